Context: an optimization exercise on an open-source flow, tuned for small area, a short achievable clock period and few clock cycles per item. The choices shown serve that exercise and are no tape-out recipe. At most, simulation tests tie the RTL to the original design; equivalence was not proved. The runs stand in the order in which they began. Some may have run side by side, so a run need not build on the results above it, and the first need not be the original design. Some runs may be left out. An edit can pass the tests and still lose a function that they never use. Function not checked in runs 2 to 4, 12, 14, 15, 17, 18, 20, 21 and 24: the RTL went through the layout flow alone. No activity file was given, so power comes from the tool's default toggle rates.

<file path="flow/config.mk">
export PLATFORM = sky130hd
export DESIGN_NAME = ntt_16point
export DESIGN_NICKNAME = ntt_16point
export VERILOG_FILES = /design/flow/design.v
export SDC_FILE = /design/flow/constraint.sdc
export NUM_CORES = 4
export LEC_CHECK = 0
export CAP_MARGIN = 20
export CORE_MARGIN = 2
export CORE_UTILIZATION = 40
export SLEW_MARGIN = 20
</file>
<file path="flow/constraint.sdc">
create_clock -name core_clock -period 16.0 [get_ports {clk}]
set_input_delay 3.2000 -clock core_clock [delete_from_list [all_inputs] [get_ports {clk}]]
set_output_delay 3.2000 -clock core_clock [all_outputs]
set_load 0.01 [all_outputs]
</file>
<file path="flow/design.v">
module ntt_16point(
    input wire clk,
    input wire rst,
    input wire start,
    input wire [111:0] data_in,
    output reg done,
    output reg [6:0] result_0,
    output reg [6:0] result_1,
    output reg [6:0] result_2,
    output reg [6:0] result_3,
    output reg [6:0] result_4,
    output reg [6:0] result_5,
    output reg [6:0] result_6,
    output reg [6:0] result_7,
    output reg [6:0] result_8,
    output reg [6:0] result_9,
    output reg [6:0] result_10,
    output reg [6:0] result_11,
    output reg [6:0] result_12,
    output reg [6:0] result_13,
    output reg [6:0] result_14,
    output reg [6:0] result_15
);
    localparam Q = 97;
    wire [6:0] omega [0:15];
    wire [6:0] input_data [0:15];
    reg [6:0] data [0:15];
    reg [3:0] stage;
    reg [4:0] i;
    reg computing;
    reg [3:0] m, k, j;
    reg [6:0] t, u, tw;
    reg [4:0] twiddle_idx;
    assign omega[0] = 1;
    assign omega[1] = 27;
    assign omega[2] = 50;
    assign omega[3] = 41;
    assign omega[4] = 96;
    assign omega[5] = 70;
    assign omega[6] = 47;
    assign omega[7] = 56;
    assign omega[8] = 1;
    assign omega[9] = 27;
    assign omega[10] = 50;
    assign omega[11] = 41;
    assign omega[12] = 96;
    assign omega[13] = 70;
    assign omega[14] = 47;
    assign omega[15] = 56;
    genvar gk;
    generate
        for (gk = 0; gk < 16; gk = gk + 1) begin : g_in
            assign input_data[gk] = data_in[7*gk +: 7];
        end
    endgenerate
    function [6:0] mod_mult;
        input [6:0] a;
        input [6:0] b;
        reg [13:0] temp;
        begin
            temp = a * b;
            mod_mult = temp % Q;
        end
    endfunction
    function [6:0] mod_add;
        input [6:0] a;
        input [6:0] b;
        reg [7:0] temp;
        begin
            temp = a + b;
            if (temp >= Q)
                mod_add = temp - Q;
            else
                mod_add = temp[6:0];
        end
    endfunction
    function [6:0] mod_sub;
        input [6:0] a;
        input [6:0] b;
        reg signed [7:0] temp;
        begin
            temp = a - b;
            if (temp < 0)
                mod_sub = temp + Q;
            else
                mod_sub = temp[6:0];
        end
    endfunction
    function [3:0] bit_reverse;
        input [3:0] idx;
        begin
            bit_reverse = {idx[0], idx[1], idx[2], idx[3]};
        end
    endfunction
    always @(posedge clk) begin
        if (rst) begin
            done <= 0;
            computing <= 0;
            stage <= 0;
            i <= 0;
        end else begin
            if (start && !computing) begin
                data[0] <= input_data[bit_reverse(0)];
                data[1] <= input_data[bit_reverse(1)];
                data[2] <= input_data[bit_reverse(2)];
                data[3] <= input_data[bit_reverse(3)];
                data[4] <= input_data[bit_reverse(4)];
                data[5] <= input_data[bit_reverse(5)];
                data[6] <= input_data[bit_reverse(6)];
                data[7] <= input_data[bit_reverse(7)];
                data[8] <= input_data[bit_reverse(8)];
                data[9] <= input_data[bit_reverse(9)];
                data[10] <= input_data[bit_reverse(10)];
                data[11] <= input_data[bit_reverse(11)];
                data[12] <= input_data[bit_reverse(12)];
                data[13] <= input_data[bit_reverse(13)];
                data[14] <= input_data[bit_reverse(14)];
                data[15] <= input_data[bit_reverse(15)];
                computing <= 1;
                done <= 0;
                stage <= 0;
                i <= 0;
            end else if (computing) begin
                if (stage < 4) begin
                    if (i < 16) begin
                        m = 1 << stage;   
                        k = i >> (stage + 1);   
                        j = i & ((1 << (stage + 1)) - 1);   
                        if (j < m) begin
                            twiddle_idx = (j << (4 - stage - 1)) & 15;
                            tw = omega[twiddle_idx];
                            t = mod_mult(tw, data[i + m]);
                            u = data[i];
                            data[i] <= mod_add(u, t);
                            data[i + m] <= mod_sub(u, t);
                        end
                        i <= i + 1;
                    end else begin
                        i <= 0;
                        stage <= stage + 1;
                    end
                end else begin
                    result_0 <= data[0];
                    result_1 <= data[1];
                    result_2 <= data[2];
                    result_3 <= data[3];
                    result_4 <= data[4];
                    result_5 <= data[5];
                    result_6 <= data[6];
                    result_7 <= data[7];
                    result_8 <= data[8];
                    result_9 <= data[9];
                    result_10 <= data[10];
                    result_11 <= data[11];
                    result_12 <= data[12];
                    result_13 <= data[13];
                    result_14 <= data[14];
                    result_15 <= data[15];
                    done <= 1;
                    computing <= 0;
                end
            end
        end
    end
endmodule
</file>
<file path="flow/run.sh">
#!/bin/bash
# synth_recipe.tcl (not shown) runs the flow's synth.tcl, then flattens the netlist and writes it again
# the make line also repeats each setting of config.mk as NAME=value (left out here)
make -C /OpenROAD-flow-scripts/flow DESIGN_CONFIG=/design/flow/config.mk WORK_HOME=/design/flow/orfs CLKGATE_MAP_FILE= SYNTH_SCRIPT=/design/flow/synth_recipe.tcl finish
</file>
==> run notes, run 1 <==
- Status: complete, no violations
- Required time worst endpoint: 16.26 ns
- TritonCTS buffer count: 25
- Number of storage elements in the synthesis netlist: 239
- Drt pass-1 iters: 6
- Fraction of layout cells with a size suffix above 1: 0.1787
- GR Util All Layers: 0.2816
- Ratio of final minimum period to clock period: 0.9672
- Critical path startpoint category: flip-flop
- Number of placed instances with taps included: 2439
- Antenna cell count: 0
- Total of hold buffers inserted after clock tree synthesis: 0
- Layout overhead on the synthesized area: 29.70%
- # Max-Cap Violations: 0
- Die Width: 209.7 um
- Via Count: 15130
- Worst-path clk slew: 0.06 ns
- Worst hold slack after final layout: 0.4495 ns
- Period minus WS final: 15.47 ns
- Number of antenna violations at the first check in global routing: 0
- Mapped Cells: 1653
- Total of endpoints with negative setup slack in the final report: 0
- End-of-flow core utilization: 0.5243
- Detailed-route DRC error count: 0
- Share of synthesized area occupied by flip-flops and latches: 0.4154
- Overall routed net length: 63340 um
- Power Dens Cells: 128.6 mW/mm^2
- Total clock sinks: 239
- Class of the tightest hold or removal check: flip-flop to flip-flop
- Final net count: 2168
- Fillcell total: 3774
- Wire length of the first global-routing pass: 92050 um
- Main synth FF type: edfxtp_1
- Last weighted congestion value of the routability-driven placer: 0.9384
- Share of async-settable or async-resettable flops after synthesis: 0
- Average cell area after synthesis: 10.23 sq um
- Crit. End Element: flip-flop
- Worst setup startpoint: stage[2]
- Aggregate negative setup slack: 0 ns
- # H-tree levels: 1
- Final ANT Viol Nets: 0
- Max Root-Sink Buffers: 3
- RSZ-0062 raised after global routing: yes
- Start point of the worst hold path: done
- Maximum number of pins on one net before global-route repair: 64
- Post-DP HPWL: 48450 um
- Timing-limited maximum frequency: 0.06462 GHz
- Later-pin clock latency in the skew report: 0.55 ns
- Beginning of the worst register-to-register path: stage[2]
- Count of non-filler cells in the finished layout: 2514
- Routed len/inst: 25.19 um
- Post-synth net total: 1865
- # rows: 75
- Number of flip-flops in the largest register: 112
- Reg with most FFs: data
- Cell variety after synth: 92
- Worst setup path category: flip-flop to flip-flop
- Violation count after the first detailed-route iteration: 1439
- Most common cell in the synthesized netlist: nand2_1
- Arrival time of the worst setup path: 15.74 ns
- Die area: 0.04396 sq mm
- Count of flip-flops with a built-in enable after synthesis: 224
- Synth top area cells: edfxtp_1 (40%), mux4_2 (8.4%), nand2_1 (5.5%), ha_1 (5.2%), o21ai_0 (3.4%)
- Via density per instance: 6.019
- Critical path's slowest cell: fa_1
- Worst Clk Skew: 0.02324 ns
- Maximum vdd drop: 0.0001870 V
- Total Power Consumption: 2.822 mW
- Num ports: 228
- Register-to-register setup slack: 0.53 ns
- Mapped cell area: 0.01692 sq mm
- Transition time at the pin with the least slew margin: 0.9790 ns
- Leakage power: 8.292 nW
- Starting Density: 0.4042
- Port Buffer Count: 227
- Post-synth top area cell: edfxtp_1
- Placeable core region: 0.04185 sq mm
- Yosys warning total: 1
- Worst rel slew slack: 0.3423
- Leading post-synthesis cells by instance count: nand2_1 (248), edfxtp_1 (224), nor2_1 (122)
- Largest fanout on the critical path: 16
- Share of the synthesized area in the top cell type: 0.3976
- Number of global-route vias before repair: 14600
- Final max-slew violation count: 0
- Largest stage delay, worst path: 0.58 ns
- TritonCTS clock tree: built
- Number of hold-slack violations in the final timing report: 0
- Root buffer selected by CTS: clkbuf_16
- Overflow left after global routing: 0
- Die H: 209.7 um
-- worst paths after layout --
check / end / depth (start not counted)
max: data[1][5] / 72
min: done / 2
min reg2reg: done / 2
max reg2reg: data[1][5] / 72
-- cell families (layout without fill, tap and decap cells) --
kind of cell | after synthesis | in the layout | share of synthesized area
compound gates | 419 | 419 | 0.1670
fa+ha+maj | 97 | 97 | 0.08372
flops | 239 | 239 | 0.4154
simple gates | 603 | 603 | 0.1659
xor+xnor | 63 | 63 | 0.03262
buf+inv | 136 | 458 | 0.03188
mux | 96 | 96 | 0.1035
-- area by class of cell --
cell class | count | area [sq um] | area share
Clock buffer | 31 | 668.1 | 0.03045
Clock inverter | 15 | 135.1 | 0.006158
Inverter | 53 | 198.9 | 0.009067
Multi-Input combinational cell | 1278 | 9843 | 0.4486
Sequential cell | 239 | 7036 | 0.3206
Tap cell | 539 | 674.4 | 0.03074
Timing Repair Buffer | 359 | 3387 | 0.1544
-- through the flow --
step | area, sq um | worst slack (ns)
2_1_floorplan | 16940 | 0.002139
3_5_place_dp | 20500 | -0.1397
4_1_cts | 21330 | 0.003510
3_3_place_gp | 20490 | 0.1016
5_1_grt | 21940 | -0.2346
6_report | 21940 | 0.5255
-- metal layers --
metal	up-vias	global-route usage	wire (um)
li1	6820	-	-
met1	7369	0.3640	24780
met2	798	0.4746	30310
met3	145	0.04998	5455
met4	0	0.1042	2797
met5	-	0	0
-- layout by cell type, fill, tap and decap left out, types with 20 or more instances in the layout --
master and n:
mux2i_1 27, o21ai_0 102, nor3_1 23, xnor2_1 30
nor2b_1 24, o21ai_1 20, nor2_1 117, o211ai_1 52
nand2_1 247, clkdlybuf4s50_1 227, mux4_2 63, ha_1 60
edfxtp_1 224, buf_4 120, fa_1 25, nand3_1 66
and2_1 27, clkbuf_16 25, a31oi_1 44, a21oi_1 58
inv_1 51
-- worst max-delay path, delay by kind of cell (launching register included) --
family	cells	cell delay (ns)
compound gates	24	4.91
mux	3	0.72
simple gates	20	3.10
flops	1	0.35
buf+inv	9	1.15
xor+xnor	4	0.76
fa+ha+maj	12	4.15
-- what timing repair did --
| action | in CTS | in global routing |
|---|---|---|
| gates resized for setup | 2 | 99 |
| setup buffers | 2 | 27 |
| setup endpoints to repair | 90 | 112 |
| pin swaps | 1 | 36 |
-- power by group --
group          total, mW  internal, mW  switching (mW)
combinational       1.51         0.541           0.970
sequential         0.726         0.706          0.0203
clock              0.585         0.329           0.255
total               2.82          1.58            1.25
Testbench counts, summed over its fixed seeds: cycles 35,840, transforms 512.
--- run 2: outline of the changes from run 1 ---
flow/design.v: 165 -> 2810 lines; modules unchanged: 0
  ntt_fa: new, 4 lines
  ntt_ha: new, 4 lines
  ntt_16point: edited, 165 -> 2802 lines, shown in part
==> module ntt_fa as of run 2 <==
module ntt_fa(input a, input b, input c, output s, output co);
  assign s = a ^ b ^ c;
  assign co = (a & b) | (c & (a ^ b));
endmodule
==> module ntt_ha as of run 2 <==
module ntt_ha(input a, input b, output s, output co);
  assign s = a ^ b;
  assign co = a & b;
endmodule
==> module ntt_16point, changes in run 2, first 61 of 2956 lines <==
@@ -4,162 +4,2799 @@
     input wire start,
     input wire [111:0] data_in,
     output reg done,
-    output reg [6:0] result_0,
-    output reg [6:0] result_1,
-    output reg [6:0] result_2,
-    output reg [6:0] result_3,
-    output reg [6:0] result_4,
-    output reg [6:0] result_5,
-    output reg [6:0] result_6,
-    output reg [6:0] result_7,
-    output reg [6:0] result_8,
-    output reg [6:0] result_9,
-    output reg [6:0] result_10,
-    output reg [6:0] result_11,
-    output reg [6:0] result_12,
-    output reg [6:0] result_13,
-    output reg [6:0] result_14,
-    output reg [6:0] result_15
+    output wire [6:0] result_0,
+    output wire [6:0] result_1,
+    output wire [6:0] result_2,
+    output wire [6:0] result_3,
+    output wire [6:0] result_4,
+    output wire [6:0] result_5,
+    output wire [6:0] result_6,
+    output wire [6:0] result_7,
+    output wire [6:0] result_8,
+    output wire [6:0] result_9,
+    output wire [6:0] result_10,
+    output wire [6:0] result_11,
+    output wire [6:0] result_12,
+    output wire [6:0] result_13,
+    output wire [6:0] result_14,
+    output wire [6:0] result_15
 );
-    localparam Q = 97;
-    wire [6:0] omega [0:15];
-    wire [6:0] input_data [0:15];
-    reg [6:0] data [0:15];
-    reg [3:0] stage;
-    reg [4:0] i;
-    reg computing;
-    reg [3:0] m, k, j;
-    reg [6:0] t, u, tw;
-    reg [4:0] twiddle_idx;
-    assign omega[0] = 1;
-    assign omega[1] = 27;
-    assign omega[2] = 50;
-    assign omega[3] = 41;
-    assign omega[4] = 96;
-    assign omega[5] = 70;
-    assign omega[6] = 47;
-    assign omega[7] = 56;
-    assign omega[8] = 1;
-    assign omega[9] = 27;
-    assign omega[10] = 50;
-    assign omega[11] = 41;
-    assign omega[12] = 96;
-    assign omega[13] = 70;
--- a/flow/config.mk
+++ b/flow/config.mk
@@ -9,3 +9,4 @@
 export CORE_MARGIN = 2
 export CORE_UTILIZATION = 40
 export SLEW_MARGIN = 20
+export SYNTH_HIERARCHICAL = 1
==> run 2 against run 1 <==
  * Still clean on timing, DRC and antenna
  * Register-to-register slack better by 15 ns
  * Cell count is 59% higher
  * Routed wire length is 24% higher
  * Global-route usage is 8.9 points lower
  * Utilization is 8.6 points lower
  * Synthesized cell count is 76% higher
  * Highest routed layer is now met5
==> run notes, run 2 <==
- Routed len/inst: 19.62 um (-22%)
- Total of endpoints with negative setup slack in the final report: 0 (unchanged)
- Most heavily used metal layer in global routing: met2
- Worst hold path cell count: 2 (unchanged)
- Max Root-Sink Buffers: 2 (-1)
- Status: complete, no violations
- Period minus WS final: 13.57 ns (-1.903 ns)
- Largest fanout on the critical path: 27 (+11)
- Post-CTS resize count: 0 (-2)
- Violation count after the first detailed-route iteration: 1473 (+2.4%)
- # H-tree levels: 4 (+3)
- Fraction of layout cells with a size suffix above 1: 0.05846 (-0.1203)
- Main synth FF type: edfxtp_1
- Average cell area after synthesis: 11.11 sq um (+8.5%)
- # Max-Cap Violations: 0 (unchanged)
- TritonCTS buffer count: 17 (-32%)
- Via density per instance: 5.229 (-13%)
- Critical path startpoint category: flip-flop
- Overflow left after global routing: 0 (unchanged)
- Worst-path clk slew: 0.06 ns (about the same)
- Crit. End Element: primary output
- Mapped Cells: 2915 (+76%)
- Class of the tightest hold or removal check: flip-flop to flip-flop
- GR Util All Layers: 0.1926 (-0.08900)
- Drt pass-1 iters: 6 (unchanged)
- Aggregate negative setup slack: 0 ns (unchanged)
- Die Width: 288.5 um (+38%)
- Most common cell after layout, fill and taps aside: fa_1
- Synth top area cells: fa_1 (45%), edfxtp_1 (13%), ha_1 (10%), inv_1 (4.5%), mux2_2 (3.8%)
- Cell variety after synth: 80 (-13%)
- Die H: 288.5 um (+38%)
- Number of cells on the worst reg-to-reg path: 2 (-97%)
- Number of storage elements in the synthesis netlist: 141 (-41%)
- Later-pin clock latency in the skew report: 0.42 ns (-0.13 ns)
- TritonCTS clock tree: built
- Number of setup buffers added after CTS: 0 (-2)
- Critical register-to-register path endpoint: done
- Hold path endpoint: done
- Final max-slew violation count: 0 (unchanged)
- Global-route track usage on met1: 0.2767 (-0.08727)
- Arrival time of the worst setup path: 10.37 ns (-5.37 ns)
- Post-synth net total: 4010 (+120%)
- Met3 usage: 0.04589 (-0.004085)
- # rows: 104 (+39%)
- Commonest cells after routing, fill and taps aside: fa_1 (721), inv_1 (384), ha_1 (259)
- Overall routed net length: 78540 um (+24%)
- Last weighted congestion value of the routability-driven placer: 0.8874 (-5.4%)
- Share of the synthesized area in the top cell type: 0.4458 (+0.04821)
- Die area: 0.08323 sq mm (+89%)
- Leading post-synthesis cells by instance count: fa_1 (721), inv_1 (384), ha_1 (259)
- Post-DP HPWL: 69970 um (+44%)
- Placeable core region: 0.08029 sq mm (+92%)
- Total clock sinks: 141 (-41%)
- Root buffer selected by CTS: clkbuf_16
- Register-to-register setup slack: 15.43 ns (+14.90 ns)
- Post-synth top area cell: fa_1
- Num ports: 228 (unchanged)
- Worst Clk Skew: 0 ns (-0.02324 ns)
- Ratio of final minimum period to clock period: 0.8482 (-0.1189)
- Worst rel slew slack: 0.3444 (+0.002061)
- Met2 usage: 0.3053 (-0.1693)
- Number of global-route vias before repair: 21500 (+47%)
- Transition time at the pin with the least slew margin: 0.9823 ns (+0.003321 ns)
- Number of antenna violations at the first check in global routing: 7 (+7)
- Start point of the worst hold path: done
- Count of flip-flops with a built-in enable after synthesis: 140 (-38%)
- Starting Density: 0.4033 (-0.0009613)
- Final ANT Viol Nets: 0 (unchanged)
- Total of hold buffers inserted after clock tree synthesis: 0 (unchanged)
- Wire length of the first global-routing pass: 121800 um (+32%)
- Share of synthesized area occupied by flip-flops and latches: 0.1305 (-0.2849)
- Mapped cell area: 0.03238 sq mm (+91%)
- RSZ-0062 raised after global routing: no
- Layout overhead on the synthesized area: 8.750%
- Worst setup path category: flip-flop to primary output
- Port Buffer Count: 227 (unchanged)
- Beginning of the worst register-to-register path: done
- Number of hold-slack violations in the final timing report: 0 (unchanged)
- Share of async-settable or async-resettable flops after synthesis: 0 (unchanged)
- Detailed-route DRC error count: 0 (unchanged)
- Required time worst endpoint: 12.80 ns (-3.46 ns)
- Final net count: 4024 (+86%)
- Yosys warning total: 7 (+6)
- Maximum number of pins on one net before global-route repair: 73 (+14%)
- Via Count: 20930 (+38%)
- Most common cell in the synthesized netlist: fa_1
- Timing-limited maximum frequency: 0.07368 GHz (+14%)
-- run 2: changes by cell type after synthesis, sizes merged, moves of 50 or more --
cell	change
fa	+694
inv	+333
ha	+189
buf	+158
mux2	+108
nand2	-92
edfxtp	-84
mux4	-55
nand3	-50
-- run 2: per-module statistics from Yosys (local to each module, per instance) --
module	cells	copies in the design
ntt_16point	2040	1
ntt_fa	1	721
ntt_ha	1	154
-- run 2: cell families after synthesis --
group / count (synthesis) / share of synthesized area
AOI/OAI and AO/OA: 491 / 0.09835
and+or+nand+nor: 486 / 0.07022
adders and majority gates: 981 / 0.5462
DFF: 141 / 0.1305
buffers and inverters: 620 / 0.08761
xor gates and xnor gates: 36 / 0.01020
muxes: 160 / 0.05693
-- run 2: layout make-up --
cell class,count,area (sq um)
Fill cell,7426,45080
Multi-Input combinational cell,2154,25320
Sequential cell,141,4224
Timing Repair Buffer,231,2303
Inverter,384,1441
Tap cell,1060,1326
Clock buffer,18,429.2
Clock inverter,14,166.4
Antenna cell,1,2.502
-- run 2: how the worst max path moves through the flow --
stage	start	end	slack [ns]	cells after the start
after floorplan	r883	result_0[0]	4.20	25
after global placement	r945	result_5[6]	2.93	25
after detailed placement	r945	result_5[6]	2.80	25
after CTS	r945	result_5[6]	2.33	25
after global routing	r945	result_5[6]	1.90	25
final	r945	result_5[6]	2.43	25
-- run 2: stage by stage --
step	instances	setup slack [ns]	util	area (sq um)	hold WS, ns
after global placement	3970	2.934	0.4311	34610	0.4552
after floorplan	2915	4.201	-	32380	0.5028
after global routing	4002	1.896	0.4385	35210	0.5073
after detailed placement	3970	2.805	0.4311	34610	0.4696
after CTS	4002	2.328	0.4385	35210	0.4848
final	4003	2.428	0.4385	35210	0.4886
-- run 2: critical path: stages (launching register included) --
cell and delay (ns):
edfxtp_1 0.41, ha_1 0.23, fa_1 0.54, inv_1 0.07, fa_1 0.42, fa_1 0.39
fa_1 0.39, fa_1 0.40, fa_1 0.39, fa_1 0.38, fa_1 0.39, fa_1 0.40
fa_1 1.15, o21ai_0 0.27, o211a_1 0.29, o21bai_1 0.18, ha_1 0.25, fa_1 0.39
fa_1 0.40, fa_1 0.39, fa_1 0.39, fa_1 0.37, ha_1 0.32, nor2b_1 0.18
a311oi_1 0.34, clkdlybuf4s50_1 0.62
-- run 2: metal layers --
metal,wire length (um),vias to the layer above,share of wire
met1,35630,10730,0.45
met3,5893,43,0.075
met5,74,-,0.00094
li1,-,9599,-
met4,767,12,0.0098
met2,36180,544,0.46
Power of run 2 is not shown: default switching activity piles up to over one toggle a cycle in this logic, so the estimate is an artifact.
==> run 3, diff against run 2 <==
--- a/flow/config.mk
+++ b/flow/config.mk
@@ -8,5 +8,6 @@
 export CAP_MARGIN = 20
 export CORE_MARGIN = 2
 export CORE_UTILIZATION = 40
+export SETUP_SLACK_MARGIN = 5
 export SLEW_MARGIN = 20
 export SYNTH_HIERARCHICAL = 1
==> run 3 against run 2 <==
  * Still clean on timing, DRC and antenna
  * Cell count rose by 7.6%
  * Hold slack better by 0.026 ns
  * First-iteration DRC count decreased by 5.8%
  * Sequential cell count is the same
  * Maximum frequency is 14% higher
  * Clock skew unchanged
  * Critical path depth shrank 1
  * Worst setup slack improved by 1.6 ns
  * Sequential share of layout area decreased by 1.4 points
  * Critical path type unchanged
  * Critical endpoint is now result_0[5]
  * Largest cell class unchanged
==> run notes, run 3 <==
- Status: complete, no violations
- Fillcell total: 6982 (-6.0%)
- Die area: 0.08323 sq mm (unchanged)
- Total of endpoints with negative setup slack in the final report: 0 (unchanged)
- Violation count after the first detailed-route iteration: 1387 (-5.8%)
- Most common cell in the synthesized netlist: fa_1
- Port Buffer Count: 227 (unchanged)
- Post-synth top area cell: fa_1
- Class of the tightest hold or removal check: flip-flop to flip-flop
- Number of hold-slack violations in the final timing report: 0 (unchanged)
- Die Width: 288.5 um (unchanged)
- Post-DP HPWL: 74460 um (+6.4%)
- Starting Density: 0.4033 (unchanged)
- Share of synthesized area occupied by flip-flops and latches: 0.1305 (unchanged)
- Timing-limited maximum frequency: 0.08375 GHz (+14%)
- Via density per instance: 5.284 (+1.1%)
- Later-pin clock latency in the skew report: 0.43 ns (about the same)
- Worst path depth: 24 (-4.0%)
- Worst hold slack after final layout: 0.5148 ns (+0.02615 ns)
- Mapped Cells: 2915 (unchanged)
- Most common cell after layout, fill and taps aside: fa_2
- Share of async-settable or async-resettable flops after synthesis: 0 (unchanged)
- # Max-Cap Violations: 0 (unchanged)
- Share of the synthesized area in the top cell type: 0.4458 (unchanged)
- TritonCTS clock tree: built
- Crit. End Element: primary output
- Via Count: 22770 (+8.8%)
- Critical path buffers and inverters: 2 (unchanged)
- Cell variety after synth: 80 (unchanged)
- Commonest cells after routing, fill and taps aside: fa_2 (399), inv_1 (357), fa_1 (322)
- Critical path's slowest cell: fa_2
- Beginning of the worst register-to-register path: done
- Post-synth net total: 4010 (unchanged)
- Arrival time of the worst setup path: 8.74 ns (-1.63 ns)
- Num ports: 228 (unchanged)
- # H-tree levels: 4 (unchanged)
- Layout overhead on the synthesized area: 23.38%
- # rows: 104 (unchanged)
- Aggregate negative setup slack: 0 ns (unchanged)
- Worst setup startpoint: r954
- Total clock sinks: 141 (unchanged)
- Required time worst endpoint: 12.80 ns (about the same)
- Max Root-Sink Buffers: 2 (unchanged)
- Detailed-route DRC error count: 0 (unchanged)
- Worst Clk Skew: 0 ns (unchanged)
- Largest fanout on the critical path: 7 (-74%)
- Leading post-synthesis cells by instance count: fa_1 (721), inv_1 (384), ha_1 (259)
- Number of storage elements in the synthesis netlist: 141 (unchanged)
- Transition time at the pin with the least slew margin: 0.9984 ns (+0.01610 ns)
- Worst rel slew slack: 0.3344 (-0.009988)
- Worst-path clk slew: 0.07 ns (about the same)
- Final ANT Viol Nets: 0 (unchanged)
- Period minus WS final: 11.94 ns (-1.631 ns)
- Placeable core region: 0.08029 sq mm (unchanged)
- Last weighted congestion value of the routability-driven placer: 0.9147 (+3.1%)
- Final net count: 4320 (+7.4%)
- Critical Path Most Common Cell: fa_2
- Mapped cell area: 0.03238 sq mm (unchanged)
- Root buffer selected by CTS: clkbuf_16
- Critical register-to-register path endpoint: done
- Fraction of layout cells with a size suffix above 1: 0.3582 (+0.2998)
- Ratio of final minimum period to clock period: 0.7463 (-0.1019)
- Drt pass-1 iters: 7 (+1)
- Number of antenna violations at the first check in global routing: 23 (+16)
- Overall routed net length: 90660 um (+15%)
- Number of global-route vias before repair: 24690 (+15%)
- Yosys warning total: 7 (unchanged)
- Synth top area cells: fa_1 (45%), edfxtp_1 (13%), ha_1 (10%), inv_1 (4.5%), mux2_2 (3.8%)
- Overflow left after global routing: 0 (unchanged)
- Timing endpoint of the critical path: result_0[5]
- TritonCTS buffer count: 17 (unchanged)
- Average cell area after synthesis: 11.11 sq um (unchanged)
- Largest stage delay, worst path: 0.64 ns (-0.51 ns)
- Critical path, cell by cell: ha_2 -> fa_2 -> fa_2 -> fa_2 -> fa_2 -> fa_2 -> fa_2 -> fa_2 -> fa_2 -> fa_2 -> fa_2 -> o22ai_2 -> a221o_1 -> or2_4 -> ha_4 -> fa_2 -> fa_2 -> fa_2 -> fa_2 -> fa_2 -> ha_4 -> buf_4 -> mux2_2 -> buf_6
- Final max-slew violation count: 0 (unchanged)
- Main synth FF type: edfxtp_1
- RSZ-0062 raised after global routing: yes
- Critical path startpoint category: flip-flop
- Register-to-register setup slack: 15.42 ns (about the same)
- Wire length of the first global-routing pass: 139200 um (+14%)
- Number of cells on the worst reg-to-reg path: 2 (unchanged)
- Family with the most delay on the worst path: adder cells
- Maximum number of pins on one net before global-route repair: 72 (-1.4%)
- Count of flip-flops with a built-in enable after synthesis: 140 (unchanged)
- Die H: 288.5 um (unchanged)
- Worst setup path category: flip-flop to primary output
- GR Util All Layers: 0.2197 (+0.02706)
- Total of hold buffers inserted after clock tree synthesis: 0 (unchanged)
- Routed len/inst: 21.04 um (+7.2%)
run 3: cell types whose count changed in the layout (fill, tap and decap cells not counted), sizes merged:
cell,change
inv,+1
bufinv,-2
dlygate4sd2,+2
clkdlybuf4s50,-112
diode,+10
clkdlybuf4s15,+2
clkinvlp,+2
buf,+397
clkinv,-1
clkbuf,+7
run 3: layout make-up:
| class | count | area (sq um) | area share |
|---|---|---|---|
| clock buffers | 18 | 429.2 | 0.01074 |
| flip-flops and latches | 141 | 4224 | 0.1057 |
| inverters | 384 | 1449 | 0.03627 |
| diodes | 11 | 27.53 | 0.0006891 |
| clock inverters | 14 | 133.9 | 0.003351 |
| repair buffers | 527 | 4826 | 0.1208 |
| multi-input cells | 2154 | 27530 | 0.6892 |
| well taps | 1060 | 1326 | 0.03320 |
run 3: stage by stage:
step / util / setup WS, ns / cells / area [sq um]
2_1_floorplan: - / 4.670 / 2915 / 33680
3_3_place_gp: 0.4424 / 3.755 / 3967 / 35520
3_5_place_dp: 0.4424 / 3.579 / 3967 / 35520
4_1_cts: 0.4845 / 4.038 / 4236 / 38900
5_1_grt: 0.4974 / 3.835 / 4304 / 39930
6_report: 0.4975 / 4.059 / 4309 / 39950
run 3: what timing repair did:
| item | in CTS | in global routing |
|---|---|---|
| resized for setup | 774 | 179 |
| setup buffers | 237 | 62 |
| gates cloned | 0 | 0 |
| setup endpoints to repair | 112 | 112 |
| pin swaps | 125 | 73 |
run 3: per-layer routing:
layer	GRT usage	up-vias	wire (um)
met2	0.3906	611	47280
met1	0.2746	11810	35840
met5	0	-	157
li1	-	10210	-
met3	0.04502	118	5348
met4	0.05000	26	2040
run 3: cells by family (layout without fill, tap and decap cells):
group / after synthesis / after routing / synth area share
compound gates: 491 / 491 / 0.09835
xor+xnor: 36 / 36 / 0.01020
fa+ha+maj: 981 / 981 / 0.5462
buf+inv: 620 / 943 / 0.08761
flops: 141 / 141 / 0.1305
mux: 160 / 160 / 0.05693
other cells: 0 / 11 / 0
simple gates: 486 / 486 / 0.07022
run 3: worst min-delay path, delay by kind of cell, from the launching register on:
| kind | cells | cell delay (ns) |
|---|---|---|
| flip-flops | 1 | 0.33 |
| AND/OR/NAND/NOR | 2 | 0.14 |
run 3: how the worst min path moves through the flow:
stage	startpoint	endpoint	slack, ns	cells after the start
2_1_floorplan	done	done	0.50	2
3_5_place_dp	done	done	0.51	2
5_1_grt	done	done	0.58	2
6_report	done	done	0.51	2
3_3_place_gp	done	done	0.51	2
4_1_cts	done	done	0.52	2
run 3: Yosys stat by module (local to each module, per instance):
module	flip-flops and latches	times used
ntt_ha	0	154
ntt_16point	141	1
ntt_fa	0	721
Power of run 3 is left out for the same reason.
## Run 4: large edit since run 3, in outline
flow/design.v: 2810 -> 6661 lines; modules unchanged: 2
  ntt_16point: edited, 2802 -> 6653 lines, shown in part
==> module ntt_16point as of run 4, first 32 of 6653 lines <==
module ntt_16point(
    input wire clk,
    input wire rst,
    input wire start,
    input wire [111:0] data_in,
    output reg done,
    output wire [6:0] result_0,
    output wire [6:0] result_1,
    output wire [6:0] result_2,
    output wire [6:0] result_3,
    output wire [6:0] result_4,
    output wire [6:0] result_5,
    output wire [6:0] result_6,
    output wire [6:0] result_7,
    output wire [6:0] result_8,
    output wire [6:0] result_9,
    output wire [6:0] result_10,
    output wire [6:0] result_11,
    output wire [6:0] result_12,
    output wire [6:0] result_13,
    output wire [6:0] result_14,
    output wire [6:0] result_15
);
  wire x1, x2, x3, x4, x5, x6, x7, g8, g9, g10, g11, g12, g13, g14, g15, g16, g17, g18, g19, g20;
  wire g21, g22, g23, g24, g25, g26, g27, g28, g29, g30, g31, g32, x33, x34, x35, x36, x37, x38, x39, x40;
  wire x41, x42, x43, x44, x45, g46, g47, g48, g49, g50, g51, g52, g53, g54, g55, g56, g57, g58, g59, g60;
  wire g61, g62, g63, g64, g65, g66, g67, g68, g69, g70, x71, x72, x73, x74, x75, x76, i77, i78, i79, i80;
  wire i81, i82, i83, x84, x85, x86, x87, x88, x89, x90, g91, g92, g93, g94, g95, g96, g97, g98, g99, g100;
  wire g101, g102, g103, g104, g105, g106, g107, g108, g109, g110, g111, g112, g113, g114, g115, x116, x117, x118, x119, x120;
  wire x121, i122, i123, i124, i125, i126, i127, i128, x129, x130, x131, x132, x133, x134, x135, g136, g137, g138, g139, g140;
  wire g141, g142, g143, g144, g145, g146, g147, g148, g149, g150, g151, g152, g153, g154, g155, g156, g157, g158, g159, g160;
  wire x161, x162, x163, x164, x165, x166, x167, x168, x169, x170, x171, x172, x173, x174, g175, g176, g177, g178, g179, g180;
==> run 4 against run 3 <==
  * Still clean
  * Critical path depth is 3 higher
  * First-iteration DRC count grew 50%
  * Register-to-register slack gained 0.02 ns
  * Hold slack worse by 0.027 ns
  * Sequential share of layout area fell by 1.6 points
  * Global-route usage decreased by 2.0 points
  * Synthesized cell count rose by 69%
  * Area after synthesis increased by 30%
  * Count of clock-buffer cells in the layout fell by 1
  * Routed wire length grew 22%
  * Maximum frequency up 12%
  * Largest cell class unchanged
==> run notes, run 4 <==
- Status: complete, no violations
- Transition time at the pin with the least slew margin: 0.8257 ns (-0.1727 ns)
- Violation count after the first detailed-route iteration: 2083 (+50%)
- Most common cell after layout, fill and taps aside: inv_1
- Post-synth top area cell: ha_1
- Routed len/inst: 17.22 um (-18%)
- Starting Density: 0.4024 (-0.0008104)
- Worst rel slew slack: 0.4495 (+0.1151)
- Total of endpoints with negative setup slack in the final report: 0 (unchanged)
- Ratio of final minimum period to clock period: 0.6685 (-0.07782)
- Port Buffer Count: 227 (unchanged)
- Required time worst endpoint: 12.80 ns (about the same)
- Share of the synthesized area in the top cell type: 0.2212 (-0.2246)
- Class of the tightest hold or removal check: flip-flop to flip-flop
- Number of hold-slack violations in the final timing report: 0 (unchanged)
- Arrival time of the worst setup path: 7.50 ns (-1.24 ns)
- Fraction of layout cells with a size suffix above 1: 0.06415 (-0.2941)
- Number of antenna violations at the first check in global routing: 11 (-52%)
- Worst setup path category: flip-flop to primary output
- Share of synthesized area occupied by flip-flops and latches: 0.09999 (-0.03048)
- Post-DP HPWL: 93930 um (+26%)
- Commonest cells after routing, fill and taps aside: inv_1 (763), ha_1 (743), nor2_1 (398)
- Die area: 0.1082 sq mm (+30%)
- Aggregate negative setup slack: 0 ns (unchanged)
- Max Root-Sink Buffers: 2 (unchanged)
- GR Util All Layers: 0.1998 (-0.01991)
- Largest fanout on the critical path: 31 (+24)
- Crit. End Element: primary output
- Start point of the worst hold path: done
- Beginning of the worst register-to-register path: done
- Detailed-route DRC error count: 0 (unchanged)
- # Max-Cap Violations: 0 (unchanged)
- Yosys warning total: 7 (unchanged)
- Period minus WS final: 10.70 ns (-1.245 ns)
- Average cell area after synthesis: 8.558 sq um (-23%)
- Mapped Cells: 4936 (+69%)
- Via density per instance: 5.214 (-1.3%)
- Overall routed net length: 110700 um (+22%)
- Final ANT Viol Nets: 0 (unchanged)
- Share of async-settable or async-resettable flops after synthesis: 0 (unchanged)
- Total clock sinks: 141 (unchanged)
- End-of-flow core utilization: 0.4476 (-0.04991)
- Die Width: 329.0 um (+14%)
- Layout overhead on the synthesized area: 11.23%
- Final net count: 6282 (+45%)
- Number of cells on the worst reg-to-reg path: 2 (unchanged)
- Final max-slew violation count: 0 (unchanged)
- Leading post-synthesis cells by instance count: inv_1 (765), ha_1 (747), nor2_1 (402)
- Overflow left after global routing: 0 (unchanged)
- Timing-limited maximum frequency: 0.09350 GHz (+12%)
- Cell variety after synth: 82 (+2.5%)
- Later-pin clock latency in the skew report: 0.45 ns (+0.02 ns)
- Die H: 329.0 um (+14%)
- Main synth FF type: edfxtp_1
- Wire length of the first global-routing pass: 173600 um (+25%)
- RSZ-0062 raised after global routing: yes
- Count of flip-flops with a built-in enable after synthesis: 140 (unchanged)
- Worst Clk Skew: 0 ns (unchanged)
- # H-tree levels: 4 (unchanged)
- Num ports: 228 (unchanged)
- Last weighted congestion value of the routability-driven placer: 0.9082 (-0.71%)
- Number of storage elements in the synthesis netlist: 141 (unchanged)
- Number of global-route vias before repair: 32030 (+30%)
- Mapped cell area: 0.04224 sq mm (+30%)
- Worst hold path cell count: 2 (unchanged)
- Register-to-register setup slack: 15.44 ns (+0.02 ns)
- Most common cell in the synthesized netlist: inv_1
- Critical register-to-register path endpoint: done
- TritonCTS buffer count: 17 (unchanged)
- Worst-path clk slew: 0.07 ns (about the same)
- Critical path startpoint category: flip-flop
- Post-synth net total: 6196 (+55%)
- Via Count: 33520 (+47%)
- Placeable core region: 0.1050 sq mm (+31%)
- Total of hold buffers inserted after clock tree synthesis: 0 (unchanged)
- Root buffer selected by CTS: clkbuf_16
- TritonCTS clock tree: built
- Synth top area cells: ha_1 (22%), fa_1 (19%), edfxtp_1 (10%), inv_1 (6.8%), xor2_1 (4.5%)
- Hold path endpoint: done
- Drt pass-1 iters: 6 (-1)
- Maximum number of pins on one net before global-route repair: 81 (+13%)
- # rows: 119 (+14%)
==> run 4: changes by cell type after synthesis, sizes merged, moves of 180 or more <==
cell,change
fa,-323
xor2,+196
nor2,+258
ha,+488
xnor2,+180
a21oi,+231
inv,+382
==> run 4: layer usage <==
metal  track usage  part of all wire
met1        0.2988              0.50
met3       0.02132             0.043
met4       0.02422             0.011
met2        0.3177              0.45
met5             0            0.0012
==> run 4: logic make-up after synthesis <==
logic type      share of synthesized area
xor+xnor                          0.08542
buf+inv                            0.1008
mux                               0.02313
fa+ha+maj                          0.4118
simple gates                       0.1043
compound gates                     0.1745
flops                             0.09999
==> run 4: cell type report <==
type | count | area (sq um)
multi-input cells | 3776 | 34570
diodes | 2 | 5.005
inverters | 772 | 2913
repair buffers | 314 | 2984
clock buffers | 17 | 425.4
flip-flops and latches | 141 | 4224
well taps | 1391 | 1740
clock inverters | 15 | 126.4
fillers | 10210 | 57980
==> run 4: Yosys stat by module (local to each module, per instance) <==
module	cell area (sq um)	cells
ntt_16point	40880	4868
ntt_fa	20.02	1
==> run 4: critical path, stage by stage, from the launching register on <==
cell and delay [ns]:
edfxtp_1 0.42, ha_1 0.24, fa_1 0.41, a21o_1 0.18
a21o_1 0.20, fa_1 0.37, xor2_1 0.29, ha_2 0.40
or3_1 0.36, o211ai_1 0.24, nor2_1 0.07, nor2_1 0.16
fa_2 0.46, buf_6 0.20, inv_2 0.21, maj3_1 0.19
mux2_2 0.14, mux2i_1 0.12, and2_1 0.21, fa_1 0.38
a21o_1 0.16, a21oi_1 0.23, o21ai_0 0.13, o211ai_1 0.11
buf_4 0.20, mux2i_1 0.22, xnor2_1 0.17, clkdlybuf4s50_1 0.58
==> run 4: worst max path at each step <==
| stage | endpoint | depth (start not counted) | slack (ns) | start |
|---|---|---|---|---|
| floorplan | result_2[1] | 29 | 6.25 | r1925 |
| global placement | result_6[0] | 27 | 4.98 | r1925 |
| detailed placement | result_6[0] | 27 | 4.84 | r1925 |
| CTS | result_6[0] | 27 | 4.87 | r1925 |
| global route | result_14[0] | 32 | 4.77 | r2030 |
| finish | result_2[0] | 27 | 5.30 | r1925 |
==> run 4: per-stage QoR <==
stage	instance area, sq um	worst slack, ns	cells	hold slack [ns]
6_report	46990	5.304	6428	0.4880
3_5_place_dp	45120	4.839	6335	0.4681
4_1_cts	45890	4.871	6370	0.4901
2_1_floorplan	42240	6.247	4936	0.5028
3_3_place_gp	45120	4.977	6335	0.4592
5_1_grt	46980	4.774	6426	0.5224
==> run 4: repair_timing <==
action / in CTS / in global routing
setup endpoints to repair: 60 / 105
hold endpoints to repair: 0 / 0
gates resized for setup: 36 / 136
pin swaps: 3 / 29
setup buffers: 3 / 53
gates cloned: 0 / 3
Power of run 4 is left out for the same reason.
--- run 5: outline of the changes from run 4 ---
flow/design.v: 6661 -> 2393 lines; modules unchanged: 2
  ntt_16point: edited, 6653 -> 2385 lines, shown in part
==> module ntt_16point as of run 5, first 32 of 2385 lines <==
module ntt_16point(
    input wire clk,
    input wire rst,
    input wire start,
    input wire [111:0] data_in,
    output reg done,
    output wire [6:0] result_0,
    output wire [6:0] result_1,
    output wire [6:0] result_2,
    output wire [6:0] result_3,
    output wire [6:0] result_4,
    output wire [6:0] result_5,
    output wire [6:0] result_6,
    output wire [6:0] result_7,
    output wire [6:0] result_8,
    output wire [6:0] result_9,
    output wire [6:0] result_10,
    output wire [6:0] result_11,
    output wire [6:0] result_12,
    output wire [6:0] result_13,
    output wire [6:0] result_14,
    output wire [6:0] result_15
);
  wire n1, n2, n3, n4, n5, n6, n7, n8, n9, n10, n11, n12, n13, n14, n15, n16, n17, n18, n19, n20;
  wire n21, n22, n23, n24, n25, n26, n27, n28, i29, i30, i31, i32, i33, i34, i35, n36, n37, n38, n39, n40;
  wire n41, n42, n43, n44, n45, n46, n47, n48, n49, i50, i51, i52, i53, i54, i55, i56, n57, n58, n59, n60;
  wire n61, n62, n63, n64, n65, n66, n67, n68, n69, n70, n71, n72, n73, n74, n75, n76, n77, n78, n79, n80;
  wire n81, n82, n83, n84, n85, n86, i87, i88, i89, i90, i91, i92, i93, i94, n95, n96, n97, n98, n99, n100;
  wire n101, n102, n103, n104, n105, n106, n107, n108, n109, n110, n111, n112, n113, n114, n115, n116, n117, n118, n119, n120;
  wire n121, n122, n123, n124, n125, n126, i127, i128, i129, i130, i131, i132, i133, i134, n135, n136, n137, n138, n139, n140;
  wire n141, n142, n143, n144, n145, n146, n147, n148, n149, n150, n151, n152, n153, n154, n155, n156, n157, n158, n159, n160;
  wire n161, n162, n163, n164, n165, n166, n167, n168, n169, n170, n171, n172, n173, n174, n175, n176, n177, n178, i179, i180;
--- a/flow/config.mk
+++ b/flow/config.mk
@@ -8,6 +8,6 @@
 export CAP_MARGIN = 20
 export CORE_MARGIN = 2
 export CORE_UTILIZATION = 40
-export SETUP_SLACK_MARGIN = 5
+export SETUP_SLACK_MARGIN = 3
 export SLEW_MARGIN = 20
 export SYNTH_HIERARCHICAL = 1
==> run 5 against run 4 <==
  * Still clean on timing, DRC and antenna
  * Area after synthesis fell by 31%
  * Utilization rose by 1.8 points
  * First-iteration DRC count fell by 49%
  * Maximum frequency fell by 16%
  * Hold slack got worse by 0.018 ns
  * Synthesized cell count fell by 48%
  * Count of clock-buffer cells in the layout did not move
  * Critical path type unchanged
  * Highest routed layer unchanged
==> run notes, run 5 <==
- Number of antenna violations at the first check in global routing: 8 (-3)
- Ratio of final minimum period to clock period: 0.7949 (+0.1264)
- Post-DP HPWL: 63270 um (-33%)
- Timing-limited maximum frequency: 0.07863 GHz (-16%)
- Die H: 273.9 um (-17%)
- Maximum number of pins on one net before global-route repair: 78 (-3.7%)
- Worst hold path cell count: 2 (unchanged)
- Last weighted congestion value of the routability-driven placer: 0.8982 (-1.1%)
- TritonCTS clock tree: built
- Average cell area after synthesis: 11.30 sq um (+32%)
- Via Count: 18950 (-43%)
- GR Util All Layers: 0.1897 (-0.01011)
- Yosys warning total: 7 (unchanged)
- # H-tree levels: 4 (unchanged)
- Aggregate negative setup slack: 0 ns (unchanged)
- Largest fanout on the critical path: 14 (-55%)
- Number of hold-slack violations in the final timing report: 0 (unchanged)
- Violation count after the first detailed-route iteration: 1061 (-49%)
- Port Buffer Count: 227 (unchanged)
- Die Width: 273.9 um (-17%)
- Starting Density: 0.4055 (+0.003056)
- Overflow left after global routing: 0 (unchanged)
- Worst Clk Skew: 0 ns (unchanged)
- Combined area of the multi-input logic cells: 0.02251 sq mm (-35%)
- Critical path startpoint category: flip-flop
- Period minus WS final: 12.72 ns (+2.023 ns)
- Later-pin clock latency in the skew report: 0.43 ns (-0.02 ns)
- Most common cell in the synthesized netlist: fa_1
- Worst setup slack after placement: 3.195 ns (-1.644 ns)
- Post-synth top area cell: fa_1
- Die area: 0.07502 sq mm (-31%)
- Post-synth net total: 3654 (-41%)
- Overall routed net length: 71540 um (-35%)
- Detailed-route DRC error count: 0 (unchanged)
- Commonest cells after routing, fill and taps aside: fa_1 (590), inv_1 (482), ha_1 (315)
- RSZ-0062 raised after global routing: yes
- Final WS setup: 3.282 ns (-2.023 ns)
- Status: complete, no violations
- Cell variety after synth: 70 (-15%)
- Final net count: 3833 (-39%)
- Final ANT Viol Nets: 0 (unchanged)
- Fillcell total: 6510 (-36%)
- Most common cell after layout, fill and taps aside: fa_1
- Num ports: 228 (unchanged)
- Drt pass-1 iters: 5 (-1)
- Count of flip-flops with a built-in enable after synthesis: 140 (unchanged)
- Worst setup path category: flip-flop to primary output
- Layout overhead on the synthesized area: 14.76%
- Mapped Cells: 2579 (-48%)
- Worst-path clk slew: 0.07 ns (about the same)
- Mapped cell area: 0.02914 sq mm (-31%)
- Antenna cell count: 0 (-2)
- Share of the synthesized area in the top cell type: 0.4404 (+0.2192)
- Number of cells on the worst reg-to-reg path: 2 (unchanged)
- # Max-Cap Violations: 0 (unchanged)
- Required time worst endpoint: 12.80 ns (about the same)
- Number of global-route vias before repair: 19930 (-38%)
- Via density per instance: 5.092 (-2.3%)
- Synth top area cells: fa_1 (44%), edfxtp_1 (14%), ha_1 (14%), inv_1 (6.2%), buf_4 (2.9%)
- Share of async-settable or async-resettable flops after synthesis: 0 (unchanged)
- Number of storage elements in the synthesis netlist: 141 (unchanged)
- Class of the tightest hold or removal check: flip-flop to flip-flop
- TritonCTS buffer count: 17 (unchanged)
- Placeable core region: 0.07185 sq mm (-32%)
- Crit. End Element: primary output
- Root buffer selected by CTS: clkbuf_16
- Worst rel slew slack: 0.3348 (-0.1147)
- Transition time at the pin with the least slew margin: 0.9978 ns (+0.1720 ns)
- Max Root-Sink Buffers: 2 (unchanged)
- Sequential cell area: 0.004224 sq mm (unchanged)
- Wire length of the first global-routing pass: 108300 um (-38%)
- Total of endpoints with negative setup slack in the final report: 0 (unchanged)
- Final max-slew violation count: 0 (unchanged)
- Share of synthesized area occupied by flip-flops and latches: 0.1450 (+0.04498)
- Routed len/inst: 19.23 um (+12%)
- Main synth FF type: edfxtp_1
- # rows: 98 (-18%)
- Total clock sinks: 141 (unchanged)
- Fraction of layout cells with a size suffix above 1: 0.09166 (+0.02751)
- Leading post-synthesis cells by instance count: fa_1 (641), inv_1 (482), ha_1 (319)
- Arrival time of the worst setup path: 9.52 ns (+2.02 ns)
-- run 5: cell count changes in the layout (fill, tap and decap cells not counted), sizes merged, moves of 174 or more --
cell	change
xor2	-207
nor2	-277
inv	-290
fa	+243
xnor2	-174
a21oi	-213
ha	-428
-- run 5: final timing paths --
path	start	end	slack (ns)
min reg2reg	done	done	0.47
min	done	done	0.47
max	r928	result_10[2]	3.28
max reg2reg	done	done	15.45
-- run 5: Yosys stat by module, one instance, submodules excluded --
| module | flops+latches | cells |
|---|---|---|
| ntt_16point | 141 | 1784 |
| ntt_fa | 0 | 1 |
| ntt_ha | 0 | 1 |
-- run 5: area by class of cell --
| type | instances | share of cell area |
|---|---|---|
| Clock buffer | 17 | 0.01272 |
| Tap cell | 950 | 0.03555 |
| Inverter | 482 | 0.05411 |
| Multi-Input combinational cell | 1797 | 0.6732 |
| Timing Repair Buffer | 319 | 0.09374 |
| Sequential cell | 141 | 0.1263 |
| Clock inverter | 15 | 0.004378 |
-- run 5: timing repair --
item                                    in CTS  in global routing
pin swaps                                    2                 37
hold endpoints to repair                     0                  0
hold buffers                                 0                  0
buffers inserted                             4                 87
cloned                                       0                  8
endpoints found under the setup margin      69                108
gates resized for setup                     24                140
-- run 5: stage by stage --
stage                     cell area, sq um  cells  utilization  hold slack (ns)
after detailed placement             31540   3590       0.4389           0.4635
final                                33440   3721       0.4653           0.4701
after CTS                            32240   3626       0.4487           0.4771
after floorplan                      29140   2579            -           0.5028
after global routing                 33440   3721       0.4653           0.5056
after global placement               31540   3590       0.4389           0.4551
-- run 5: critical path, cell delays in order (launching register included) --
cell and delay [ns]:
edfxtp_1 0.45, ha_1 0.26, fa_2 0.61, inv_1 0.08, fa_1 0.41, fa_1 0.38
fa_1 0.38, fa_1 0.39, fa_1 0.38, fa_1 0.39, fa_1 0.42, fa_2 0.44
ha_4 0.31, and2_1 0.21, a211oi_1 0.26, o21ai_1 0.11, ha_1 0.20, fa_1 0.38
fa_1 0.41, fa_1 0.40, fa_1 0.41, fa_1 0.39, ha_1 0.34, a31oi_4 0.31
mux2i_1 0.23, clkdlybuf4s50_1 0.55
-- run 5: logic make-up (layout without fill, tap and decap cells) --
logic type | Yosys count | count (layout) | synth area share
buf+inv | 649 | 833 | 0.09877
xor+xnor | 33 | 33 | 0.009920
mux | 58 | 58 | 0.02246
compound gates | 397 | 405 | 0.08971
flops | 141 | 141 | 0.1450
simple gates | 338 | 338 | 0.05574
fa+ha+maj | 963 | 963 | 0.5784
-- run 5: routing by layer --
| metal | vias to the layer above | GRT usage | part of all wire |
|---|---|---|---|
| met1 | 9744 | 0.2476 | 0.42 |
| li1 | 8656 | - | - |
| met5 | - | 0 | 0.0012 |
| met4 | 14 | 0.03247 | 0.015 |
| met2 | 465 | 0.3223 | 0.50 |
| met3 | 68 | 0.04887 | 0.066 |
Testbench counts for the RTL of run 5, summed over its fixed seeds: cycles 512, transforms 512.
Power of run 5 is left out for the same reason.
==> run 6, diff against run 5 <==
--- a/flow/config.mk
+++ b/flow/config.mk
@@ -8,6 +8,5 @@
 export CAP_MARGIN = 20
 export CORE_MARGIN = 2
 export CORE_UTILIZATION = 40
-export SETUP_SLACK_MARGIN = 3
 export SLEW_MARGIN = 20
 export SYNTH_HIERARCHICAL = 1
==> run 6 against run 5 <==
  * First-iteration DRC count is 2.0% lower
  * Largest cell class unchanged
  * Final area shrank 4.0%
  * Critical path depth up 2
  * Clock skew unchanged
  * Hold slack about the same
  * Register-to-register slack barely moved
  * Highest routed layer unchanged
  * Sequential cell count stayed put
  * Critical path type unchanged
==> run notes, run 6 <==
- Worst Clk Skew: 0 ns (unchanged)
- Combined area of the multi-input logic cells: 0.02203 sq mm (-2.1%)
- Post-synthesis compound-gate area fraction: 0.08971 (unchanged)
- Post-DP HPWL: 63270 um (unchanged)
- Max Root-Sink Buffers: 2 (unchanged)
- Die H: 273.9 um (unchanged)
- Fillcell total: 6617 (+1.6%)
- RSZ-0062 raised after global routing: no
- Die area: 0.07502 sq mm (unchanged)
- Worst setup slack after placement: 3.195 ns (unchanged)
- Cell area after placement: 0.03154 sq mm (unchanged)
- Most common cell in the synthesized netlist: fa_1
- Number of cells on the worst reg-to-reg path: 2 (unchanged)
- TritonCTS clock tree: built
- Drt pass-1 iters: 5 (unchanged)
- Commonest cells after routing, fill and taps aside: fa_1 (641), inv_1 (482), ha_1 (319)
- Post-CTS resize count: 0 (-100%)
- GR Util All Layers: 0.1892 (-0.0004852)
- Root buffer selected by CTS: clkbuf_16
- Total clock sinks: 141 (unchanged)
- Ratio of final minimum period to clock period: 0.8267 (+0.03179)
- Via Count: 18480 (-2.5%)
- Share of async-settable or async-resettable flops after synthesis: 0 (unchanged)
- Largest fanout on the critical path: 10 (-4)
- Worst setup path category: flip-flop to primary output
- Share of synthesized area occupied by flip-flops and latches: 0.1450 (unchanged)
- Later-pin clock latency in the skew report: 0.43 ns (about the same)
- Synth top area cells: fa_1 (44%), edfxtp_1 (14%), ha_1 (14%), inv_1 (6.2%), buf_4 (2.9%)
- Most common cell after layout, fill and taps aside: fa_1
- Last weighted congestion value of the routability-driven placer: 0.8982 (unchanged)
- Main combinational cell family by area after synthesis: adder cells
- Maximum number of pins on one net before global-route repair: 78 (unchanged)
- Overflow left after global routing: 0 (unchanged)
- TritonCTS buffer count: 17 (unchanged)
- Aggregate negative setup slack: 0 ns (unchanged)
- Worst hold path cell count: 2 (unchanged)
- Worst-path clk slew: 0.07 ns (about the same)
- Routed len/inst: 19.15 um (-0.38%)
- Area fraction in and, or, nand and nor cells after synthesis: 0.05574 (unchanged)
- Multiplexer area fraction after synthesis: 0.02246 (unchanged)
- Starting Density: 0.4055 (unchanged)
- Total of endpoints with negative setup slack in the final report: 0 (unchanged)
- Placeable core region: 0.07185 sq mm (unchanged)
- Arrival time of the worst setup path: 10.03 ns (+0.51 ns)
- Worst rel slew slack: 0.3377 (+0.002865)
- Period minus WS final: 13.23 ns (+0.5086 ns)
- Number of storage elements in the synthesis netlist: 141 (unchanged)
- Class of the tightest hold or removal check: flip-flop to flip-flop
- Required time worst endpoint: 12.80 ns (about the same)
- Fraction of layout cells with a size suffix above 1: 0.02844 (-0.06322)
- Via density per instance: 5.100 (+0.17%)
- Final max-slew violation count: 0 (unchanged)
- Layout overhead on the synthesized area: 10.21%
- Yosys warning total: 7 (unchanged)
- Number of global-route vias before repair: 19840 (-0.46%)
- Leading post-synthesis cells by instance count: fa_1 (641), inv_1 (482), ha_1 (319)
- Final WS setup: 2.773 ns (-0.5086 ns)
- Cell variety after synth: 70 (unchanged)
- Status: complete, no violations
- Mapped cell area: 0.02914 sq mm (unchanged)
- Post-route cell area: 0.03211 sq mm (-4.0%)
- Overall routed net length: 69400 um (-3.0%)
- Adder-cell area share of the yosys netlist: 0.5784 (unchanged)
- Sequential cell area: 0.004224 sq mm (unchanged)
- Die Width: 273.9 um (unchanged)
- Violation count after the first detailed-route iteration: 1040 (-2.0%)
- Number of setup buffers added after CTS: 0 (-4)
- Post-synth top area cell: fa_1
- Wire length of the first global-routing pass: 108000 um (-0.28%)
- # rows: 98 (unchanged)
- Number of antenna violations at the first check in global routing: 8 (unchanged)
- Critical path startpoint category: flip-flop
- Port Buffer Count: 227 (unchanged)
- Transition time at the pin with the least slew margin: 0.9935 ns (-0.004298 ns)
- Main synth FF type: edfxtp_1
- Xor and xnor fraction of the mapped netlist area: 0.009920 (unchanged)
- Final net count: 3734 (-2.6%)
- Mapped Cells: 2579 (unchanged)
- Total of hold buffers inserted after clock tree synthesis: 0 (unchanged)
- Detailed-route DRC error count: 0 (unchanged)
- Count of flip-flops with a built-in enable after synthesis: 140 (unchanged)
- Final ANT Viol Nets: 0 (unchanged)
- Post-synth net total: 3654 (unchanged)
- Number of hold-slack violations in the final timing report: 0 (unchanged)
- Num ports: 228 (unchanged)
- # H-tree levels: 4 (unchanged)
- Timing-limited maximum frequency: 0.07560 GHz (-3.8%)
- Crit. End Element: primary output
- # Max-Cap Violations: 0 (unchanged)
- Share of the synthesized area in the top cell type: 0.4404 (unchanged)
- Average cell area after synthesis: 11.30 sq um (unchanged)
[run 6: changes by cell type in the layout (fill, tap and decap cells not counted), moves of 8 or more]
cell	previous run	this run
buf_4	85	1
dlymetal6s2s_1	65	0
clkdlybuf4s50_1	162	226
fa_1	590	641
fa_2	51	0
o21bai_4	12	0
nor4b_1	5	13
nor4b_2	8	0
[run 6: cell families (layout without fill, tap and decap cells)]
family                   Yosys count  count (layout)
multiplexers                      58              58
adder cells (fa/ha/maj)          963             963
XOR/XNOR                          33              33
AND/OR/NAND/NOR                  338             338
flip-flops                       141             141
other                              0               1
buffers and inverters            649             742
AO/OA/AOI/OAI                    397             397
[run 6: metrics by stage]
| stage | hold slack [ns] | cells | util |
|---|---|---|---|
| 2_1_floorplan | 0.5028 | 2579 | - |
| 3_3_place_gp | 0.4551 | 3590 | 0.4389 |
| 3_5_place_dp | 0.4635 | 3590 | 0.4389 |
| 4_1_cts | 0.4771 | 3622 | 0.4469 |
| 5_1_grt | 0.5056 | 3622 | 0.4469 |
| 6_report | 0.4701 | 3623 | 0.4469 |
[run 6: worst paths after layout]
check	start	endpoint	slack, ns
worst min register to register	done	done	0.47
worst max-delay path	r936	result_11[1]	2.77
worst min-delay path	done	done	0.47
worst max register to register	done	done	15.45
[run 6: area by class of cell]
type,instances,area share
repair buffers,228,0.07103
multi-input cells,1789,0.6862
diodes,1,0.00007793
clock buffers,17,0.01325
clock inverters,15,0.004559
flip-flops and latches,141,0.1315
inverters,482,0.05634
well taps,950,0.03702
[run 6: per-layer routing]
layer,GRT usage,vias to the layer above,part of all wire
met1,0.2474,9485,0.42
li1,-,8439,-
met5,0,-,0.0013
met2,0.3208,479,0.49
met4,0.03247,14,0.016
met3,0.04887,62,0.068
[run 6: per-module statistics from Yosys (local to each module, per instance)]
module | cells | cell area [sq um] | copies in the design
ntt_16point | 1784 | 14380 | 1
ntt_fa | 1 | 20.02 | 641
ntt_ha | 1 | 12.51 | 154
[run 6: worst max-delay path, stage by stage (launching register included)]
cell             delay, ns
edfxtp_1              0.41
ha_1                  0.24
fa_1                  0.39
fa_1                  0.59
inv_1                 0.09
fa_1                  0.43
fa_1                  0.40
fa_1                  0.39
fa_1                  0.39
fa_1                  0.39
fa_1                  0.38
fa_1                  0.39
fa_1                  0.72
nor2b_1               0.27
mux2i_1               0.18
o221a_2               0.34
ha_1                  0.19
fa_1                  0.38
fa_1                  0.39
fa_1                  0.38
fa_1                  0.39
fa_1                  0.37
ha_1                  0.32
nand2_1               0.07
o21bai_2              0.32
nor2_1                0.07
a21oi_1               0.15
clkdlybuf4s50_1       0.57
Power of run 6 is left out for the same reason.
==> run 7: too many edits to list; what changed since run 6 <==
flow/design.v: 2393 -> 2137 lines; modules unchanged: 2
  ntt_16point: edited, 2385 -> 2129 lines, shown in part
==> module ntt_16point as of run 7, first 32 of 2129 lines <==
module ntt_16point(
    input wire clk,
    input wire rst,
    input wire start,
    input wire [111:0] data_in,
    output reg done,
    output wire [6:0] result_0,
    output wire [6:0] result_1,
    output wire [6:0] result_2,
    output wire [6:0] result_3,
    output wire [6:0] result_4,
    output wire [6:0] result_5,
    output wire [6:0] result_6,
    output wire [6:0] result_7,
    output wire [6:0] result_8,
    output wire [6:0] result_9,
    output wire [6:0] result_10,
    output wire [6:0] result_11,
    output wire [6:0] result_12,
    output wire [6:0] result_13,
    output wire [6:0] result_14,
    output wire [6:0] result_15
);
  wire n1, n2, n3, n4, n5, n6, n7, n8, n9, n10, n11, n12, n13, n14, n15, n16, n17, n18, n19, n20;
  wire n21, n22, n23, n24, n25, n26, n27, n28, i29, i30, i31, i32, i33, i34, i35, n36, n37, n38, n39, n40;
  wire n41, n42, n43, n44, n45, n46, n47, n48, n49, i50, i51, i52, i53, i54, i55, i56, n57, n58, n59, n60;
  wire n61, n62, n63, n64, n65, n66, n67, n68, n69, n70, n71, n72, n73, n74, n75, n76, n77, n78, n79, n80;
  wire n81, n82, n83, n84, n85, n86, i87, i88, i89, i90, i91, i92, i93, i94, n95, n96, n97, n98, n99, n100;
  wire n101, n102, n103, n104, n105, n106, n107, n108, n109, n110, n111, n112, n113, n114, n115, n116, n117, n118, n119, n120;
  wire n121, n122, n123, n124, n125, n126, i127, i128, i129, i130, i131, i132, i133, i134, n135, n136, n137, n138, n139, n140;
  wire n141, n142, n143, n144, n145, n146, n147, n148, n149, n150, n151, n152, n153, n154, n155, n156, n157, n158, n159, n160;
  wire n161, n162, n163, n164, n165, n166, n167, n168, n169, n170, n171, n172, n173, n174, n175, n176, n177, n178, i179, i180;
==> run 7 against run 6 <==
  * Area after synthesis up 0.94%
  * Routed wire length down 13%
  * Worst setup slack better by 1.5 ns
  * Final area up 1.0%
  * Register-to-register slack worse by 0.06 ns
  * Utilization down 0.16 points
  * Cell count down 9.8%
  * Largest cell class unchanged
  * Via count down 19%
==> run notes, run 7 <==
- Status: complete, no violations
- Wire length of the first global-routing pass: 99500 um (-7.8%)
- Post-synth top area cell: fa_1
- # rows: 99 (+1.0%)
- Share of the synthesized area in the top cell type: 0.5262 (+0.08575)
- Share of synthesized area occupied by flip-flops and latches: 0.1426 (-0.002372)
- Required time worst endpoint: 12.80 ns (about the same)
- Layout overhead on the synthesized area: 10.27% (about the same)
- Most common cell in the synthesized netlist: fa_1
- Multiplexer area fraction after synthesis: 0.03676 (+0.01430)
- Placeable core region: 0.07283 sq mm (+1.4%)
- Beginning of the worst register-to-register path: done
- Average cell area after synthesis: 13.50 sq um (+20%)
- Fillcell total: 6613 (-0.060%)
- Share of async-settable or async-resettable flops after synthesis: 0 (unchanged)
- Total clock sinks: 140 (-0.71%)
- Worst-path clk slew: 0.07 ns (about the same)
- Commonest cells after routing, fill and taps aside: fa_1 (773), inv_1 (620), ha_1 (377)
- Ratio of final minimum period to clock period: 0.7308 (-0.09590)
- Total of hold buffers inserted after clock tree synthesis: 0 (unchanged)
- Main combinational cell family by area after synthesis: adder cells
- Xor and xnor fraction of the mapped netlist area: 0.01132 (+0.001397)
- TritonCTS buffer count: 17 (unchanged)
- Via density per instance: 4.589 (-10%)
- Crit. End Element: primary output
- Port Buffer Count: 227 (unchanged)
- Antenna cell count: 0 (-1)
- Main synth FF type: edfxtp_1
- Area fraction in and, or, nand and nor cells after synthesis: 0.008253 (-0.04749)
- Cell variety after synth: 15 (-79%)
- Number of antenna violations at the first check in global routing: 1 (-7)
- Start point of the worst hold path: done
- GR Util All Layers: 0.1743 (-0.01493)
- Post-synth net total: 3443 (-5.8%)
- Number of storage elements in the synthesis netlist: 140 (-0.71%)
- Arrival time of the worst setup path: 8.49 ns (-1.54 ns)
- Routed len/inst: 18.47 um (-3.6%)
- Yosys warning total: 7 (unchanged)
- Leading post-synthesis cells by instance count: fa_1 (773), inv_1 (620), ha_1 (377)
- # H-tree levels: 4 (unchanged)
- Critical path startpoint category: flip-flop
- Adder-cell area share of the yosys netlist: 0.6865 (+0.1081)
- Number of global-route vias before repair: 18370 (-7.4%)
- Root buffer selected by CTS: clkbuf_16
- Violation count after the first detailed-route iteration: 525 (-50%)
- Last weighted congestion value of the routability-driven placer: 0.8781 (-2.2%)
- Number of setup buffers added after CTS: 0 (unchanged)
- Post-synthesis compound-gate area fraction: 0.0006807 (-0.08903)
- Number of hold-slack violations in the final timing report: 0 (unchanged)
- Synth top area cells: fa_1 (53%), ha_1 (16%), edfxtp_1 (14%), inv_1 (7.9%), mux2_4 (3.3%)
- Most common cell after layout, fill and taps aside: fa_1
- Transition time at the pin with the least slew margin: 0.8062 ns (-0.1873 ns)
- Starting Density: 0.4038 (-0.001699)
- Largest fanout on the critical path: 7 (-3)
- Die H: 275.2 um (+0.46%)
- Worst setup startpoint: r1176
- Total of endpoints with negative setup slack in the final report: 0 (unchanged)
- Class of the tightest hold or removal check: flip-flop to flip-flop
- Fraction of layout cells with a size suffix above 1: 0.04892 (+0.02047)
- Overflow left after global routing: 0 (unchanged)
- Num ports: 228 (unchanged)
- RSZ-0062 raised after global routing: no
- Post-DP HPWL: 57300 um (-9.4%)
- Detailed-route DRC error count: 0 (unchanged)
- Drt pass-1 iters: 4 (-1)
- Die Width: 275.2 um (+0.46%)
- Worst rel slew slack: 0.4625 (+0.1249)
- Via Count: 15000 (-19%)
- Mapped cell area: 0.02941 sq mm (+0.94%)
- Mapped Cells: 2178 (-16%)
- # Max-Cap Violations: 0 (unchanged)
- Worst setup path category: flip-flop to primary output
- Maximum number of pins on one net before global-route repair: 80 (+2.6%)
- Timing-limited maximum frequency: 0.08552 GHz (+13%)
- Period minus WS final: 11.69 ns (-1.534 ns)
- Count of flip-flops with a built-in enable after synthesis: 139 (-0.71%)
- Overall routed net length: 60390 um (-13%)
- Worst Clk Skew: 0 ns (unchanged)
- Final net count: 3562 (-4.6%)
- Die area: 0.07571 sq mm (+0.93%)
- Final ANT Viol Nets: 0 (unchanged)
- Max Root-Sink Buffers: 2 (unchanged)
- Aggregate negative setup slack: 0 ns (unchanged)
- Final max-slew violation count: 0 (unchanged)
- TritonCTS clock tree: built
- Later-pin clock latency in the skew report: 0.43 ns (about the same)
- Post-CTS resize count: 0 (unchanged)
[run 7: cell families after synthesis]
group | Yosys count
multiplexers | 76
XOR/XNOR | 38
buffers and inverters | 748
adder cells (fa/ha/maj) | 1150
flip-flops | 140
AO/OA/AOI/OAI | 4
AND/OR/NAND/NOR | 22
[run 7: layer usage]
metal,track usage,share of wire
met2,0.3167,0.54
met5,0,0
met3,0.02392,0.037
met4,0.03385,0.017
met1,0.2225,0.41
[run 7: final cells by class]
type | instances | area, sq um | share of cell area
Clock buffer | 17 | 425.4 | 0.01312
Inverter | 620 | 2327 | 0.07176
Tap cell | 959 | 1200 | 0.03700
Clock inverter | 15 | 136.4 | 0.004205
Multi-Input combinational cell | 1290 | 21870 | 0.6743
Sequential cell | 140 | 4194 | 0.1293
Timing Repair Buffer | 228 | 2281 | 0.07033
[run 7: worst max-delay path, stage by stage, from the launching register on]
cell	delay (ns)
edfxtp_1	0.40
ha_1	0.23
fa_1	0.38
fa_1	0.40
fa_1	0.39
fa_1	0.39
fa_1	0.39
fa_1	0.56
inv_1	0.08
fa_1	0.40
fa_1	0.40
fa_1	0.39
fa_1	0.46
ha_1	0.33
fa_1	0.38
fa_1	0.49
inv_1	0.04
ha_1	0.27
inv_1	0.04
ha_1	0.19
fa_1	0.55
nand2b_4	0.21
xnor2_1	0.13
clkdlybuf4s50_1	0.56
[run 7: worst paths after layout]
kind | endpoint | slack, ns | depth (start not counted)
max reg2reg | done | 15.39 | 2
min reg2reg | done | 0.55 | 2
min | done | 0.55 | 2
max | result_4[6] | 4.31 | 23
[run 7: modules after synthesis (local to each module, per instance)]
| module | copies in the design | cells inside |
|---|---|---|
| ntt_16point | 1 | 1101 |
| ntt_ha | 304 | 1 |
| ntt_fa | 773 | 1 |
[run 7: per-stage QoR]
stage	utilization	instance area, sq um	setup slack (ns)	hold slack [ns]	std cells
floorplan	-	29410	5.529	0.5028	2178
global placement	0.4376	31870	4.836	0.5368	3237
detailed placement	0.4376	31870	4.684	0.5434	3237
CTS	0.4453	32430	4.259	0.5551	3269
global route	0.4453	32430	3.950	0.6048	3269
finish	0.4453	32430	4.308	0.5483	3269
Testbench counts for the RTL of run 7, summed over its fixed seeds: cycles 512, transforms 512.
Power of run 7 is left out for the same reason.
==> run 8, diff against run 7 <==
--- a/flow/config.mk
+++ b/flow/config.mk
@@ -7,6 +7,7 @@
 export LEC_CHECK = 0
 export CAP_MARGIN = 20
 export CORE_MARGIN = 2
-export CORE_UTILIZATION = 40
+export CORE_UTILIZATION = 65
+export PLACE_DENSITY = 0.75
 export SLEW_MARGIN = 20
 export SYNTH_HIERARCHICAL = 1
==> run 8 against run 7 <==
  * Still clean on timing, DRC and antenna
  * Sequential cell count stayed put
  * Hold slack got worse by 0.071 ns
  * First-iteration DRC count rose by 35%
  * Critical path depth unchanged
  * Maximum frequency about the same
  * Routed wire length decreased by 8.4%
  * Register-to-register slack better by 0.06 ns
  * Non-clock buffer count grew 1
  * Die area down 38%
  * Via count is 0.93% higher
  * Cell count fell by 11%
  * Synthesized cell count stayed put
  * Largest cell class unchanged
==> run notes, run 8 <==
- Drt pass-1 iters: 5 (+1)
- GR Util All Layers: 0.2637 (+0.08946)
- Aggregate negative setup slack: 0 ns (unchanged)
- Post-route cell area: 0.03209 sq mm (-1.1%)
- # H-tree levels: 4 (unchanged)
- Leading post-synthesis cells by instance count: fa_1 (773), inv_1 (620), ha_1 (377)
- Last weighted congestion value of the routability-driven placer: 0.9126 (+3.9%)
- Status: complete, no violations
- Arrival time of the worst setup path: 8.49 ns (about the same)
- Crit. End Element: primary output
- Worst rel slew slack: 0.5571 (+0.09459)
- Required time worst endpoint: 12.80 ns (about the same)
- Total of hold buffers inserted after clock tree synthesis: 0 (unchanged)
- Fillcell total: 3024 (-54%)
- TritonCTS clock tree: built
- Main combinational cell family by area after synthesis: adder cells
- Multiplexer area fraction after synthesis: 0.03676 (unchanged)
- Wire length of the first global-routing pass: 93840 um (-5.7%)
- Most common cell after layout, fill and taps aside: fa_1
- Number of storage elements in the synthesis netlist: 140 (unchanged)
- Area fraction in and, or, nand and nor cells after synthesis: 0.008253 (unchanged)
- Sequential cell area: 0.004194 sq mm (unchanged)
- Starting Density: 0.6622 (+0.2584)
- Critical path startpoint category: flip-flop
- Critical Path Most Common Cell: fa_1
- Yosys warning total: 7 (unchanged)
- Commonest cells after routing, fill and taps aside: fa_1 (773), inv_1 (620), ha_1 (377)
- Antenna cell count: 0 (unchanged)
- Critical path, cell by cell: ha_1 -> fa_1 -> fa_1 -> fa_1 -> fa_1 -> inv_1 -> fa_1 -> fa_1 -> fa_1 -> fa_1 -> fa_1 -> ha_1 -> fa_1 -> fa_1 -> fa_1 -> inv_1 -> ha_1 -> inv_1 -> ha_1 -> fa_1 -> nand2b_4 -> xnor2_1 -> clkdlybuf4s50_1
- Port Buffer Count: 227 (unchanged)
- Post-DP HPWL: 51710 um (-9.8%)
- Largest stage delay, worst path: 0.56 ns (about the same)
- Class of the tightest hold or removal check: flip-flop to flip-flop
- Worst hold slack after final layout: 0.4772 ns (-0.07110 ns)
- Violation count after the first detailed-route iteration: 711 (+35%)
- Critical register-to-register path endpoint: done
- Num ports: 228 (unchanged)
- Overflow left after global routing: 0 (unchanged)
- Overall routed net length: 55330 um (-8.4%)
- Number of antenna violations at the first check in global routing: 0 (-1)
- Beginning of the worst register-to-register path: done
- Number of cells on the worst reg-to-reg path: 2 (unchanged)
- Via Count: 15140 (+0.93%)
- Via density per instance: 5.215 (+14%)
- Count of flip-flops with a built-in enable after synthesis: 139 (unchanged)
- Die Width: 216.7 um (-21%)
- Cell variety after synth: 15 (unchanged)
- Later-pin clock latency in the skew report: 0.43 ns (about the same)
- Timing-limited maximum frequency: 0.08557 GHz (about the same)
- Worst setup path category: flip-flop to primary output
- Mapped cell area: 0.02941 sq mm (unchanged)
- Period minus WS final: 11.69 ns (-0.006810 ns)
- Largest fanout on the critical path: 7 (unchanged)
- Register-to-register setup slack: 15.45 ns (+0.06 ns)
- Total clock sinks: 140 (unchanged)
- Critical path's slowest cell: fa_1
- Most common cell in the synthesized netlist: fa_1
- Post-CTS resize count: 0 (unchanged)
- Die area: 0.04697 sq mm (-38%)
- Cell area after placement: 0.03142 sq mm (-1.4%)
- Share of async-settable or async-resettable flops after synthesis: 0 (unchanged)
- Placeable core region: 0.04441 sq mm (-39%)
- Final net count: 3563 (+0.028%)
- Worst-path clk slew: 0.06 ns (about the same)
- TritonCTS buffer count: 17 (unchanged)
- Post-synth net total: 3443 (unchanged)
- Post-synthesis compound-gate area fraction: 0.0006807 (unchanged)
- Layout overhead on the synthesized area: 9.096%
- Share of the synthesized area in the top cell type: 0.5262 (unchanged)
- Number of setup buffers added after CTS: 0 (unchanged)
- Detailed-route DRC error count: 0 (unchanged)
- Root buffer selected by CTS: clkbuf_16
- Total of endpoints with negative setup slack in the final report: 0 (unchanged)
- Xor and xnor fraction of the mapped netlist area: 0.01132 (unchanged)
- Post-synth top area cell: fa_1
- # Max-Cap Violations: 0 (unchanged)
- Fraction of layout cells with a size suffix above 1: 0.04933 (+0.0004115)
- Final ANT Viol Nets: 0 (unchanged)
- Final max-slew violation count: 0 (unchanged)
- Mapped Cells: 2178 (unchanged)
- Ratio of final minimum period to clock period: 0.7304 (about the same)
- # rows: 77 (-22%)
- RSZ-0062 raised after global routing: no
- Main synth FF type: edfxtp_1
- Number of hold-slack violations in the final timing report: 0 (unchanged)
- Timing endpoint of the critical path: result_6[6]
- Maximum number of pins on one net before global-route repair: 49 (-39%)
- Routed len/inst: 19.06 um (+3.2%)
- Worst Clk Skew: 0 ns (unchanged)
- Transition time at the pin with the least slew margin: 0.6643 ns (-0.1419 ns)
- Synth top area cells: fa_1 (53%), ha_1 (16%), edfxtp_1 (14%), inv_1 (7.9%), mux2_4 (3.3%)
- Share of synthesized area occupied by flip-flops and latches: 0.1426 (unchanged)
- Max Root-Sink Buffers: 2 (unchanged)
- Average cell area after synthesis: 13.50 sq um (unchanged)
- Number of global-route vias before repair: 18360 (-0.060%)
- Adder-cell area share of the yosys netlist: 0.6865 (unchanged)
- Combined area of the multi-input logic cells: 0.02187 sq mm (unchanged)
- Die H: 216.7 um (-21%)
- Worst setup startpoint: r1185
==> run 8: worst min path at each step <==
stage / startpoint / endpoint / slack (ns) / cells past startpoint
after floorplan: done / done / 0.50 / 2
after global placement: done / done / 0.46 / 2
after detailed placement: done / done / 0.47 / 2
after CTS: done / done / 0.48 / 2
after global routing: done / done / 0.50 / 2
final: done / done / 0.48 / 2
==> run 8: per-layer routing <==
metal,vias up,share of wire,track usage
li1,6650,-,-
met4,0,0.028,0.07397
met3,66,0.036,0.02568
met1,8081,0.39,0.3399
met2,343,0.54,0.4793
met5,-,0,0
==> run 8: cell type report <==
| cell class | count | share of cell area |
|---|---|---|
| Tap cell | 592 | 0.02309 |
| Sequential cell | 140 | 0.1307 |
| Inverter | 620 | 0.07253 |
| Clock buffer | 18 | 0.01338 |
| Multi-Input combinational cell | 1290 | 0.6816 |
| Clock inverter | 14 | 0.007526 |
| Timing Repair Buffer | 229 | 0.07121 |
==> run 8: stage by stage <==
| stage | setup WS (ns) | std cells | util |
|---|---|---|---|
| finish | 4.314 | 2903 | 0.7224 |
| global route | 3.991 | 2903 | 0.7224 |
| CTS | 4.269 | 2903 | 0.7224 |
| detailed placement | 4.752 | 2871 | 0.7073 |
| global placement | 4.878 | 2871 | 0.7073 |
| floorplan | 5.529 | 2178 | - |
==> run 8: cells by family after synthesis <==
| kind of cell | after synthesis |
|---|---|
| multiplexers | 76 |
| AND/OR/NAND/NOR | 22 |
| AO/OA/AOI/OAI | 4 |
| buffers and inverters | 748 |
| XOR/XNOR | 38 |
| adder cells (fa/ha/maj) | 1150 |
| flip-flops | 140 |
==> run 8: critical path, delay by kind of cell, from the launching register on <==
| family | cells | cell delay (ns) |
|---|---|---|
| adder cells (fa/ha/maj) | 17 | 6.58 |
| buffers and inverters | 4 | 0.71 |
| AND/OR/NAND/NOR | 1 | 0.21 |
| XOR/XNOR | 1 | 0.13 |
| flip-flops | 1 | 0.41 |
==> run 8: modules after synthesis (local to each module, per instance) <==
module       flip-flops and latches  area (sq um)
ntt_16point                     140         10130
ntt_fa                            0         20.02
ntt_ha                            0         12.51
Power of run 8 is left out for the same reason.
==> run 9, diff against run 8 <==
--- a/flow/config.mk
+++ b/flow/config.mk
@@ -9,5 +9,6 @@
 export CORE_MARGIN = 2
 export CORE_UTILIZATION = 65
 export PLACE_DENSITY = 0.75
+export SETUP_SLACK_MARGIN = 5
 export SLEW_MARGIN = 20
 export SYNTH_HIERARCHICAL = 1
==> run 9 against run 8 <==
  * Maximum frequency grew 5.0%
  * Register-to-register slack hardly changed
  * First-iteration DRC count grew 6.2%
  * Critical endpoint is now result_14[6]
  * Largest cell class unchanged
==> run notes, run 9 <==
- Detailed-route DRC error count: 0 (unchanged)
- Post-synth top area cell: fa_1
- Worst rel slew slack: 0.5547 (-0.002387)
- Most common cell after layout, fill and taps aside: inv_1
- Timing-limited maximum frequency: 0.08984 GHz (+5.0%)
- Worst Clk Skew: 0 ns (unchanged)
- Later-pin clock latency in the skew report: 0.43 ns (about the same)
- Yosys warning total: 7 (unchanged)
- Total of hold buffers inserted after clock tree synthesis: 0 (unchanged)
- Last weighted congestion value of the routability-driven placer: 0.9126 (unchanged)
- Max Root-Sink Buffers: 2 (unchanged)
- Family with the most delay on the worst path: adder cells
- Combined area of the multi-input logic cells: 0.02265 sq mm (+3.6%)
- Die Width: 216.7 um (unchanged)
- Most common cell in the synthesized netlist: fa_1
- Post-synthesis compound-gate area fraction: 0.0006807 (unchanged)
- GR Util All Layers: 0.2742 (+0.01045)
- Largest stage delay, worst path: 0.49 ns (-0.07 ns)
- Worst setup path category: flip-flop to primary output
- Status: complete, no violations
- Number of antenna violations at the first check in global routing: 0 (unchanged)
- Adder-cell area share of the yosys netlist: 0.6865 (unchanged)
- Cell variety after synth: 15 (unchanged)
- Class of the tightest hold or removal check: flip-flop to flip-flop
- Overall routed net length: 59590 um (+7.7%)
- Final ANT Viol Nets: 0 (unchanged)
- Critical path startpoint category: flip-flop
- Starting Density: 0.6622 (unchanged)
- # rows: 77 (unchanged)
- # Max-Cap Violations: 0 (unchanged)
- Port Buffer Count: 227 (unchanged)
- Share of synthesized area occupied by flip-flops and latches: 0.1426 (unchanged)
- Num ports: 228 (unchanged)
- Period minus WS final: 11.13 ns (-0.5544 ns)
- Drt pass-1 iters: 7 (+2)
- Register-to-register setup slack: 15.45 ns (about the same)
- Timing endpoint of the critical path: result_14[6]
- TritonCTS clock tree: built
- Ratio of final minimum period to clock period: 0.6957 (-0.03465)
- Main combinational cell family by area after synthesis: adder cells
- TritonCTS buffer count: 17 (unchanged)
- Arrival time of the worst setup path: 7.93 ns (-0.56 ns)
- Mapped cell area: 0.02941 sq mm (unchanged)
- Share of the synthesized area in the top cell type: 0.5262 (unchanged)
- RSZ-0062 raised after global routing: yes
- Sequential cell area: 0.004194 sq mm (unchanged)
- Final net count: 3691 (+3.6%)
- Routed len/inst: 19.66 um (+3.2%)
- Multiplexer area fraction after synthesis: 0.03676 (unchanged)
- Count of flip-flops with a built-in enable after synthesis: 139 (unchanged)
- Synth top area cells: fa_1 (53%), ha_1 (16%), edfxtp_1 (14%), inv_1 (7.9%), mux2_4 (3.3%)
- Placeable core region: 0.04441 sq mm (unchanged)
- Total clock sinks: 140 (unchanged)
- Post-DP HPWL: 51710 um (unchanged)
- Fraction of layout cells with a size suffix above 1: 0.2276 (+0.1782)
- Via density per instance: 5.218 (about the same)
- Number of global-route vias before repair: 19140 (+4.2%)
- Worst-path clk slew: 0.06 ns (about the same)
- Via Count: 15820 (+4.5%)
- Transition time at the pin with the least slew margin: 0.6679 ns (+0.003580 ns)
- Area fraction in and, or, nand and nor cells after synthesis: 0.008253 (unchanged)
- Aggregate negative setup slack: 0 ns (unchanged)
- Worst setup startpoint: r1149
- Largest fanout on the critical path: 5 (-2)
- Number of storage elements in the synthesis netlist: 140 (unchanged)
- Required time worst endpoint: 12.80 ns (about the same)
- Mapped Cells: 2178 (unchanged)
- Maximum number of pins on one net before global-route repair: 49 (unchanged)
- Commonest cells after routing, fill and taps aside: inv_1 (616), fa_1 (571), ha_1 (345)
- Critical path buffers and inverters: 7 (+3)
- Share of async-settable or async-resettable flops after synthesis: 0 (unchanged)
- Number of hold-slack violations in the final timing report: 0 (unchanged)
- Root buffer selected by CTS: clkbuf_16
- Die H: 216.7 um (unchanged)
- Crit. End Element: primary output
- Average cell area after synthesis: 13.50 sq um (unchanged)
- Critical path's slowest cell: fa_1
- Post-synth net total: 3443 (unchanged)
- Layout overhead on the synthesized area: 14.86%
- Critical Path Most Common Cell: fa_2
- Beginning of the worst register-to-register path: done
- Main synth FF type: edfxtp_1
- Overflow left after global routing: 0 (unchanged)
- Die area: 0.04697 sq mm (unchanged)
- Violation count after the first detailed-route iteration: 755 (+6.2%)
- Number of cells on the worst reg-to-reg path: 2 (unchanged)
- Final max-slew violation count: 0 (unchanged)
- Critical register-to-register path endpoint: done
- Antenna cell count: 0 (unchanged)
- Xor and xnor fraction of the mapped netlist area: 0.01132 (unchanged)
- Wire length of the first global-routing pass: 97010 um (+3.4%)
- Worst path depth: 26 (+13%)
- # H-tree levels: 4 (unchanged)
- Fillcell total: 2797 (-7.5%)
- Total of endpoints with negative setup slack in the final report: 0 (unchanged)
- Leading post-synthesis cells by instance count: fa_1 (773), inv_1 (620), ha_1 (377)
-- run 9: changes by cell type in the layout (fill, tap and decap cells not counted), sizes merged --
| cell | before | now |
|---|---|---|
| buf | 3 | 170 |
| clkbuf | 18 | 45 |
| clkdlybuf4s15 | 0 | 4 |
| clkdlybuf4s50 | 226 | 118 |
| dlygate4sd2 | 0 | 15 |
| dlymetal6s2s | 0 | 23 |
-- run 9: worst min-delay path, cell delays in order, from the launching register on --
cell	delay, ns
dfxtp_1	0.33
nor2_1	0.05
nor2_1	0.07
-- run 9: cell families after synthesis --
family | count (synthesis)
xor+xnor | 38
buf+inv | 748
flops | 140
simple gates | 22
compound gates | 4
fa+ha+maj | 1150
mux | 76
-- run 9: final cells by class --
class                      count  area share
sequential                   140      0.1242
inverter                     620     0.06889
tap                          592     0.02193
clock buffer                  18     0.01270
clock inverter                14    0.007148
timing repair buffer         357     0.09456
multi-input combinational   1290      0.6706
-- run 9: stage by stage --
stage / instances / cell area [sq um] / util / setup WS [ns] / hold WS (ns)
floorplan: 2178 / 29410 / - / 5.529 / 0.5028
global placement: 2871 / 31420 / 0.7073 / 4.878 / 0.4579
detailed placement: 2871 / 31420 / 0.7073 / 4.752 / 0.4677
CTS: 2982 / 33030 / 0.7436 / 4.760 / 0.4820
global route: 3031 / 33780 / 0.7606 / 4.631 / 0.5037
finish: 3031 / 33780 / 0.7606 / 4.869 / 0.4770
-- run 9: repair_timing --
item                       4_1_cts  5_1_grt
buffers inserted                79       49
gates resized for setup        354      246
setup endpoints to repair       99      110
gates cloned                     0        0
pin swaps                       87      122
-- run 9: layer usage --
metal / share of wire / track usage / vias to the layer above
li1: - / - / 6907
met1: 0.37 / 0.3394 / 8346
met4: 0.041 / 0.1016 / 0
met3: 0.041 / 0.03775 / 124
met2: 0.54 / 0.4933 / 439
met5: 0 / 0 / -
-- run 9: Yosys stat by module (local to each module, per instance) --
| module | times used | cells inside | flops+latches |
|---|---|---|---|
| ntt_fa | 773 | 1 | 0 |
| ntt_16point | 1 | 1101 | 140 |
| ntt_ha | 304 | 1 | 0 |
-- run 9: how the worst min path moves through the flow --
stage	start	endpoint	slack (ns)	cells after the start
floorplan	done	done	0.50	2
global placement	done	done	0.46	2
global route	done	done	0.50	2
CTS	done	done	0.48	2
finish	done	done	0.48	2
detailed placement	done	done	0.47	2
Power of run 9 is left out for the same reason.
==> run 10, diff against run 9 <==
==> flow/flow/run.sh (new file) <==
#!/bin/bash
set -euo pipefail
export BUFFER_PORTS_ARGS="-buffer_cell sky130_fd_sc_hd__buf_2"
bash standard.sh > flow_make.log 2>&1
==> flow/standard.sh (new file) <==
#!/bin/bash
# synth_recipe.tcl (not shown) runs the flow's synth.tcl, then flattens the netlist and writes it again
# the make line also repeats each setting of config.mk as NAME=value (left out here)
make -C /OpenROAD-flow-scripts/flow DESIGN_CONFIG=/design/flow/config.mk WORK_HOME=/design/flow/orfs CLKGATE_MAP_FILE= SYNTH_SCRIPT=/design/flow/synth_recipe.tcl "${@:-finish}"
--- a/flow/config.mk
+++ b/flow/config.mk
@@ -7,8 +7,6 @@
 export LEC_CHECK = 0
 export CAP_MARGIN = 20
 export CORE_MARGIN = 2
-export CORE_UTILIZATION = 65
-export PLACE_DENSITY = 0.75
-export SETUP_SLACK_MARGIN = 5
+export CORE_UTILIZATION = 40
 export SLEW_MARGIN = 20
 export SYNTH_HIERARCHICAL = 1
removed: flow/run.sh
==> run 10 against run 9 <==
  * Global-route usage shrank 10 points
  * First-iteration DRC count shrank 37%
  * Still clean on timing, DRC and antenna
  * Maximum frequency shrank 1.8%
  * Die area grew 61%
  * Clock skew is the same
  * Critical path depth shrank 3
  * Non-clock buffer count shrank 129
==> run notes, run 10 <==
- Status: complete, no violations
- Beginning of the worst register-to-register path: done
- Total clock sinks: 140 (unchanged)
- Start point of the worst hold path: done
- Fraction of layout cells with a size suffix above 1: 0.1472 (-0.08037)
- Overflow left after global routing: 0 (unchanged)
- Most common cell after layout, fill and taps aside: fa_1
- Leading post-synthesis cells by instance count: fa_1 (773), inv_1 (620), ha_1 (377)
- Max Root-Sink Buffers: 2 (unchanged)
- # rows: 99 (+29%)
- Worst Clk Skew: 0 ns (unchanged)
- Worst rel slew slack: 0.3865 (-0.1683)
- Total of endpoints with negative setup slack in the final report: 0 (unchanged)
- Required time worst endpoint: 12.80 ns (about the same)
- Total of hold buffers inserted after clock tree synthesis: 0 (unchanged)
- Post-synth top area cell: fa_1
- Share of synthesized area occupied by flip-flops and latches: 0.1426 (unchanged)
- Via Count: 14840 (-6.2%)
- Worst hold path cell count: 2 (unchanged)
- Critical path startpoint category: flip-flop
- Overall routed net length: 59550 um (about the same)
- Main synth FF type: edfxtp_1
- # Max-Cap Violations: 0 (unchanged)
- Worst-path clk slew: 0.07 ns (about the same)
- Commonest cells after routing, fill and taps aside: fa_1 (773), inv_1 (620), ha_1 (377)
- Routed len/inst: 18.22 um (-7.3%)
- Yosys warning total: 7 (unchanged)
- Most common cell in the synthesized netlist: fa_1
- Number of hold-slack violations in the final timing report: 0 (unchanged)
- Number of global-route vias before repair: 18070 (-5.6%)
- TritonCTS buffer count: 17 (unchanged)
- Later-pin clock latency in the skew report: 0.43 ns (about the same)
- Last weighted congestion value of the routability-driven placer: 0.8938 (-2.1%)
- Critical register-to-register path endpoint: done
- Maximum number of pins on one net before global-route repair: 75 (+53%)
- Ratio of final minimum period to clock period: 0.7085 (+0.01276)
- Detailed-route DRC error count: 0 (unchanged)
- Post-DP HPWL: 56520 um (+9.3%)
- Critical path's slowest cell: fa_1
- Arrival time of the worst setup path: 8.14 ns (+0.21 ns)
- Starting Density: 0.4038 (-0.2584)
- Mapped Cells: 2178 (unchanged)
- Worst setup path category: flip-flop to primary output
- Crit. End Element: primary output
- Die area: 0.07571 sq mm (+61%)
- Number of antenna violations at the first check in global routing: 0 (unchanged)
- Register-to-register setup slack: 15.41 ns (-0.04 ns)
- Violation count after the first detailed-route iteration: 473 (-37%)
- Cell variety after synth: 15 (unchanged)
- Count of flip-flops with a built-in enable after synthesis: 139 (unchanged)
- Timing-limited maximum frequency: 0.08822 GHz (-1.8%)
- Share of the synthesized area in the top cell type: 0.5262 (unchanged)
- Period minus WS final: 11.34 ns (+0.2041 ns)
- Aggregate negative setup slack: 0 ns (unchanged)
- Number of cells on the worst reg-to-reg path: 2 (unchanged)
- Largest fanout on the critical path: 7 (+2)
- Average cell area after synthesis: 13.50 sq um (unchanged)
- Placeable core region: 0.07283 sq mm (+64%)
- Worst hold slack after final layout: 0.4939 ns (+0.01694 ns)
- Critical path, cell by cell: ha_1 -> fa_1 -> fa_1 -> fa_1 -> fa_1 -> fa_1 -> fa_1 -> fa_1 -> inv_1 -> fa_1 -> fa_1 -> fa_1 -> ha_1 -> fa_1 -> fa_1 -> inv_1 -> ha_1 -> inv_1 -> ha_1 -> fa_1 -> nand2b_4 -> xnor2_1 -> buf_2
- Critical path buffers and inverters: 4 (-3)
- Wire length of the first global-routing pass: 97790 um (+0.80%)
- Largest stage delay, worst path: 0.55 ns (+0.06 ns)
- RSZ-0062 raised after global routing: no
- Via density per instance: 4.539 (-13%)
- Layout overhead on the synthesized area: 6.581%
- Drt pass-1 iters: 4 (-3)
- # H-tree levels: 4 (unchanged)
- Final net count: 3562 (-3.5%)
- Root buffer selected by CTS: clkbuf_16
- Synth top area cells: fa_1 (53%), ha_1 (16%), edfxtp_1 (14%), inv_1 (7.9%), mux2_4 (3.3%)
- Class of the tightest hold or removal check: flip-flop to flip-flop
- Num ports: 228 (unchanged)
- Antenna cell count: 0 (unchanged)
- Number of storage elements in the synthesis netlist: 140 (unchanged)
- Port Buffer Count: 227 (unchanged)
- Critical Path Most Common Cell: fa_1
- Transition time at the pin with the least slew margin: 0.9203 ns (+0.2524 ns)
- Hold path endpoint: done
- Post-synth net total: 3443 (unchanged)
- GR Util All Layers: 0.1709 (-0.1033)
- Mapped cell area: 0.02941 sq mm (unchanged)
- Share of async-settable or async-resettable flops after synthesis: 0 (unchanged)
- TritonCTS clock tree: built
- Family with the most delay on the worst path: adder cells
- Die H: 275.2 um (+27%)
- Post-CTS resize count: 0 (-100%)
- Final max-slew violation count: 0 (unchanged)
- Number of setup buffers added after CTS: 0 (-100%)
- Die Width: 275.2 um (+27%)
- Final ANT Viol Nets: 0 (unchanged)
==> run 10: final cells by class <==
type | count | area, sq um
multi-input cells | 1290 | 21870
well taps | 959 | 1200
flip-flops and latches | 140 | 4194
clock inverters | 15 | 181.4
clock buffers | 17 | 425.4
fillers | 6662 | 41490
inverters | 620 | 2327
repair buffers | 228 | 1150
==> run 10: worst max-delay path by stage <==
stage	cells after the start	end	slack, ns	startpoint
finish	23	result_4[6]	4.66	r1176
floorplan	23	result_4[1]	5.53	r1176
global placement	21	result_8[4]	5.24	r1140
detailed placement	22	result_8[1]	5.08	r1176
global route	23	result_4[6]	4.39	r1176
CTS	23	result_4[6]	4.61	r1176
==> run 10: per-module statistics from Yosys (local to each module, per instance) <==
| module | times used | flip-flops and latches |
|---|---|---|
| ntt_ha | 304 | 0 |
| ntt_16point | 1 | 140 |
| ntt_fa | 773 | 0 |
==> run 10: logic make-up (layout without fill, tap and decap cells) <==
family | after synthesis | in the layout | share of synthesized area
buffers and inverters | 748 | 880 | 0.1138
AO/OA/AOI/OAI | 4 | 4 | 0.0006807
adder cells (fa/ha/maj) | 1150 | 1150 | 0.6865
XOR/XNOR | 38 | 38 | 0.01132
flip-flops | 140 | 140 | 0.1426
AND/OR/NAND/NOR | 22 | 22 | 0.008253
multiplexers | 76 | 76 | 0.03676
==> run 10: layer usage <==
metal  vias up  track usage  wire length (um)
met2       204       0.3098             32120
met3        23      0.01894              2128
met1      7966       0.2237             24570
met4         0      0.02817               729
li1       6646            -                 -
met5         -            0                 0
==> run 10: stage by stage <==
stage | area, sq um | util | setup WS [ns] | cells
detailed placement | 30740 | 0.4220 | 5.077 | 3237
global placement | 30740 | 0.4220 | 5.238 | 3237
finish | 31350 | 0.4304 | 4.665 | 3269
CTS | 31350 | 0.4304 | 4.606 | 3269
floorplan | 29410 | - | 5.529 | 2178
global route | 31350 | 0.4304 | 4.386 | 3269
==> run 10: worst reg2reg max path: stages (launching register included) <==
cell     delay (ns)
dfxtp_1        0.32
nor2_1         0.12
nor2_1         0.05
Power of run 10 is left out for the same reason.
==> run 11, diff against run 10 <==
==> flow/flow/run.sh (replaced) <==
#!/bin/bash
set -euo pipefail
export BUFFER_PORTS_ARGS="-buffer_cell sky130_fd_sc_hd__buf_1"
bash standard.sh > flow_make.log 2>&1
==> run 11 against run 10 <==
  * Worst setup slack better by 0.021 ns
  * First-iteration DRC count fell by 1.5%
  * Sequential cell count did not move
  * Largest cell class unchanged
==> run notes, run 11 <==
- Number of setup buffers added after CTS: 0 (unchanged)
- GR Util All Layers: 0.1712 (+0.0003879)
- Number of cells on the worst reg-to-reg path: 2 (unchanged)
- Post-synth net total: 3443 (unchanged)
- Critical path startpoint category: flip-flop
- Status: complete, no violations
- Worst hold slack after final layout: 0.4728 ns (-0.02109 ns)
- Via Count: 14980 (+0.96%)
- Wire length of the first global-routing pass: 97610 um (-0.18%)
- Average cell area after synthesis: 13.50 sq um (unchanged)
- Later-pin clock latency in the skew report: 0.43 ns (about the same)
- Ratio of final minimum period to clock period: 0.7072 (-0.001302)
- Synth top area cells: fa_1 (53%), ha_1 (16%), edfxtp_1 (14%), inv_1 (7.9%), mux2_4 (3.3%)
- Number of antenna violations at the first check in global routing: 0 (unchanged)
- # rows: 99 (unchanged)
- Register-to-register setup slack: 15.43 ns (+0.02 ns)
- Post-synth top area cell: fa_1
- Worst-path clk slew: 0.07 ns (about the same)
- Mapped cell area: 0.02941 sq mm (unchanged)
- Share of the synthesized area in the top cell type: 0.5262 (unchanged)
- Share of async-settable or async-resettable flops after synthesis: 0 (unchanged)
- Count of non-filler cells in the finished layout: 3269 (unchanged)
- Placeable core region: 0.07283 sq mm (unchanged)
- Layout overhead on the synthesized area: 5.450%
- Aggregate negative setup slack: 0 ns (unchanged)
- Transition time at the pin with the least slew margin: 0.9729 ns (+0.05265 ns)
- Total of hold buffers inserted after clock tree synthesis: 0 (unchanged)
- Most common cell after layout, fill and taps aside: fa_1
- Die H: 275.2 um (unchanged)
- Number of global-route vias before repair: 18150 (+0.45%)
- Overall routed net length: 59920 um (+0.62%)
- Worst rel slew slack: 0.3514 (-0.03510)
- Worst Clk Skew: 0 ns (unchanged)
- Largest stage delay, worst path: 0.55 ns (about the same)
- Final net count: 3563 (+0.028%)
- Commonest cells after routing, fill and taps aside: fa_1 (773), inv_1 (620), ha_1 (377)
- Critical path, cell by cell: ha_1 -> fa_1 -> fa_1 -> fa_1 -> fa_1 -> fa_1 -> fa_1 -> fa_1 -> fa_1 -> fa_1 -> ha_1 -> fa_1 -> fa_1 -> fa_1 -> inv_1 -> ha_1 -> inv_1 -> ha_1 -> fa_1 -> nand2b_4 -> xnor2_1 -> buf_1
- Violation count after the first detailed-route iteration: 466 (-1.5%)
- Worst setup path category: flip-flop to primary output
- Routed len/inst: 18.33 um (+0.62%)
- Via density per instance: 4.583 (+0.96%)
- Count of flip-flops with a built-in enable after synthesis: 139 (unchanged)
- Total clock sinks: 140 (unchanged)
- Overflow left after global routing: 0 (unchanged)
- Critical Path Most Common Cell: fa_1
- Class of the tightest hold or removal check: flip-flop to flip-flop
- Detailed-route DRC error count: 0 (unchanged)
- Hold path endpoint: done
- Start point of the worst hold path: done
- Total of endpoints with negative setup slack in the final report: 0 (unchanged)
- Fraction of layout cells with a size suffix above 1: 0.04935 (-0.09784)
- Die Width: 275.2 um (unchanged)
- Post-CTS resize count: 0 (unchanged)
- Port Buffer Count: 227 (unchanged)
- Worst hold path cell count: 2 (unchanged)
- Crit. End Element: primary output
- Cell variety after synth: 15 (unchanged)
- TritonCTS clock tree: built
- Most common cell in the synthesized netlist: fa_1
- Mapped Cells: 2178 (unchanged)
- Number of hold-slack violations in the final timing report: 0 (unchanged)
- Antenna cell count: 0 (unchanged)
- Critical register-to-register path endpoint: done
- Required time worst endpoint: 12.80 ns (about the same)
- RSZ-0062 raised after global routing: no
- # Max-Cap Violations: 0 (unchanged)
- Leading post-synthesis cells by instance count: fa_1 (773), inv_1 (620), ha_1 (377)
- Starting Density: 0.4038 (unchanged)
- Arrival time of the worst setup path: 8.11 ns (-0.03 ns)
- Final ANT Viol Nets: 0 (unchanged)
- Beginning of the worst register-to-register path: done
- Period minus WS final: 11.31 ns (-0.02084 ns)
- # H-tree levels: 4 (unchanged)
- Yosys warning total: 7 (unchanged)
- Maximum number of pins on one net before global-route repair: 75 (unchanged)
- Largest fanout on the critical path: 7 (unchanged)
- Share of synthesized area occupied by flip-flops and latches: 0.1426 (unchanged)
- Max Root-Sink Buffers: 2 (unchanged)
- Number of storage elements in the synthesis netlist: 140 (unchanged)
- Die area: 0.07571 sq mm (unchanged)
- Critical path's slowest cell: fa_1
- Root buffer selected by CTS: clkbuf_16
- Final max-slew violation count: 0 (unchanged)
- Num ports: 228 (unchanged)
- TritonCTS buffer count: 17 (unchanged)
- Timing-limited maximum frequency: 0.08838 GHz (+0.18%)
- Post-DP HPWL: 56960 um (+0.79%)
- Main synth FF type: edfxtp_1
- Drt pass-1 iters: 4 (unchanged)
- Last weighted congestion value of the routability-driven placer: 0.8913 (-0.28%)
- Number of placed instances with taps included: 3238 (+0.031%)
-- run 11: worst max-delay path, delay by kind of cell, from the launching register on --
| kind | cells | cell delay [ns] |
|---|---|---|
| DFF | 1 | 0.42 |
| buffers and inverters | 3 | 0.25 |
| xor gates and xnor gates | 1 | 0.14 |
| adders and majority gates | 17 | 6.65 |
| and+or+nand+nor | 1 | 0.21 |
-- run 11: logic make-up after synthesis --
| kind of cell | share of synthesized area |
|---|---|
| fa+ha+maj | 0.6865 |
| xor+xnor | 0.01132 |
| simple gates | 0.008253 |
| compound gates | 0.0006807 |
| flops | 0.1426 |
| buf+inv | 0.1138 |
| mux | 0.03676 |
-- run 11: area by class of cell --
| class | instances | area (sq um) |
|---|---|---|
| Inverter | 620 | 2327 |
| Clock buffer | 17 | 425.4 |
| Tap cell | 959 | 1200 |
| Fill cell | 6672 | 41820 |
| Sequential cell | 140 | 4194 |
| Multi-Input combinational cell | 1290 | 21870 |
| Clock inverter | 14 | 127.6 |
| Timing Repair Buffer | 229 | 870.8 |
-- run 11: per-module statistics from Yosys, one instance, submodules excluded --
| module | flip-flops and latches | cells |
|---|---|---|
| ntt_16point | 140 | 1101 |
| ntt_fa | 0 | 1 |
| ntt_ha | 0 | 1 |
-- run 11: metrics by stage --
| step | area, sq um | setup slack (ns) | utilization |
|---|---|---|---|
| floorplan | 29410 | 5.529 | - |
| global placement | 30460 | 5.219 | 0.4182 |
| detailed placement | 30460 | 5.059 | 0.4182 |
| CTS | 31010 | 4.607 | 0.4258 |
| global route | 31010 | 4.351 | 0.4258 |
| finish | 31010 | 4.685 | 0.4258 |
-- run 11: how the worst max path moves through the flow --
stage | startpoint | end | cells after the start
5_1_grt | r1149 | result_14[6] | 22
6_report | r1149 | result_6[6] | 22
4_1_cts | r1149 | result_6[6] | 22
3_5_place_dp | r1149 | result_6[6] | 22
3_3_place_gp | r1140 | result_8[6] | 22
2_1_floorplan | r1176 | result_4[1] | 23
-- run 11: metal layers --
metal  vias to the layer above  global-route usage  part of all wire
met5                         -                   0                 0
met4                         0             0.04040             0.023
met3                        49             0.02784             0.043
met2                       255              0.3070              0.53
met1                      8027              0.2164              0.41
li1                       6650                   -                 -
Power of run 11 is left out for the same reason.
--- run 12: outline of the changes from run 11 ---
flow/design.v: 2137 -> 2831 lines; modules unchanged: 2
  ntt_16point: edited, 2129 -> 2823 lines, shown in part
==> module ntt_16point as of run 12, first 32 of 2823 lines <==
module ntt_16point(
    input wire clk,
    input wire rst,
    input wire start,
    input wire [111:0] data_in,
    output reg done,
    output wire [6:0] result_0,
    output wire [6:0] result_1,
    output wire [6:0] result_2,
    output wire [6:0] result_3,
    output wire [6:0] result_4,
    output wire [6:0] result_5,
    output wire [6:0] result_6,
    output wire [6:0] result_7,
    output wire [6:0] result_8,
    output wire [6:0] result_9,
    output wire [6:0] result_10,
    output wire [6:0] result_11,
    output wire [6:0] result_12,
    output wire [6:0] result_13,
    output wire [6:0] result_14,
    output wire [6:0] result_15
);
  wire n1, n2, n3, n4, n5, n6, n7, n8, n9, n10, n11, n12, n13, n14, n15, n16, n17, n18, n19, n20;
  wire n21, n22, n23, n24, n25, n26, n27, n28, i29, i30, i31, i32, i33, i34, i35, n36, n37, n38, n39, n40;
  wire n41, n42, n43, n44, n45, n46, n47, n48, n49, i50, i51, i52, i53, i54, i55, i56, n57, n58, n59, n60;
  wire n61, n62, n63, n64, n65, n66, n67, n68, n69, n70, n71, n72, n73, n74, n75, n76, n77, n78, n79, n80;
  wire n81, n82, n83, n84, n85, n86, i87, i88, i89, i90, i91, i92, i93, i94, n95, n96, n97, n98, n99, n100;
  wire n101, n102, n103, n104, n105, n106, n107, n108, n109, n110, n111, n112, n113, n114, n115, n116, n117, n118, n119, n120;
  wire n121, n122, n123, n124, n125, n126, i127, i128, i129, i130, i131, i132, i133, i134, n135, n136, n137, n138, n139, n140;
  wire n141, n142, n143, n144, n145, n146, n147, n148, n149, n150, n151, n152, n153, n154, n155, n156, n157, n158, n159, n160;
  wire n161, n162, n163, n164, n165, n166, n167, n168, n169, n170, n171, n172, n173, n174, n175, n176, n177, n178, i179, i180;
==> run 12 against run 11 <==
  * Largest cell class unchanged
  * Hold slack improved by 0.00069 ns
  * Synthesized cell count is 19% higher
  * Highest routed layer is now met5
  * Area after synthesis is 6.1% higher
  * First-iteration DRC count grew 67%
  * Routed wire length up 14%
  * Cell count grew 15%
  * Register-to-register slack about the same
  * Sequential share of layout area down 0.82 points
==> run notes, run 12 <==
- Routed len/inst: 18.28 um (-0.29%)
- Met3 usage: 0.04106 (+0.01322)
- Met2 usage: 0.2981 (-0.008895)
- Final net count: 3991 (+12%)
- Fraction of layout cells with a size suffix above 1: 0.03957 (-0.009780)
- Violation count after the first detailed-route iteration: 776 (+67%)
- Share of the synthesized area in the top cell type: 0.4548 (-0.07133)
- Aggregate negative setup slack: 0 ns (unchanged)
- Placeable core region: 0.07734 sq mm (+6.2%)
- Maximum number of pins on one net before global-route repair: 75 (unchanged)
- Total of hold buffers inserted after clock tree synthesis: 0 (unchanged)
- Hold path endpoint: done
- Total of endpoints with negative setup slack in the final report: 0 (unchanged)
- Wire length of the first global-routing pass: 111000 um (+14%)
- Status: complete, no violations
- Worst setup path category: flip-flop to primary output
- Post-synth net total: 3890 (+13%)
- Cell area after placement: 0.03239 sq mm (+6.3%)
- Timing-limited maximum frequency: 0.09039 GHz (+2.3%)
- Post-CTS resize count: 0 (unchanged)
- Ratio of final minimum period to clock period: 0.6915 (-0.01570)
- Share of async-settable or async-resettable flops after synthesis: 0 (unchanged)
- Detailed-route DRC error count: 0 (unchanged)
- Commonest cells after routing, fill and taps aside: fa_1 (709), inv_1 (663), ha_1 (476)
- Number of global-route vias before repair: 20550 (+13%)
- Worst rel slew slack: 0.3003 (-0.05104)
- Number of storage elements in the synthesis netlist: 140 (unchanged)
- Post-DP HPWL: 63660 um (+12%)
- Synth top area cells: fa_1 (45%), ha_1 (19%), edfxtp_1 (13%), inv_1 (8.0%), buf_4 (2.7%)
- # H-tree levels: 4 (unchanged)
- Most common cell after layout, fill and taps aside: fa_1
- Final ANT Viol Nets: 0 (unchanged)
- TritonCTS clock tree: built
- Worst setup startpoint: r1202
- Number of placed instances with taps included: 3712 (+15%)
- Die area: 0.08026 sq mm (+6.0%)
- Number of setup buffers added after CTS: 0 (unchanged)
- Antenna cell count: 0 (unchanged)
- Most heavily used metal layer in global routing: met2
- Mapped cell area: 0.03121 sq mm (+6.1%)
- Number of cells on the worst reg-to-reg path: 2 (unchanged)
- Via Count: 17730 (+18%)
- Last weighted congestion value of the routability-driven placer: 0.9392 (+5.4%)
- Drt pass-1 iters: 5 (+1)
- Later-pin clock latency in the skew report: 0.44 ns (about the same)
- RSZ-0062 raised after global routing: no
- Die H: 283.3 um (+3.0%)
- Transition time at the pin with the least slew margin: 1.050 ns (+0.07656 ns)
- Period minus WS final: 11.06 ns (-0.2512 ns)
- Yosys warning total: 7 (unchanged)
- Post-route cell area: 0.03301 sq mm (+6.4%)
- Layout overhead on the synthesized area: 5.790%
- Cell variety after synth: 46 (+31)
- Worst Clk Skew: 0 ns (unchanged)
- GR Util All Layers: 0.1799 (+0.008679)
- Root buffer selected by CTS: clkbuf_16
- TritonCTS buffer count: 17 (unchanged)
- Beginning of the worst register-to-register path: done
- Critical register-to-register path endpoint: done
- Leading post-synthesis cells by instance count: fa_1 (709), inv_1 (663), ha_1 (476)
- Most common cell in the synthesized netlist: fa_1
- # rows: 102 (+3.0%)
- Critical path startpoint category: flip-flop
- Via density per instance: 4.736 (+3.3%)
- Total clock sinks: 140 (unchanged)
- Mapped Cells: 2590 (+19%)
- Crit. End Element: primary output
- Num ports: 228 (unchanged)
- Worst hold path cell count: 2 (unchanged)
- Count of flip-flops with a built-in enable after synthesis: 139 (unchanged)
- Class of the tightest hold or removal check: flip-flop to flip-flop
- Overflow left after global routing: 0 (unchanged)
- Post-synth top area cell: fa_1
- Count of non-filler cells in the finished layout: 3744 (+15%)
- Average cell area after synthesis: 12.05 sq um (-11%)
- Arrival time of the worst setup path: 7.86 ns (-0.25 ns)
- Number of antenna violations at the first check in global routing: 6 (+6)
- Number of hold-slack violations in the final timing report: 0 (unchanged)
- Required time worst endpoint: 12.80 ns (about the same)
- # Max-Cap Violations: 0 (unchanged)
- Worst hold slack after final layout: 0.4735 ns (+0.0006890 ns)
- Starting Density: 0.4035 (about the same)
- Start point of the worst hold path: done
- Final max-slew violation count: 0 (unchanged)
- Die Width: 283.3 um (+3.0%)
- Register-to-register setup slack: 15.44 ns (about the same)
- Share of synthesized area occupied by flip-flops and latches: 0.1344 (-0.008205)
- Main synth FF type: edfxtp_1
- Port Buffer Count: 227 (unchanged)
- Overall routed net length: 68430 um (+14%)
- Worst-path clk slew: 0.07 ns (about the same)
- Max Root-Sink Buffers: 2 (unchanged)
- Global-route track usage on met1: 0.2455 (+0.02914)
- Largest fanout on the critical path: 8 (+1)
-- run 12: changes by cell type in the layout (fill, tap and decap cells not counted), moves of 13 or more --
cell / change
o21ai_0: +13
ha_1: +99
a21oi_1: +37
mux2_4: -64
mux2_2: +62
nand2b_4: -16
inv_1: +43
xor2_1: +19
xnor2_1: +41
nand2b_1: +33
nand2_1: +30
fa_1: -64
nor2_1: +44
a21o_1: +16
-- run 12: per-stage QoR --
| step | util | setup slack, ns |
|---|---|---|
| final | 0.4269 | 4.937 |
| after CTS | 0.4269 | 4.894 |
| after floorplan | - | 5.742 |
| after global placement | 0.4188 | 5.437 |
| after global routing | 0.4269 | 4.574 |
| after detailed placement | 0.4188 | 5.382 |
-- run 12: per-layer routing --
layer,up-vias,wire length [um]
li1,8051,-
met1,9289,30580
met2,341,33060
met3,42,3951
met4,8,777
met5,-,64
-- run 12: worst max-delay path by stage --
| stage | to | slack (ns) | cells after the start |
|---|---|---|---|
| after floorplan | result_14[6] | 5.74 | 25 |
| after global placement | result_14[6] | 5.44 | 24 |
| after detailed placement | result_14[6] | 5.38 | 24 |
| after CTS | result_14[6] | 4.89 | 24 |
| after global routing | result_14[6] | 4.57 | 25 |
| final | result_5[6] | 4.94 | 22 |
-- run 12: cell type report --
class,instances,area (sq um)
clock inverter,15,195.2
sequential,140,4194
inverter,663,2489
multi-input combinational,1639,23530
fill,7337,44330
clock buffer,17,425.4
timing repair buffer,230,878.3
tap,1040,1301
-- run 12: cell families after synthesis --
logic type / count (synthesis) / share of synthesized area
and+or+nand+nor: 154 / 0.02426
xor gates and xnor gates: 98 / 0.02750
muxes: 80 / 0.02815
DFF: 140 / 0.1344
AOI/OAI and AO/OA: 122 / 0.02843
adders and majority gates: 1185 / 0.6457
buffers and inverters: 811 / 0.1116
-- run 12: worst max-delay path, cell delays in order (launching register included) --
cell and delay, ns:
edfxtp_1 0.40, ha_1 0.23, fa_1 0.44, fa_1 0.55, inv_1 0.07, fa_1 0.40, fa_1 0.40, fa_1 0.41
fa_1 0.41, fa_1 0.41, fa_1 0.42, fa_1 0.40, fa_1 0.46, fa_1 0.39, fa_1 0.49, inv_1 0.04
ha_1 0.26, inv_1 0.04, ha_1 0.20, fa_1 0.50, nand2b_1 0.21, xnor2_1 0.12, buf_1 0.17
-- run 12: per-module statistics from Yosys (local to each module, per instance) --
module,area (sq um),copies in the design,cells inside,flip-flops and latches
ntt_ha,12.51,282,1,0
ntt_fa,20.02,653,1,0
ntt_16point,14610,1,1655,140
Power of run 12 is left out for the same reason.
==> run 13: too many edits to list; what changed since run 12 <==
flow/design.v: 2831 -> 2192 lines; modules unchanged: 2
  ntt_16point: edited, 2823 -> 2184 lines, shown in part
==> module ntt_16point as of run 13, first 32 of 2184 lines <==
module ntt_16point(
    input wire clk,
    input wire rst,
    input wire start,
    input wire [111:0] data_in,
    output reg done,
    output wire [6:0] result_0,
    output wire [6:0] result_1,
    output wire [6:0] result_2,
    output wire [6:0] result_3,
    output wire [6:0] result_4,
    output wire [6:0] result_5,
    output wire [6:0] result_6,
    output wire [6:0] result_7,
    output wire [6:0] result_8,
    output wire [6:0] result_9,
    output wire [6:0] result_10,
    output wire [6:0] result_11,
    output wire [6:0] result_12,
    output wire [6:0] result_13,
    output wire [6:0] result_14,
    output wire [6:0] result_15
);
  wire n1, n2, n3, n4, n5, n6, n7, n8, n9, n10, n11, n12, n13, n14, n15, n16, n17, n18, n19, n20;
  wire n21, n22, n23, n24, n25, n26, n27, n28, i29, i30, i31, i32, i33, i34, i35, n36, n37, n38, n39, n40;
  wire n41, n42, n43, n44, n45, n46, n47, n48, n49, i50, i51, i52, i53, i54, i55, i56, n57, n58, n59, n60;
  wire n61, n62, n63, n64, n65, n66, n67, n68, n69, n70, n71, n72, n73, n74, n75, n76, n77, n78, n79, n80;
  wire n81, n82, n83, n84, n85, n86, i87, i88, i89, i90, i91, i92, i93, i94, n95, n96, n97, n98, n99, n100;
  wire n101, n102, n103, n104, n105, n106, n107, n108, n109, n110, n111, n112, n113, n114, n115, n116, n117, n118, n119, n120;
  wire n121, n122, n123, n124, n125, n126, i127, i128, i129, i130, i131, i132, i133, i134, n135, n136, n137, n138, n139, n140;
  wire n141, n142, n143, n144, n145, n146, n147, n148, n149, n150, n151, n152, n153, n154, n155, n156, n157, n158, n159, n160;
  wire n161, n162, n163, n164, n165, n166, n167, n168, n169, n170, n171, n172, n173, n174, n175, n176, n177, n178, i179, i180;
==> run 13 against run 12 <==
  * Worst setup slack improved by 0.68 ns
  * Utilization shrank 0.17 points
  * Routed wire length shrank 11%
  * Register-to-register slack barely moved
  * Critical path depth shrank 2
  * Sequential cell count is 16 higher
  * Cell count decreased by 12%
  * Area after synthesis decreased by 4.2%
  * Clock skew unchanged
  * Synthesized cell count shrank 15%
  * Die area shrank 4.2%
  * Global-route usage fell by 0.87 points
  * Critical endpoint unchanged
  * Largest cell class unchanged
  * Highest routed layer unchanged
==> run notes, run 13 <==
- Fillcell total: 6788 (-7.5%)
- Post-synth net total: 3459 (-11%)
- Layout overhead on the synthesized area: 5.565%
- Total of hold buffers inserted after clock tree synthesis: 0 (unchanged)
- Post-CTS resize count: 0 (unchanged)
- Combined area of the multi-input logic cells: 0.02186 sq mm (-7.1%)
- Detailed-route DRC error count: 0 (unchanged)
- Final max-slew violation count: 0 (unchanged)
- Average cell area after synthesis: 13.62 sq um (+13%)
- Port Buffer Count: 227 (unchanged)
- Main synth FF type: edfxtp_1
- GR Util All Layers: 0.1712 (-0.008675)
- Overflow left after global routing: 0 (unchanged)
- Root buffer selected by CTS: clkbuf_16
- Ratio of final minimum period to clock period: 0.6487 (-0.04272)
- Period minus WS final: 10.38 ns (-0.6835 ns)
- Final ANT Viol Nets: 0 (unchanged)
- Number of global-route vias before repair: 18350 (-11%)
- Starting Density: 0.4027 (-0.0007658)
- Total clock sinks: 156 (+11%)
- Number of antenna violations at the first check in global routing: 3 (-3)
- TritonCTS buffer count: 17 (unchanged)
- Number of setup buffers added after CTS: 0 (unchanged)
- Num ports: 228 (unchanged)
- Share of the synthesized area in the top cell type: 0.5179 (+0.06305)
- End-of-flow core utilization: 0.4251 (-0.001716)
- Total of endpoints with negative setup slack in the final report: 0 (unchanged)
- Maximum number of pins on one net before global-route repair: 72 (-4.0%)
- Mapped cell area: 0.02988 sq mm (-4.2%)
- Arrival time of the worst setup path: 7.18 ns (-0.68 ns)
- Status: complete, no violations
- Count of flip-flops with a built-in enable after synthesis: 155 (+12%)
- Worst Clk Skew: 0 ns (unchanged)
- Mapped Cells: 2194 (-15%)
- Synth top area cells: fa_1 (52%), ha_1 (16%), edfxtp_1 (16%), inv_1 (7.8%), mux2_4 (3.2%)
- RSZ-0062 raised after global routing: no
- Commonest cells after routing, fill and taps aside: fa_1 (773), inv_1 (619), ha_1 (377)
- Placeable core region: 0.07420 sq mm (-4.1%)
- Final net count: 3579 (-10%)
- Timing-limited maximum frequency: 0.09634 GHz (+6.6%)
- Class of the tightest hold or removal check: flip-flop to flip-flop
- Yosys warning total: 7 (unchanged)
- Violation count after the first detailed-route iteration: 514 (-34%)
- Die H: 277.3 um (-2.1%)
- # Max-Cap Violations: 0 (unchanged)
- Via density per instance: 4.594 (-3.0%)
- Worst setup path category: flip-flop to primary output
- Transition time at the pin with the least slew margin: 0.9300 ns (-0.1195 ns)
- Number of storage elements in the synthesis netlist: 156 (+11%)
- Share of async-settable or async-resettable flops after synthesis: 0 (unchanged)
- Share of synthesized area occupied by flip-flops and latches: 0.1564 (+0.02204)
- Number of hold-slack violations in the final timing report: 0 (unchanged)
- Most common cell after layout, fill and taps aside: fa_1
- Overall routed net length: 61210 um (-11%)
- Worst-path clk slew: 0.07 ns (about the same)
- Most common cell in the synthesized netlist: fa_1
- Max Root-Sink Buffers: 2 (unchanged)
- Sequential cell area: 0.004674 sq mm (+11%)
- Via Count: 15140 (-15%)
- Worst rel slew slack: 0.3800 (+0.07964)
- # H-tree levels: 4 (unchanged)
- Critical path startpoint category: flip-flop
- Routed len/inst: 18.57 um (+1.6%)
- Post-synth top area cell: fa_1
- TritonCTS clock tree: built
- # rows: 100 (-2.0%)
- Largest fanout on the critical path: 8 (unchanged)
- Fraction of layout cells with a size suffix above 1: 0.04772 (+0.008150)
- Die area: 0.07691 sq mm (-4.2%)
- Wire length of the first global-routing pass: 100400 um (-9.6%)
- Required time worst endpoint: 12.80 ns (about the same)
- Later-pin clock latency in the skew report: 0.43 ns (about the same)
- Crit. End Element: primary output
- Last weighted congestion value of the routability-driven placer: 0.9098 (-3.1%)
- Drt pass-1 iters: 4 (-1)
- Die Width: 277.3 um (-2.1%)
- Leading post-synthesis cells by instance count: fa_1 (773), inv_1 (619), ha_1 (377)
- Cell variety after synth: 16 (-65%)
- Post-DP HPWL: 57790 um (-9.2%)
- Aggregate negative setup slack: 0 ns (unchanged)
==> run 13: changes by cell type after synthesis, moves of 41 or more <==
cell	previous run	this run
ha_1	476	377
xnor2_1	67	26
inv_1	663	619
nor2_1	46	3
mux2_4	0	63
mux2_2	62	0
fa_1	709	773
==> run 13: final cells by class <==
cell class                      instances  share of cell area
Multi-Input combinational cell       1291              0.6931
Sequential cell                       156              0.1482
Inverter                              619             0.07366
Tap cell                              969             0.03844
Timing Repair Buffer                  229             0.02761
Clock buffer                           18             0.01361
Clock inverter                         13            0.005355
Antenna cell                            1          0.00007933
==> run 13: final timing paths <==
kind	startpoint	to	slack, ns	depth (start not counted)
max	r1376	result_5[6]	5.62	20
min	done	done	0.48	2
max reg2reg	done	done	15.45	2
min reg2reg	done	done	0.48	2
==> run 13: critical path: stages, from the launching register on <==
cell and delay [ns]:
edfxtp_1 0.41, ha_1 0.23, fa_1 0.38, fa_1 0.39
fa_1 0.42, fa_1 0.41, fa_1 0.39, fa_1 0.40
fa_1 0.40, fa_1 0.39, fa_1 0.46, fa_1 0.39
fa_1 0.49, inv_1 0.04, ha_1 0.26, inv_1 0.04
ha_1 0.20, fa_1 0.55, nand2b_4 0.21, xnor2_1 0.12
buf_1 0.18
==> run 13: logic make-up after synthesis <==
| group | count (synthesis) | share of synthesized area |
|---|---|---|
| xor+xnor | 38 | 0.01114 |
| buf+inv | 747 | 0.1119 |
| compound gates | 5 | 0.0008373 |
| fa+ha+maj | 1150 | 0.6757 |
| simple gates | 23 | 0.008249 |
| flops | 156 | 0.1564 |
| mux | 75 | 0.03568 |
==> run 13: per-layer routing <==
| layer | global-route usage | vias up | wire length [um] |
|---|---|---|---|
| met3 | 0.02830 | 50 | 2456 |
| li1 | - | 6711 | - |
| met2 | 0.3070 | 277 | 32580 |
| met5 | 0 | - | 12 |
| met4 | 0.03972 | 2 | 1334 |
| met1 | 0.2164 | 8103 | 24830 |
==> run 13: per-stage QoR <==
step	area (sq um)	hold WS [ns]	setup slack (ns)	std cells
finish	31540	0.4762	5.620	3296
global route	31540	0.5067	5.320	3296
CTS	31540	0.4820	5.579	3295
detailed placement	30940	0.4644	5.402	3264
global placement	30940	0.4525	5.640	3264
floorplan	29880	0.5028	5.970	2194
==> run 13: modules after synthesis (local to each module, per instance) <==
module,area [sq um],cells,flip-flops and latches,times used
ntt_16point,10600,1117,156,1
ntt_ha,12.51,1,0,304
ntt_fa,20.02,1,0,773
Testbench counts for the RTL of run 13, summed over its fixed seeds: cycles 512, transforms 512.
Power of run 13 is left out for the same reason.
--- run 14: outline of the changes from run 13 ---
flow/design.v: 2192 -> 2244 lines; modules unchanged: 2
  ntt_16point: edited, 2184 -> 2236 lines, shown in part
==> module ntt_16point, changes in run 14, first 14 of 3352 lines <==
@@ -61,120 +61,123 @@
   wire n741, n742, n743, n744, n745, n746, n747, n748, n749, n750, n751, n752, n753, n754, n755, n756, i757, i758, i759, n760;
   wire n761, n762, n763, n764, n765, n766, n767, n768, n769, n770, n771, n772, n773, n774, n775, n776, n777, n778, n779, n780;
   wire n781, n782, n783, n784, n785, n786, n787, n788, n789, n790, n791, n792, n793, n794, n795, i796, i797, i798, i799, i800;
-  wire i801, i802, n803, n804, n805, n806, n807, n808, n809, n810, n811, n812, n813, n814, i815, i816, n817, n818, n819, n820;
-  wire n821, n822, n823, n824, n825, n826, n827, n828, n829, n830, n831, n832, n833, n834, n835, n836, n837, n838, n839, n840;
-  wire n841, n842, n843, n844, n845, n846, n847, n848, i849, i850, i851, i852, n853, n854, n855, n856, n857, n858, n859, n860;
+  wire i801, n802, n803, n804, n805, n806, n807, n808, n809, n810, n811, n812, n813, n814, n815, n816, n817, n818, n819, i820;
+  wire i821, i822, n823, n824, n825, n826, n827, n828, n829, n830, n831, n832, n833, n834, n835, n836, n837, n838, n839, n840;
+  wire n841, n842, n843, n844, n845, n846, n847, n848, n849, n850, n851, n852, n853, n854, n855, n856, i857, i858, i859, i860;
   wire n861, n862, n863, n864, n865, n866, n867, n868, n869, n870, n871, n872, n873, n874, n875, n876, n877, n878, n879, n880;
-  wire i881, i882, i883, n884, n885, n886, n887, n888, n889, n890, n891, n892, n893, n894, n895, n896, n897, n898, n899, n900;
-  wire n901, n902, n903, n904, n905, n906, n907, n908, n909, n910, n911, n912, n913, n914, n915, n916, n917, n918, n919, i920;
-  wire i921, i922, i923, i924, n925, n926, n927, n928, n929, n930, n931, n932, n933, n934, n935, n936, n937, n938, n939, n940;
==> run 14 against run 13 <==
  * Still clean on timing, DRC and antenna
  * Global-route usage grew 0.15 points
  * Synthesized cell count up 2.0%
  * First-iteration DRC count is 20% higher
  * Sequential cell count grew 1
  * Area after synthesis is 1.6% higher
  * Critical path depth is the same
  * Hold slack got worse by 0.0045 ns
  * Non-clock buffer count did not move
  * Via count grew 2.1%
  * Critical path type unchanged
  * Highest routed layer unchanged
==> run notes, run 14 <==
- Status: complete, no violations
- Critical register-to-register path endpoint: done
- Via density per instance: 4.608 (+0.29%)
- Final WS setup: 5.687 ns (+0.06738 ns)
- Die Width: 279.5 um (+0.80%)
- Number of storage elements in the synthesis netlist: 157 (+0.64%)
- Worst hold slack after final layout: 0.4717 ns (-0.004513 ns)
- Xor and xnor fraction of the mapped netlist area: 0.01269 (+0.001551)
- Total of hold buffers inserted after clock tree synthesis: 0 (unchanged)
- # rows: 101 (+1.0%)
- Worst setup slack after placement: 6.119 ns (+0.7173 ns)
- Total clock sinks: 157 (+0.64%)
- Last weighted congestion value of the routability-driven placer: 0.8992 (-1.2%)
- Average cell area after synthesis: 13.57 sq um (-0.37%)
- Area fraction in and, or, nand and nor cells after synthesis: 0.007746 (-0.0005033)
- Placeable core region: 0.07557 sq mm (+1.9%)
- Multiplexer area fraction after synthesis: 0.03626 (+0.0005804)
- Critical path buffers and inverters: 3 (unchanged)
- Die H: 279.5 um (+0.80%)
- Wire length of the first global-routing pass: 102000 um (+1.6%)
- Starting Density: 0.4019 (-0.0008643)
- Period minus WS final: 10.31 ns (-0.06738 ns)
- Total of endpoints with negative setup slack in the final report: 0 (unchanged)
- Final max-slew violation count: 0 (unchanged)
- Mapped Cells: 2238 (+2.0%)
- Main synth FF type: edfxtp_1
- Cell variety after synth: 15 (-1)
- Largest stage delay, worst path: 0.54 ns (about the same)
- Overflow left after global routing: 0 (unchanged)
- Critical path, cell by cell: ha_1 -> fa_1 -> fa_1 -> fa_1 -> fa_1 -> fa_1 -> fa_1 -> fa_1 -> fa_1 -> fa_1 -> fa_1 -> fa_1 -> inv_1 -> ha_1 -> inv_1 -> ha_1 -> fa_1 -> nand2b_4 -> xnor2_1 -> buf_1
- Start point of the worst hold path: done
- Via Count: 15460 (+2.1%)
- Adder-cell area share of the yosys netlist: 0.6766 (+0.0008430)
- Root buffer selected by CTS: clkbuf_16
- Violation count after the first detailed-route iteration: 617 (+20%)
- Share of async-settable or async-resettable flops after synthesis: 0 (unchanged)
- Worst setup path category: flip-flop to primary output
- Number of cells on the worst reg-to-reg path: 2 (unchanged)
- Required time worst endpoint: 12.80 ns (about the same)
- Later-pin clock latency in the skew report: 0.43 ns (about the same)
- Number of setup buffers added after CTS: 0 (unchanged)
- Worst Clk Skew: 0 ns (unchanged)
- Die area: 0.07814 sq mm (+1.6%)
- Transition time at the pin with the least slew margin: 1.113 ns (+0.1826 ns)
- Critical path startpoint category: flip-flop
- Synth top area cells: fa_1 (51%), ha_1 (17%), edfxtp_1 (15%), inv_1 (7.8%), mux2_4 (3.2%)
- Main combinational cell family by area after synthesis: adder cells
- Aggregate negative setup slack: 0 ns (unchanged)
- Count of flip-flops with a built-in enable after synthesis: 156 (+0.65%)
- Num ports: 228 (unchanged)
- Post-CTS resize count: 0 (unchanged)
- Register-to-register setup slack: 15.44 ns (about the same)
- Fraction of layout cells with a size suffix above 1: 0.04766 (-0.00006219)
- Number of hold-slack violations in the final timing report: 0 (unchanged)
- TritonCTS clock tree: built
- Final net count: 3652 (+2.0%)
- Most common cell in the synthesized netlist: fa_1
- Worst rel slew slack: 0.2583 (-0.1217)
- TritonCTS buffer count: 17 (unchanged)
- # H-tree levels: 4 (unchanged)
- Overall routed net length: 62840 um (+2.7%)
- Mapped cell area: 0.03037 sq mm (+1.6%)
- Post-synth top area cell: fa_1
- Post-synth net total: 3532 (+2.1%)
- Detailed-route DRC error count: 0 (unchanged)
- Worst hold path cell count: 2 (unchanged)
- Share of synthesized area occupied by flip-flops and latches: 0.1549 (-0.001525)
- Routed len/inst: 18.72 um (+0.82%)
- Number of global-route vias before repair: 18640 (+1.6%)
- Family with the most delay on the worst path: adder cells
- Critical Path Most Common Cell: fa_1
- Post-DP HPWL: 59120 um (+2.3%)
- Ratio of final minimum period to clock period: 0.6445 (-0.004211)
- # Max-Cap Violations: 0 (unchanged)
- Timing-limited maximum frequency: 0.09697 GHz (+0.65%)
- Drt pass-1 iters: 5 (+1)
- Class of the tightest hold or removal check: flip-flop to flip-flop
- Most common cell after layout, fill and taps aside: fa_1
- Port Buffer Count: 227 (unchanged)
- Leading post-synthesis cells by instance count: fa_1 (772), inv_1 (630), ha_1 (407)
- Layout overhead on the synthesized area: 5.455%
- Critical path's slowest cell: fa_1
- Commonest cells after routing, fill and taps aside: fa_1 (772), inv_1 (630), ha_1 (407)
- Number of antenna violations at the first check in global routing: 24 (+21)
- Max Root-Sink Buffers: 2 (unchanged)
- Beginning of the worst register-to-register path: done
- Share of the synthesized area in the top cell type: 0.5089 (-0.008980)
- Crit. End Element: primary output
- Arrival time of the worst setup path: 7.11 ns (-0.07 ns)
- Largest fanout on the critical path: 7 (-1)
- Final ANT Viol Nets: 0 (unchanged)
- Hold path endpoint: done
- Post-synthesis compound-gate area fraction: 0.0003296 (-0.0005079)
- GR Util All Layers: 0.1728 (+0.001523)
- Yosys warning total: 7 (unchanged)
- Maximum number of pins on one net before global-route repair: 81 (+13%)
- RSZ-0062 raised after global routing: no
- Worst-path clk slew: 0.07 ns (about the same)
-- run 14: cell types whose count changed in the layout (fill, tap and decap cells not counted), sizes merged, moves of 2 or more --
cell    delta
xnor2      -3
diode      +6
o21ai      -2
bufinv     -2
nand2      -2
ha        +30
inv       +15
mux2i      +2
xor2       +9
-- run 14: final cells by class --
cell class | count | area [sq um]
clock inverter | 14 | 136.4
sequential | 157 | 4705
fill | 6942 | 43540
antenna | 7 | 17.52
clock buffer | 18 | 429.2
inverter | 630 | 2365
tap | 978 | 1224
timing repair buffer | 229 | 870.8
multi-input combinational | 1323 | 22280
-- run 14: how the worst max path moves through the flow --
stage	startpoint	endpoint	slack (ns)	cells after the start
after floorplan	r1158	result_0[1]	6.42	20
after global placement	r1158	result_0[6]	6.22	20
after detailed placement	r1158	result_0[6]	6.12	20
after CTS	r1158	result_0[6]	5.64	20
after global routing	r1158	result_0[6]	5.42	20
final	r1158	result_0[6]	5.69	20
-- run 14: per-stage QoR --
stage / instance area, sq um / utilization / instances
2_1_floorplan: 30370 / - / 2238
3_3_place_gp: 31440 / 0.4161 / 3317
3_5_place_dp: 31440 / 0.4161 / 3317
4_1_cts: 32010 / 0.4236 / 3349
5_1_grt: 32020 / 0.4237 / 3353
6_report: 32030 / 0.4238 / 3356
-- run 14: kinds of logic (layout without fill, tap and decap cells) --
group | after synthesis | count (layout)
compound gates | 2 | 2
other cells | 0 | 7
buf+inv | 758 | 891
xor+xnor | 44 | 44
fa+ha+maj | 1179 | 1179
mux | 78 | 78
simple gates | 20 | 20
flops | 157 | 157
-- run 14: routing by layer --
layer / track usage / vias up / part of all wire
li1: - / 6878 / -
met5: 0 / - / 0.0018
met3: 0.03987 / 74 / 0.059
met4: 0.04360 / 18 / 0.022
met1: 0.2126 / 8235 / 0.39
met2: 0.3062 / 259 / 0.53
-- run 14: modules after synthesis, one instance, submodules excluded --
module,cells inside,times used
ntt_fa,1,772
ntt_16point,1135,1
ntt_ha,1,331
-- run 14: tightest hold or removal path, stage by stage, from the launching register on --
cell and delay [ns]:
dfxtp_1 0.33, nor2_1 0.05, nor2_1 0.07
Power of run 14 is left out for the same reason.
--- run 15: outline of the changes from run 14 ---
flow/design.v: 2244 -> 2113 lines; modules unchanged: 2
  ntt_16point: edited, 2236 -> 2105 lines, shown in part
==> module ntt_16point, changes in run 15, first 14 of 3498 lines <==
@@ -51,133 +51,123 @@
   wire i541, i542, i543, i544, n545, n546, n547, n548, n549, n550, n551, n552, n553, n554, n555, n556, n557, n558, n559, n560;
   wire n561, n562, n563, n564, n565, n566, n567, n568, n569, n570, n571, n572, n573, n574, n575, n576, i577, i578, i579, i580;
   wire i581, i582, i583, i584, n585, n586, n587, n588, n589, n590, n591, n592, n593, n594, n595, n596, n597, n598, n599, n600;
-  wire i601, i602, i603, n604, n605, n606, n607, n608, n609, n610, n611, n612, n613, n614, n615, n616, n617, n618, n619, n620;
-  wire n621, n622, n623, n624, n625, n626, n627, n628, n629, n630, n631, n632, n633, n634, n635, n636, n637, n638, n639, i640;
-  wire i641, i642, n643, n644, n645, n646, n647, n648, n649, n650, n651, n652, n653, n654, n655, n656, n657, n658, n659, n660;
-  wire n661, n662, n663, n664, n665, n666, n667, n668, n669, n670, n671, n672, n673, n674, n675, n676, n677, n678, i679, i680;
-  wire i681, n682, n683, n684, n685, n686, n687, n688, n689, n690, n691, n692, n693, n694, n695, n696, n697, n698, n699, n700;
-  wire n701, n702, n703, n704, n705, n706, n707, n708, n709, n710, n711, n712, n713, n714, n715, n716, n717, i718, i719, i720;
+  wire i601, i602, i603, i604, i605, i606, i607, i608, i609, i610, i611, i612, i613, i614, i615, i616, i617, i618, i619, i620;
+  wire i621, i622, i623, i624, i625, i626, i627, i628, i629, i630, i631, i632, i633, i634, i635, i636, i637, i638, i639, i640;
+  wire i641, i642, i643, i644, i645, i646, i647, i648, i649, i650, i651, i652, i653, i654, i655, i656, i657, n658, n659, n660;
+  wire n661, n662, n663, n664, n665, n666, n667, n668, n669, n670, n671, n672, n673, n674, n675, n676, n677, n678, n679, n680;
==> run 15 against run 14 <==
  * Register-to-register slack about the same
  * Area after synthesis decreased by 2.8%
  * Via count decreased by 2.6%
  * Routed wire length decreased by 0.59%
  * Die area decreased by 2.8%
  * Sequential cell count unchanged
  * Clock skew unchanged
  * Utilization increased by 0.34 points
  * Still clean on timing, DRC and antenna
  * Critical path depth unchanged
  * First-iteration DRC count increased by 15%
==> run notes, run 15 <==
- Status: complete, no violations
- Die H: 275.7 um (-1.4%)
- Most common cell after layout, fill and taps aside: fa_1
- Class of the tightest hold or removal check: flip-flop to flip-flop
- Number of antenna violations at the first check in global routing: 10 (-58%)
- Final max-slew violation count: 0 (unchanged)
- Critical Path Most Common Cell: fa_1
- Worst rel slew slack: 0.3142 (+0.05593)
- Total clock sinks: 157 (unchanged)
- Most common cell in the synthesized netlist: fa_1
- Critical path startpoint category: flip-flop
- Aggregate negative setup slack: 0 ns (unchanged)
- Drt pass-1 iters: 4 (-1)
- Worst hold path cell count: 2 (unchanged)
- Via Count: 15060 (-2.6%)
- Share of the synthesized area in the top cell type: 0.5310 (+0.02215)
- Number of global-route vias before repair: 18260 (-2.1%)
- Commonest cells after routing, fill and taps aside: fa_1 (783), inv_1 (664), ha_1 (323)
- Worst-path clk slew: 0.08 ns (about the same)
- Number of setup buffers added after CTS: 0 (unchanged)
- # rows: 99 (-2.0%)
- Placeable core region: 0.07296 sq mm (-3.5%)
- Maximum number of pins on one net before global-route repair: 80 (-1.2%)
- Arrival time of the worst setup path: 7.29 ns (+0.18 ns)
- Detailed-route DRC error count: 0 (unchanged)
- Cell area after placement: 0.03057 sq mm (-2.8%)
- Leading post-synthesis cells by instance count: fa_1 (783), inv_1 (664), ha_1 (323)
- # H-tree levels: 4 (unchanged)
- Crit. End Element: primary output
- Num ports: 228 (unchanged)
- Critical register-to-register path endpoint: done
- Die Width: 275.7 um (-1.4%)
- Post-DP HPWL: 58650 um (-0.80%)
- Violation count after the first detailed-route iteration: 711 (+15%)
- Post-synth top area cell: fa_1
- Wire length of the first global-routing pass: 101200 um (-0.76%)
- Critical path's slowest cell: fa_1
- Register-to-register setup slack: 15.44 ns (about the same)
- Transition time at the pin with the least slew margin: 1.029 ns (-0.08390 ns)
- Total of endpoints with negative setup slack in the final report: 0 (unchanged)
- Main synth FF type: edfxtp_1
- Number of hold-slack violations in the final timing report: 0 (unchanged)
- Ratio of final minimum period to clock period: 0.6556 (+0.01106)
- Final ANT Viol Nets: 0 (unchanged)
- Hold path endpoint: done
- Mapped cell area: 0.02952 sq mm (-2.8%)
- Die area: 0.07598 sq mm (-2.8%)
- Later-pin clock latency in the skew report: 0.43 ns (about the same)
- Largest fanout on the critical path: 7 (unchanged)
- Max Root-Sink Buffers: 2 (unchanged)
- Count of flip-flops with a built-in enable after synthesis: 156 (unchanged)
- Share of async-settable or async-resettable flops after synthesis: 0 (unchanged)
- Period minus WS final: 10.49 ns (+0.1769 ns)
- Routed len/inst: 19.03 um (+1.6%)
- Required time worst endpoint: 12.80 ns (about the same)
- GR Util All Layers: 0.1774 (+0.004622)
- Overflow left after global routing: 0 (unchanged)
- Worst setup startpoint: r1402
- Synth top area cells: fa_1 (53%), edfxtp_1 (16%), ha_1 (14%), inv_1 (8.4%), mux2_4 (3.2%)
- Family with the most delay on the worst path: adder cells
- Critical path buffers and inverters: 3 (unchanged)
- Yosys warning total: 7 (unchanged)
- Starting Density: 0.4046 (+0.002704)
- Count of non-filler cells in the finished layout: 3283 (-2.2%)
- Worst Clk Skew: 0 ns (unchanged)
- Post-CTS resize count: 0 (unchanged)
- Port Buffer Count: 227 (unchanged)
- TritonCTS buffer count: 17 (unchanged)
- RSZ-0062 raised after global routing: no
- Via density per instance: 4.586 (-0.47%)
- Average cell area after synthesis: 13.48 sq um (-0.68%)
- Timing-limited maximum frequency: 0.09533 GHz (-1.7%)
- Number of placed instances with taps included: 3250 (-2.0%)
- Number of storage elements in the synthesis netlist: 157 (unchanged)
- Layout overhead on the synthesized area: 5.578%
- Share of synthesized area occupied by flip-flops and latches: 0.1594 (+0.004472)
- Critical path, cell by cell: ha_1 -> fa_1 -> fa_1 -> fa_1 -> fa_1 -> fa_1 -> fa_1 -> fa_1 -> fa_1 -> fa_1 -> fa_1 -> fa_1 -> inv_1 -> ha_1 -> inv_1 -> ha_1 -> fa_1 -> nand2b_4 -> xnor2_1 -> buf_1
- Overall routed net length: 62460 um (-0.59%)
- # Max-Cap Violations: 0 (unchanged)
- Cell variety after synth: 16 (+1)
- Last weighted congestion value of the routability-driven placer: 0.8868 (-1.4%)
- Root buffer selected by CTS: clkbuf_16
- Post-synth net total: 3411 (-3.4%)
- Post-route cell area: 0.03116 sq mm (-2.7%)
- Mapped Cells: 2190 (-2.1%)
- Worst setup path category: flip-flop to primary output
- TritonCTS clock tree: built
- Start point of the worst hold path: done
- Number of cells on the worst reg-to-reg path: 2 (unchanged)
- Total of hold buffers inserted after clock tree synthesis: 0 (unchanged)
- Fraction of layout cells with a size suffix above 1: 0.04735 (-0.0003067)
- End-of-flow core utilization: 0.4271 (+0.003352)
- Largest stage delay, worst path: 0.55 ns (about the same)
- Final net count: 3531 (-3.3%)
- Beginning of the worst register-to-register path: done
## run 15: changes by cell type after synthesis, sizes merged, moves of 3 or more
cell	before	now
inv	630	664
xor2	21	9
nand2	2	6
fa	772	783
nand2b	16	13
ha	407	323
## run 15: cells by family after synthesis
| family | synth area share |
|---|---|
| flops | 0.1594 |
| simple gates | 0.007333 |
| mux | 0.03595 |
| buf+inv | 0.1190 |
| fa+ha+maj | 0.6680 |
| compound gates | 0.0008476 |
| xor+xnor | 0.009495 |
## run 15: worst reg2reg max path, cell delays in order, from the launching register on
cell and delay, ns:
dfxtp_1 0.32, nor2_1 0.10, nor2_1 0.05
## run 15: worst max path at each step
stage                              end  slack [ns]  depth (start not counted)
after detailed placement         r1389        5.91                         19
after global placement           r1322        6.02                         20
after global routing       result_9[6]        5.20                         20
final                     result_12[6]        5.51                         20
after CTS                  result_1[6]        5.46                         20
after floorplan                  r1322        6.33                         19
## run 15: cell type report
cell class | count | area, sq um
fillers | 6640 | 41800
multi-input cells | 1241 | 21300
flip-flops and latches | 157 | 4705
inverters | 664 | 2492
well taps | 959 | 1200
repair buffers | 229 | 870.8
clock buffers | 17 | 425.4
clock inverters | 15 | 168.9
diodes | 1 | 2.502
## run 15: per-module statistics from Yosys, one instance, submodules excluded
module       cell area, sq um  flip-flops and latches  copies in the design
ntt_ha                  12.51                       0                   243
ntt_fa                  20.02                       0                   783
ntt_16point             10800                     157                     1
## run 15: metrics by stage
step / hold slack, ns / setup WS (ns)
after detailed placement: 0.4678 / 5.914
after CTS: 0.4858 / 5.457
after floorplan: 0.5028 / 6.326
final: 0.4836 / 5.511
after global placement: 0.4537 / 6.020
after global routing: 0.5397 / 5.201
## run 15: per-layer routing
metal	vias up	track usage	share of wire
met3	49	0.02758	0.038
met4	16	0.02546	0.010
met2	239	0.3169	0.53
li1	6608	-	-
met5	-	0	0.0016
met1	8145	0.2329	0.42
Power of run 15 is left out for the same reason.
--- run 16: outline of the changes from run 15 ---
flow/design.v: 2113 -> 2128 lines; modules unchanged: 2
  ntt_16point: edited, 2105 -> 2120 lines, shown in part
==> module ntt_16point as of run 16, first 32 of 2120 lines <==
module ntt_16point(
    input wire clk,
    input wire rst,
    input wire start,
    input wire [111:0] data_in,
    output reg done,
    output wire [6:0] result_0,
    output wire [6:0] result_1,
    output wire [6:0] result_2,
    output wire [6:0] result_3,
    output wire [6:0] result_4,
    output wire [6:0] result_5,
    output wire [6:0] result_6,
    output wire [6:0] result_7,
    output wire [6:0] result_8,
    output wire [6:0] result_9,
    output wire [6:0] result_10,
    output wire [6:0] result_11,
    output wire [6:0] result_12,
    output wire [6:0] result_13,
    output wire [6:0] result_14,
    output wire [6:0] result_15
);
  wire n1, n2, n3, n4, n5, n6, n7, n8, n9, n10, n11, n12, n13, n14, n15, n16, n17, n18, n19, n20;
  wire n21, n22, n23, n24, n25, n26, n27, n28, i29, i30, i31, i32, i33, i34, i35, n36, n37, n38, n39, n40;
  wire n41, n42, n43, n44, n45, n46, n47, n48, n49, i50, i51, i52, i53, i54, i55, i56, n57, n58, n59, n60;
  wire n61, n62, n63, n64, n65, n66, n67, n68, n69, n70, n71, n72, n73, n74, n75, n76, n77, n78, n79, n80;
  wire n81, n82, n83, n84, n85, n86, i87, i88, i89, i90, i91, i92, i93, i94, n95, n96, n97, n98, n99, n100;
  wire n101, n102, n103, n104, n105, n106, n107, n108, n109, n110, n111, n112, n113, n114, n115, n116, n117, n118, n119, n120;
  wire n121, n122, n123, n124, n125, n126, i127, i128, i129, i130, i131, i132, i133, i134, n135, n136, n137, n138, n139, n140;
  wire n141, n142, n143, n144, n145, n146, n147, n148, n149, n150, n151, n152, n153, n154, n155, n156, n157, n158, n159, n160;
  wire n161, n162, n163, n164, n165, n166, n167, n168, n169, n170, n171, n172, n173, n174, n175, n176, n177, n178, i179, i180;
==> run 16 against run 15 <==
  * Area after synthesis up 1.7%
  * Still clean
  * Sequential share of layout area up 1.4 points
  * Critical path depth down 1
  * Routed wire length up 0.63%
  * Count of clock-buffer cells in the layout unchanged
  * Cell count up 0.82%
  * Sequential cell count up 17
  * Die area up 1.7%
  * Worst setup slack better by 0.36 ns
  * Final area up 1.7%
==> run notes, run 16 <==
- Worst setup slack after placement: 5.448 ns (-0.4660 ns)
- Final max-slew violation count: 0 (unchanged)
- Placeable core region: 0.07432 sq mm (+1.9%)
- # H-tree levels: 4 (unchanged)
- Largest fanout on the critical path: 3 (-4)
- Starting Density: 0.4039 (-0.0006495)
- Overall routed net length: 62860 um (+0.63%)
- Maximum number of pins on one net before global-route repair: 73 (-8.8%)
- Commonest cells after routing, fill and taps aside: fa_1 (783), inv_1 (662), ha_1 (323)
- Total of endpoints with negative setup slack in the final report: 0 (unchanged)
- Yosys warning total: 7 (unchanged)
- Post-synth top area cell: fa_1
- Status: complete, no violations
- Worst Clk Skew: 0 ns (unchanged)
- Leading post-synthesis cells by instance count: fa_1 (783), inv_1 (662), ha_1 (323)
- Transition time at the pin with the least slew margin: 1.020 ns (-0.008631 ns)
- Most common cell after layout, fill and taps aside: fa_1
- Layout overhead on the synthesized area: 5.551% (about the same)
- Fraction of layout cells with a size suffix above 1: 0.04705 (-0.0003038)
- Number of hold-slack violations in the final timing report: 0 (unchanged)
- Most common cell in the synthesized netlist: fa_1
- Ratio of final minimum period to clock period: 0.6329 (-0.02265)
- Critical register-to-register path endpoint: done
- Mapped Cells: 2205 (+0.68%)
- Die Width: 278.0 um (+0.83%)
- Count of non-filler cells in the finished layout: 3310 (+0.82%)
- Num ports: 228 (unchanged)
- Count of flip-flops with a built-in enable after synthesis: 173 (+11%)
- Start point of the worst hold path: done
- Die area: 0.07726 sq mm (+1.7%)
- Worst hold path cell count: 2 (unchanged)
- Last weighted congestion value of the routability-driven placer: 0.9042 (+2.0%)
- Sequential cell area: 0.005215 sq mm (+11%)
- Final net count: 3546 (+0.42%)
- Period minus WS final: 10.13 ns (-0.3625 ns)
- Number of cells on the worst reg-to-reg path: 2 (unchanged)
- Drt pass-1 iters: 5 (+1)
- Average cell area after synthesis: 13.61 sq um (+1.0%)
- Share of synthesized area occupied by flip-flops and latches: 0.1737 (+0.01433)
- # rows: 100 (+1.0%)
- Combined area of the multi-input logic cells: 0.02130 sq mm (unchanged)
- TritonCTS buffer count: 17 (unchanged)
- Post-CTS resize count: 0 (unchanged)
- Final ANT Viol Nets: 0 (unchanged)
- Routed len/inst: 18.99 um (-0.19%)
- Total clock sinks: 174 (+11%)
- Hold path endpoint: done
- Via density per instance: 4.590 (about the same)
- Share of the synthesized area in the top cell type: 0.5222 (-0.008898)
- Synth top area cells: fa_1 (52%), edfxtp_1 (17%), ha_1 (13%), inv_1 (8.3%), mux2_4 (3.1%)
- Worst rel slew slack: 0.3200 (+0.005754)
- Number of antenna violations at the first check in global routing: 5 (-5)
- Number of setup buffers added after CTS: 0 (unchanged)
- Crit. End Element: flip-flop
- Root buffer selected by CTS: clkbuf_16
- Class of the tightest hold or removal check: flip-flop to flip-flop
- Main synth FF type: edfxtp_1
- Share of async-settable or async-resettable flops after synthesis: 0 (unchanged)
- Arrival time of the worst setup path: 10.33 ns (+3.04 ns)
- Final WS setup: 5.873 ns (+0.3625 ns)
- Violation count after the first detailed-route iteration: 707 (-0.56%)
- Required time worst endpoint: 16.20 ns (+3.40 ns)
- TritonCTS clock tree: built
- RSZ-0062 raised after global routing: no
- Port Buffer Count: 227 (unchanged)
- Later-pin clock latency in the skew report: 0.46 ns (+0.03 ns)
- Wire length of the first global-routing pass: 101900 um (+0.68%)
- Timing-limited maximum frequency: 0.09875 GHz (+3.6%)
- Beginning of the worst register-to-register path: done
- Worst setup path category: input pin to flip-flop
- Fillcell total: 6942 (+4.5%)
- Total of hold buffers inserted after clock tree synthesis: 0 (unchanged)
- Detailed-route DRC error count: 0 (unchanged)
- Critical path startpoint category: input pin
- Number of storage elements in the synthesis netlist: 174 (+11%)
- Overflow left after global routing: 0 (unchanged)
- GR Util All Layers: 0.1761 (-0.001315)
- Die H: 278.0 um (+0.83%)
- Worst-path clk slew: 0.07 ns (about the same)
- Post-synth net total: 3426 (+0.44%)
- Mapped cell area: 0.03002 sq mm (+1.7%)
- Number of global-route vias before repair: 18490 (+1.3%)
- # Max-Cap Violations: 0 (unchanged)
- Aggregate negative setup slack: 0 ns (unchanged)
- Max Root-Sink Buffers: 2 (unchanged)
- Register-to-register setup slack: 15.43 ns (about the same)
- Cell variety after synth: 16 (unchanged)
- Via Count: 15190 (+0.90%)
- Number of placed instances with taps included: 3275 (+0.77%)
- Post-DP HPWL: 59080 um (+0.73%)
[run 16: worst max-delay path by stage]
stage                 from  endpoint  slack, ns  depth (start not counted)
3_5_place_dp   data_in[77]     r1618       5.45                         19
4_1_cts        data_in[77]     r1618       5.95                         19
2_1_floorplan  data_in[77]     r1618       6.08                         18
3_3_place_gp   data_in[77]     r1618       5.60                         19
6_report       data_in[77]     r1618       5.87                         19
5_1_grt        data_in[77]     r1618       5.68                         19
[run 16: modules after synthesis, one instance, submodules excluded]
| module | times used | cells inside | cell area [sq um] |
|---|---|---|---|
| ntt_16point | 1 | 1179 | 11300 |
| ntt_fa | 783 | 1 | 20.02 |
| ntt_ha | 243 | 1 | 12.51 |
[run 16: metal layers]
layer	vias up	wire length, um	track usage	part of all wire
met5	-	41	0	0.00065
met2	333	31560	0.2992	0.50
met4	6	1654	0.04851	0.026
met1	8111	26070	0.2256	0.41
met3	70	3533	0.04197	0.056
li1	6673	-	-	-
[run 16: layout make-up]
class                      count  area share
clock buffer                  17     0.01343
tap                          969     0.03826
clock inverter                15    0.005410
antenna                        3   0.0002369
timing repair buffer         229     0.02748
multi-input combinational   1241      0.6722
inverter                     662     0.07842
sequential                   174      0.1646
[run 16: cells by family (layout without fill, tap and decap cells)]
group,count (synthesis),count (layout),share of synthesized area
AO/OA/AOI/OAI,5,5,0.0008334
XOR/XNOR,32,32,0.009336
adder cells (fa/ha/maj),1106,1106,0.6568
buffers and inverters,790,923,0.1168
flip-flops,174,174,0.1737
multiplexers,75,75,0.03534
other,0,3,0
AND/OR/NAND/NOR,23,23,0.007210
[run 16: per-stage QoR]
step                      hold slack, ns  cell area [sq um]  utilization
final                             0.4817              31690       0.4263
after global routing              0.5199              31680       0.4263
after CTS                         0.4853              31680       0.4262
after detailed placement          0.4659              31080       0.4182
after global placement            0.4540              31080       0.4182
after floorplan                   0.5028              30020            -
[run 16: critical path, stage by stage]
cell	delay (ns)
buf_1	0.10
inv_1	0.05
ha_1	0.19
fa_1	0.52
fa_1	0.48
fa_1	0.42
fa_1	0.43
fa_1	0.40
fa_1	0.39
fa_1	0.51
fa_1	0.60
fa_1	0.49
fa_1	0.57
inv_1	0.07
fa_1	0.41
fa_1	0.40
fa_1	0.55
inv_1	0.09
fa_1	0.45
Testbench counts for the RTL of run 16, summed over its fixed seeds: cycles 512, transforms 512.
Power of run 16 is left out for the same reason.
--- run 17: outline of the changes from run 16 ---
flow/design.v: 2128 -> 2115 lines; modules unchanged: 2
  ntt_16point: edited, 2120 -> 2107 lines, shown in part
==> module ntt_16point as of run 17, first 32 of 2107 lines <==
module ntt_16point(
    input wire clk,
    input wire rst,
    input wire start,
    input wire [111:0] data_in,
    output reg done,
    output wire [6:0] result_0,
    output wire [6:0] result_1,
    output wire [6:0] result_2,
    output wire [6:0] result_3,
    output wire [6:0] result_4,
    output wire [6:0] result_5,
    output wire [6:0] result_6,
    output wire [6:0] result_7,
    output wire [6:0] result_8,
    output wire [6:0] result_9,
    output wire [6:0] result_10,
    output wire [6:0] result_11,
    output wire [6:0] result_12,
    output wire [6:0] result_13,
    output wire [6:0] result_14,
    output wire [6:0] result_15
);
  wire n1, n2, n3, n4, n5, n6, n7, n8, n9, n10, n11, n12, n13, n14, n15, n16, n17, n18, n19, n20;
  wire n21, n22, n23, n24, n25, n26, n27, n28, i29, i30, i31, i32, i33, i34, i35, n36, n37, n38, n39, n40;
  wire n41, n42, n43, n44, n45, n46, n47, n48, n49, i50, i51, i52, i53, i54, i55, i56, n57, n58, n59, n60;
  wire n61, n62, n63, n64, n65, n66, n67, n68, n69, n70, n71, n72, n73, n74, n75, n76, n77, n78, n79, n80;
  wire n81, n82, n83, n84, n85, n86, i87, i88, i89, i90, i91, i92, i93, i94, n95, n96, n97, n98, n99, n100;
  wire n101, n102, n103, n104, n105, n106, n107, n108, n109, n110, n111, n112, n113, n114, n115, n116, n117, n118, n119, n120;
  wire n121, n122, n123, n124, n125, n126, i127, i128, i129, i130, i131, i132, i133, i134, n135, n136, n137, n138, n139, n140;
  wire n141, n142, n143, n144, n145, n146, n147, n148, n149, n150, n151, n152, n153, n154, n155, n156, n157, n158, n159, n160;
  wire n161, n162, n163, n164, n165, n166, n167, n168, n169, n170, n171, n172, n173, n174, n175, n176, n177, n178, i179, i180;
==> run 17 against run 16 <==
  * Sequential share of layout area rose by 0.85 points
  * Synthesized cell count fell by 7.8%
  * Clock skew is the same
  * Cell count is 5.5% lower
  * Hold slack about the same
  * Routed wire length is 5.4% lower
  * Die area fell by 5.5%
  * Global-route usage shrank 0.073 points
  * Maximum frequency shrank 2.7%
  * Count of clock-buffer cells in the layout grew 1
  * Utilization rose by 0.33 points
  * Critical endpoint is now result_6[6]
  * Largest cell class unchanged
  * Highest routed layer unchanged
==> run notes, run 17 <==
- Placeable core region: 0.07015 sq mm (-5.6%)
- Critical register-to-register path endpoint: done
- Number of hold-slack violations in the final timing report: 0 (unchanged)
- Total clock sinks: 174 (unchanged)
- Later-pin clock latency in the skew report: 0.44 ns (-0.02 ns)
- Overflow left after global routing: 0 (unchanged)
- Root buffer selected by CTS: clkbuf_16
- Die H: 270.3 um (-2.8%)
- Via Count: 14190 (-6.6%)
- Period minus WS final: 10.41 ns (+0.2849 ns)
- Num ports: 228 (unchanged)
- Cell variety after synth: 11 (-5)
- # Max-Cap Violations: 0 (unchanged)
- Class of the tightest hold or removal check: flip-flop to flip-flop
- Average cell area after synthesis: 13.95 sq um (+2.5%)
- Worst setup startpoint: r1517
- Number of setup buffers added after CTS: 0 (unchanged)
- Wire length of the first global-routing pass: 96650 um (-5.2%)
- Worst hold slack after final layout: 0.4813 ns (-0.0003860 ns)
- Detailed-route DRC error count: 0 (unchanged)
- Mapped Cells: 2032 (-7.8%)
- TritonCTS buffer count: 17 (unchanged)
- Timing-limited maximum frequency: 0.09604 GHz (-2.7%)
- Post-CTS resize count: 0 (unchanged)
- Final ANT Viol Nets: 0 (unchanged)
- # H-tree levels: 4 (unchanged)
- Worst hold path cell count: 1 (-1)
- Largest fanout on the critical path: 2 (-1)
- Violation count after the first detailed-route iteration: 578 (-18%)
- Most common cell in the synthesized netlist: fa_1
- Number of cells on the worst reg-to-reg path: 1 (-1)
- Register-to-register setup slack: 15.42 ns (about the same)
- Die area: 0.07304 sq mm (-5.5%)
- Routed len/inst: 19.02 um (+0.14%)
- Worst rel slew slack: 0.3484 (+0.02849)
- Total of endpoints with negative setup slack in the final report: 0 (unchanged)
- Mapped cell area: 0.02836 sq mm (-5.5%)
- Total of hold buffers inserted after clock tree synthesis: 0 (unchanged)
- Yosys warning total: 7 (unchanged)
- Crit. End Element: primary output
- Worst Clk Skew: 0 ns (unchanged)
- RSZ-0062 raised after global routing: no
- Worst-path clk slew: 0.07 ns (about the same)
- Die Width: 270.3 um (-2.8%)
- Number of storage elements in the synthesis netlist: 174 (unchanged)
- Beginning of the worst register-to-register path: done
- Share of async-settable or async-resettable flops after synthesis: 0 (unchanged)
- Share of the synthesized area in the top cell type: 0.5556 (+0.03347)
- Number of antenna violations at the first check in global routing: 17 (+12)
- Post-synth top area cell: fa_1
- Layout overhead on the synthesized area: 6.288%
- Maximum number of pins on one net before global-route repair: 70 (-4.1%)
- Overall routed net length: 59480 um (-5.4%)
- TritonCTS clock tree: built
- Count of flip-flops with a built-in enable after synthesis: 173 (unchanged)
- # rows: 97 (-3.0%)
- Commonest cells after routing, fill and taps aside: fa_1 (787), inv_1 (601), ha_1 (325)
- Transition time at the pin with the least slew margin: 0.9773 ns (-0.04273 ns)
- Worst setup path category: flip-flop to primary output
- Synth top area cells: fa_1 (56%), edfxtp_1 (18%), ha_1 (14%), inv_1 (8.0%), buf_4 (3.0%)
- Most common cell after layout, fill and taps aside: fa_1
- Fillcell total: 6528 (-6.0%)
- Start point of the worst hold path: done
- Main synth FF type: edfxtp_1
- Status: complete, no violations
- Drt pass-1 iters: 4 (-1)
- Combined area of the multi-input logic cells: 0.02004 sq mm (-5.9%)
- Aggregate negative setup slack: 0 ns (unchanged)
- Fraction of layout cells with a size suffix above 1: 0.01421 (-0.03284)
- Final net count: 3395 (-4.3%)
- Final max-slew violation count: 0 (unchanged)
- Ratio of final minimum period to clock period: 0.6507 (+0.01781)
- Critical path startpoint category: flip-flop
- Port Buffer Count: 227 (unchanged)
- Via density per instance: 4.536 (-1.2%)
- Share of synthesized area occupied by flip-flops and latches: 0.1839 (+0.01019)
- Number of global-route vias before repair: 17550 (-5.1%)
- Post-DP HPWL: 55540 um (-6.0%)
- Last weighted congestion value of the routability-driven placer: 0.9014 (-0.31%)
- GR Util All Layers: 0.1753 (-0.0007320)
- Post-synth net total: 3259 (-4.9%)
- Starting Density: 0.4042 (about the same)
- Max Root-Sink Buffers: 2 (unchanged)
- Sequential cell area: 0.005215 sq mm (unchanged)
- Hold path endpoint: done
- Leading post-synthesis cells by instance count: fa_1 (787), inv_1 (601), ha_1 (325)
- Required time worst endpoint: 12.80 ns (-3.40 ns)
- Arrival time of the worst setup path: 7.21 ns (-3.12 ns)
-- run 17: worst max-delay path: stages (launching register included) --
cell      delay (ns)
edfxtp_1        0.48
fa_1            0.48
fa_1            0.58
inv_1           0.08
fa_1            0.41
fa_1            0.39
fa_1            0.39
fa_1            0.41
fa_1            0.46
fa_1            0.39
fa_1            0.49
inv_1           0.04
ha_1            0.26
inv_1           0.04
ha_1            0.19
fa_1            0.38
inv_1           0.07
ha_1            0.14
ha_1            0.14
ha_1            0.14
ha_1            0.14
ha_1            0.13
nor2_1          0.04
ha_1            0.18
xor2_1          0.14
buf_1           0.16
-- run 17: logic make-up after synthesis --
family	share of synthesized area
compound gates	0.0003530
xor+xnor	0.004942
fa+ha+maj	0.6990
buf+inv	0.1092
flops	0.1839
simple gates	0.002559
-- run 17: through the flow --
stage	utilization	cells	area, sq um	worst slack [ns]
6_report	0.4296	3128	30140	5.588
5_1_grt	0.4296	3127	30140	5.222
4_1_cts	0.4294	3121	30120	5.522
3_5_place_dp	0.4214	3089	29560	5.536
3_3_place_gp	0.4214	3089	29560	5.663
2_1_floorplan	-	2032	28360	6.077
-- run 17: cell type report --
type	instances	area share
diodes	7	0.0005812
repair buffers	229	0.02889
flip-flops and latches	174	0.1730
clock buffers	18	0.01424
well taps	940	0.03902
clock inverters	14	0.004318
multi-input cells	1145	0.6651
inverters	601	0.07485
-- run 17: layer usage --
layer | vias up | part of all wire | track usage
li1 | 6184 | - | -
met1 | 7653 | 0.40 | 0.2174
met2 | 258 | 0.52 | 0.3058
met3 | 80 | 0.045 | 0.03601
met4 | 14 | 0.033 | 0.05932
met5 | - | 0.0014 | 0
-- run 17: worst max path at each step --
| stage | end | depth (start not counted) |
|---|---|---|
| after floorplan | r1633 | 18 |
| after global placement | r1633 | 19 |
| after detailed placement | r1633 | 19 |
| after CTS | result_6[6] | 25 |
| after global routing | result_6[6] | 25 |
| final | result_6[6] | 25 |
-- run 17: Yosys stat by module, one instance, submodules excluded --
module,flops+latches,cell area (sq um),cells inside
ntt_fa,0,20.02,1
ntt_ha,0,12.51,1
ntt_16point,174,10310,1062
Power of run 17 is left out for the same reason.
## Run 18: large edit since run 17, in outline
flow/design.v: 2115 -> 2165 lines; modules unchanged: 2
  ntt_16point: edited, 2107 -> 2157 lines, shown in part
==> module ntt_16point as of run 18, first 32 of 2157 lines <==
module ntt_16point(
    input wire clk,
    input wire rst,
    input wire start,
    input wire [111:0] data_in,
    output reg done,
    output wire [6:0] result_0,
    output wire [6:0] result_1,
    output wire [6:0] result_2,
    output wire [6:0] result_3,
    output wire [6:0] result_4,
    output wire [6:0] result_5,
    output wire [6:0] result_6,
    output wire [6:0] result_7,
    output wire [6:0] result_8,
    output wire [6:0] result_9,
    output wire [6:0] result_10,
    output wire [6:0] result_11,
    output wire [6:0] result_12,
    output wire [6:0] result_13,
    output wire [6:0] result_14,
    output wire [6:0] result_15
);
  wire n1, n2, n3, n4, n5, n6, n7, n8, n9, n10, n11, n12, n13, n14, n15, n16, n17, n18, n19, n20;
  wire n21, n22, n23, n24, n25, n26, n27, n28, i29, i30, i31, i32, i33, i34, i35, n36, n37, n38, n39, n40;
  wire n41, n42, n43, n44, n45, n46, n47, n48, n49, i50, i51, i52, i53, i54, i55, i56, n57, n58, n59, n60;
  wire n61, n62, n63, n64, n65, n66, n67, n68, n69, n70, n71, n72, n73, n74, n75, n76, n77, n78, n79, n80;
  wire n81, n82, n83, n84, n85, n86, i87, i88, i89, i90, i91, i92, i93, i94, n95, n96, n97, n98, n99, n100;
  wire n101, n102, n103, n104, n105, n106, n107, n108, n109, n110, n111, n112, n113, n114, n115, n116, n117, n118, n119, n120;
  wire n121, n122, n123, n124, n125, n126, i127, i128, i129, i130, i131, i132, i133, i134, n135, n136, n137, n138, n139, n140;
  wire n141, n142, n143, n144, n145, n146, n147, n148, n149, n150, n151, n152, n153, n154, n155, n156, n157, n158, n159, n160;
  wire n161, n162, n163, n164, n165, n166, n167, n168, n169, n170, n171, n172, n173, n174, n175, n176, n177, n178, i179, i180;
==> run 18 against run 17 <==
  * Cell count grew 2.6%
  * Utilization is 0.23 points higher
  * Sequential cell count is the same
  * Non-clock buffer count is the same
  * Critical path type is now input pin to flip-flop
  * Highest routed layer unchanged
==> run notes, run 18 <==
- Die area: 0.07359 sq mm (+0.76%)
- TritonCTS clock tree: built
- Post-DP HPWL: 57630 um (+3.8%)
- Yosys warning total: 7 (unchanged)
- Share of the synthesized area in the top cell type: 0.5514 (-0.004258)
- Post-CTS resize count: 0 (unchanged)
- Mapped Cells: 2115 (+4.1%)
- Maximum number of pins on one net before global-route repair: 83 (+19%)
- Routed len/inst: 19.03 um (about the same)
- Drt pass-1 iters: 5 (+1)
- Transition time at the pin with the least slew margin: 1.048 ns (+0.07051 ns)
- Largest fanout on the critical path: 3 (+1)
- Critical Path Most Common Cell: fa_1
- Worst setup path category: input pin to flip-flop
- Family with the most delay on the worst path: adder cells
- Starting Density: 0.4059 (+0.001717)
- Number of cells on the worst reg-to-reg path: 2 (+1)
- Worst-path clk slew: 0.06 ns (about the same)
- # Max-Cap Violations: 0 (unchanged)
- Period minus WS final: 9.963 ns (-0.4494 ns)
- Final net count: 3414 (+0.56%)
- Number of hold-slack violations in the final timing report: 0 (unchanged)
- Port Buffer Count: 227 (unchanged)
- # rows: 97 (unchanged)
- Class of the tightest hold or removal check: flip-flop to flip-flop
- Die Width: 271.3 um (+0.38%)
- Via density per instance: 4.603 (+1.5%)
- Final max-slew violation count: 0 (unchanged)
- Mapped cell area: 0.02857 sq mm (+0.77%)
- Hold path endpoint: done
- Largest stage delay, worst path: 0.59 ns (about the same)
- Worst hold path cell count: 2 (+1)
- Post-synth net total: 3278 (+0.58%)
- Beginning of the worst register-to-register path: done
- Violation count after the first detailed-route iteration: 644 (+11%)
- Main synth FF type: edfxtp_1
- Critical path, cell by cell: buf_1 -> inv_1 -> ha_1 -> fa_1 -> fa_1 -> fa_1 -> fa_1 -> fa_1 -> fa_1 -> fa_1 -> fa_1 -> fa_1 -> fa_1 -> inv_1 -> fa_1 -> inv_1 -> fa_1 -> fa_1 -> fa_1
- Number of storage elements in the synthesis netlist: 174 (unchanged)
- Cell area after placement: 0.02978 sq mm (+0.74%)
- Root buffer selected by CTS: clkbuf_16
- Aggregate negative setup slack: 0 ns (unchanged)
- Num ports: 228 (unchanged)
- Critical path startpoint category: input pin
- Fraction of layout cells with a size suffix above 1: 0.01635 (+0.002136)
- Timing-limited maximum frequency: 0.1004 GHz (+4.5%)
- GR Util All Layers: 0.1777 (+0.002356)
- Number of antenna violations at the first check in global routing: 14 (-3)
- Total clock sinks: 174 (unchanged)
- Total of hold buffers inserted after clock tree synthesis: 0 (unchanged)
- Cell variety after synth: 20 (+9)
- Number of global-route vias before repair: 17690 (+0.80%)
- Number of setup buffers added after CTS: 0 (unchanged)
- Total of endpoints with negative setup slack in the final report: 0 (unchanged)
- Count of flip-flops with a built-in enable after synthesis: 173 (unchanged)
- Overall routed net length: 61070 um (+2.7%)
- Post-synth top area cell: fa_1
- Most common cell after layout, fill and taps aside: fa_1
- Most common cell in the synthesized netlist: fa_1
- Required time worst endpoint: 16.22 ns (+3.42 ns)
- Arrival time of the worst setup path: 10.18 ns (+2.97 ns)
- Via Count: 14770 (+4.1%)
- # H-tree levels: 4 (unchanged)
- Critical register-to-register path endpoint: done
- Share of async-settable or async-resettable flops after synthesis: 0 (unchanged)
- Status: complete, no violations
- Post-route cell area: 0.03040 sq mm (+0.88%)
- Placeable core region: 0.07039 sq mm (+0.35%)
- Average cell area after synthesis: 13.51 sq um (-3.2%)
- Later-pin clock latency in the skew report: 0.48 ns (+0.04 ns)
- Last weighted congestion value of the routability-driven placer: 0.9441 (+4.7%)
- Synth top area cells: fa_1 (55%), edfxtp_1 (18%), ha_1 (11%), inv_1 (7.9%), buf_4 (2.9%)
- Wire length of the first global-routing pass: 97550 um (+0.94%)
- Number of placed instances with taps included: 3172 (+2.7%)
- TritonCTS buffer count: 17 (unchanged)
- Critical path buffers and inverters: 4 (-1)
- Max Root-Sink Buffers: 2 (unchanged)
- Worst Clk Skew: 0 ns (unchanged)
- Layout overhead on the synthesized area: 6.402%
- Critical path's slowest cell: fa_1
- Leading post-synthesis cells by instance count: fa_1 (787), inv_1 (601), ha_1 (261)
- Crit. End Element: flip-flop
- Register-to-register setup slack: 15.44 ns (+0.02 ns)
- RSZ-0062 raised after global routing: no
- Count of non-filler cells in the finished layout: 3209 (+2.6%)
- Worst rel slew slack: 0.3014 (-0.04701)
- Final ANT Viol Nets: 0 (unchanged)
- Ratio of final minimum period to clock period: 0.6227 (-0.02809)
- Die H: 271.3 um (+0.38%)
- Commonest cells after routing, fill and taps aside: fa_1 (787), inv_1 (601), ha_1 (261)
- Share of synthesized area occupied by flip-flops and latches: 0.1825 (-0.001409)
- Worst hold slack after final layout: 0.4808 ns (-0.0005030 ns)
- Detailed-route DRC error count: 0 (unchanged)
- Overflow left after global routing: 0 (unchanged)
- Start point of the worst hold path: done
run 18: cell count changes in the layout (fill, tap and decap cells not counted), moves of 4 or more:
cell     previous run  this run
a31oi_1             0         9
and2b_1             0         5
and3_1              0        12
ha_1              325       261
nand2_1             0        25
nand3_1             0        16
nand4_1             0         9
nor2b_1             5         0
o21a_1              0         4
xnor2_1             5        45
xor2_1             11        35
run 18: per-module statistics from Yosys, one instance, submodules excluded:
module       cells inside  flops+latches
ntt_ha                  1              0
ntt_fa                  1              0
ntt_16point          1145            174
run 18: metal layers:
layer,GRT usage,part of all wire,vias up
met5,0,0.0015,-
met4,0.05610,0.027,16
met3,0.04096,0.051,82
met2,0.3144,0.53,290
met1,0.2149,0.39,7928
li1,-,-,6456
run 18: worst max path at each step:
stage | from | to | slack (ns) | cells past startpoint
6_report | data_in[77] | r1633 | 6.04 | 19
5_1_grt | data_in[77] | r1633 | 5.77 | 19
4_1_cts | data_in[77] | r1633 | 6.06 | 19
3_5_place_dp | data_in[77] | r1633 | 5.53 | 19
3_3_place_gp | data_in[77] | r1633 | 5.66 | 19
2_1_floorplan | data_in[77] | r1633 | 6.08 | 18
run 18: layout make-up:
cell class	count	area, sq um
timing repair buffer	229	870.8
multi-input combinational	1228	20260
clock inverter	14	182.7
clock buffer	17	425.4
tap	940	1176
inverter	601	2256
antenna	6	15.01
fill	6554	39990
sequential	174	5215
run 18: per-stage QoR:
step / setup slack, ns / utilization
2_1_floorplan: 6.077 / -
3_3_place_gp: 5.658 / 0.4231
3_5_place_dp: 5.526 / 0.4231
4_1_cts: 6.055 / 0.4317
5_1_grt: 5.773 / 0.4319
6_report: 6.038 / 0.4319
run 18: cell families (layout without fill, tap and decap cells):
family / Yosys count / count (layout) / share of synthesized area
xor gates and xnor gates: 80 / 80 / 0.02452
and+or+nand+nor: 85 / 85 / 0.01559
buffers and inverters: 713 / 861 / 0.1084
other: 0 / 6 / 0
AOI/OAI and AO/OA: 15 / 15 / 0.003371
DFF: 174 / 174 / 0.1825
adders and majority gates: 1048 / 1048 / 0.6656
run 18: worst register-to-register path: stages, from the launching register on:
cell and delay (ns):
dfxtp_1 0.31, nor2_1 0.10, nor2_1 0.05
Power of run 18 is left out for the same reason.
==> run 19: too many edits to list; what changed since run 18 <==
flow/design.v: 2165 -> 2165 lines; modules unchanged: 2
  ntt_16point: edited, 2157 -> 2157 lines, shown in part
==> module ntt_16point as of run 19, first 32 of 2157 lines <==
module ntt_16point(
    input wire clk,
    input wire rst,
    input wire start,
    input wire [111:0] data_in,
    output reg done,
    output wire [6:0] result_0,
    output wire [6:0] result_1,
    output wire [6:0] result_2,
    output wire [6:0] result_3,
    output wire [6:0] result_4,
    output wire [6:0] result_5,
    output wire [6:0] result_6,
    output wire [6:0] result_7,
    output wire [6:0] result_8,
    output wire [6:0] result_9,
    output wire [6:0] result_10,
    output wire [6:0] result_11,
    output wire [6:0] result_12,
    output wire [6:0] result_13,
    output wire [6:0] result_14,
    output wire [6:0] result_15
);
  wire n1, n2, n3, n4, n5, n6, n7, n8, n9, n10, n11, n12, n13, n14, n15, n16, n17, n18, n19, n20;
  wire n21, n22, n23, n24, n25, n26, n27, n28, i29, i30, i31, i32, i33, i34, i35, n36, n37, n38, n39, n40;
  wire n41, n42, n43, n44, n45, n46, n47, n48, n49, i50, i51, i52, i53, i54, i55, i56, n57, n58, n59, n60;
  wire n61, n62, n63, n64, n65, n66, n67, n68, n69, n70, n71, n72, n73, n74, n75, n76, n77, n78, n79, n80;
  wire n81, n82, n83, n84, n85, n86, i87, i88, i89, i90, i91, i92, i93, i94, n95, n96, n97, n98, n99, n100;
  wire n101, n102, n103, n104, n105, n106, n107, n108, n109, n110, n111, n112, n113, n114, n115, n116, n117, n118, n119, n120;
  wire n121, n122, n123, n124, n125, n126, i127, i128, i129, i130, i131, i132, i133, i134, n135, n136, n137, n138, n139, n140;
  wire n141, n142, n143, n144, n145, n146, n147, n148, n149, n150, n151, n152, n153, n154, n155, n156, n157, n158, n159, n160;
  wire n161, n162, n163, n164, n165, n166, n167, n168, n169, n170, n171, n172, n173, n174, n175, n176, n177, n178, i179, i180;
==> run 19 against run 18 <==
  * Maximum frequency up 0.85%
  * Synthesized cell count unchanged
  * Critical path depth down 1
  * Non-clock buffer count unchanged
  * Cell count about the same
  * Register-to-register slack about the same
==> run notes, run 19 <==
- Yosys warning total: 7 (unchanged)
- GR Util All Layers: 0.1748 (-0.002912)
- # H-tree levels: 4 (unchanged)
- Leading post-synthesis cells by instance count: fa_1 (787), inv_1 (601), ha_1 (261)
- Most common cell after layout, fill and taps aside: fa_1
- Class of the tightest hold or removal check: flip-flop to flip-flop
- Crit. End Element: primary output
- Commonest cells after routing, fill and taps aside: fa_1 (787), inv_1 (601), ha_1 (261)
- Maximum number of pins on one net before global-route repair: 69 (-17%)
- Later-pin clock latency in the skew report: 0.45 ns (-0.03 ns)
- Total clock sinks: 174 (unchanged)
- Most common cell in the synthesized netlist: fa_1
- Average cell area after synthesis: 13.51 sq um (unchanged)
- Port Buffer Count: 227 (unchanged)
- Aggregate negative setup slack: 0 ns (unchanged)
- Overflow left after global routing: 0 (unchanged)
- Post-DP HPWL: 57040 um (-1.0%)
- Arrival time of the worst setup path: 6.68 ns (-3.50 ns)
- Detailed-route DRC error count: 0 (unchanged)
- Drt pass-1 iters: 5 (unchanged)
- Count of flip-flops with a built-in enable after synthesis: 173 (unchanged)
- Number of antenna violations at the first check in global routing: 12 (-2)
- Share of async-settable or async-resettable flops after synthesis: 0 (unchanged)
- TritonCTS buffer count: 17 (unchanged)
- Final ANT Viol Nets: 0 (unchanged)
- Final WS setup: 6.121 ns (+0.08393 ns)
- Number of global-route vias before repair: 17680 (-0.0057%)
- Required time worst endpoint: 12.80 ns (-3.42 ns)
- Cell variety after synth: 20 (unchanged)
- Max Root-Sink Buffers: 2 (unchanged)
- Die Width: 271.3 um (unchanged)
- Number of hold-slack violations in the final timing report: 0 (unchanged)
- Violation count after the first detailed-route iteration: 616 (-4.3%)
- Critical path buffers and inverters: 3 (-1)
- Root buffer selected by CTS: clkbuf_16
- Worst setup path category: flip-flop to primary output
- Number of storage elements in the synthesis netlist: 174 (unchanged)
- Cell area after placement: 0.02978 sq mm (unchanged)
- Overall routed net length: 60550 um (-0.85%)
- Post-route cell area: 0.03035 sq mm (-0.17%)
- Die H: 271.3 um (unchanged)
- Routed len/inst: 18.88 um (-0.79%)
- Post-CTS resize count: 0 (unchanged)
- Fraction of layout cells with a size suffix above 1: 0.01678 (+0.0004345)
- Period minus WS final: 9.879 ns (-0.08393 ns)
- Via Count: 14580 (-1.3%)
- TritonCTS clock tree: built
- Critical Path Most Common Cell: fa_1
- End-of-flow core utilization: 0.4312 (-0.0007290)
- # rows: 97 (unchanged)
- Final max-slew violation count: 0 (unchanged)
- Share of the synthesized area in the top cell type: 0.5514 (unchanged)
- Timing-limited maximum frequency: 0.1012 GHz (+0.85%)
- Critical path startpoint category: flip-flop
- RSZ-0062 raised after global routing: no
- Critical path's slowest cell: fa_1
- Family with the most delay on the worst path: adder cells
- Critical path, cell by cell: fa_1 -> fa_1 -> fa_1 -> fa_1 -> fa_1 -> fa_1 -> fa_1 -> fa_1 -> fa_1 -> inv_1 -> ha_1 -> inv_1 -> ha_1 -> fa_1 -> and3b_2 -> nand3_2 -> xnor2_1 -> buf_1
- Main synth FF type: edfxtp_1
- Total of hold buffers inserted after clock tree synthesis: 0 (unchanged)
- Largest stage delay, worst path: 0.55 ns (-0.04 ns)
- Status: complete, no violations
- Last weighted congestion value of the routability-driven placer: 0.8867 (-6.1%)
- Share of synthesized area occupied by flip-flops and latches: 0.1825 (unchanged)
- Starting Density: 0.4059 (unchanged)
- Final net count: 3414 (unchanged)
- Mapped Cells: 2115 (unchanged)
- Ratio of final minimum period to clock period: 0.6174 (-0.005246)
- Total of endpoints with negative setup slack in the final report: 0 (unchanged)
- Transition time at the pin with the least slew margin: 0.9016 ns (-0.1462 ns)
- Wire length of the first global-routing pass: 97230 um (-0.33%)
- Mapped cell area: 0.02857 sq mm (unchanged)
- Die area: 0.07359 sq mm (unchanged)
- Number of setup buffers added after CTS: 0 (unchanged)
- # Max-Cap Violations: 0 (unchanged)
- Num ports: 228 (unchanged)
- Synth top area cells: fa_1 (55%), edfxtp_1 (18%), ha_1 (11%), inv_1 (7.9%), buf_4 (2.9%)
- Worst-path clk slew: 0.07 ns (about the same)
- Post-synth net total: 3278 (unchanged)
- Via density per instance: 4.548 (-1.2%)
- Worst Clk Skew: 0 ns (unchanged)
- Placeable core region: 0.07039 sq mm (unchanged)
- Worst setup slack after placement: 5.755 ns (+0.2290 ns)
- Largest fanout on the critical path: 3 (unchanged)
- Layout overhead on the synthesized area: 6.222%
- Post-synth top area cell: fa_1
- Worst rel slew slack: 0.3989 (+0.09747)
[run 19: worst paths after layout]
path,cells past startpoint,to,startpoint,slack [ns]
worst max-delay path,18,result_1[4],r1467,6.12
worst min-delay path,2,done,done,0.49
worst max register to register,2,done,done,15.43
worst min register to register,2,done,done,0.49
[run 19: logic make-up after synthesis]
group	share of synthesized area
AO/OA/AOI/OAI	0.003371
XOR/XNOR	0.02452
adder cells (fa/ha/maj)	0.6656
buffers and inverters	0.1084
flip-flops	0.1825
AND/OR/NAND/NOR	0.01559
[run 19: through the flow]
step           cells  hold WS, ns
2_1_floorplan   2115       0.5028
3_3_place_gp    3172       0.4618
3_5_place_dp    3172       0.4738
4_1_cts         3204       0.4903
5_1_grt         3206       0.5302
6_report        3207       0.4857
[run 19: modules after synthesis, one instance, submodules excluded]
module       cells  times used  flops+latches
ntt_fa           1         787              0
ntt_16point   1145           1            174
ntt_ha           1         183              0
[run 19: per-layer routing]
| layer | GRT usage | part of all wire | wire length [um] | up-vias |
|---|---|---|---|---|
| met4 | 0.04078 | 0.019 | 1130 | 12 |
| met5 | 0 | 0.0014 | 85 | - |
| met2 | 0.3166 | 0.54 | 32450 | 231 |
| li1 | - | - | - | 6443 |
| met3 | 0.02946 | 0.039 | 2366 | 51 |
| met1 | 0.2182 | 0.40 | 24520 | 7847 |
[run 19: cell type report]
cell class / instances / area, sq um
Antenna cell: 3 / 7.507
Clock buffer: 18 / 429.2
Clock inverter: 14 / 135.1
Fill cell: 6532 / 40040
Inverter: 601 / 2256
Multi-Input combinational cell: 1228 / 20260
Sequential cell: 174 / 5215
Tap cell: 940 / 1176
Timing Repair Buffer: 229 / 870.8
[run 19: tightest hold or removal path, cell delays in order (launching register included)]
cell and delay (ns):
dfxtp_1 0.34, nor2_1 0.05, nor2_1 0.06
Testbench counts for the RTL of run 19, summed over its fixed seeds: cycles 512, transforms 512.
Power of run 19 is left out for the same reason.
## Run 20: large edit since run 19, in outline
flow/design.v: 2165 -> 2092 lines; modules unchanged: 2
  ntt_16point: edited, 2157 -> 2084 lines, shown in part
==> module ntt_16point as of run 20, first 32 of 2084 lines <==
module ntt_16point(
    input wire clk,
    input wire rst,
    input wire start,
    input wire [111:0] data_in,
    output reg done,
    output wire [6:0] result_0,
    output wire [6:0] result_1,
    output wire [6:0] result_2,
    output wire [6:0] result_3,
    output wire [6:0] result_4,
    output wire [6:0] result_5,
    output wire [6:0] result_6,
    output wire [6:0] result_7,
    output wire [6:0] result_8,
    output wire [6:0] result_9,
    output wire [6:0] result_10,
    output wire [6:0] result_11,
    output wire [6:0] result_12,
    output wire [6:0] result_13,
    output wire [6:0] result_14,
    output wire [6:0] result_15
);
  wire n1, n2, n3, n4, n5, n6, n7, n8, n9, n10, n11, n12, n13, n14, n15, n16, n17, n18, n19, n20;
  wire n21, n22, n23, n24, n25, n26, n27, n28, i29, i30, i31, i32, i33, i34, i35, n36, n37, n38, n39, n40;
  wire n41, n42, n43, n44, n45, n46, n47, n48, n49, i50, i51, i52, i53, i54, i55, i56, n57, n58, n59, n60;
  wire n61, n62, n63, n64, n65, n66, n67, n68, n69, n70, n71, n72, n73, n74, n75, n76, n77, n78, n79, n80;
  wire n81, n82, n83, n84, n85, n86, i87, i88, i89, i90, i91, i92, i93, i94, n95, n96, n97, n98, n99, n100;
  wire n101, n102, n103, n104, n105, n106, n107, n108, n109, n110, n111, n112, n113, n114, n115, n116, n117, n118, n119, n120;
  wire n121, n122, n123, n124, n125, n126, i127, i128, i129, i130, i131, i132, i133, i134, n135, n136, n137, n138, n139, n140;
  wire n141, n142, n143, n144, n145, n146, n147, n148, n149, n150, n151, n152, n153, n154, n155, n156, n157, n158, n159, n160;
  wire n161, n162, n163, n164, n165, n166, n167, n168, n169, n170, n171, n172, n173, n174, n175, n176, n177, n178, i179, i180;
==> run 20 against run 19 <==
  * Worst setup slack better by 0.042 ns
  * Utilization is 0.26 points lower
  * Count of clock-buffer cells in the layout stayed put
  * Via count is 2.2% lower
  * Critical endpoint is now r1538
  * Still clean
  * Sequential share of layout area is 0.33 points lower
  * Die area is 3.4% lower
  * Register-to-register slack better by 0.02 ns
  * Critical path depth stayed put
  * Global-route usage is 0.79 points higher
  * Sequential cell count is 9 lower
  * Final area is 3.3% lower
  * First-iteration DRC count is 12% higher
==> run notes, run 20 <==
- Count of flip-flops with a built-in enable after synthesis: 164 (-5.2%)
- Critical path buffers and inverters: 2 (-1)
- Overflow left after global routing: 0 (unchanged)
- Total of endpoints with negative setup slack in the final report: 0 (unchanged)
- Synth top area cells: fa_1 (57%), edfxtp_1 (18%), ha_1 (10%), inv_1 (7.7%), buf_4 (3.0%)
- Most common cell after layout, fill and taps aside: fa_1
- Average cell area after synthesis: 13.64 sq um (+0.95%)
- Leading post-synthesis cells by instance count: fa_1 (779), inv_1 (565), ha_1 (228)
- Die area: 0.07109 sq mm (-3.4%)
- Wire length of the first global-routing pass: 96080 um (-1.2%)
- Share of synthesized area occupied by flip-flops and latches: 0.1792 (-0.003290)
- Crit. End Element: flip-flop
- Worst rel slew slack: 0.2799 (-0.1190)
- Total of hold buffers inserted after clock tree synthesis: 0 (unchanged)
- Share of the synthesized area in the top cell type: 0.5652 (+0.01385)
- Layout overhead on the synthesized area: 6.353%
- Worst-path clk slew: 0.06 ns (about the same)
- Critical path's slowest cell: fa_1
- Status: complete, no violations
- Commonest cells after routing, fill and taps aside: fa_1 (779), inv_1 (565), ha_1 (228)
- Share of async-settable or async-resettable flops after synthesis: 0 (unchanged)
- Drt pass-1 iters: 5 (unchanged)
- Post-DP HPWL: 56150 um (-1.6%)
- Mapped cell area: 0.02759 sq mm (-3.4%)
- Num ports: 228 (unchanged)
- Root buffer selected by CTS: clkbuf_16
- Via Count: 14260 (-2.2%)
- Final ANT Viol Nets: 0 (unchanged)
- Cell variety after synth: 29 (+45%)
- GR Util All Layers: 0.1827 (+0.007899)
- Violation count after the first detailed-route iteration: 687 (+12%)
- Family with the most delay on the worst path: adder cells
- Largest stage delay, worst path: 0.53 ns (-0.02 ns)
- Yosys warning total: 7 (unchanged)
- Number of setup buffers added after CTS: 0 (unchanged)
- Max Root-Sink Buffers: 2 (unchanged)
- Maximum number of pins on one net before global-route repair: 78 (+13%)
- Port Buffer Count: 227 (unchanged)
- Main synth FF type: edfxtp_1
- Critical Path Most Common Cell: fa_1
- Detailed-route DRC error count: 0 (unchanged)
- Period minus WS final: 9.837 ns (-0.04169 ns)
- Die H: 266.6 um (-1.7%)
- Number of hold-slack violations in the final timing report: 0 (unchanged)
- Fillcell total: 6308 (-3.4%)
- # Max-Cap Violations: 0 (unchanged)
- Timing-limited maximum frequency: 0.1017 GHz (+0.42%)
- Worst Clk Skew: 0 ns (unchanged)
- Largest fanout on the critical path: 3 (unchanged)
- Critical path startpoint category: input pin
- Final net count: 3281 (-3.9%)
- Class of the tightest hold or removal check: flip-flop to flip-flop
- TritonCTS clock tree: built
- Final max-slew violation count: 0 (unchanged)
- Critical path, cell by cell: buf_1 -> inv_1 -> ha_1 -> fa_1 -> fa_1 -> fa_1 -> fa_1 -> fa_1 -> fa_1 -> fa_1 -> fa_1 -> fa_1 -> fa_1 -> fa_1 -> fa_1 -> fa_1 -> fa_1 -> fa_1
- Number of global-route vias before repair: 17270 (-2.4%)
- Routed len/inst: 19.56 um (+3.6%)
- Number of storage elements in the synthesis netlist: 165 (-5.2%)
- Post-CTS resize count: 0 (unchanged)
- Mapped Cells: 2023 (-4.3%)
- Die Width: 266.6 um (-1.7%)
- Via density per instance: 4.670 (+2.7%)
- Starting Density: 0.4030 (-0.002940)
- Total clock sinks: 165 (-5.2%)
- Sequential cell area: 0.004945 sq mm (-5.2%)
- Transition time at the pin with the least slew margin: 1.080 ns (+0.1785 ns)
- Number of antenna violations at the first check in global routing: 2 (-10)
- Later-pin clock latency in the skew report: 0.44 ns (about the same)
- Placeable core region: 0.06847 sq mm (-2.7%)
- Post-synth net total: 3145 (-4.1%)
- Overall routed net length: 59710 um (-1.4%)
- Combined area of the multi-input logic cells: 0.01969 sq mm (-2.9%)
- # rows: 96 (-1.0%)
- Ratio of final minimum period to clock period: 0.6148 (-0.002606)
- # H-tree levels: 4 (unchanged)
- RSZ-0062 raised after global routing: no
- Post-synth top area cell: fa_1
- Aggregate negative setup slack: 0 ns (unchanged)
- Required time worst endpoint: 16.18 ns (+3.38 ns)
- Most common cell in the synthesized netlist: fa_1
- TritonCTS buffer count: 17 (unchanged)
- Fraction of layout cells with a size suffix above 1: 0.01521 (-0.001570)
- Worst setup path category: input pin to flip-flop
- Last weighted congestion value of the routability-driven placer: 0.9705 (+9.5%)
- Arrival time of the worst setup path: 10.02 ns (+3.34 ns)
## run 20: cell types whose count changed in the layout (fill, tap and decap cells not counted), moves of 6 or more
cell / change
nor2_1: +9
edfxtp_1: -9
xor2_1: +7
inv_1: -36
nand2_1: -9
ha_1: -33
fa_1: -8
nand3_1: -6
xnor2_1: -8
## run 20: path summary, 6_finish.rpt
path               startpoint  endpoint  slack, ns  depth (start not counted)
setup / recovery  data_in[77]     r1538       6.16                         18
hold / removal           done      done       0.48                          2
setup reg to reg         done      done      15.45                          2
hold reg to reg          done      done       0.48                          2
## run 20: cell families (layout without fill, tap and decap cells)
logic type	count (synthesis)	after routing	synth area share
adder cells (fa/ha/maj)	1007	1007	0.6686
buffers and inverters	677	823	0.1073
flip-flops	165	165	0.1792
AND/OR/NAND/NOR	81	81	0.01619
XOR/XNOR	79	79	0.02508
AO/OA/AOI/OAI	14	14	0.003583
other	0	2	0
## run 20: stage by stage
stage	worst slack (ns)	utilization	cells	cell area [sq um]	hold WS, ns
global route	5.989	0.4286	3053	29340	0.5331
detailed placement	5.686	0.4196	3022	28730	0.4636
finish	6.163	0.4286	3053	29340	0.4750
global placement	5.797	0.4196	3022	28730	0.4611
floorplan	6.208	-	2023	27590	0.5028
CTS	6.176	0.4285	3051	29340	0.4787
## run 20: per-module statistics from Yosys, one instance, submodules excluded
module,cells inside,flops+latches,cell area (sq um)
ntt_16point,1089,165,10060
ntt_fa,1,0,20.02
ntt_ha,1,0,12.51
## run 20: layout make-up
type	instances	share of cell area
repair buffers	229	0.02968
clock buffers	18	0.01463
diodes	2	0.0001706
flip-flops and latches	165	0.1685
inverters	565	0.07227
clock inverters	11	0.006311
well taps	882	0.03761
multi-input cells	1181	0.6708
## run 20: worst reg2reg max path, delay by kind of cell (launching register included)
kind             cells  cell delay (ns)
DFF                  1             0.31
and+or+nand+nor      2             0.13
## run 20: per-layer routing
metal / vias up / GRT usage / share of wire
met5: - / 0 / 0
met4: 0 / 0.04798 / 0.024
met3: 61 / 0.05305 / 0.075
met2: 349 / 0.2995 / 0.49
met1: 7683 / 0.2384 / 0.41
li1: 6164 / - / -
Power of run 20 is left out for the same reason.
--- run 21: outline of the changes from run 20 ---
flow/design.v: 2092 -> 2068 lines; modules unchanged: 2
  ntt_16point: edited, 2084 -> 2060 lines, shown in part
==> module ntt_16point as of run 21, first 32 of 2060 lines <==
module ntt_16point(
    input wire clk,
    input wire rst,
    input wire start,
    input wire [111:0] data_in,
    output reg done,
    output wire [6:0] result_0,
    output wire [6:0] result_1,
    output wire [6:0] result_2,
    output wire [6:0] result_3,
    output wire [6:0] result_4,
    output wire [6:0] result_5,
    output wire [6:0] result_6,
    output wire [6:0] result_7,
    output wire [6:0] result_8,
    output wire [6:0] result_9,
    output wire [6:0] result_10,
    output wire [6:0] result_11,
    output wire [6:0] result_12,
    output wire [6:0] result_13,
    output wire [6:0] result_14,
    output wire [6:0] result_15
);
  wire n1, n2, n3, n4, n5, n6, n7, n8, n9, n10, n11, n12, n13, n14, n15, n16, n17, n18, n19, n20;
  wire n21, n22, n23, n24, n25, n26, n27, n28, i29, i30, i31, i32, i33, i34, i35, n36, n37, n38, n39, n40;
  wire n41, n42, n43, n44, n45, n46, n47, n48, n49, i50, i51, i52, i53, i54, i55, i56, n57, n58, n59, n60;
  wire n61, n62, n63, n64, n65, n66, n67, n68, n69, n70, n71, n72, n73, n74, n75, n76, n77, n78, n79, n80;
  wire n81, n82, n83, n84, n85, n86, i87, i88, i89, i90, i91, i92, i93, i94, n95, n96, n97, n98, n99, n100;
  wire n101, n102, n103, n104, n105, n106, n107, n108, n109, n110, n111, n112, n113, n114, n115, n116, n117, n118, n119, n120;
  wire n121, n122, n123, n124, n125, n126, i127, i128, i129, i130, i131, i132, i133, i134, n135, n136, n137, n138, n139, n140;
  wire n141, n142, n143, n144, n145, n146, n147, n148, n149, n150, n151, n152, n153, n154, n155, n156, n157, n158, n159, n160;
  wire n161, n162, n163, n164, n165, n166, n167, n168, n169, n170, n171, n172, n173, n174, n175, n176, n177, n178, i179, i180;
==> run 21 against run 20 <==
  * Critical path type is now flip-flop to primary output
  * Global-route usage fell by 0.59 points
  * First-iteration DRC count fell by 7.4%
  * Clock skew did not move
  * Area after synthesis fell by 2.7%
  * Worst setup slack got worse by 0.33 ns
  * Hold slack improved by 0.018 ns
  * Critical path depth rose by 1
  * Sequential cell count fell by 20
  * Register-to-register slack barely moved
  * Count of clock-buffer cells in the layout fell by 1
  * Via count fell by 2.9%
  * Still clean on timing, DRC and antenna
  * Non-clock buffer count did not move
==> run notes, run 21 <==
- Num ports: 228 (unchanged)
- Total clock sinks: 145 (-12%)
- Total of hold buffers inserted after clock tree synthesis: 0 (unchanged)
- Share of the synthesized area in the top cell type: 0.5806 (+0.01540)
- Via Count: 13850 (-2.9%)
- Worst setup path category: flip-flop to primary output
- Crit. End Element: primary output
- Class of the tightest hold or removal check: flip-flop to flip-flop
- Starting Density: 0.4021 (-0.0009180)
- Count of flip-flops with a built-in enable after synthesis: 144 (-12%)
- Placeable core region: 0.06680 sq mm (-2.4%)
- Arrival time of the worst setup path: 6.97 ns (-3.05 ns)
- Routed len/inst: 18.63 um (-4.7%)
- Number of global-route vias before repair: 16860 (-2.3%)
- Worst hold path cell count: 2 (unchanged)
- Timing-limited maximum frequency: 0.09835 GHz (-3.3%)
- Worst setup startpoint: r1462
- Root buffer selected by CTS: clkbuf_16
- TritonCTS buffer count: 17 (unchanged)
- Worst-path clk slew: 0.07 ns (about the same)
- Post-DP HPWL: 53030 um (-5.5%)
- Share of synthesized area occupied by flip-flops and latches: 0.1617 (-0.01748)
- Total of endpoints with negative setup slack in the final report: 0 (unchanged)
- Synth top area cells: fa_1 (58%), edfxtp_1 (16%), ha_1 (9.9%), inv_1 (7.9%), buf_4 (3.1%)
- Maximum number of pins on one net before global-route repair: 77 (-1.3%)
- Largest fanout on the critical path: 4 (+1)
- Post-synth net total: 3100 (-1.4%)
- Worst rel slew slack: 0.3396 (+0.05967)
- Overall routed net length: 56340 um (-5.7%)
- Detailed-route DRC error count: 0 (unchanged)
- Final max-slew violation count: 0 (unchanged)
- Number of hold-slack violations in the final timing report: 0 (unchanged)
- Drt pass-1 iters: 5 (unchanged)
- Die area: 0.06924 sq mm (-2.6%)
- # Max-Cap Violations: 0 (unchanged)
- Transition time at the pin with the least slew margin: 0.9906 ns (-0.08951 ns)
- Critical register-to-register path endpoint: done
- Required time worst endpoint: 12.80 ns (-3.38 ns)
- Critical path startpoint category: flip-flop
- Ratio of final minimum period to clock period: 0.6355 (+0.02066)
- Worst Clk Skew: 0 ns (unchanged)
- Yosys warning total: 7 (unchanged)
- # rows: 95 (-1.0%)
- Aggregate negative setup slack: 0 ns (unchanged)
- Later-pin clock latency in the skew report: 0.44 ns (about the same)
- Overflow left after global routing: 0 (unchanged)
- Commonest cells after routing, fill and taps aside: fa_1 (779), inv_1 (568), buf_1 (226)
- Port Buffer Count: 227 (unchanged)
- Post-synth top area cell: fa_1
- Last weighted congestion value of the routability-driven placer: 0.9197 (-5.2%)
- Number of cells on the worst reg-to-reg path: 2 (unchanged)
- Main synth FF type: edfxtp_1
- Fraction of layout cells with a size suffix above 1: 0.01774 (+0.002526)
- Max Root-Sink Buffers: 2 (unchanged)
- Number of storage elements in the synthesis netlist: 145 (-12%)
- Most common cell after layout, fill and taps aside: fa_1
- Start point of the worst hold path: done
- Final net count: 3236 (-1.4%)
- Share of async-settable or async-resettable flops after synthesis: 0 (unchanged)
- Status: complete, no violations
- Die Width: 263.1 um (-1.3%)
- Beginning of the worst register-to-register path: done
- TritonCTS clock tree: built
- Die H: 263.1 um (-1.3%)
- # H-tree levels: 4 (unchanged)
- Most common cell in the synthesized netlist: fa_1
- Average cell area after synthesis: 13.48 sq um (-1.2%)
- Via density per instance: 4.580 (-1.9%)
- Final ANT Viol Nets: 0 (unchanged)
- RSZ-0062 raised after global routing: no
- Post-CTS resize count: 0 (unchanged)
- Timing endpoint of the critical path: result_14[3]
- Number of antenna violations at the first check in global routing: 16 (+14)
- Register-to-register setup slack: 15.44 ns (about the same)
- Leading post-synthesis cells by instance count: fa_1 (779), inv_1 (568), ha_1 (213)
- Wire length of the first global-routing pass: 92400 um (-3.8%)
- Layout overhead on the synthesized area: 6.452% (about the same)
- Mapped cell area: 0.02686 sq mm (-2.7%)
- Mapped Cells: 1993 (-1.5%)
- Cell variety after synth: 37 (+28%)
- Period minus WS final: 10.17 ns (+0.3305 ns)
- GR Util All Layers: 0.1768 (-0.005859)
- Violation count after the first detailed-route iteration: 636 (-7.4%)
- Number of setup buffers added after CTS: 0 (unchanged)
[run 21: changes by cell type in the layout (fill, tap and decap cells not counted), moves of 2 or more]
cell       previous run  this run
bufinv_16             5         2
inv_6                 0         2
ha_1                228       213
and3b_1               4         2
clkinv_4              1         3
inv_1               565       568
nor2_1               21        18
and3_1                8         6
clkinv_1              1         3
edfxtp_1            164       144
nor2b_1               2         4
diode_2               2         9
[run 21: Yosys stat by module (local to each module, per instance)]
| module | flip-flops and latches | cells | area, sq um | times used |
|---|---|---|---|---|
| ntt_16point | 145 | 1075 | 9525 | 1 |
| ntt_fa | 0 | 1 | 20.02 | 779 |
| ntt_ha | 0 | 1 | 12.51 | 139 |
[run 21: how the worst min path moves through the flow]
| stage | end | slack (ns) |
|---|---|---|
| final | done | 0.49 |
| after global routing | done | 0.53 |
| after CTS | done | 0.51 |
| after detailed placement | done | 0.49 |
| after global placement | done | 0.49 |
| after floorplan | done | 0.50 |
[run 21: per-stage QoR]
step                cell area (sq um)  worst slack, ns  utilization  instances  hold slack [ns]
finish                          28590            5.833       0.4280       3024           0.4933
global route                    28590            5.514       0.4280       3024           0.5350
CTS                             28540            5.765       0.4273       3014           0.5088
detailed placement              27970            5.692       0.4188       2982           0.4944
global placement                27970            5.821       0.4188       2982           0.4907
floorplan                       26860            6.208            -       1993           0.5028
[run 21: cell type report]
| class | instances | area [sq um] |
|---|---|---|
| antenna | 9 | 22.52 |
| clock buffer | 17 | 425.4 |
| clock inverter | 15 | 142.6 |
| fill | 6225 | 38210 |
| inverter | 568 | 2132 |
| multi-input combinational | 1168 | 19540 |
| sequential | 145 | 4344 |
| tap | 873 | 1092 |
| timing repair buffer | 229 | 890.9 |
[run 21: cell families (layout without fill, tap and decap cells)]
group | count (synthesis) | in the layout | share of synthesized area
flip-flops | 145 | 145 | 0.1617
AND/OR/NAND/NOR | 82 | 82 | 0.01817
AO/OA/AOI/OAI | 16 | 16 | 0.004146
buffers and inverters | 680 | 829 | 0.1107
XOR/XNOR | 78 | 78 | 0.02543
adder cells (fa/ha/maj) | 992 | 992 | 0.6798
other | 0 | 9 | 0
[run 21: metal layers]
layer / global-route usage / vias to the layer above / wire (um)
li1: - / 6054 / -
met1: 0.2261 / 7467 / 23200
met2: 0.3090 / 254 / 29090
met3: 0.02750 / 64 / 2364
met4: 0.05699 / 10 / 1612
met5: 0 / - / 62
[run 21: worst max-delay path, cell delays in order (launching register included)]
cell	delay, ns
edfxtp_1	0.44
ha_1	0.24
fa_1	0.38
fa_1	0.39
fa_1	0.40
fa_1	0.40
fa_1	0.40
fa_1	0.39
fa_1	0.40
fa_1	0.45
fa_1	0.40
fa_1	0.49
inv_1	0.04
ha_1	0.26
inv_1	0.04
ha_1	0.19
fa_1	0.43
nor4b_2	0.37
xor2_1	0.23
buf_1	0.18
Power of run 21 is left out for the same reason.
==> run 22: too many edits to list; what changed since run 21 <==
flow/design.v: 2068 -> 2084 lines; modules unchanged: 2
  ntt_16point: edited, 2060 -> 2076 lines, shown in part
==> module ntt_16point as of run 22, first 32 of 2076 lines <==
module ntt_16point(
    input wire clk,
    input wire rst,
    input wire start,
    input wire [111:0] data_in,
    output reg done,
    output wire [6:0] result_0,
    output wire [6:0] result_1,
    output wire [6:0] result_2,
    output wire [6:0] result_3,
    output wire [6:0] result_4,
    output wire [6:0] result_5,
    output wire [6:0] result_6,
    output wire [6:0] result_7,
    output wire [6:0] result_8,
    output wire [6:0] result_9,
    output wire [6:0] result_10,
    output wire [6:0] result_11,
    output wire [6:0] result_12,
    output wire [6:0] result_13,
    output wire [6:0] result_14,
    output wire [6:0] result_15
);
  wire n1, n2, n3, n4, n5, n6, n7, n8, n9, n10, n11, n12, n13, n14, n15, n16, n17, n18, n19, n20;
  wire n21, n22, n23, n24, n25, n26, n27, n28, i29, i30, i31, i32, i33, i34, i35, n36, n37, n38, n39, n40;
  wire n41, n42, n43, n44, n45, n46, n47, n48, n49, i50, i51, i52, i53, i54, i55, i56, n57, n58, n59, n60;
  wire n61, n62, n63, n64, n65, n66, n67, n68, n69, n70, n71, n72, n73, n74, n75, n76, n77, n78, n79, n80;
  wire n81, n82, n83, n84, n85, n86, i87, i88, i89, i90, i91, i92, i93, i94, n95, n96, n97, n98, n99, n100;
  wire n101, n102, n103, n104, n105, n106, n107, n108, n109, n110, n111, n112, n113, n114, n115, n116, n117, n118, n119, n120;
  wire n121, n122, n123, n124, n125, n126, i127, i128, i129, i130, i131, i132, i133, i134, n135, n136, n137, n138, n139, n140;
  wire n141, n142, n143, n144, n145, n146, n147, n148, n149, n150, n151, n152, n153, n154, n155, n156, n157, n158, n159, n160;
  wire n161, n162, n163, n164, n165, n166, n167, n168, n169, n170, n171, n172, n173, n174, n175, n176, n177, n178, i179, i180;
==> run 22 against run 21 <==
  * Highest routed layer unchanged
  * Area after synthesis increased by 1.8%
  * First-iteration DRC count shrank 2.0%
  * Utilization grew 0.32 points
  * Worst setup slack improved by 0.36 ns
  * Still clean on timing, DRC and antenna
  * Cell count rose by 0.23%
  * Largest cell class unchanged
  * Routed wire length rose by 1.5%
  * Hold slack lost 0.0078 ns
  * Count of clock-buffer cells in the layout grew 2
  * Critical endpoint is now r1550
  * Global-route usage fell by 0.090 points
==> run notes, run 22 <==
- Share of synthesized area occupied by flip-flops and latches: 0.1765 (+0.01473)
- Commonest cells after routing, fill and taps aside: fa_1 (779), inv_1 (568), buf_1 (226)
- Worst hold slack after final layout: 0.4855 ns (-0.007801 ns)
- Critical register-to-register path endpoint: done
- Beginning of the worst register-to-register path: done
- Count of flip-flops with a built-in enable after synthesis: 160 (+11%)
- Maximum number of pins on one net before global-route repair: 81 (+5.2%)
- Number of setup buffers added after CTS: 0 (unchanged)
- Number of hold-slack violations in the final timing report: 0 (unchanged)
- Placeable core region: 0.06740 sq mm (+0.89%)
- Class of the tightest hold or removal check: flip-flop to flip-flop
- Mapped Cells: 2009 (+0.80%)
- Final max-slew violation count: 0 (unchanged)
- Critical path startpoint category: input pin
- GR Util All Layers: 0.1759 (-0.0008986)
- Max Root-Sink Buffers: 2 (unchanged)
- Register-to-register setup slack: 15.44 ns (about the same)
- Transition time at the pin with the least slew margin: 1.050 ns (+0.05957 ns)
- Routed len/inst: 18.87 um (+1.3%)
- Worst hold path cell count: 2 (unchanged)
- Root buffer selected by CTS: clkbuf_16
- Crit. End Element: flip-flop
- Layout overhead on the synthesized area: 6.306%
- Drt pass-1 iters: 5 (unchanged)
- Aggregate negative setup slack: 0 ns (unchanged)
- Detailed-route DRC error count: 0 (unchanged)
- Arrival time of the worst setup path: 10.00 ns (+3.03 ns)
- Port Buffer Count: 227 (unchanged)
- Die area: 0.07046 sq mm (+1.8%)
- Post-DP HPWL: 53820 um (+1.5%)
- Fraction of layout cells with a size suffix above 1: 0.01715 (-0.0005870)
- Total clock sinks: 161 (+11%)
- Worst setup path category: input pin to flip-flop
- Overflow left after global routing: 0 (unchanged)
- Post-CTS resize count: 0 (unchanged)
- Yosys warning total: 7 (unchanged)
- Mapped cell area: 0.02734 sq mm (+1.8%)
- Total of hold buffers inserted after clock tree synthesis: 0 (unchanged)
- Main synth FF type: edfxtp_1
- RSZ-0062 raised after global routing: no
- Cell variety after synth: 37 (unchanged)
- Number of storage elements in the synthesis netlist: 161 (+11%)
- Share of the synthesized area in the top cell type: 0.5704 (-0.01020)
- Die Width: 265.4 um (+0.88%)
- Ratio of final minimum period to clock period: 0.6131 (-0.02232)
- Final net count: 3252 (+0.49%)
- Total of endpoints with negative setup slack in the final report: 0 (unchanged)
- Average cell area after synthesis: 13.61 sq um (+0.98%)
- TritonCTS buffer count: 17 (unchanged)
- Leading post-synthesis cells by instance count: fa_1 (779), inv_1 (568), ha_1 (213)
- Post-synth net total: 3116 (+0.52%)
- Num ports: 228 (unchanged)
- Worst setup startpoint: data_in[77]
- Later-pin clock latency in the skew report: 0.46 ns (+0.02 ns)
- Worst Clk Skew: 0 ns (unchanged)
- Share of async-settable or async-resettable flops after synthesis: 0 (unchanged)
- Worst rel slew slack: 0.2999 (-0.03971)
- Via Count: 14140 (+2.1%)
- Final ANT Viol Nets: 0 (unchanged)
- Post-synth top area cell: fa_1
- Timing endpoint of the critical path: r1550
- # rows: 95 (unchanged)
- # H-tree levels: 4 (unchanged)
- Last weighted congestion value of the routability-driven placer: 0.8950 (-2.7%)
- # Max-Cap Violations: 0 (unchanged)
- TritonCTS clock tree: built
- Via density per instance: 4.665 (+1.9%)
- Period minus WS final: 9.810 ns (-0.3571 ns)
- Number of cells on the worst reg-to-reg path: 2 (unchanged)
- Number of global-route vias before repair: 16940 (+0.44%)
- Largest fanout on the critical path: 3 (-1)
- Overall routed net length: 57200 um (+1.5%)
- Die H: 265.4 um (+0.88%)
- Timing-limited maximum frequency: 0.1019 GHz (+3.6%)
- Required time worst endpoint: 16.19 ns (+3.39 ns)
- Most common cell after layout, fill and taps aside: fa_1
- Violation count after the first detailed-route iteration: 623 (-2.0%)
- Starting Density: 0.4057 (+0.003583)
- Status: complete, no violations
- Wire length of the first global-routing pass: 92530 um (+0.14%)
- Worst-path clk slew: 0.07 ns (about the same)
- Synth top area cells: fa_1 (57%), edfxtp_1 (18%), ha_1 (9.7%), inv_1 (7.8%), buf_4 (3.1%)
- Number of antenna violations at the first check in global routing: 5 (-11)
- Most common cell in the synthesized netlist: fa_1
## run 22: per-layer routing
metal / global-route usage / wire (um) / vias to the layer above
li1: - / - / 6107
met1: 0.2498 / 25760 / 7672
met2: 0.2828 / 27360 / 312
met3: 0.04018 / 3424 / 42
met4: 0.02779 / 599 / 8
met5: 0 / 54 / -
## run 22: critical path: stages
cell and delay (ns):
buf_1 0.12, inv_1 0.06, ha_1 0.19, fa_1 0.39, fa_1 0.41, fa_1 0.40
fa_1 0.52, fa_1 0.46, fa_1 0.40, fa_1 0.41, fa_1 0.47, fa_1 0.42
fa_1 0.40, fa_1 0.40, fa_1 0.52, fa_1 0.41, fa_1 0.39, fa_1 0.44
## run 22: final cells by class
class                      count  area (sq um)
sequential                   161          4825
timing repair buffer         229         870.8
clock inverter                12         166.4
clock buffer                  19         432.9
tap                          873          1092
multi-input combinational   1168         19540
inverter                     568          2132
antenna                        1         2.502
fill                        6100         38330
## run 22: worst min-delay path by stage
stage | startpoint | endpoint | slack (ns)
after detailed placement | done | done | 0.48
after CTS | done | done | 0.49
after global routing | done | done | 0.52
final | done | done | 0.49
after floorplan | done | done | 0.50
after global placement | done | done | 0.46
## run 22: Yosys stat by module (local to each module, per instance)
| module | area, sq um | flops+latches |
|---|---|---|
| ntt_ha | 12.51 | 0 |
| ntt_16point | 10010 | 161 |
| ntt_fa | 20.02 | 0 |
## run 22: per-stage QoR
stage                 util  worst slack [ns]  cell area (sq um)  std cells
floorplan                -             6.208              27340       2009
global placement    0.4223             5.810              28460       2999
detailed placement  0.4223             5.684              28460       2999
CTS                 0.4312             6.178              29060       3030
global route        0.4312             5.974              29060       3030
finish              0.4312             6.190              29060       3031
## run 22: kinds of logic (layout without fill, tap and decap cells)
group / Yosys count / after routing / synth area share
xor+xnor: 78 / 78 / 0.02499
other cells: 0 / 1 / 0
flops: 161 / 161 / 0.1765
compound gates: 16 / 16 / 0.004073
buf+inv: 680 / 828 / 0.1087
simple gates: 82 / 82 / 0.01785
fa+ha+maj: 992 / 992 / 0.6679
Testbench counts for the RTL of run 22, summed over its fixed seeds: cycles 512, transforms 512.
Power of run 22 is left out for the same reason.
==> run 23, diff against run 22 <==
--- a/flow/config.mk
+++ b/flow/config.mk
@@ -8,5 +8,6 @@
 export CAP_MARGIN = 20
 export CORE_MARGIN = 2
 export CORE_UTILIZATION = 40
+export SETUP_SLACK_MARGIN = 5
 export SLEW_MARGIN = 20
 export SYNTH_HIERARCHICAL = 1
==> run 23 against run 22 <==
  * Register-to-register slack is essentially flat
  * Hold slack unchanged
  * Global-route usage unchanged
  * Non-clock buffer count is the same
  * Critical path type unchanged
  * Critical path depth stayed put
  * Via count is the same
  * Still clean on timing, DRC and antenna
  * Synthesized cell count unchanged
  * Count of clock-buffer cells in the layout stayed put
  * Die area did not move
  * Routed wire length did not move
  * Area after synthesis unchanged
==> run notes, run 23 <==
- Violation count after the first detailed-route iteration: 623 (unchanged)
- Period minus WS final: 9.810 ns (unchanged)
- Transition time at the pin with the least slew margin: 1.050 ns (unchanged)
- Family with the most delay on the worst path: adder cells
- Port Buffer Count: 227 (unchanged)
- Count of flip-flops with a built-in enable after synthesis: 160 (unchanged)
- Average cell area after synthesis: 13.61 sq um (unchanged)
- Critical path buffers and inverters: 2 (unchanged)
- Post-CTS resize count: 0 (unchanged)
- Die Width: 265.4 um (unchanged)
- Final net count: 3252 (unchanged)
- Worst-path clk slew: 0.07 ns (about the same)
- Starting Density: 0.4057 (unchanged)
- Class of the tightest hold or removal check: flip-flop to flip-flop
- Largest fanout on the critical path: 3 (unchanged)
- Critical path startpoint category: input pin
- Die area: 0.07046 sq mm (unchanged)
- Status: complete, no violations
- Number of global-route vias before repair: 16940 (unchanged)
- Ratio of final minimum period to clock period: 0.6131 (unchanged)
- Max Root-Sink Buffers: 2 (unchanged)
- Placeable core region: 0.06740 sq mm (unchanged)
- Cell variety after synth: 37 (unchanged)
- Post-DP HPWL: 53820 um (unchanged)
- Final max-slew violation count: 0 (unchanged)
- Post-route cell area: 0.02906 sq mm (unchanged)
- Register-to-register setup slack: 15.44 ns (about the same)
- Overall routed net length: 57200 um (unchanged)
- Crit. End Element: flip-flop
- Post-synth top area cell: fa_1
- Synth top area cells: fa_1 (57%), edfxtp_1 (18%), ha_1 (9.7%), inv_1 (7.8%), buf_4 (3.1%)
- Routed len/inst: 18.87 um (unchanged)
- Number of setup buffers added after CTS: 0 (unchanged)
- Share of synthesized area occupied by flip-flops and latches: 0.1765 (unchanged)
- Via Count: 14140 (unchanged)
- Required time worst endpoint: 16.19 ns (about the same)
- RSZ-0062 raised after global routing: no
- # rows: 95 (unchanged)
- Most common cell in the synthesized netlist: fa_1
- Overflow left after global routing: 0 (unchanged)
- Final ANT Viol Nets: 0 (unchanged)
- Later-pin clock latency in the skew report: 0.46 ns (about the same)
- TritonCTS clock tree: built
- GR Util All Layers: 0.1759 (unchanged)
- Fraction of layout cells with a size suffix above 1: 0.01715 (unchanged)
- Post-synth net total: 3116 (unchanged)
- Number of hold-slack violations in the final timing report: 0 (unchanged)
- Worst hold slack after final layout: 0.4855 ns (unchanged)
- Worst Clk Skew: 0 ns (unchanged)
- Total of endpoints with negative setup slack in the final report: 0 (unchanged)
- Aggregate negative setup slack: 0 ns (unchanged)
- TritonCTS buffer count: 17 (unchanged)
- Most common cell after layout, fill and taps aside: fa_1
- Leading post-synthesis cells by instance count: fa_1 (779), inv_1 (568), ha_1 (213)
- Worst setup path category: input pin to flip-flop
- # Max-Cap Violations: 0 (unchanged)
- Share of the synthesized area in the top cell type: 0.5704 (unchanged)
- Critical path, cell by cell: buf_1 -> inv_1 -> ha_1 -> fa_1 -> fa_1 -> fa_1 -> fa_1 -> fa_1 -> fa_1 -> fa_1 -> fa_1 -> fa_1 -> fa_1 -> fa_1 -> fa_1 -> fa_1 -> fa_1 -> fa_1
- Worst rel slew slack: 0.2999 (unchanged)
- Mapped Cells: 2009 (unchanged)
- Root buffer selected by CTS: clkbuf_16
- Last weighted congestion value of the routability-driven placer: 0.8950 (unchanged)
- Detailed-route DRC error count: 0 (unchanged)
- Maximum number of pins on one net before global-route repair: 81 (unchanged)
- Num ports: 228 (unchanged)
- Layout overhead on the synthesized area: 6.306% (unchanged)
- Commonest cells after routing, fill and taps aside: fa_1 (779), inv_1 (568), buf_1 (226)
- Mapped cell area: 0.02734 sq mm (unchanged)
- Largest stage delay, worst path: 0.52 ns (about the same)
- Critical path's slowest cell: fa_1
- Total clock sinks: 161 (unchanged)
- Main synth FF type: edfxtp_1
- Yosys warning total: 7 (unchanged)
- Die H: 265.4 um (unchanged)
- Arrival time of the worst setup path: 10.00 ns (about the same)
- Share of async-settable or async-resettable flops after synthesis: 0 (unchanged)
- Cell area after placement: 0.02846 sq mm (unchanged)
- Number of storage elements in the synthesis netlist: 161 (unchanged)
- # H-tree levels: 4 (unchanged)
- Timing-limited maximum frequency: 0.1019 GHz (unchanged)
- Number of antenna violations at the first check in global routing: 5 (unchanged)
- Via density per instance: 4.665 (unchanged)
- Critical Path Most Common Cell: fa_1
- Wire length of the first global-routing pass: 92530 um (unchanged)
- Drt pass-1 iters: 5 (unchanged)
- Total of hold buffers inserted after clock tree synthesis: 0 (unchanged)
-- run 23: cell counts after synthesis --
No cell type changed its count.
-- run 23: cell type report --
class                      instances  area, sq um
fill                            6100        38330
multi-input combinational       1168        19540
sequential                       161         4825
inverter                         568         2132
tap                              873         1092
timing repair buffer             229        870.8
clock buffer                      19        432.9
clock inverter                    12        166.4
antenna                            1        2.502
-- run 23: Yosys stat by module, one instance, submodules excluded --
| module | flip-flops and latches | times used | cells |
|---|---|---|---|
| ntt_16point | 161 | 1 | 1091 |
| ntt_fa | 0 | 779 | 1 |
| ntt_ha | 0 | 139 | 1 |
-- run 23: per-stage QoR --
step                      setup slack [ns]    util  instances
after detailed placement             5.684  0.4223       2999
after floorplan                      6.208       -       2009
after global placement               5.810  0.4223       2999
after global routing                 5.974  0.4312       3030
final                                6.190  0.4312       3031
after CTS                            6.178  0.4312       3030
-- run 23: path summary, 6_finish.rpt --
path | endpoint | depth (start not counted) | start
max | r1550 | 18 | data_in[77]
min | done | 2 | done
max reg2reg | done | 2 | done
min reg2reg | done | 2 | done
-- run 23: routing by layer --
metal | track usage | up-vias | share of wire
met1 | 0.2498 | 7672 | 0.45
met2 | 0.2828 | 312 | 0.48
met3 | 0.04018 | 42 | 0.060
li1 | - | 6107 | -
met5 | 0 | - | 0.00094
met4 | 0.02779 | 8 | 0.010
-- run 23: cells by family (layout without fill, tap and decap cells) --
logic type	count (synthesis)	after routing	share of synthesized area
adder cells (fa/ha/maj)	992	992	0.6679
buffers and inverters	680	828	0.1087
AND/OR/NAND/NOR	82	82	0.01785
other	0	1	0
XOR/XNOR	78	78	0.02499
AO/OA/AOI/OAI	16	16	0.004073
flip-flops	161	161	0.1765
-- run 23: worst register-to-register path: cells and delay by family (launching register included) --
kind	cells	cell delay, ns
DFF	1	0.32
and+or+nand+nor	2	0.15
Power of run 23 is left out for the same reason.
## Run 24: large edit since run 23, in outline
flow/design.v: 2084 -> 2052 lines; modules unchanged: 2
  ntt_16point: edited, 2076 -> 2044 lines, shown in part
==> module ntt_16point as of run 24, first 32 of 2044 lines <==
module ntt_16point(
    input wire clk,
    input wire rst,
    input wire start,
    input wire [111:0] data_in,
    output reg done,
    output wire [6:0] result_0,
    output wire [6:0] result_1,
    output wire [6:0] result_2,
    output wire [6:0] result_3,
    output wire [6:0] result_4,
    output wire [6:0] result_5,
    output wire [6:0] result_6,
    output wire [6:0] result_7,
    output wire [6:0] result_8,
    output wire [6:0] result_9,
    output wire [6:0] result_10,
    output wire [6:0] result_11,
    output wire [6:0] result_12,
    output wire [6:0] result_13,
    output wire [6:0] result_14,
    output wire [6:0] result_15
);
  wire n1, n2, n3, n4, n5, n6, n7, n8, n9, n10, n11, n12, n13, n14, n15, n16, n17, n18, n19, n20;
  wire n21, n22, n23, n24, n25, n26, n27, n28, i29, i30, i31, i32, i33, i34, i35, n36, n37, n38, n39, n40;
  wire n41, n42, n43, n44, n45, n46, n47, n48, n49, i50, i51, i52, i53, i54, i55, i56, n57, n58, n59, n60;
  wire n61, n62, n63, n64, n65, n66, n67, n68, n69, n70, n71, n72, n73, n74, n75, n76, n77, n78, n79, n80;
  wire n81, n82, n83, n84, n85, n86, i87, i88, i89, i90, i91, i92, i93, i94, n95, n96, n97, n98, n99, n100;
  wire n101, n102, n103, n104, n105, n106, n107, n108, n109, n110, n111, n112, n113, n114, n115, n116, n117, n118, n119, n120;
  wire n121, n122, n123, n124, n125, n126, i127, i128, i129, i130, i131, i132, i133, i134, n135, n136, n137, n138, n139, n140;
  wire n141, n142, n143, n144, n145, n146, n147, n148, n149, n150, n151, n152, n153, n154, n155, n156, n157, n158, n159, n160;
  wire n161, n162, n163, n164, n165, n166, n167, n168, n169, n170, n171, n172, n173, n174, n175, n176, n177, n178, i179, i180;
--- a/flow/config.mk
+++ b/flow/config.mk
@@ -8,6 +8,5 @@
 export CAP_MARGIN = 20
 export CORE_MARGIN = 2
 export CORE_UTILIZATION = 40
-export SETUP_SLACK_MARGIN = 5
 export SLEW_MARGIN = 20
 export SYNTH_HIERARCHICAL = 1
==> run 24 against run 23 <==
  * Non-clock buffer count unchanged
  * Still clean on timing, DRC and antenna
  * Critical endpoint is now result_4[5]
  * Routed wire length down 1.9%
  * Area after synthesis is 0.56% lower
  * Highest routed layer unchanged
  * Sequential cell count unchanged
==> run notes, run 24 <==
- Status: complete, no violations
- Worst hold slack after final layout: 0.4745 ns (-0.01100 ns)
- Critical path, cell by cell: fa_1 -> fa_1 -> fa_1 -> fa_1 -> inv_1 -> fa_1 -> fa_1 -> inv_1 -> fa_1 -> fa_1 -> inv_1 -> ha_1 -> inv_1 -> ha_1 -> inv_1 -> ha_1 -> ha_1 -> ha_1 -> ha_1 -> ha_1 -> nor2_1 -> ha_1 -> inv_1 -> buf_1
- Total of hold buffers inserted after clock tree synthesis: 0 (unchanged)
- Final WS setup: 6.128 ns (-0.06129 ns)
- Last weighted congestion value of the routability-driven placer: 0.9064 (+1.3%)
- Crit. End Element: primary output
- Beginning of the worst register-to-register path: done
- Transition time at the pin with the least slew margin: 0.8171 ns (-0.2331 ns)
- Overflow left after global routing: 0 (unchanged)
- Violation count after the first detailed-route iteration: 694 (+11%)
- Worst rel slew slack: 0.4553 (+0.1554)
- Number of hold-slack violations in the final timing report: 0 (unchanged)
- Start point of the worst hold path: done
- Mapped cell area: 0.02719 sq mm (-0.56%)
- Worst setup startpoint: r1508
- TritonCTS buffer count: 17 (unchanged)
- Most common cell in the synthesized netlist: fa_1
- Max Root-Sink Buffers: 2 (unchanged)
- Worst path depth: 24 (+6)
- Worst hold path cell count: 2 (unchanged)
- Port Buffer Count: 227 (unchanged)
- GR Util All Layers: 0.1745 (-0.001474)
- Commonest cells after routing, fill and taps aside: fa_1 (779), inv_1 (570), ha_1 (253)
- Required time worst endpoint: 12.80 ns (-3.39 ns)
- Most heavily used metal layer in global routing: met2
- Worst-path clk slew: 0.07 ns (about the same)
- Detailed-route DRC error count: 0 (unchanged)
- Num ports: 228 (unchanged)
- Drt pass-1 iters: 4 (-1)
- Largest stage delay, worst path: 0.63 ns (+0.11 ns)
- Critical path buffers and inverters: 7 (+5)
- Via Count: 13690 (-3.2%)
- Final net count: 3244 (-0.25%)
- Average cell area after synthesis: 13.86 sq um (+1.9%)
- Ratio of final minimum period to clock period: 0.6170 (+0.003831)
- Met3 usage: 0.03493 (-0.005250)
- Class of the tightest hold or removal check: flip-flop to flip-flop
- RSZ-0062 raised after global routing: no
- Post-CTS resize count: 0 (unchanged)
- Worst setup slack after placement: 5.683 ns (-0.0007900 ns)
- # rows: 95 (unchanged)
- Via density per instance: 4.588 (-1.7%)
- Number of antenna violations at the first check in global routing: 3 (-2)
- Leading post-synthesis cells by instance count: fa_1 (779), inv_1 (570), ha_1 (253)
- TritonCTS clock tree: built
- Count of flip-flops with a built-in enable after synthesis: 160 (unchanged)
- Mapped Cells: 1961 (-2.4%)
- Post-synth top area cell: fa_1
- Starting Density: 0.4041 (-0.001552)
- Fraction of layout cells with a size suffix above 1: 0.01517 (-0.001980)
- Overall routed net length: 56120 um (-1.9%)
- Die H: 264.7 um (-0.28%)
- # H-tree levels: 4 (unchanged)
- Met2 usage: 0.2814 (-0.001428)
- Cell variety after synth: 23 (-38%)
- Post-DP HPWL: 53070 um (-1.4%)
- Layout overhead on the synthesized area: 6.107%
- Critical path's slowest cell: fa_1
- Placeable core region: 0.06728 sq mm (-0.18%)
- Worst Clk Skew: 0 ns (unchanged)
- Total clock sinks: 161 (unchanged)
- Number of global-route vias before repair: 16500 (-2.6%)
- Maximum number of pins on one net before global-route repair: 83 (+2.5%)
- Synth top area cells: fa_1 (57%), edfxtp_1 (18%), ha_1 (12%), inv_1 (7.9%), buf_4 (3.1%)
- Number of setup buffers added after CTS: 0 (unchanged)
- Post-synth net total: 3108 (-0.26%)
- Timing-limited maximum frequency: 0.1013 GHz (-0.62%)
- Final max-slew violation count: 0 (unchanged)
- Period minus WS final: 9.872 ns (+0.06129 ns)
- Die Width: 264.7 um (-0.28%)
- Share of synthesized area occupied by flip-flops and latches: 0.1775 (+0.0009908)
- Family with the most delay on the worst path: adder cells
- Share of async-settable or async-resettable flops after synthesis: 0 (unchanged)
- Aggregate negative setup slack: 0 ns (unchanged)
- Worst setup path category: flip-flop to primary output
- Number of cells on the worst reg-to-reg path: 2 (unchanged)
- Share of the synthesized area in the top cell type: 0.5736 (+0.003203)
- Later-pin clock latency in the skew report: 0.45 ns (about the same)
- Most common cell after layout, fill and taps aside: fa_1
- Final ANT Viol Nets: 0 (unchanged)
- Main synth FF type: edfxtp_1
- Root buffer selected by CTS: clkbuf_16
- Number of storage elements in the synthesis netlist: 161 (unchanged)
- Largest fanout on the critical path: 2 (-1)
- # Max-Cap Violations: 0 (unchanged)
- Die area: 0.07007 sq mm (-0.55%)
- Routed len/inst: 18.81 um (-0.31%)
- Global-route track usage on met1: 0.2467 (-0.003104)
- Wire length of the first global-routing pass: 91270 um (-1.4%)
- Critical path startpoint category: flip-flop
- Yosys warning total: 7 (unchanged)
- Arrival time of the worst setup path: 6.67 ns (-3.33 ns)
- Total of endpoints with negative setup slack in the final report: 0 (unchanged)
## run 24: changes by cell type after synthesis, moves of 5 or more
cell,delta
nand2_1,-10
nor2b_1,+5
xnor2_1,-18
nand3_1,-6
nor2_1,-9
ha_1,+40
xor2_1,-20
## run 24: final timing paths
check,endpoint,slack (ns)
worst min-delay path,done,0.47
worst min register to register,done,0.47
worst max register to register,done,15.45
worst max-delay path,result_4[5],6.13
## run 24: routing by layer
layer  share of wire  up-vias
met3           0.051       38
met4           0.018        2
met2            0.48      297
li1                -     5946
met5         0.00014        -
met1            0.45     7402
## run 24: cell families (layout without fill, tap and decap cells)
group	Yosys count	after routing	synth area share
compound gates	6	6	0.001519
simple gates	40	40	0.008468
fa+ha+maj	1032	1032	0.6900
xor+xnor	40	40	0.01289
buf+inv	682	830	0.1096
flops	161	161	0.1775
other cells	0	1	0
## run 24: layout make-up
class,count,area (sq um)
clock inverter,13,102.6
timing repair buffer,229,874.6
sequential,161,4825
tap,873,1092
fill,6229,38430
multi-input combinational,1118,19380
inverter,570,2140
clock buffer,18,429.2
antenna,1,2.502
## run 24: through the flow
stage | area [sq um] | util | cells
3_3_place_gp | 28310 | 0.4208 | 2951
4_1_cts | 28840 | 0.4287 | 2982
3_5_place_dp | 28310 | 0.4208 | 2951
5_1_grt | 28850 | 0.4288 | 2983
6_report | 28850 | 0.4288 | 2983
2_1_floorplan | 27190 | - | 1961
## run 24: per-module statistics from Yosys (local to each module, per instance)
module / flip-flops and latches / times used / cell area [sq um] / cells
ntt_fa: 0 / 779 / 20.02 / 1
ntt_16point: 161 / 1 / 9853 / 1043
ntt_ha: 0 / 139 / 12.51 / 1
## run 24: worst min-delay path: stages, from the launching register on
cell and delay [ns]:
dfxtp_1 0.33, nor2_1 0.05, nor2_1 0.06
Power of run 24 is left out for the same reason.

-- what the ideal ports hide --
The flow's constraints put no driver on any port. The routed layouts listed below were extracted and timed again, unchanged, in two steps.
Step 1: set_driving_cell puts a clkbuf_16 on clk and a buf_2 on each other input, an assumption about the parent block.
Step 2 moves the port delays by t, midway between the first and last clock arrival at a register: inputs arrive t later, outputs are due t later. That takes back most of the time a late clock gives input paths.
Three values: ideal, step 1, step 2; two values: the first two.
run | t (ns) | slack for setup (ns) | worst register clock-pin slew, ns
run 1 | 0.592 | 0.525 / 0.525 / 0.525 | 0.07 / 0.07
run 2 | 0.474 | 2.428 / 2.376 / 2.850 | 0.06 / 0.06
run 3 | 0.480 | 4.059 / 4.004 / 4.484 | 0.07 / 0.07
run 4 | 0.502 | 5.304 / 5.247 / 5.749 | 0.07 / 0.07
run 5 | 0.475 | 3.282 / 3.228 / 3.704 | 0.07 / 0.07
run 6 | 0.476 | 2.773 / 2.720 / 3.196 | 0.07 / 0.07
run 7 | 0.487 | 4.308 / 4.249 / 4.736 | 0.07 / 0.07
run 8 | 0.478 | 4.314 / 4.264 / 4.742 | 0.07 / 0.07
run 9 | 0.477 | 4.869 / 4.818 / 5.090 | 0.07 / 0.07
run 10 | 0.476 | 4.665 / 4.607 / 5.083 | 0.07 / 0.07
run 11 | 0.480 | 4.685 / 4.629 / 5.109 | 0.07 / 0.07
run 12 | 0.493 | 4.937 / 4.882 / 5.375 | 0.07 / 0.07
run 13 | 0.478 | 5.620 / 5.563 / 5.485 | 0.07 / 0.07
run 14 | 0.484 | 5.687 / 5.632 / 6.116 | 0.07 / 0.07
run 15 | 0.489 | 5.511 / 5.456 / 5.908 | 0.08 / 0.08
run 16 | 0.518 | 5.873 / 5.907 / 5.389 | 0.08 / 0.08
run 17 | 0.497 | 5.588 / 5.535 / 5.585 | 0.08 / 0.08
run 18 | 0.542 | 6.037 / 6.069 / 5.527 | 0.08 / 0.08
run 19 | 0.513 | 6.121 / 6.059 / 5.846 | 0.08 / 0.08
run 20 | 0.496 | 6.163 / 6.199 / 5.703 | 0.07 / 0.07
run 21 | 0.493 | 5.833 / 5.780 / 5.622 | 0.07 / 0.07
run 22 | 0.506 | 6.190 / 6.206 / 5.700 | 0.07 / 0.07
run 23 | 0.506 | 6.190 / 6.206 / 5.700 | 0.07 / 0.07
run 24 | 0.506 | 6.128 / 6.073 / 5.744 | 0.08 / 0.08
After both steps every run listed still meets setup and hold. The setup slack of run 18, which loses most, moves by +0.032 ns with the drivers and by -0.510 ns with both steps.
